This design comes from an exercise in tuning for small area and a short achievable clock period on the open sky130 flow, not from production work. RTL that was checked went through simulation tests only; none was proved equivalent to the original. Order is by start time. A run may have started before the one above it ended, and the first run may already hold edits. Some runs may be left out. An edit can pass the tests and still lose a function that they never use. No functional check of the RTL was part of run 1. Power and IR drop assume default switching activity.

**flow/run.sh**
```bash
#!/bin/bash
# synth_recipe.tcl (not shown) runs the flow's synth.tcl, then flattens the netlist and writes it again
# the make line also repeats each setting of config.mk as NAME=value (left out here)
make -C /OpenROAD-flow-scripts/flow DESIGN_CONFIG=/design/flow/config.mk WORK_HOME=/design/flow/orfs CLKGATE_MAP_FILE= SYNTH_SCRIPT=/design/flow/synth_recipe.tcl finish
```
**flow/config.mk**
```make
export PLATFORM = sky130hd
export DESIGN_NAME = t5_rv32i
export DESIGN_NICKNAME = t5_rv32i
export VERILOG_FILES = /design/flow/design.v
export SDC_FILE = /design/flow/constraint.sdc
export NUM_CORES = 4
export LEC_CHECK = 0
export CAP_MARGIN = 20
export CELL_PAD_IN_SITES_DETAIL_PLACEMENT = 1
export CORE_MARGIN = 2
export CORE_UTILIZATION = 30
export GPL_ROUTABILITY_DRIVEN = 1
export PLACE_DENSITY = 0.38
export SLEW_MARGIN = 20
```
**flow/constraint.sdc**
```tcl
create_clock -name core_clock -period 10.0 [get_ports {sys_clk}]
set_input_delay 2.0000 -clock core_clock [delete_from_list [all_inputs] [get_ports {sys_clk}]]
set_output_delay 2.0000 -clock core_clock [all_outputs]
set_load 0.01 [all_outputs]
```
**flow/design.v**
```verilog
module t5_rv32i ( 
   mpc, iwb_wre, iwb_stb, iwb_sel, iwb_adr, dwb_wre, dwb_stb, dwb_sel,
   dwb_dto, dwb_adr,
   sys_rst, sys_ena, sys_clk, sexe, iwb_dat, dwb_dti, dwb_ack
   );
   parameter XLEN = 32;   
   output [31:2]	dwb_adr;		 
   output [31:0]	dwb_dto;		 
   output [3:0]		dwb_sel;		 
   output		dwb_stb;		 
   output		dwb_wre;		 
   output [31:2]	iwb_adr;		 
   output [3:0]		iwb_sel;		 
   output		iwb_stb;		 
   output		iwb_wre;		 
   output [31:2]	mpc;			 
   input		dwb_ack;		 
   input [31:0]		dwb_dti;		 
   input [31:0]		iwb_dat;		 
   input		sexe;			 
   input		sys_clk;		 
   input		sys_ena;		 
   input		sys_rst;		 
   wire			dbra;			 
   wire [31:0]		dcp1;			 
   wire [31:0]		dcp2;			 
   wire			dcsr;			 
   wire			dexc;			 
   wire [14:12]		dfn3;			 
   wire [31:25]		dfn7;			 
   wire [1:0]		dhart;			 
   wire			djmp;			 
   wire [31:0]		dop1;			 
   wire [31:0]		dop2;			 
   wire [6:2]		dopc;			 
   wire			dsub;			 
   wire [1:0]		fhart;			 
   wire [31:0]		fpc;			 
   wire [31:0]		malu;			 
   wire [31:0]		mepc;			 
   wire [1:0]		mhart;			 
   wire [31:0]		mtvec;			 
   wire			mwre;			 
   wire [4:0]		rd0a;			 
   wire [31:0]		rd0d;			 
   wire [4:0]		rs1a;			 
   wire [XLEN-1:0]	rs1d;			 
   wire [4:0]		rs2a;			 
   wire [XLEN-1:0]	rs2d;			 
   wire			sclk;			 
   wire			sena;			 
   wire			srst;			 
   wire [31:2]		xbpc;			 
   wire [1:0]		xbra;			 
   wire [31:0]		xdat;			 
   wire [31:2]		xepc;			 
   wire [14:12]		xfn3;			 
   wire [6:2]		xopc;			 
   wire [31:2]		xpc;			 
   wire [3:0]		xsel;			 
   wire [1:0]		xstb;			 
   wire			xwre;			 
   t5_sysc #( 
	     .XLEN			(XLEN))
   csys ( 
	 .sclk				(sclk),
	 .srst				(srst),
	 .sena				(sena),
	 .sys_clk			(sys_clk),
	 .sys_rst			(sys_rst),
	 .sys_ena			(sys_ena),
	 .xstb				(xstb[1:0]),
	 .dwb_ack			(dwb_ack));
   t5_regs #( 
	     .XLEN			(XLEN))
   regs ( 
	 .rs1d				(rs1d[XLEN-1:0]),
	 .rs2d				(rs2d[XLEN-1:0]),
	 .fhart				(fhart[1:0]),
	 .mhart				(mhart[1:0]),
	 .mwre				(mwre),
	 .rd0a				(rd0a[4:0]),
	 .rd0d				(rd0d[XLEN-1:0]),
	 .rs1a				(rs1a[4:0]),
	 .rs2a				(rs2a[4:0]),
	 .sclk				(sclk));
   t5_back #( 
	     .XLEN			(XLEN))
   back ( 
	 .rd0d				(rd0d[31:0]),
	 .rd0a				(rd0a[4:0]),
	 .mwre				(mwre),
	 .iwb_dat			(iwb_dat[11:7]),
	 .xopc				(xopc[6:2]),
	 .xfn3				(xfn3[14:12]),
	 .xstb				(xstb[1:0]),
	 .dwb_dti			(dwb_dti[31:0]),
	 .xsel				(xsel[3:0]),
	 .malu				(malu[31:0]),
	 .srst				(srst),
	 .sclk				(sclk),
	 .sena				(sena));
   t5_inst #( 
	     .XLEN			(XLEN))
   inst ( 
	 .fpc				(fpc[31:0]),
	 .iwb_adr			(iwb_adr[31:2]),
	 .iwb_wre			(iwb_wre),
	 .iwb_stb			(iwb_stb),
	 .iwb_sel			(iwb_sel[3:0]),
	 .fhart				(fhart[1:0]),
	 .mhart				(mhart[1:0]),
	 .dhart				(dhart[1:0]),
	 .xbpc				(xbpc[31:2]),
	 .xpc				(xpc[31:2]),
	 .xbra				(xbra[1:0]),
	 .xsel				(xsel[3:0]),
	 .xstb				(xstb[1:0]),
	 .sclk				(sclk),
	 .sena				(sena),
	 .srst				(srst),
	 .sys_rst			(sys_rst),
	 .mtvec				(mtvec[31:0]),
	 .mepc				(mepc[31:0]));
   t5_data #( 
	     .XLEN			(XLEN))
   data ( 
	 .dwb_adr			(dwb_adr[31:2]),
	 .dwb_dto			(dwb_dto[31:0]),
	 .dwb_sel			(dwb_sel[3:0]),
	 .dwb_wre			(dwb_wre),
	 .dwb_stb			(dwb_stb),
	 .xsel				(xsel[3:0]),
	 .xstb				(xstb[1:0]),
	 .xwre				(xwre),
	 .xbpc				(xbpc[31:2]),
	 .xdat				(xdat[31:0]),
	 .dopc				(dopc[6:2]),
	 .dfn3				(dfn3[14:12]),
	 .dcp1				(dcp1[1:0]),
	 .dcp2				(dcp2[1:0]),
	 .sclk				(sclk),
	 .srst				(srst),
	 .sena				(sena));
   t5_aslu #( 
	     .XLEN			(XLEN))
   aslu ( 
	 .xfn3				(xfn3[14:12]),
	 .malu				(malu[31:0]),
	 .xbpc				(xbpc[31:2]),
	 .xbra				(xbra[1:0]),
	 .xstb				(xstb[1:0]),
	 .xdat				(xdat[31:0]),
	 .xopc				(xopc[6:2]),
	 .mtvec				(mtvec[31:0]),
	 .mepc				(mepc[31:0]),
	 .xepc				(xepc[31:2]),
	 .dop1				(dop1[31:0]),
	 .dop2				(dop2[31:0]),
	 .dcp1				(dcp1[31:0]),
	 .dcp2				(dcp2[31:0]),
	 .dopc				(dopc[6:2]),
	 .dfn7				(dfn7[31:25]),
	 .dfn3				(dfn3[14:12]),
	 .xpc				(xpc[31:2]),
	 .dhart				(dhart[1:0]),
	 .xwre				(xwre),
	 .dexc				(dexc),
	 .dcsr				(dcsr),
	 .dsub				(dsub),
	 .dbra				(dbra),
	 .djmp				(djmp),
	 .sclk				(sclk),
	 .srst				(srst),
	 .sena				(sena));
   t5_ctrl #( 
	     .XLEN			(XLEN))
   ctrl ( 
	 .dfn3				(dfn3[14:12]),
	 .dfn7				(dfn7[31:25]),
	 .dop1				(dop1[31:0]),
	 .dop2				(dop2[31:0]),
	 .dcp1				(dcp1[31:0]),
	 .dcp2				(dcp2[31:0]),
	 .mpc				(mpc[31:2]),
	 .xpc				(xpc[31:2]),
	 .dopc				(dopc[6:2]),
	 .xepc				(xepc[31:2]),
	 .dexc				(dexc),
	 .dcsr				(dcsr),
	 .dsub				(dsub),
	 .dbra				(dbra),
	 .djmp				(djmp),
	 .rs1a				(rs1a[4:0]),
	 .rs2a				(rs2a[4:0]),
	 .fpc				(fpc[31:2]),
	 .iwb_dat			(iwb_dat[31:0]),
	 .rs2d				(rs2d[31:0]),
	 .rs1d				(rs1d[31:0]),
	 .fhart				(fhart[1:0]),
	 .sclk				(sclk),
	 .srst				(srst),
	 .sena				(sena),
	 .sexe				(sexe));
endmodule  
module t5_sysc( 
   sclk, srst, sena,
   sys_clk, sys_rst, sys_ena, xstb, dwb_ack
   );
   parameter XLEN = 32;
   output sclk;
   output srst;
   output sena;
   input  sys_clk;
   input  sys_rst;
   input  sys_ena;
   input [1:0] xstb;
   input  dwb_ack;   
   assign sclk = sys_clk;
   reg [3:0] rst;
   assign srst = rst[3];
   reg 	     ena;
   assign sena = sys_ena & ena & !(xstb[1] ^ dwb_ack);   
   always @(posedge sys_clk)
     if (sys_rst) begin
	rst <= 4'hF;	
     end else begin
	rst <= {rst[2:0],sys_rst};	
     end
   always @(posedge sys_clk)
     if (srst) begin
	ena <= 1'h0;
     end else begin
	ena <= 1'b1;	
     end
endmodule  
module t5_regs ( 
   rs2d, rs1d,
   sclk, rs2a, rs1a, rd0d, rd0a, mwre, mhart, fhart
   );
   parameter XLEN = 32;
   output [XLEN-1:0]	rs1d;			 
   output [XLEN-1:0]	rs2d;			 
   input [1:0]		fhart;			 
   input [1:0]		mhart;			 
   input		mwre;			 
   input [4:0]		rd0a;			 
   input [XLEN-1:0]	rd0d;			 
   input [4:0]		rs1a;			 
   input [4:0]		rs2a;			 
   input		sclk;			 
   t5_gprf
     #( 
       .XLEN				(XLEN))
   gprf
     ( 
      .rs1d				(rs1d[XLEN-1:0]),
      .rs2d				(rs2d[XLEN-1:0]),
      .fhart				(fhart[1:0]),
      .mhart				(mhart[1:0]),
      .mwre				(mwre),
      .rd0a				(rd0a[4:0]),
      .rd0d				(rd0d[XLEN-1:0]),
      .rs1a				(rs1a[4:0]),
      .rs2a				(rs2a[4:0]),
      .sclk				(sclk));
endmodule  
module t5_gprf( 
   rs2d, rs1d,
   sclk, rs2a, rs1a, rd0d, rd0a, mwre, mhart, fhart
   );
   parameter XLEN = 32;
   localparam AW = 7;   
   output [XLEN-1:0]	rs1d;			 
   output [XLEN-1:0]	rs2d;			 
   input [1:0]		fhart;			 
   input [1:0]		mhart;			 
   input		mwre;			 
   input [4:0]		rd0a;			 
   input [XLEN-1:0]	rd0d;			 
   input [4:0]		rs1a;			 
   input [4:0]		rs2a;			 
   input		sclk;			 
   wire [XLEN-1:0]	rs1x, rs2x;
   assign rs1d = (rs1a == 5'd0) ? {XLEN{1'b0}} : rs1x;
   assign rs2d = (rs2a == 5'd0) ? {XLEN{1'b0}} : rs2x;
   dpram #( 
	   .AW				(AW),			  
	   .DW				(XLEN))			  
   rs1 ( 
	.dat_o				(),			  
	.xdat_o				(rs1x[XLEN-1:0]),	  
	.adr_i				({mhart[1:0],rd0a[4:0]}),  
	.dat_i				(rd0d[XLEN-1:0]),	  
	.wre_i				(mwre),			  
	.xadr_i				({fhart[1:0],rs1a[4:0]}),  
	.clk_i				(sclk),			  
	.ena_i				(1'b1));			  
   dpram #( 
	   .AW				(AW),			  
	   .DW				(XLEN))			  
   rs2 ( 
	.dat_o				(),			  
	.xdat_o				(rs2x[XLEN-1:0]),	  
	.adr_i				({mhart[1:0],rd0a[4:0]}),  
	.dat_i				(rd0d[XLEN-1:0]),	  
	.wre_i				(mwre),			  
	.xadr_i				({fhart[1:0],rs2a[4:0]}),  
	.clk_i				(sclk),			  
	.ena_i				(1'b1));			  
endmodule  
module dpram ( 
   dat_o, xdat_o,
   adr_i, dat_i, wre_i, xadr_i, clk_i, ena_i
   ) ;
   parameter AW = 5;  
   parameter DW = 2;  
   output [DW-1:0] dat_o;  
   input [AW-1:0]  adr_i;
   input [DW-1:0]  dat_i;
   input 	   wre_i;
   output [DW-1:0] xdat_o;  
   input [AW-1:0]  xadr_i;
   input 	   clk_i, 
		   ena_i;
   reg [DW-1:0]    rRAM [(1<<AW)-1:0];
   always @(posedge clk_i)
     if (wre_i & ena_i) rRAM[adr_i] <= dat_i;	
   assign 	   dat_o = rRAM[adr_i];
   assign 	   xdat_o = rRAM[xadr_i];   
endmodule  
module t5_back( 
   rd0d, rd0a, mwre,
   iwb_dat, xopc, xfn3, xstb, dwb_dti, xsel, malu, srst, sclk, sena
   );
   parameter XLEN = 32;
   output [31:0] rd0d;
   output [4:0]      rd0a;
   output 	     mwre;
   input [11:7]      iwb_dat;   
   input [6:2] 	     xopc;
   input [14:12]     xfn3;   
   input [1:0] 	     xstb;
   input [31:0]      dwb_dti;
   input [3:0] 	     xsel;   
   input [31:0]      malu;   
   input 	     srst, sclk, sena;   
   wire 	     btype = xopc[6] & !xopc[4] & !xopc[2]; 
   wire 	     stype = !xopc[6] & xopc[5] & !xopc[4];  
   assign rd0a = mrd;
   reg [6:2] 	     mopc;
   always @(posedge sclk)
     if (srst) begin
	mopc <= 5'h0D;	
     end else if (sena) begin
	mopc <= xopc;	
     end
   reg [XLEN-1:0]    dext;
   always @(posedge sclk)
     if (srst) begin
	dext <= {XLEN{1'b0}};
     end else if (sena) begin
	case (xsel)
	  4'h1: begin
	     dext[7:0] <= dwb_dti[7:0];
	     dext[XLEN-1:8] <= (xfn3[14]) ? 24'd0 : {24{dwb_dti[7]}};	   
	  end
	  4'h2: begin
	     dext[7:0] <= dwb_dti[15:8];
	     dext[XLEN-1:8] <= (xfn3[14]) ? 24'd0 : {24{dwb_dti[15]}};	   
	  end
	  4'h4: begin
	     dext[7:0] <= dwb_dti[23:16];
	     dext[XLEN-1:8] <= (xfn3[14]) ? 24'd0 : {24{dwb_dti[23]}};	   
	  end
	  4'h8: begin
	     dext[7:0] <= dwb_dti[31:24];
	     dext[XLEN-1:8] <= (xfn3[14]) ? 24'd0 : {24{dwb_dti[31]}};	   
	  end
	  4'h3: begin
	     dext[15:0] <= dwb_dti[15:0];
	     dext[XLEN-1:16] <= (xfn3[14]) ? 16'd0 : {16{dwb_dti[15]}}; 
	  end
	  4'hC: begin
	     dext[15:0] <= dwb_dti[31:16];
	     dext[XLEN-1:16] <= (xfn3[14]) ? 16'd0 : {16{dwb_dti[31]}}; 
	  end
	  4'hF: begin
	     dext <= dwb_dti;	   
	  end
	  default: dext <= 32'h0;	
	endcase  
     end
   reg [XLEN-1:0] dmux;
   assign rd0d = dmux;   
   always @( dext or malu or mopc) begin
      dmux = (mopc == 5'd0) ? dext : malu;      
   end   
   reg [4:0] 	     drd, xrd, mrd;   
   always @(posedge sclk)
     if (srst) begin
	drd <= 5'h0;
	mrd <= 5'h0;
	xrd <= 5'h0;
     end else if (sena) begin
	mrd <= xrd;
	xrd <= drd;
	drd <= iwb_dat[11:7];	
     end
   reg mwre;   
   always @(posedge sclk)
     if (srst) begin
	mwre <= 1'b1;	
     end else if (sena) begin
	mwre <= ~&xstb & |xrd & !stype & !btype;	
     end
endmodule  
module t5_inst( 
   fpc, iwb_adr, iwb_wre, iwb_stb, iwb_sel, fhart, mhart, dhart,
   xbpc, xpc, xbra, xsel, xstb, sclk, sena, srst, sys_rst, mtvec,
   mepc
   );
   parameter XLEN = 32;
   output [31:0] fpc;   
   output [31:2] iwb_adr;
   output 	 iwb_wre;
   output 	 iwb_stb;   
   output [3:0]  iwb_sel;
   output [1:0]  fhart, mhart, dhart;
   input [31:2]  xbpc, xpc;   
   input [1:0] 	 xbra;
   input [3:0] 	 xsel;
   input [1:0]	 xstb;
   input 	 sclk, sena, srst, sys_rst;
   input [31:0]  mtvec,mepc;   
   assign iwb_sel = 4'hF;
   assign iwb_wre = 1'b0;
   reg [1:0] 	     hart, dhart;
   wire [1:0] 	     whart = {hart[0],!hart[1]};   
   assign mhart = hart;   
   always @(posedge sclk)     
     if (sys_rst) begin
	dhart <= 2'h3;	
	hart <= 2'h0;
     end else if (sena|srst) begin
	hart <= whart;  
	dhart <= ~whart;	
     end
   reg [31:0]    fpc;
   assign fhart = fpc[1:0];
   always @(posedge sclk)
     if (srst) begin
	fpc <= 32'h0;
     end else if (sena) begin 
	fpc <= {iwb_adr, hart};
     end
   reg [31:2]    iwb_adr;
   assign iwb_stb = sena;   
   always @(posedge sclk)
     if (srst) begin
       iwb_adr <= 30'h0;
     end else if (sena) begin
	case ({xbra,&xstb})
	  3'b110,3'b001: iwb_adr <= mtvec[31:2];  
	  3'b010: iwb_adr <= mepc[31:2]; 	  
	  3'b100: iwb_adr <= xbpc[31:2];  
	  default: iwb_adr <= xpc[31:2];  
	endcase  
     end
endmodule  
module t5_data ( 
   dwb_adr, dwb_dto, dwb_sel, dwb_wre, dwb_stb, xsel, xstb, xwre,
   xbpc, xdat, dopc, dfn3, dcp1, dcp2, sclk, srst, sena
   );
   parameter XLEN = 32;
   output [31:2] dwb_adr;
   output [31:0] dwb_dto;
   output [3:0]  dwb_sel;
   output 	 dwb_wre,
		 dwb_stb;
   output [3:0]  xsel;
   output [1:0]  xstb;   
   output 	 xwre;   
   input [31:2]  xbpc;
   input [31:0]  xdat;
   input [6:2] 	 dopc;
   input [14:12] dfn3;
   input [1:0] 	 dcp1, dcp2;		    
   input 	 sclk,
		 srst,
		 sena;   
   reg [3:0] 	 xsel;
   wire [1:0] 	 xoff = dcp1 + dcp2;   
   assign dwb_sel = xsel;
   always @(posedge sclk)
     if (srst) begin
	xsel <= 4'h0;
     end else if (sena) begin
	case ({dfn3[13:12],xoff[1:0]})
	  4'h0: xsel <= 4'h1; 
	  4'h1: xsel <= 4'h2; 
	  4'h2: xsel <= 4'h4; 
	  4'h3: xsel <= 4'h8; 
	  4'h4: xsel <= 4'h3; 
	  4'h6: xsel <= 4'hC; 
	  4'h8: xsel <= 4'hF; 
	  default: xsel <= 4'h0;  
	endcase  
     end
   reg [1:0]		    xstb;
   reg 			    xwre;
   assign dwb_stb = xstb[1];
   assign dwb_wre = xwre;
   always @(posedge sclk)
     if (srst) begin
	xstb <= 2'h0;
	xwre <= 1'h0;
     end else if (sena) begin
	xstb[1] <= !dopc[6] & !dopc[4] & !dopc[2];
	case ({dfn3[13:12],xoff[1:0]})
	  4'h0, 4'h1, 4'h2, 4'h3, 4'h4, 4'h6, 4'h8: begin
	     xstb[0] <= 1'b0;
	  end
	  default: begin  
	     xstb[0] <= 1'b1;
	  end
	endcase  
	xwre <= dopc[5];
     end
   assign dwb_adr = xbpc[31:2];
   assign dwb_dto = xdat[31:0];   
endmodule  
module t5_aslu ( 
   xfn3, malu, xbpc, xbra, xstb, xdat, xopc, mtvec, mepc,
   xepc, dop1, dop2, dcp1, dcp2, dopc, dfn7, dfn3, xpc, dhart, xwre,
   dexc, dcsr, dsub, dbra, djmp, sclk, srst, sena
   );
   parameter XLEN = 32;
   output [14:12] xfn3; 	     
   output [31:0]  malu;
   output [31:2]  xbpc;
   output [1:0]	  xbra;
   input [1:0]	  xstb;
   output [31:0]  xdat;
   output [6:2]   xopc;
   output [31:0]  mtvec,mepc;   
   input [31:2]   xepc;   
   input [31:0]   dop1, dop2;
   input [31:0]   dcp1, dcp2;
   input [6:2] 	  dopc;
   input [31:25]  dfn7;
   input [14:12]  dfn3;
   input [31:2]   xpc;
   input [1:0] 	  dhart;
   input 	  xwre;
   input 	  dexc, dcsr, dsub, dbra, djmp;
   input 	  sclk, srst, sena;
   reg [6:2] 	  xopc;
   reg [14:12] 	  xfn3;
   always @(posedge sclk)
     if (srst) begin
	xopc <= 5'h0D;	
	xfn3 <= 3'h0;
     end else if (sena) begin
	xopc <= dopc;
	xfn3 <= dfn3;	
     end
   reg [31:0] xadr;
   always @( dcp1 or dcp2)
     xadr = dcp1 + dcp2;   
   reg [32:0]    xadd;
   wire [32:0] 	 wop1, wop2;
   assign wop1[32] = (&dfn3[14:13] | &dfn3[13:12]) ? 1'b0 : dop1[31];
   assign wop2[32] = (&dfn3[14:13] | &dfn3[13:12]) ? 1'b0 : dop2[31];
   assign wop1[31:0] = dop1;
   assign wop2[31:0] = dop2;
   always @( dsub or wop1 or wop2)     
       xadd = (dsub) ? wop1 - wop2 :  
	      wop1 + wop2;  
   reg [31:0]    xlog;
   always @( dfn3 or dop1 or dop2)
     case (dfn3[13:12])
       2'b00: xlog = dop1 ^ dop2;  
       2'b10: xlog = dop1 | dop2;  
       2'b11: xlog = dop1 & dop2;  
       default: xlog = 32'h0;       
     endcase  
   reg [31:0]    xshf;
   always @( dfn3 or dfn7 or dop1 or dop2) begin
      case ({dfn3[14],dfn7[30]})
	2'b00: xshf = dop1 << dop2[4:0];  
	2'b10: xshf = dop1 >> dop2[4:0];  
	2'b11: case (dop2[4:0])  
		 5'd00: xshf = dop1;		 
		 5'd01: xshf = {{(1){dop1[31]}}, dop1[31:1]};
		 5'd02: xshf = {{(2){dop1[31]}}, dop1[31:2]};
		 5'd03: xshf = {{(3){dop1[31]}}, dop1[31:3]};
		 5'd04: xshf = {{(4){dop1[31]}}, dop1[31:4]};
		 5'd05: xshf = {{(5){dop1[31]}}, dop1[31:5]};
		 5'd06: xshf = {{(6){dop1[31]}}, dop1[31:6]};
		 5'd07: xshf = {{(7){dop1[31]}}, dop1[31:7]};
		 5'd08: xshf = {{(8){dop1[31]}}, dop1[31:8]};
		 5'd09: xshf = {{(9){dop1[31]}}, dop1[31:9]};
		 5'd10: xshf = {{(10){dop1[31]}}, dop1[31:10]};
		 5'd11: xshf = {{(11){dop1[31]}}, dop1[31:11]};
		 5'd12: xshf = {{(12){dop1[31]}}, dop1[31:12]};
		 5'd13: xshf = {{(13){dop1[31]}}, dop1[31:13]};
		 5'd14: xshf = {{(14){dop1[31]}}, dop1[31:14]};
		 5'd15: xshf = {{(15){dop1[31]}}, dop1[31:15]};
		 5'd16: xshf = {{(16){dop1[31]}}, dop1[31:16]};
		 5'd17: xshf = {{(17){dop1[31]}}, dop1[31:17]};
		 5'd18: xshf = {{(18){dop1[31]}}, dop1[31:18]};
		 5'd19: xshf = {{(19){dop1[31]}}, dop1[31:19]};
		 5'd20: xshf = {{(20){dop1[31]}}, dop1[31:20]};
		 5'd21: xshf = {{(21){dop1[31]}}, dop1[31:21]};
		 5'd22: xshf = {{(22){dop1[31]}}, dop1[31:22]};
		 5'd23: xshf = {{(23){dop1[31]}}, dop1[31:23]};
		 5'd24: xshf = {{(24){dop1[31]}}, dop1[31:24]};
		 5'd25: xshf = {{(25){dop1[31]}}, dop1[31:25]};
		 5'd26: xshf = {{(26){dop1[31]}}, dop1[31:26]};
		 5'd27: xshf = {{(27){dop1[31]}}, dop1[31:27]};
		 5'd28: xshf = {{(28){dop1[31]}}, dop1[31:28]};
		 5'd29: xshf = {{(29){dop1[31]}}, dop1[31:29]};
		 5'd30: xshf = {{(30){dop1[31]}}, dop1[31:30]};
		 5'd31: xshf = {{(31){dop1[31]}}, dop1[31]};
	       endcase  
	default: xshf = 32'h0;	
      endcase  
   end
   wire xneq = |xadd[31:0];   
   reg xcmp;
   always @( dfn3 or xadd or xneq)
     case (dfn3)
       3'o0: xcmp = !xneq;  
       3'o1: xcmp = xneq;  
       3'o2: xcmp = xadd[32];  
       3'o3: xcmp = xadd[32];  
       3'o4: xcmp = xadd[32];  
       3'o5: xcmp = !xadd[32];  
       3'o6: xcmp = xadd[32];  
       3'o7: xcmp = !xadd[32];  
     endcase  
   reg [31:0] xset;
   always @( xadd) begin
     xset = {31'd0, xadd[32]};
   end
   reg [XLEN-1:0] xcsr;
   reg [31:0] 	  rcsr, wcsr;   
   wire [31:0] 	  mask = (dfn3[14]) ? {27'd0,dcp2[19:15]} : dop1;   
   wire 	  wecsr = dcsr;
   always @( dfn3 or mask or rcsr)
     case(dfn3[13:12])
       default: wcsr = 32'h0;       
       2'd1: wcsr = mask;  
       2'd2: wcsr = rcsr | mask;  
       2'd3: wcsr = rcsr & ~mask;  
     endcase  
   localparam [11:0]
     CSR_ECALL = 12'h000,
     CSR_MSTATUS = 12'h300,
     CSR_MISA = 12'h301,
     CSR_MEDELEG = 12'h302,
     CSR_MIDELEG = 12'h303,
     CSR_MIE = 12'h304,
     CSR_MIP = 12'h344,
     CSR_MTVEC = 12'h305,
     CSR_MTVAL = 12'h343,
     CSR_MCAUSE = 12'h342,
     CSR_MSCRATCH = 12'h340,
     CSR_MEPC = 12'h341,
     CSR_MHARTID = 12'hF14;
   reg [31:0] mepc;
   reg [3:0]  mcause;   
   reg [31:0] medeleg, mtvec, mtval;
   reg [31:0] mscratch;   
   reg 	      mie, mpie;
   reg [31:0] mip;   
   always @(posedge sclk)
     if (srst)  begin
	medeleg <= 32'h0;
	mscratch <= 32'h0;
	mtvec <= 32'h0;
     end else if (sena & wecsr) begin
	if (dcp2[31:20] == CSR_MEDELEG) medeleg <= wcsr;
	if (dcp2[31:20] == CSR_MSCRATCH) mscratch <= wcsr;
	if (dcp2[31:20] == CSR_MTVEC) mtvec <= wcsr;
     end
   always @( dcp2 or dhart or mcause or medeleg or mepc
	    or mie or mpie or mscratch or mtval or mtvec)
     case (dcp2[31:20])
       CSR_MHARTID: rcsr = {30'd0,dhart};
       CSR_MISA: rcsr = 32'h40000100;
       CSR_MSCRATCH: rcsr = mscratch;       
       CSR_MEDELEG: rcsr = medeleg;
       CSR_MEPC: rcsr = {mepc[31:2], 2'd0};
       CSR_MTVAL: rcsr = mtval;
       CSR_MTVEC: rcsr = mtvec;
       CSR_MIE,
       CSR_MIP : rcsr = 32'h00000080;  
       CSR_MCAUSE: rcsr = {28'd0,mcause};
       CSR_MSTATUS: rcsr = {21'd3,3'o0,mpie,3'o0,mie,3'o0};       
       default: rcsr = {(XLEN){1'b0}};	  
     endcase  
   always @(posedge sclk)
     if (srst) begin
	xcsr <= {XLEN{1'b0}};
     end else if (sena) begin
	xcsr <= rcsr;	
     end
   wire 	  wbra = (dopc[6] & dopc[5] & !dopc[4] & (dopc[2] | xcmp));  
   wire 	  balign = (|xadr[1:0] & dbra & xcmp) | (djmp & xadr[1]);  
   always @(posedge sclk)
     if (srst) begin
	xbra <= 2'h0;
     end else if (sena) begin
	xbra <= {wbra|(dexc & !dcp2[21]),balign|dexc};	
     end
   reg [31:2] xbpc;
   reg [31:0] xdat;   
   reg [31:0] xmov;
   always @(posedge sclk)
     if (srst) begin
	xbpc <= 30'h0;
	xdat <= 32'h0;
	xmov <= 32'h0;
     end else if (sena) begin
	case ({dexc,dcp2[21]})
	  2'b11: xbpc <= mepc[31:2];  
	  default: xbpc <= {xadr[31:2]};
	endcase  
	xmov <= xadd[31:0];
	case (dfn3[13:12]) 
	  2'o0: xdat <= {4{xadd[7:0]}};
	  2'o1: xdat <= {2{xadd[15:0]}};
	  2'o2: xdat <= xadd[31:0];
	  default: xdat <= 32'h0;       
	endcase  
     end
   reg [XLEN-1:0] xalu, malu;   
   always @(posedge sclk)
     if (srst) begin
	malu <= 32'h0;
	xalu <= {XLEN{1'b0}};
     end else if (sena) begin
	case ({xopc[6],xopc[5],xopc[4],xopc[2]})
	  4'b0111: malu <= xmov;  
	  4'b1101: malu <= {xpc[31:2],2'd0};  
	  4'b0011: malu <= {xbpc[31:2],2'd0};  
	  4'b0010,4'b0110: malu <= xalu;  
	  4'b1110: malu <= xcsr;       
	  default: malu <= 32'h0;       
	endcase  
	case (dfn3)
	  3'o0: xalu <= xadd[31:0];
	  3'o1: xalu <= xshf;
	  3'o2: xalu <= xset;
	  3'o3: xalu <= xset;
	  3'o4: xalu <= xlog;
	  3'o5: xalu <= xshf;
	  3'o6: xalu <= xlog;
	  3'o7: xalu <= xlog;       
	endcase  
     end
   reg [1:0]	  xbra;
   reg [1:0] 	  xoff;
   reg 		  xexc;
   wire 	  wtval = (dcp2[31:20] == CSR_MTVAL) & wecsr;   
   wire 	  wepc = (dcp2[31:20] == CSR_MEPC) & wecsr;
   wire 	  wcause =  (dcp2[31:20] == CSR_MCAUSE) & wecsr;
   wire 	  wstatus = (dcp2[31:20] == CSR_MSTATUS) & wecsr;
   wire 	  xbrk = xbpc[20];
   always @(posedge sclk)
     if (srst) begin
	mcause <= 4'h0;
	mepc <= 32'h0;
	mie <= 1'h0;
	mpie <= 1'h0;
	mtval <= 32'h0;
	xexc <= 1'h0;
	xoff <= 2'h0;
     end else if (sena) begin
	case({xbra,wstatus})
	  3'b110: {mpie,mie} <= {mie,1'b0};
	  3'b010: {mpie,mie} <= {1'b1,mpie};	  
	  default: if (wstatus) {mpie, mie} <= {wcsr[7],wcsr[3]};	  
	endcase  
	case({&xbra|wepc,&xstb|wepc})
	  2'b11: mepc <= wcsr;	  
	  2'b10,2'b01: mepc <= {xepc, 2'd0};
	  default: mepc <= mepc;	  
	endcase  
	case({xexc,&xbra|wcause,&xstb|wcause})
	  3'b011: mcause <= wcsr[3:0];  
	  3'b010: mcause <= 4'h0;  
	  3'b110: mcause <= {!xbrk,3'o3};  
	  3'b001: mcause <= {2'o1, xwre, 1'b0};	 
	  default: mcause <= mcause;	  
	endcase  
	case({&xbra|wtval,&xstb|wtval})
	  2'b11: mtval <= wcsr;	  
	  2'b10, 2'b01: mtval <= {xbpc, xoff};
	  default: mtval <= mtval;	  
	endcase  
	xoff <= (djmp) ? {xadr[1],1'b0} : xadr[1:0];
	xexc <= dexc;
     end
endmodule  
module t5_ctrl ( 
   dfn3, dfn7, dop1, dop2, dcp1, dcp2, mpc, xpc, dopc, xepc, dexc,
   dcsr, dsub, dbra, djmp, rs1a, rs2a,
   fpc, iwb_dat, rs2d, rs1d, fhart, sclk, srst, sena, sexe
   );
   parameter XLEN = 32;
   output [14:12] dfn3;
   output [31:25] dfn7;   
   output [31:0]  dop1, dop2;
   output [31:0]  dcp1, dcp2;
   output [31:2]  mpc, xpc;
   output [6:2]   dopc;
   output [31:2]  xepc;   
   output 	  dexc, dcsr, dsub, dbra, djmp;		  
   output [4:0]   rs1a, rs2a;   
   input [31:2]   fpc;
   input [31:0]   iwb_dat;
   input [31:0]   rs2d, rs1d;
   input [1:0] 	  fhart;
   input 	  sclk, srst, sena, sexe;
   wire [31:0] 	  ireg = iwb_dat;
   wire [6:2] 	  opc = ireg[6:2];
   wire 	  rv32 = ireg[1] & ireg[0];
   wire 	  btype = opc[6] & !opc[4] & !opc[2]; 
   wire 	  stype = !opc[6] & opc[5] & !opc[4];  
   wire 	  utype = !opc[6] & !opc[3] & opc[2];  
   wire 	  jtype = opc[6] & opc[3] & opc[2];  
   wire 	  rtype = !opc[6] & opc[5] & opc[4] & !opc[2];
   wire 	  itype = (!opc[5] & !opc[2]) | (opc == 5'b11001);
   wire 	  ctype = opc[6] & opc[4] & |ireg[13:12];
   wire 	  etype = opc[6] & opc[4] & ~|ireg[13:12];
   reg 		  dexc, dcsr, dsub, dbra, djmp;   
   always @(posedge sclk)
     if (srst) begin
	dbra <= 1'h0;
	dcsr <= 1'h0;
	dexc <= 1'h0;
	djmp <= 1'h0;
	dsub <= 1'h0;
     end else if (sena) begin
	dexc <= etype;
	dcsr <= ctype;
	dsub <= btype | (rtype & (ireg[13] | ireg[30])) | (itype & ireg[13]);
	dbra <= btype;
	djmp <= jtype | (itype & opc[6]);	
     end
   assign rs1a = ireg[19:15];
   assign rs2a = ireg[24:20];   
   reg [31:0]    imm;
   always @( btype or ireg or itype or jtype or stype
	    or utype) begin
      case ({itype,stype})
	2'b10: imm[0] = ireg[20];
	2'b01: imm[0] = ireg[7];
	2'b00: imm[0] = 1'b0;
	default: imm[0] = 1'b0;
      endcase  
      case ({(itype|jtype),(stype|btype)})
	2'b10: imm[4:1] = ireg[24:21];
	2'b01: imm[4:1] = ireg[11:8];
	2'b00: imm[4:1] = 4'h0;	
	default: imm[4:1] = 4'h0;	
      endcase  
      case (utype)
	1'b1: imm[10:5] = 6'd0;
	default: imm[10:5] = ireg[30:25];	
      endcase  
      case ({(utype|jtype),(utype|btype)})
	2'b10: imm[11] = ireg[20];  
	2'b01: imm[11] = ireg[7];  
	2'b11: imm[11] = 1'b0;	 
	default: imm[11] = ireg[31]; 
      endcase  
      case (utype|jtype)
	1'b1: imm[19:12] = ireg[19:12];
	default: imm[19:12] = {8{ireg[31]}};	
      endcase  
      case(utype)
	1'b1: imm[30:20] = ireg[30:20];
	default: imm[30:20] = {11{ireg[31]}};	
      endcase  
      imm[31] = ireg[31];            
   end
   reg [31:0]    dop1, dop2;
   reg [31:0] 	 dcp1, dcp2;
   always @(posedge sclk)
     if (srst) begin
	dcp1 <= 32'h0;
	dcp2 <= 32'h0;
	dop1 <= 32'h0;
	dop2 <= 32'h0;
     end else if (sena & rv32) begin
	dcp1 <= (stype | itype | etype) ? rs1d : {fpc,2'd0};
	dcp2 <= (ctype | etype) ? {ireg[31:15],15'h0} : imm;  
	dop1 <= (rtype | itype | btype | ctype) ? rs1d : 32'd0;	
	dop2 <= (rtype | stype | btype) ? rs2d : imm;		
     end
   reg [14:12] dfn3;
   reg [31:25] dfn7;
   reg [6:2]   dopc;
   always @(posedge sclk)
     if (srst) begin
	dopc <= 5'h0D;	
	dfn3 <= 3'h0;
	dfn7 <= 7'h0;
     end else if (sena & rv32) begin
	dopc <= ireg[6:2];
	dfn3 <= ireg[14:12];
	dfn7 <= ireg[31:25];
     end
   reg [31:2]    dpc, xpc, mpc;
   reg [31:2]    xepc, depc;   
   wire [31:2]   npc = fpc[31:2] + 1;  
   always @(posedge sclk)
     if (srst) begin
	depc <= 30'h0;
	dpc <= 30'h0;
	mpc <= 30'h0;
	xepc <= 30'h0;
	xpc <= 30'h0;
     end else if (sena & rv32) begin
	mpc <= xpc;
	xpc <= dpc;
	dpc <= npc;	
	xepc <= depc;	
	depc <= fpc[31:2];	
     end	 
endmodule  
```
==> results.toml, run 1 <==
[routing]
drtIter0Drc = 17100
wirelength_mm = 1030
postRouteAntennaNets = 0
drtPass1Iterations = 9
wl_per_cell_um = 41.3
vias_per_cell = 5.99
drc = 0
vias = 149000

[setup_path]
crit_required_ns = 10.98
crit_buf_inv = 3
crit_path_cell_trace = "clkinv_1 > ha_1 > clkinv_1 > nor4b_2 > buf_4 > nand3_1 > nor2_2 > a31oi_1 > xnor2_1 > ha_1 > a21o_1 > a2111oi_1 > a21oi_1 > nor2b_1 > nor4b_1 > nand3_1 > nor4_2 > nand4b_1 > nor4_4 > mux2i_1 > a41oi_2"
crit_fanout = 31
critPathCaptureType = "flip-flop"
crit_family = "simple AND/OR/NAND/NOR gates"
cp.arrival_ns = 8.53
crit_path_start_kind = "flip-flop"
crit_type = "flip-flop to flip-flop"
max_stage_delay_ns = 0.79
cp_slowest_cell = "ha_1"

[final_layout]
areaGrowthSynthToFinish_pct = 15.0
fin_nets = 14300
drive_gt1_share_pct = 29.8
nFillCells = 77700
postLayoutCellArea_um2 = 270000

[yosys]
synth-main-ff-cell = "edfxtp_1"
synth_top_area_share_pct = 52.5
ys_types = 94
synth-edff-count = 4096
yosys_warnings = 14
synth-seq-cells = 4884
ys_seq_area_share_pct = 59.2
postSynthAreaPerCell_um2 = 16.7
ys_async_sr_fraction_pct = 0
yosys-top-cells-area = "edfxtp_1, mux4_2, dfxtp_1"
yosysMostFrequentCell = "edfxtp_1"
synth_area_leader_cell = "edfxtp_1"
ys_top_cells_by_count = "edfxtp_1, mux4_2, nand2_1"
syn-cell-area_um2 = 234000
syn_inst = 14000

[placement]
place_area_um2 = 251000
portBuffers = 196
dpl.hpwl_mm = 658
post-place-ws_ns = 2.56
gp_congestion = 0.911

[grt]
grt_use_met1_pct = 34.8
grt_use_total_pct = 25.5
grt_max_degree = 204
antenna_found_initial = 137
gr-total-overflow = 0
grt_pass1_vias = 155000
use_met3_pct = 3.70
busiest_layer = "met2"
gr-usage-met2_pct = 41.0
grt_pass1_wl_mm = 1390

[timing]
fin_crit_ns = 7.55
min_period_over_period_pct = 75.5
slew_violations = 0
final_hold_viol_count = 0
max_slew.worst_pin.slew_ns = 1.21
fin_ws_ns = 2.45
setup_tns_ns = 0
rsz0062_at_grt = "no"
finClkSkew_ns = 0.0671
max-slew-margin-rel_pct = 19.1
setup_viol = 0
timing.fmax_ghz = 0.133

[floorplan]
io_pins = 203
die_h_um = 888
initial_core_util_pct = 30.1
rows = 324
core_um2 = 778000
die_x_um = 888
die_area_um2 = 788000

[clock_tree]
cts.sinks = 4884
clk_pin_slew_worst_paths_ns = 0.07
root_buffer = "clkbuf_16"
clk_latency_ns = 1.15
cts_max_level = 6
cts-buffers-inserted = 585
cts_setup_buffers = 0
cts_tree = "done"
clock_path_buffers = 4
cts_hold_buffers = 0
cts_repair_resize_count = 0

[power_and_ir_drop]
leakage_nw = 88.2
ir_worst_vdd_uv = 144
p_per_area_nw_per_um2 = 168

[outcome]
status = "no timing/DRC/antenna violations"

[job]
drv_cap = 0

[hold_path]
min_path_type = "flip-flop to flip-flop"
layer usage:
metal,vias up,wire (um)
met5,-,146
met4,24,49400
met3,1463,64400
met2,6160,482000
met1,82900,432000
li1,58600,-
path summary, 6_finish.rpt:
check | slack (ns) | cells past startpoint | endpoint | startpoint
setup / recovery | 2.45 | 21 | aslu.xbra[0] | ctrl.dop2[1]
hold / removal | 0.38 | 1 | csys.rst[3] | csys.rst[2]
setup reg to reg | 2.45 | 21 | aslu.xbra[0] | ctrl.dop2[1]
hold reg to reg | 0.38 | 1 | csys.rst[3] | csys.rst[2]
registers in the layout, indices dropped and copies added (netlist names), 32 cells and up:
register,count
aslu.xdat,32
ctrl.dcp1,32
regs.gprf.rs1.rRAM,32
regs.gprf.rs2.rRAM,4064
ctrl.dcp2,32
aslu.malu,32
aslu.xmov,32
aslu.mtval,32
back.dext,32
inst.fpc,32
aslu.medeleg,32
aslu.xalu,32
aslu.xcsr,32
ctrl.dop2,32
aslu.mtvec,32
ctrl.dop1,32
aslu.mscratch,32
layout make-up:
cell class	count	area [um^2]	share of cell area, %
Tap cell	10300	12800	4.77
Antenna cell	84	210	0.0780
Multi-Input combinational cell	7783	91900	34.1
Timing Repair Buffer	755	7240	2.69
Clock inverter	261	2150	0.798
Sequential cell	4884	139000	51.5
Clock buffer	769	16000	5.95
Inverter	105	403	0.149
metrics by stage:
| stage | hold slack [ns] | power, mW | utilization, % | cells |
|---|---|---|---|---|
| floorplan | 0.389 | 23.7 | - | 14000 |
| global placement | 0.397 | 24.9 | 32.2 | 23800 |
| detailed placement | 0.400 | 24.9 | 32.2 | 23800 |
| CTS | 0.382 | 45.8 | 34.6 | 24800 |
| global route | 0.406 | 46.5 | 34.6 | 24800 |
| finish | 0.381 | 45.3 | 34.6 | 24900 |
where the power goes:
group / internal, mW / switching (mW)
Combinational: 1.02 / 1.60
Sequential: 21.8 / 0.0194
Clock: 12.0 / 8.92
worst register-to-register path: stages (launching register included):
cell and delay (ns):
dfxtp_4 0.48, clkinv_1 0.36, ha_1 0.80, clkinv_1 0.72, nor4b_2 0.44, buf_4 0.21, nand3_1 0.18, nor2_2 0.31
a31oi_1 0.15, xnor2_1 0.21, ha_1 0.35, a21o_1 0.22, a2111oi_1 0.62, a21oi_1 0.28, nor2b_1 0.20, nor4b_1 0.30
nand3_1 0.17, nor4_2 0.33, nand4b_1 0.28, nor4_4 0.44, mux2i_1 0.26, a41oi_2 0.13
placed cells by master, fill, tap and decap left out, drive strengths merged, types with 84 or more instances in the layout:
master	count
a21oi	660
a211oi	273
clkdlybuf4s50	186
a22oi	220
o22ai	115
nand2	957
nand3	107
o21ai	346
ha	141
dfxtp	788
mux4	2660
edfxtp	4096
buf	569
mux2i	250
nor3	95
a31oi	102
a22o	107
inv	121
clkinv	207
clkbuf	769
diode	84
nor2	903
cell families after synthesis:
group | Yosys count | share of synthesized area, %
buf+inv | 1335 | 2.24
mux | 2975 | 26.9
other cells | 2 | 0.00320
simple gates | 2313 | 4.13
fa+ha+maj | 143 | 0.770
flops | 4884 | 59.2
xor+xnor | 106 | 0.396
compound gates | 2241 | 6.30
==> run 2, diff against run 1 <==
--- a/flow/design.v
+++ b/flow/design.v
@@ -265,50 +265,53 @@
       .rs2a				(rs2a[4:0]),
       .sclk				(sclk));
 endmodule  
-module t5_gprf( 
+module t5_gprf(
    rs2d, rs1d,
    sclk, rs2a, rs1a, rd0d, rd0a, mwre, mhart, fhart
    );
    parameter XLEN = 32;
-   localparam AW = 7;   
-   output [XLEN-1:0]	rs1d;			 
-   output [XLEN-1:0]	rs2d;			 
-   input [1:0]		fhart;			 
-   input [1:0]		mhart;			 
-   input		mwre;			 
-   input [4:0]		rd0a;			 
-   input [XLEN-1:0]	rd0d;			 
-   input [4:0]		rs1a;			 
-   input [4:0]		rs2a;			 
-   input		sclk;			 
-   wire [XLEN-1:0]	rs1x, rs2x;
-   assign rs1d = (rs1a == 5'd0) ? {XLEN{1'b0}} : rs1x;
-   assign rs2d = (rs2a == 5'd0) ? {XLEN{1'b0}} : rs2x;
-   dpram #( 
-	   .AW				(AW),			  
-	   .DW				(XLEN))			  
-   rs1 ( 
-	.dat_o				(),			  
-	.xdat_o				(rs1x[XLEN-1:0]),	  
-	.adr_i				({mhart[1:0],rd0a[4:0]}),  
-	.dat_i				(rd0d[XLEN-1:0]),	  
-	.wre_i				(mwre),			  
-	.xadr_i				({fhart[1:0],rs1a[4:0]}),  
-	.clk_i				(sclk),			  
-	.ena_i				(1'b1));			  
-   dpram #( 
-	   .AW				(AW),			  
-	   .DW				(XLEN))			  
-   rs2 ( 
-	.dat_o				(),			  
-	.xdat_o				(rs2x[XLEN-1:0]),	  
-	.adr_i				({mhart[1:0],rd0a[4:0]}),  
-	.dat_i				(rd0d[XLEN-1:0]),	  
-	.wre_i				(mwre),			  
-	.xadr_i				({fhart[1:0],rs2a[4:0]}),  
-	.clk_i				(sclk),			  
-	.ena_i				(1'b1));			  
-endmodule  
+   output [XLEN-1:0] rs1d;
+   output [XLEN-1:0] rs2d;
+   input [1:0]       fhart;
+   input [1:0]       mhart;
+   input             mwre;
+   input [4:0]       rd0a;
+   input [XLEN-1:0]  rd0d;
+   input [4:0]       rs1a;
+   input [4:0]       rs2a;
+   input             sclk;
+   wire [3:0] fsel = {fhart == 2'd3, fhart == 2'd2, fhart == 2'd1, fhart == 2'd0};
+   wire [3:0] wsel = {mhart == 2'd3, mhart == 2'd2, mhart == 2'd1, mhart == 2'd0};
+   wire [XLEN-1:0] cur [0:31];
+   assign cur[0] = {XLEN{1'b0}};
+   genvar r;
+   generate
+      for (r = 1; r < 32; r = r + 1) begin : g
+         reg [XLEN-1:0] h0, h1, h2, h3;
+         wire wr = mwre & (rd0a == r);
+         always @(posedge sclk) begin
+            if (wr & wsel[0]) h0 <= rd0d;
+            if (wr & wsel[1]) h1 <= rd0d;
+            if (wr & wsel[2]) h2 <= rd0d;
+            if (wr & wsel[3]) h3 <= rd0d;
+         end
+         assign cur[r] = ({XLEN{fsel[0]}} & h0) | ({XLEN{fsel[1]}} & h1) |
+                         ({XLEN{fsel[2]}} & h2) | ({XLEN{fsel[3]}} & h3);
+      end
+   endgenerate
+   reg [XLEN-1:0] rs1x, rs2x;
+   integer i;
+   always @* begin
+      rs1x = {XLEN{1'b0}};
+      rs2x = {XLEN{1'b0}};
+      for (i = 1; i < 32; i = i + 1) begin
+         rs1x = rs1x | ({XLEN{rs1a == i}} & cur[i]);
+         rs2x = rs2x | ({XLEN{rs2a == i}} & cur[i]);
+      end
+   end
+   assign rs1d = rs1x;
+   assign rs2d = rs2x;
+endmodule
 module dpram ( 
    dat_o, xdat_o,
    adr_i, dat_i, wre_i, xadr_i, clk_i, ena_i
--- a/flow/config.mk
+++ b/flow/config.mk
@@ -11,4 +11,5 @@
 export CORE_UTILIZATION = 30
 export GPL_ROUTABILITY_DRIVEN = 1
 export PLACE_DENSITY = 0.38
+export SETUP_SLACK_MARGIN = 5
 export SLEW_MARGIN = 20
==> results.toml, run 2 <==
[final_layout]
postLayoutCellArea_um2 = 237000
fin_nets = 13800
final_cell_mix = "edfxtp_1, a22oi_1, nand2_1, mux4_2, dfxtp_1"
areaGrowthSynthToFinish_pct = 18.1
drive_gt1_share_pct = 21.8
layout_commonest_cell = "edfxtp_1"
nFillCells = 67400

[timing]
setup_tns_ns = 0
finClkSkew_ns = 0.127
max-slew-margin-rel_pct = 12.6
final_hold_viol_count = 0
timing.fmax_ghz = 0.188
min_period_over_period_pct = 53.2
fin_crit_ns = 5.32
slew_violations = 0
rsz0062_at_grt = "yes"
setup_viol = 0
max_slew.worst_pin.slew_ns = 1.30

[power_and_ir_drop]
ir_worst_vdd_uv = 189
seqPwrFrac_pct = 50.5
p_clk_share_pct = 47.6
sw_frac_of_total_pct = 22.3
p_per_area_nw_per_um2 = 177
leakage_nw = 76.7
total_switching_power_mw = 9.34
combPwrFrac_pct = 1.9
p_int_mw = 32.6

[grt]
busiest_layer = "met2"
gr-usage-met2_pct = 49.2
gr-total-overflow = 0
grt_max_degree = 184
grt_use_met1_pct = 39.0
grt_pass1_wl_mm = 1410
antenna_found_initial = 135
grt_pass1_vias = 141000
grt_use_total_pct = 31.4
use_met3_pct = 8.93

[placement]
dpl.hpwl_mm = 703
place_area_um2 = 217000
portBuffers = 196
gp_congestion = 0.923

[yosys]
ys_seq_area_share_pct = 67.2
synth_area_leader_cell = "edfxtp_1"
yosys-top-cells-area = "edfxtp_1, mux4_2, dfxtp_1"
yosys_warnings = 14
synth-main-ff-cell = "edfxtp_1"
synth-seq-cells = 4756
yosysMostFrequentCell = "edfxtp_1"
synth_top_area_share_pct = 59.4
syn_inst = 13200
syn-cell-area_um2 = 201000
postSynthAreaPerCell_um2 = 15.2
ys_async_sr_fraction_pct = 0
synth-edff-count = 3968
ys_types = 90
ys_top_cells_by_count = "edfxtp_1, a22oi_1, nand2_1"

[clock_tree]
cts-buffers-inserted = 561
cts_tree = "done"
root_buffer = "clkbuf_16"
cts_max_level = 6
cts.sinks = 4756
clk_pin_slew_worst_paths_ns = 0.06
cts_hold_buffers = 0
clock_path_buffers = 4
clk_latency_ns = 1.16

[floorplan]
die_h_um = 822
core_um2 = 667000
io_pins = 203
initial_core_util_pct = 30.1
rows = 300
die_x_um = 822
die_area_um2 = 676000

[setup_path]
crit_type = "primary input to flip-flop"
crit_buf_inv = 3
critPathCaptureType = "flip-flop"
crit_required_ns = 11.05
cp_slowest_cell = "buf_4"
crit_path_cell_trace = "dlygate4sd2_1 > or3_1 > nor2_4 > buf_4 > buf_4 > a22oi_1 > nand4_1 > or4_1 > nor2_1 > nor3_1 > a21oi_1 > nor2_1"
crit_family = "simple AND/OR/NAND/NOR gates"
cp.arrival_ns = 6.38
crit_fanout = 20
max_stage_delay_ns = 0.79
crit_path_start_kind = "primary input"

[outcome]
status = "no timing/DRC/antenna violations"

[job]
drv_cap = 0

[hold_path]
min_path_type = "flip-flop to flip-flop"

[routing]
vias_per_cell = 6.28
wl_per_cell_um = 47.7
drtIter0Drc = 23000
vias = 145000
drc = 0
postRouteAntennaNets = 0
wirelength_mm = 1100
drtPass1Iterations = 12
-- run 2: layout make-up --
cell class | instances | area, um^2 | area share, %
inverter | 106 | 427 | 0.180
sequential | 4756 | 135000 | 56.9
clock buffer | 708 | 15000 | 6.31
tap | 8909 | 11100 | 4.70
antenna | 74 | 185 | 0.0781
timing repair buffer | 881 | 8260 | 3.48
timing repair inverter | 3 | 26.3 | 0.0111
clock inverter | 275 | 2530 | 1.07
multi-input combinational | 7324 | 64500 | 27.2
-- run 2: cell families after synthesis --
kind of cell	share of synthesized area, %
DFF	67.2
muxes	12.6
adders and majority gates	0.899
other	0.00374
buffers and inverters	2.18
AOI/OAI and AO/OA	10.5
and+or+nand+nor	6.21
xor gates and xnor gates	0.415
-- run 2: worst paths after layout --
path | end | slack (ns) | start | cells past startpoint
worst max-delay path | ctrl.dcp1[29] | 4.68 | iwb_dat[15] | 12
worst min-delay path | csys.rst[3] | 0.41 | csys.rst[2] | 1
worst max register to register | aslu.xbra[1] | 4.95 | ctrl.dop2[1] | 21
worst min register to register | csys.rst[3] | 0.41 | csys.rst[2] | 1
-- run 2: power by group through the flow --
| stage | logic (mW) | registers, mW | clock network, mW |
|---|---|---|---|
| after global placement | 0.731 | 21.6 | 0 |
| after detailed placement | 0.733 | 21.6 | 0 |
| after floorplan | 0.220 | 21.6 | 0 |
| after global routing | 0.792 | 21.2 | 21.0 |
| final | 0.812 | 21.2 | 20.0 |
| after CTS | 0.753 | 21.2 | 20.3 |
-- run 2: stage by stage --
step                power, mW  util [%]  setup slack, ns  hold WS, ns  instances
floorplan                21.8         -             4.96        0.389      13200
global placement         22.3      32.5             3.12        0.393      21900
detailed placement       22.3      32.5             3.19        0.398      21900
CTS                      42.2      35.3             4.95        0.413      22900
global route             42.9      35.5             4.80        0.427      23000
finish                   42.0      35.5             4.68        0.409      23000
-- run 2: per-layer routing --
layer | up-vias | share of wire, %
li1 | 54300 | -
met1 | 78000 | 38
met2 | 9556 | 45
met3 | 2657 | 9.6
met4 | 50 | 7.1
met5 | - | 0.056
-- run 2: timing repair --
item                       CTS  global route
resized for setup          148           132
setup buffers               62            30
setup endpoints to repair  153            84
gates cloned                 6             3
pin swaps                   46            39
-- run 2: worst register-to-register path: cells and delay by family, from the launching register on --
family / cells / cell delay (ns)
AND/OR/NAND/NOR: 6 / 1.42
AO/OA/AOI/OAI: 6 / 1.34
buffers and inverters: 4 / 0.63
adder cells (fa/ha/maj): 2 / 0.45
XOR/XNOR: 2 / 0.44
flip-flops: 1 / 0.38
multiplexers: 1 / 0.36
==> run 3, diff against run 2 <==
--- a/flow/design.v
+++ b/flow/design.v
@@ -35,8 +35,9 @@
    wire [6:2]		dopc;			 
    wire			dsub;			 
    wire [1:0]		fhart;			 
+   wire [3:0]		fsel;			 
    wire [31:0]		fpc;			 
-   wire [31:0]		malu;			 
+   wire [31:0]		mald;			 
    wire [31:0]		mepc;			 
    wire [1:0]		mhart;			 
    wire [31:0]		mtvec;			 
@@ -76,7 +77,7 @@
    regs ( 
 	 .rs1d				(rs1d[XLEN-1:0]),
 	 .rs2d				(rs2d[XLEN-1:0]),
-	 .fhart				(fhart[1:0]),
+	 .fsel				(fsel[3:0]),
 	 .mhart				(mhart[1:0]),
 	 .mwre				(mwre),
 	 .rd0a				(rd0a[4:0]),
@@ -96,7 +97,7 @@
 	 .xstb				(xstb[1:0]),
 	 .dwb_dti			(dwb_dti[31:0]),
 	 .xsel				(xsel[3:0]),
-	 .malu				(malu[31:0]),
+	 .mald				(mald[31:0]),
 	 .srst				(srst),
 	 .sclk				(sclk),
 	 .sena				(sena));
@@ -109,6 +110,7 @@
 	 .iwb_stb			(iwb_stb),
 	 .iwb_sel			(iwb_sel[3:0]),
 	 .fhart				(fhart[1:0]),
+	 .fsel				(fsel[3:0]),
 	 .mhart				(mhart[1:0]),
 	 .dhart				(dhart[1:0]),
 	 .xbpc				(xbpc[31:2]),
@@ -146,7 +148,7 @@
 	     .XLEN			(XLEN))
    aslu ( 
 	 .xfn3				(xfn3[14:12]),
-	 .malu				(malu[31:0]),
+	 .mald				(mald[31:0]),
 	 .xbpc				(xbpc[31:2]),
 	 .xbra				(xbra[1:0]),
 	 .xstb				(xstb[1:0]),
@@ -236,12 +238,12 @@
 endmodule  
 module t5_regs ( 
    rs2d, rs1d,
-   sclk, rs2a, rs1a, rd0d, rd0a, mwre, mhart, fhart
+   sclk, rs2a, rs1a, rd0d, rd0a, mwre, mhart, fsel
    );
    parameter XLEN = 32;
    output [XLEN-1:0]	rs1d;			 
    output [XLEN-1:0]	rs2d;			 
-   input [1:0]		fhart;			 
+   input [3:0]		fsel;			 
    input [1:0]		mhart;			 
    input		mwre;			 
    input [4:0]		rd0a;			 
@@ -256,7 +258,7 @@
      ( 
       .rs1d				(rs1d[XLEN-1:0]),
       .rs2d				(rs2d[XLEN-1:0]),
-      .fhart				(fhart[1:0]),
+      .fsel				(fsel[3:0]),
       .mhart				(mhart[1:0]),
       .mwre				(mwre),
       .rd0a				(rd0a[4:0]),
@@ -267,12 +269,12 @@
 endmodule  
 module t5_gprf(
    rs2d, rs1d,
-   sclk, rs2a, rs1a, rd0d, rd0a, mwre, mhart, fhart
+   sclk, rs2a, rs1a, rd0d, rd0a, mwre, mhart, fsel
    );
    parameter XLEN = 32;
    output [XLEN-1:0] rs1d;
    output [XLEN-1:0] rs2d;
-   input [1:0]       fhart;
+   input [3:0]       fsel;	 
    input [1:0]       mhart;
    input             mwre;
    input [4:0]       rd0a;
@@ -280,7 +282,6 @@
    input [4:0]       rs1a;
    input [4:0]       rs2a;
    input             sclk;
-   wire [3:0] fsel = {fhart == 2'd3, fhart == 2'd2, fhart == 2'd1, fhart == 2'd0};
    wire [3:0] wsel = {mhart == 2'd3, mhart == 2'd2, mhart == 2'd1, mhart == 2'd0};
    wire [XLEN-1:0] cur [0:31];
    assign cur[0] = {XLEN{1'b0}};
@@ -332,9 +333,9 @@
    assign 	   dat_o = rRAM[adr_i];
    assign 	   xdat_o = rRAM[xadr_i];   
 endmodule  
-module t5_back( 
+module t5_back(
    rd0d, rd0a, mwre,
-   iwb_dat, xopc, xfn3, xstb, dwb_dti, xsel, malu, srst, sclk, sena
+   iwb_dat, xopc, xfn3, xstb, dwb_dti, xsel, mald, srst, sclk, sena
    );
    parameter XLEN = 32;
    output [31:0] rd0d;
@@ -346,59 +347,52 @@
    input [1:0] 	     xstb;
    input [31:0]      dwb_dti;
    input [3:0] 	     xsel;   
-   input [31:0]      malu;   
+   input [31:0]      mald;   
    input 	     srst, sclk, sena;   
    wire 	     btype = xopc[6] & !xopc[4] & !xopc[2]; 
    wire 	     stype = !xopc[6] & xopc[5] & !xopc[4];  
    assign rd0a = mrd;
-   reg [6:2] 	     mopc;
-   always @(posedge sclk)
-     if (srst) begin
-	mopc <= 5'h0D;	
-     end else if (sena) begin
-	mopc <= xopc;	
-     end
    reg [XLEN-1:0]    dext;
-   always @(posedge sclk)
-     if (srst) begin
-	dext <= {XLEN{1'b0}};
-     end else if (sena) begin
+   always @* begin
 	case (xsel)
 	  4'h1: begin
-	     dext[7:0] <= dwb_dti[7:0];
-	     dext[XLEN-1:8] <= (xfn3[14]) ? 24'd0 : {24{dwb_dti[7]}};	   
+	     dext[7:0] = dwb_dti[7:0];
+	     dext[XLEN-1:8] = (xfn3[14]) ? 24'd0 : {24{dwb_dti[7]}};	   
 	  end
 	  4'h2: begin
-	     dext[7:0] <= dwb_dti[15:8];
-	     dext[XLEN-1:8] <= (xfn3[14]) ? 24'd0 : {24{dwb_dti[15]}};	   
+	     dext[7:0] = dwb_dti[15:8];
+	     dext[XLEN-1:8] = (xfn3[14]) ? 24'd0 : {24{dwb_dti[15]}};	   
 	  end
 	  4'h4: begin
-	     dext[7:0] <= dwb_dti[23:16];
-	     dext[XLEN-1:8] <= (xfn3[14]) ? 24'd0 : {24{dwb_dti[23]}};	   
+	     dext[7:0] = dwb_dti[23:16];
+	     dext[XLEN-1:8] = (xfn3[14]) ? 24'd0 : {24{dwb_dti[23]}};	   
 	  end
 	  4'h8: begin
-	     dext[7:0] <= dwb_dti[31:24];
-	     dext[XLEN-1:8] <= (xfn3[14]) ? 24'd0 : {24{dwb_dti[31]}};	   
+	     dext[7:0] = dwb_dti[31:24];
+	     dext[XLEN-1:8] = (xfn3[14]) ? 24'd0 : {24{dwb_dti[31]}};	   
 	  end
 	  4'h3: begin
-	     dext[15:0] <= dwb_dti[15:0];
-	     dext[XLEN-1:16] <= (xfn3[14]) ? 16'd0 : {16{dwb_dti[15]}}; 
+	     dext[15:0] = dwb_dti[15:0];
+	     dext[XLEN-1:16] = (xfn3[14]) ? 16'd0 : {16{dwb_dti[15]}}; 
 	  end
 	  4'hC: begin
-	     dext[15:0] <= dwb_dti[31:16];
-	     dext[XLEN-1:16] <= (xfn3[14]) ? 16'd0 : {16{dwb_dti[31]}}; 
+	     dext[15:0] = dwb_dti[31:16];
+	     dext[XLEN-1:16] = (xfn3[14]) ? 16'd0 : {16{dwb_dti[31]}}; 
 	  end
 	  4'hF: begin
-	     dext <= dwb_dti;	   
+	     dext = dwb_dti;	   
 	  end
-	  default: dext <= 32'h0;	
-	endcase  
+	  default: dext = 32'h0;	
+	endcase
+   end
+   reg [XLEN-1:0] mres;
+   assign rd0d = mres;   
+   always @(posedge sclk)
+     if (srst) begin
+	mres <= {XLEN{1'b0}};
+     end else if (sena) begin
+	mres <= (xopc == 5'd0) ? dext : mald;
      end
-   reg [XLEN-1:0] dmux;
-   assign rd0d = dmux;   
-   always @( dext or malu or mopc) begin
-      dmux = (mopc == 5'd0) ? dext : malu;      
-   end   
    reg [4:0] 	     drd, xrd, mrd;   
    always @(posedge sclk)
      if (srst) begin
@@ -419,7 +413,7 @@
      end
 endmodule  
 module t5_inst( 
-   fpc, iwb_adr, iwb_wre, iwb_stb, iwb_sel, fhart, mhart, dhart,
+   fpc, iwb_adr, iwb_wre, iwb_stb, iwb_sel, fhart, fsel, mhart, dhart,
    xbpc, xpc, xbra, xsel, xstb, sclk, sena, srst, sys_rst, mtvec,
    mepc
    );
@@ -430,6 +424,7 @@
    output 	 iwb_stb;   
    output [3:0]  iwb_sel;
    output [1:0]  fhart, mhart, dhart;
+   output [3:0]  fsel;	 
    input [31:2]  xbpc, xpc;   
    input [1:0] 	 xbra;
    input [3:0] 	 xsel;
@@ -438,24 +433,26 @@
    input [31:0]  mtvec,mepc;   
    assign iwb_sel = 4'hF;
    assign iwb_wre = 1'b0;
-   reg [1:0] 	     hart, dhart;
+   reg [1:0] 	     hart;
+   wire [1:0] 	     dhart = ~hart;
    wire [1:0] 	     whart = {hart[0],!hart[1]};   
    assign mhart = hart;   
    always @(posedge sclk)     
      if (sys_rst) begin
-	dhart <= 2'h3;	
 	hart <= 2'h0;
      end else if (sena|srst) begin
 	hart <= whart;  
-	dhart <= ~whart;	
      end
    reg [31:0]    fpc;
+   reg [3:0] 	 fsel;
    assign fhart = fpc[1:0];
    always @(posedge sclk)
      if (srst) begin
 	fpc <= 32'h0;
+	fsel <= 4'h1;
      end else if (sena) begin 
 	fpc <= {iwb_adr, hart};
+	fsel <= {hart == 2'd3, hart == 2'd2, hart == 2'd1, hart == 2'd0};
      end
    reg [31:2]    iwb_adr;
    assign iwb_stb = sena;   
@@ -533,14 +530,14 @@
    assign dwb_adr = xbpc[31:2];
    assign dwb_dto = xdat[31:0];   
 endmodule  
-module t5_aslu ( 
-   xfn3, malu, xbpc, xbra, xstb, xdat, xopc, mtvec, mepc,
+module t5_aslu (
+   xfn3, mald, xbpc, xbra, xstb, xdat, xopc, mtvec, mepc,
    xepc, dop1, dop2, dcp1, dcp2, dopc, dfn7, dfn3, xpc, dhart, xwre,
    dexc, dcsr, dsub, dbra, djmp, sclk, srst, sena
    );
    parameter XLEN = 32;
-   output [14:12] xfn3; 	     
-   output [31:0]  malu;
+   output [14:12] xfn3;
+   output [31:0]  mald;	 
    output [31:2]  xbpc;
    output [1:0]	  xbra;
    input [1:0]	  xstb;
@@ -568,96 +565,52 @@
 	xopc <= dopc;
 	xfn3 <= dfn3;	
      end
-   reg [31:0] xadr;
-   always @( dcp1 or dcp2)
-     xadr = dcp1 + dcp2;   
-   reg [32:0]    xadd;
-   wire [32:0] 	 wop1, wop2;
-   assign wop1[32] = (&dfn3[14:13] | &dfn3[13:12]) ? 1'b0 : dop1[31];
-   assign wop2[32] = (&dfn3[14:13] | &dfn3[13:12]) ? 1'b0 : dop2[31];
-   assign wop1[31:0] = dop1;
-   assign wop2[31:0] = dop2;
-   always @( dsub or wop1 or wop2)     
-       xadd = (dsub) ? wop1 - wop2 :  
-	      wop1 + wop2;  
+   wire [31:0] xadr = dcp1 + dcp2;
+   wire [31:0] xadd = dsub ? dop1 - dop2 : dop1 + dop2;
+   wire        xuns = &dfn3[14:13] | &dfn3[13:12];
+   wire        xlt = {dop1[31] ^ !xuns, dop1[30:0]} < {dop2[31] ^ !xuns, dop2[30:0]};
+   wire        xeq = dop1 == dop2;
    reg [31:0]    xlog;
-   always @( dfn3 or dop1 or dop2)
+   always @*
      case (dfn3[13:12])
        2'b00: xlog = dop1 ^ dop2;  
        2'b10: xlog = dop1 | dop2;  
        2'b11: xlog = dop1 & dop2;  
        default: xlog = 32'h0;       
-     endcase  
-   reg [31:0]    xshf;
-   always @( dfn3 or dfn7 or dop1 or dop2) begin
-      case ({dfn3[14],dfn7[30]})
-	2'b00: xshf = dop1 << dop2[4:0];  
-	2'b10: xshf = dop1 >> dop2[4:0];  
-	2'b11: case (dop2[4:0])  
-		 5'd00: xshf = dop1;		 
-		 5'd01: xshf = {{(1){dop1[31]}}, dop1[31:1]};
-		 5'd02: xshf = {{(2){dop1[31]}}, dop1[31:2]};
-		 5'd03: xshf = {{(3){dop1[31]}}, dop1[31:3]};
-		 5'd04: xshf = {{(4){dop1[31]}}, dop1[31:4]};
-		 5'd05: xshf = {{(5){dop1[31]}}, dop1[31:5]};
-		 5'd06: xshf = {{(6){dop1[31]}}, dop1[31:6]};
-		 5'd07: xshf = {{(7){dop1[31]}}, dop1[31:7]};
-		 5'd08: xshf = {{(8){dop1[31]}}, dop1[31:8]};
-		 5'd09: xshf = {{(9){dop1[31]}}, dop1[31:9]};
-		 5'd10: xshf = {{(10){dop1[31]}}, dop1[31:10]};
-		 5'd11: xshf = {{(11){dop1[31]}}, dop1[31:11]};
-		 5'd12: xshf = {{(12){dop1[31]}}, dop1[31:12]};
-		 5'd13: xshf = {{(13){dop1[31]}}, dop1[31:13]};
-		 5'd14: xshf = {{(14){dop1[31]}}, dop1[31:14]};
-		 5'd15: xshf = {{(15){dop1[31]}}, dop1[31:15]};
-		 5'd16: xshf = {{(16){dop1[31]}}, dop1[31:16]};
-		 5'd17: xshf = {{(17){dop1[31]}}, dop1[31:17]};
-		 5'd18: xshf = {{(18){dop1[31]}}, dop1[31:18]};
-		 5'd19: xshf = {{(19){dop1[31]}}, dop1[31:19]};
-		 5'd20: xshf = {{(20){dop1[31]}}, dop1[31:20]};
-		 5'd21: xshf = {{(21){dop1[31]}}, dop1[31:21]};
-		 5'd22: xshf = {{(22){dop1[31]}}, dop1[31:22]};
-		 5'd23: xshf = {{(23){dop1[31]}}, dop1[31:23]};
-		 5'd24: xshf = {{(24){dop1[31]}}, dop1[31:24]};
-		 5'd25: xshf = {{(25){dop1[31]}}, dop1[31:25]};
-		 5'd26: xshf = {{(26){dop1[31]}}, dop1[31:26]};
-		 5'd27: xshf = {{(27){dop1[31]}}, dop1[31:27]};
-		 5'd28: xshf = {{(28){dop1[31]}}, dop1[31:28]};
-		 5'd29: xshf = {{(29){dop1[31]}}, dop1[31:29]};
-		 5'd30: xshf = {{(30){dop1[31]}}, dop1[31:30]};
-		 5'd31: xshf = {{(31){dop1[31]}}, dop1[31]};
-	       endcase  
-	default: xshf = 32'h0;	
-      endcase  
+     endcase
+   wire        sleft = !dfn3[14];
+   wire        sarith = dfn3[14] & dfn7[30];
+   reg [31:0]  sin, sout, xshf;
+   integer     k;
+   always @* begin
+      for (k = 0; k < 32; k = k + 1) sin[k] = sleft ? dop1[31-k] : dop1[k];
+      sout = sin;
+      if (dop2[0]) sout = {{1{sarith & sin[31]}}, sout[31:1]};
+      if (dop2[1]) sout = {{2{sarith & sin[31]}}, sout[31:2]};
+      if (dop2[2]) sout = {{4{sarith & sin[31]}}, sout[31:4]};
+      if (dop2[3]) sout = {{8{sarith & sin[31]}}, sout[31:8]};
+      if (dop2[4]) sout = {{16{sarith & sin[31]}}, sout[31:16]};
+      for (k = 0; k < 32; k = k + 1) xshf[k] = sleft ? sout[31-k] : sout[k];
    end
-   wire xneq = |xadd[31:0];   
    reg xcmp;
-   always @( dfn3 or xadd or xneq)
+   always @*
      case (dfn3)
-       3'o0: xcmp = !xneq;  
-       3'o1: xcmp = xneq;  
-       3'o2: xcmp = xadd[32];  
-       3'o3: xcmp = xadd[32];  
-       3'o4: xcmp = xadd[32];  
-       3'o5: xcmp = !xadd[32];  
-       3'o6: xcmp = xadd[32];  
-       3'o7: xcmp = !xadd[32];  
-     endcase  
-   reg [31:0] xset;
-   always @( xadd) begin
-     xset = {31'd0, xadd[32]};
-   end
-   reg [XLEN-1:0] xcsr;
-   reg [31:0] 	  rcsr, wcsr;   
+       3'o0: xcmp = xeq;  
+       3'o1: xcmp = !xeq;  
+       3'o5: xcmp = !xlt;  
+       3'o7: xcmp = !xlt;  
+       default: xcmp = xlt;
+     endcase
+   reg [31:0] rcsr, wcsr;   
    wire [31:0] 	  mask = (dfn3[14]) ? {27'd0,dcp2[19:15]} : dop1;   
    wire 	  wecsr = dcsr;
-   always @( dfn3 or mask or rcsr)
+   always @*
      case(dfn3[13:12])
        default: wcsr = 32'h0;       
        2'd1: wcsr = mask;  
        2'd2: wcsr = rcsr | mask;  
        2'd3: wcsr = rcsr & ~mask;  
-     endcase  
+     endcase
    localparam [11:0]
      CSR_ECALL = 12'h000,
      CSR_MSTATUS = 12'h300,
@@ -672,12 +625,13 @@
      CSR_MSCRATCH = 12'h340,
      CSR_MEPC = 12'h341,
      CSR_MHARTID = 12'hF14;
-   reg [31:0] mepc;
+   reg [31:2] mepc_r;
    reg [3:0]  mcause;   
-   reg [31:0] medeleg, mtvec, mtval;
-   reg [31:0] mscratch;   
+   reg [31:0] medeleg, mtval;
+   reg [31:0] mtvec;
+   reg [31:0] mscratch;
    reg 	      mie, mpie;
-   reg [31:0] mip;   
+   assign mepc = {mepc_r, 2'b00};
    always @(posedge sclk)
      if (srst)  begin
 	medeleg <= 32'h0;
@@ -688,14 +642,13 @@
 	if (dcp2[31:20] == CSR_MSCRATCH) mscratch <= wcsr;
 	if (dcp2[31:20] == CSR_MTVEC) mtvec <= wcsr;
      end
-   always @( dcp2 or dhart or mcause or medeleg or mepc
-	    or mie or mpie or mscratch or mtval or mtvec)
+   always @*
      case (dcp2[31:20])
        CSR_MHARTID: rcsr = {30'd0,dhart};
        CSR_MISA: rcsr = 32'h40000100;
        CSR_MSCRATCH: rcsr = mscratch;       
        CSR_MEDELEG: rcsr = medeleg;
-       CSR_MEPC: rcsr = {mepc[31:2], 2'd0};
+       CSR_MEPC: rcsr = mepc;
        CSR_MTVAL: rcsr = mtval;
        CSR_MTVEC: rcsr = mtvec;
        CSR_MIE,
@@ -703,15 +656,10 @@
        CSR_MCAUSE: rcsr = {28'd0,mcause};
        CSR_MSTATUS: rcsr = {21'd3,3'o0,mpie,3'o0,mie,3'o0};       
        default: rcsr = {(XLEN){1'b0}};	  
-     endcase  
-   always @(posedge sclk)
-     if (srst) begin
-	xcsr <= {XLEN{1'b0}};
-     end else if (sena) begin
-	xcsr <= rcsr;	
-     end
+     endcase
    wire 	  wbra = (dopc[6] & dopc[5] & !dopc[4] & (dopc[2] | xcmp));  
    wire 	  balign = (|xadr[1:0] & dbra & xcmp) | (djmp & xadr[1]);  
+   reg [1:0]	  xbra;
    always @(posedge sclk)
      if (srst) begin
 	xbra <= 2'h0;
@@ -720,51 +668,44 @@
      end
    reg [31:2] xbpc;
    reg [31:0] xdat;   
-   reg [31:0] xmov;
+   reg [31:0] xres;
+   wire       dlui = !dopc[6] & dopc[5] & dopc[4] & dopc[2];
+   wire       dsys = dopc[6] & dopc[5] & dopc[4] & !dopc[2];
    always @(posedge sclk)
      if (srst) begin
 	xbpc <= 30'h0;
 	xdat <= 32'h0;
-	xmov <= 32'h0;
+	xres <= 32'h0;
      end else if (sena) begin
 	case ({dexc,dcp2[21]})
 	  2'b11: xbpc <= mepc[31:2];  
 	  default: xbpc <= {xadr[31:2]};
-	endcase  
-	xmov <= xadd[31:0];
+	endcase
 	case (dfn3[13:12]) 
-	  2'o0: xdat <= {4{xadd[7:0]}};
-	  2'o1: xdat <= {2{xadd[15:0]}};
-	  2'o2: xdat <= xadd[31:0];
+	  2'o0: xdat <= {4{dop2[7:0]}};
+	  2'o1: xdat <= {2{dop2[15:0]}};
+	  2'o2: xdat <= dop2[31:0];
 	  default: xdat <= 32'h0;       
-	endcase  
-     end
-   reg [XLEN-1:0] xalu, malu;   
-   always @(posedge sclk)
-     if (srst) begin
-	malu <= 32'h0;
-	xalu <= {XLEN{1'b0}};
-     end else if (sena) begin
-	case ({xopc[6],xopc[5],xopc[4],xopc[2]})
-	  4'b0111: malu <= xmov;  
-	  4'b1101: malu <= {xpc[31:2],2'd0};  
-	  4'b0011: malu <= {xbpc[31:2],2'd0};  
-	  4'b0010,4'b0110: malu <= xalu;  
-	  4'b1110: malu <= xcsr;       
-	  default: malu <= 32'h0;       
-	endcase  
-	case (dfn3)
-	  3'o0: xalu <= xadd[31:0];
-	  3'o1: xalu <= xshf;
-	  3'o2: xalu <= xset;
-	  3'o3: xalu <= xset;
-	  3'o4: xalu <= xlog;
-	  3'o5: xalu <= xshf;
-	  3'o6: xalu <= xlog;
-	  3'o7: xalu <= xlog;       
-	endcase  
-     end
-   reg [1:0]	  xbra;
+	endcase
+	if (dlui) xres <= xadd;
+	else if (dsys) xres <= rcsr;
+	else case (dfn3)
+	  3'o0: xres <= xadd[31:0];
+	  3'o1: xres <= xshf;
+	  3'o2: xres <= {31'd0, xlt};
+	  3'o3: xres <= {31'd0, xlt};
+	  3'o5: xres <= xshf;
+	  default: xres <= xlog;
+	endcase
+     end
+   reg [31:0] mald;
+   always @*
+     case ({xopc[6],xopc[5],xopc[4],xopc[2]})
+       4'b0111, 4'b0010, 4'b0110, 4'b1110: mald = xres;
+       4'b1101: mald = {xpc[31:2],2'd0};  
+       4'b0011: mald = {xbpc[31:2],2'd0};  
+       default: mald = 32'h0;       
+     endcase
    reg [1:0] 	  xoff;
    reg 		  xexc;
    wire 	  wtval = (dcp2[31:20] == CSR_MTVAL) & wecsr;   
@@ -775,7 +716,7 @@
    always @(posedge sclk)
      if (srst) begin
 	mcause <= 4'h0;
-	mepc <= 32'h0;
+	mepc_r <= 30'h0;
 	mie <= 1'h0;
 	mpie <= 1'h0;
 	mtval <= 32'h0;
@@ -786,24 +727,24 @@
 	  3'b110: {mpie,mie} <= {mie,1'b0};
 	  3'b010: {mpie,mie} <= {1'b1,mpie};	  
 	  default: if (wstatus) {mpie, mie} <= {wcsr[7],wcsr[3]};	  
-	endcase  
+	endcase
 	case({&xbra|wepc,&xstb|wepc})
-	  2'b11: mepc <= wcsr;	  
-	  2'b10,2'b01: mepc <= {xepc, 2'd0};
-	  default: mepc <= mepc;	  
-	endcase  
+	  2'b11: mepc_r <= wcsr[31:2];	  
+	  2'b10,2'b01: mepc_r <= xepc;
+	  default: mepc_r <= mepc_r;	  
+	endcase
 	case({xexc,&xbra|wcause,&xstb|wcause})
 	  3'b011: mcause <= wcsr[3:0];  
 	  3'b010: mcause <= 4'h0;  
 	  3'b110: mcause <= {!xbrk,3'o3};  
 	  3'b001: mcause <= {2'o1, xwre, 1'b0};	 
 	  default: mcause <= mcause;	  
-	endcase  
+	endcase
 	case({&xbra|wtval,&xstb|wtval})
 	  2'b11: mtval <= wcsr;	  
 	  2'b10, 2'b01: mtval <= {xbpc, xoff};
 	  default: mtval <= mtval;	  
-	endcase  
+	endcase
 	xoff <= (djmp) ? {xadr[1],1'b0} : xadr[1:0];
 	xexc <= dexc;
      end
@@ -899,7 +840,7 @@
 	dcp2 <= 32'h0;
 	dop1 <= 32'h0;
 	dop2 <= 32'h0;
-     end else if (sena & rv32) begin
+     end else if (sena) begin
 	dcp1 <= (stype | itype | etype) ? rs1d : {fpc,2'd0};
 	dcp2 <= (ctype | etype) ? {ireg[31:15],15'h0} : imm;  
 	dop1 <= (rtype | itype | btype | ctype) ? rs1d : 32'd0;	
@@ -913,26 +854,27 @@
 	dopc <= 5'h0D;	
 	dfn3 <= 3'h0;
 	dfn7 <= 7'h0;
-     end else if (sena & rv32) begin
+     end else if (sena) begin
 	dopc <= ireg[6:2];
 	dfn3 <= ireg[14:12];
 	dfn7 <= ireg[31:25];
      end
-   reg [31:2]    dpc, xpc, mpc;
-   reg [31:2]    xepc, depc;   
-   wire [31:2]   npc = fpc[31:2] + 1;  
+   reg [31:2]    mpc;
+   reg [31:2]    xepc, depc;
+   reg 		 dz, xz;
+   assign xpc = xz ? 30'h0 : xepc + 30'd1;
    always @(posedge sclk)
      if (srst) begin
 	depc <= 30'h0;
-	dpc <= 30'h0;
 	mpc <= 30'h0;
 	xepc <= 30'h0;
-	xpc <= 30'h0;
-     end else if (sena & rv32) begin
+	dz <= 1'b1;
+	xz <= 1'b1;
+     end else if (sena) begin
 	mpc <= xpc;
-	xpc <= dpc;
-	dpc <= npc;	
-	xepc <= depc;	
-	depc <= fpc[31:2];	
-     end	 
+	xepc <= depc;
+	depc <= fpc[31:2];
+	dz <= 1'b0;
+	xz <= dz;
+     end
 endmodule  
--- a/flow/config.mk
+++ b/flow/config.mk
@@ -9,6 +9,7 @@
 export CELL_PAD_IN_SITES_DETAIL_PLACEMENT = 1
 export CORE_MARGIN = 2
 export CORE_UTILIZATION = 30
+export CTS_BUF_LIST = sky130_fd_sc_hd__clkbuf_8
 export GPL_ROUTABILITY_DRIVEN = 1
 export PLACE_DENSITY = 0.38
 export SETUP_SLACK_MARGIN = 5
==> results.toml, run 3 <==
[timing]
max-slew-margin-rel_pct = 7.75
finClkSkew_ns = 0.195
min_period_over_period_pct = 53.1
timing.fmax_ghz = 0.188
fin_crit_ns = 5.31
fin_ws_ns = 4.69
setup_viol = 0
slew_violations = 0
setup_tns_ns = 0
rsz0062_at_grt = "no"
final_hold_viol_count = 0
max_slew.worst_pin.slew_ns = 1.38

[power_and_ir_drop]
p_clk_share_pct = 43.6
p_per_area_nw_per_um2 = 170
power.total_mw = 37.6
seqPwrFrac_pct = 54.6
leakage_nw = 75.1
p_int_mw = 28.7
combPwrFrac_pct = 1.8
sw_frac_of_total_pct = 23.7
ir_worst_vdd_uv = 141
total_switching_power_mw = 8.92

[setup_path]
crit_type = "primary input to flip-flop"
crit_family = "simple AND/OR/NAND/NOR gates"
path_depth = 10
crit_path_cell_trace = "clkdlybuf4s50_1 > buf_4 > nor2_1 > nand2_2 > buf_12 > o22ai_1 > nor4_1 > nand4_1 > o211ai_1 > a21oi_1"
crit_path_start_kind = "primary input"
crit_buf_inv = 3
max_stage_delay_ns = 0.76
reg2reg_setup_slack_ns = 4.88
cp_slowest_cell = "nor4_1"
crit_fanout = 19
cp.arrival_ns = 6.50
critPathCaptureType = "flip-flop"
reg2regPathDepth = 10
crit_required_ns = 11.19

[placement]
gp_congestion = 0.987
dpl.cell_count = 21800
post-place-ws_ns = 3.05
dpl.hpwl_mm = 762
portBuffers = 194
place_area_um2 = 206000

[job]
drv_cap = 0

[yosys]
synth-edff-count = 3968
ys_async_sr_fraction_pct = 0
ys_types = 99
postSynthAreaPerCell_um2 = 13.9
ys_top_cells_by_count = "edfxtp_1, nand2_1, a221oi_1"
yosys-top-cells-area = "edfxtp_1, dfxtp_1, a221oi_1"
synth_area_leader_cell = "edfxtp_1"
yosysMostFrequentCell = "edfxtp_1"
synth-seq-cells = 4597
syn-cell-area_um2 = 187000
yosys_warnings = 7
ys_seq_area_share_pct = 70.4
synth-main-ff-cell = "edfxtp_1"
synth_top_area_share_pct = 63.7
syn_inst = 13400

[floorplan]
die_x_um = 794
core_um2 = 623000
rows = 290
die_area_um2 = 630000
io_pins = 203
initial_core_util_pct = 30.1
die_h_um = 794

[final_layout]
seqCellArea_um2 = 132000
multi_input_area_um2 = 53500
nFillCells = 64500
layout_commonest_cell = "edfxtp_1"
drive_gt1_share_pct = 17.2
stdcell_count = 23400
areaGrowthSynthToFinish_pct = 18.2
final_cell_mix = "edfxtp_1, nand2_1, a22o_1, o22ai_1, buf_4"
postLayoutCellArea_um2 = 221000
fin_nets = 14600

[grt]
antenna_found_initial = 149
grt_pass1_wl_mm = 1430
grt_pass1_vias = 140000
grt_max_degree = 140
gr-total-overflow = 0
grt_use_total_pct = 34.0

[clock_tree]
cts_tree = "done"
cts-buffers-inserted = 805
root_buffer = "clkbuf_8"
clock_path_buffers = 4
clk_latency_ns = 1.44
cts_max_level = 6
cts.sinks = 4597
clk_pin_slew_worst_paths_ns = 0.06

[hold_path]
min_path_type = "flip-flop to flip-flop"
hold_depth = 1

[routing]
drtPass1Iterations = 9
vias = 145000
drc = 0
wirelength_mm = 1110
postRouteAntennaNets = 0
drtIter0Drc = 21300
vias_per_cell = 6.19
wl_per_cell_um = 47.6

[outcome]
status = "no timing/DRC/antenna violations"
[run 3: cell count changes after synthesis, moves of 104 or more]
cell,before,now
a22oi_1,1148,189
a222oi_1,110,6
nor2_1,935,726
o21ai_0,371,491
a22o_1,80,973
mux4_2,1051,66
a221oi_1,71,984
nand4_1,296,47
dfxtp_1,788,629
o22ai_1,26,911
nor4_1,48,256
[run 3: routing by layer]
layer	GRT usage [%]	wire length, um	up-vias
li1	-	-	56800
met1	46.7	475000	77400
met2	49.6	469000	8375
met3	9.65	106000	2121
met4	15.5	61600	28
met5	0	490	-
[run 3: worst paths after layout]
path,from,end
min,csys.rst[2],csys.rst[3]
max,iwb_dat[21],ctrl.dop2[2]
max reg2reg,inst.fsel[3],ctrl.dop2[2]
min reg2reg,csys.rst[2],csys.rst[3]
[run 3: final cells by class]
type | instances | area share, %
inverters | 141 | 0.249
clock buffers | 839 | 5.22
flip-flops and latches | 4597 | 59.6
repair inverters | 3 | 0.0119
well taps | 8322 | 4.71
repair buffers | 1177 | 4.48
clock inverters | 603 | 1.44
diodes | 53 | 0.0600
multi-input cells | 7635 | 24.2
[run 3: cells by family after synthesis]
family | Yosys count | synth area share [%]
simple gates | 2506 | 6.02
flops | 4597 | 70.4
compound gates | 4730 | 18.3
xor+xnor | 81 | 0.379
other cells | 2 | 0.00401
fa+ha+maj | 138 | 0.933
mux | 174 | 1.43
buf+inv | 1213 | 2.55
[run 3: repair_timing]
item | CTS | global route
gates resized for setup | 43 | 32
hold buffers | 0 | 0
cloned | 4 | 0
endpoints found under the setup margin | 53 | 41
buffers inserted | 7 | 8
pin swaps | 5 | 4
[run 3: power groups by stage]
| stage | registers [mW] | clock network (mW) | logic, mW |
|---|---|---|---|
| 2_1_floorplan | 20.9 | 0 | 0.195 |
| 3_5_place_dp | 20.9 | 0 | 0.635 |
| 4_1_cts | 20.5 | 16.8 | 0.643 |
| 5_1_grt | 20.5 | 17.5 | 0.659 |
| 3_3_place_gp | 20.9 | 0 | 0.636 |
| 6_report | 20.5 | 16.4 | 0.679 |
[run 3: metrics by stage]
step	utilization, %	hold slack (ns)
after floorplan	-	0.389
after global placement	32.9	0.394
after detailed placement	33.0	0.397
after CTS	35.4	0.405
after global routing	35.5	0.419
final	35.5	0.396
==> run 4, diff against run 3 <==
--- a/flow/design.v
+++ b/flow/design.v
@@ -222,7 +222,8 @@
    reg [3:0] rst;
    assign srst = rst[3];
    reg 	     ena;
-   assign sena = sys_ena & ena & !(xstb[1] ^ dwb_ack);   
+   wire      idle = ena & !xstb[1];
+   assign sena = (sys_ena & idle) | (sys_ena & ena & dwb_ack);
    always @(posedge sys_clk)
      if (sys_rst) begin
 	rst <= 4'hF;	
==> flow/flow/run.sh (new file) <==
#!/bin/bash
# The standard layout (standard.sh: the standard flow's synthesis, floorplan, placement,
# CTS and routing), with two changes:
#  - the port buffers that global placement inserts are buf_4 cells, which
#    repair can resize, instead of the delay cell buffer_ports picks itself;
#  - timing repair aims for a setup slack of SETUP_MARGIN ns at the 10 ns clock.
set -euo pipefail
SETUP_MARGIN=5.3
export BUFFER_PORTS_ARGS="-buffer_cell sky130_fd_sc_hd__buf_4"
bash standard.sh SETUP_SLACK_MARGIN=$SETUP_MARGIN finish > standard.log 2>&1
==> flow/standard.sh (new file) <==
#!/bin/bash
# synth_recipe.tcl (not shown) runs the flow's synth.tcl, then flattens the netlist and writes it again
# the make line also repeats each setting of config.mk as NAME=value (left out here)
make -C /OpenROAD-flow-scripts/flow DESIGN_CONFIG=/design/flow/config.mk WORK_HOME=/design/flow/orfs CLKGATE_MAP_FILE= SYNTH_SCRIPT=/design/flow/synth_recipe.tcl "${@:-finish}"
--- a/flow/config.mk
+++ b/flow/config.mk
@@ -12,5 +12,4 @@
 export CTS_BUF_LIST = sky130_fd_sc_hd__clkbuf_8
 export GPL_ROUTABILITY_DRIVEN = 1
 export PLACE_DENSITY = 0.38
-export SETUP_SLACK_MARGIN = 5
 export SLEW_MARGIN = 20
removed: flow/run.sh
==> results.toml, run 4 <==
[outcome]
status = "no timing/DRC/antenna violations"

[floorplan]
core_um2 = 624000
die_x_um = 795
initial_core_util_pct = 30.1
die_area_um2 = 633000
die_h_um = 795
rows = 290
io_pins = 203

[grt]
grt_use_total_pct = 35.6
antenna_found_initial = 128
grt_max_degree = 164
grt_pass1_vias = 140000
grt_pass1_wl_mm = 1490
gr-total-overflow = 0

[power_and_ir_drop]
leakage_nw = 76.3
ir_worst_vdd_uv = 158
p_per_area_nw_per_um2 = 169

[setup_path]
crit_path_start_kind = "primary input"
reg2reg_setup_slack_ns = 5.06
crit_required_ns = 11.20
critPathCaptureType = "flip-flop"
rr_startpoint = "inst.fsel[2]"
crit_fanout = 19
reg2regPathDepth = 10
endpoint = "ctrl.dop2[6]"
crit_type = "primary input to flip-flop"
startpoint = "iwb_dat[20]"
cp.arrival_ns = 6.20
timing.rr.end = "ctrl.dcp1[28]"

[yosys]
synth-simple-area-share_pct = 6.35
synth_top_area_share_pct = 63.4
muxShareOfSynthArea_pct = 1.53
syn-cell-area_um2 = 188000
ys_async_sr_fraction_pct = 0
synth_area_leader_cell = "edfxtp_1"
yosys_warnings = 7
yosys-top-cells-area = "edfxtp_1, dfxtp_1, a221oi_1"
synth_xor_area_share_pct = 0.359
postSynthAreaPerCell_um2 = 13.8
ys_top_cells_by_count = "edfxtp_1, nand2_1, a221oi_1"
synth-main-ff-cell = "edfxtp_1"
synth-edff-count = 3968
syn_inst = 13600
synth_compound_area_share_pct = 18.3
ys_types = 101
synth_top_family_by_area = "compound AO/OA/AOI/OAI gates"
synth-seq-cells = 4597
ys_seq_area_share_pct = 70.1
synthAdderAreaFrac_pct = 0.929
yosysMostFrequentCell = "edfxtp_1"

[hold_path]
hold_depth = 2
min_path_type = "flip-flop to flip-flop"

[timing]
max-slew-margin-rel_pct = 4.66
rsz0062_at_grt = "yes"
fin_crit_ns = 5.00
max_slew.worst_pin.slew_ns = 1.43
timing.fmax_ghz = 0.200
min_period_over_period_pct = 50.0
setup_tns_ns = 0
finClkSkew_ns = 0.102
setup_viol = 0
slew_violations = 0
whs_ns = 0.409
final_hold_viol_count = 0

[final_layout]
drive_gt1_share_pct = 19.5
final_cell_mix = "edfxtp_1, nand2_1, buf_4, a22o_1, clkbuf_8"
utilization_pct = 35.9
areaGrowthSynthToFinish_pct = 19.0
fin_nets = 14800
layout_commonest_cell = "edfxtp_1"

[routing]
drtIter0Drc = 20500
drc = 0
wirelength_mm = 1170
postRouteAntennaNets = 0
drtPass1Iterations = 6
vias_per_cell = 6.16
vias = 145000
wl_per_cell_um = 49.5

[clock_tree]
cts_max_level = 6
clk_pin_slew_worst_paths_ns = 0.06
cts_hold_buffers = 0
root_buffer = "clkbuf_8"
clock_path_buffers = 4
cts_tree = "done"
clk_latency_ns = 1.38
cts.sinks = 4597
cts-buffers-inserted = 800

[job]
drv_cap = 0

[placement]
gp_congestion = 1.02
portBuffers = 194
dpl.hpwl_mm = 826
-- run 4: cell count changes after synthesis, moves of 23 or more --
| cell | delta |
|---|---|
| a221oi_1 | -59 |
| nand2b_1 | -27 |
| o21ai_0 | -57 |
| nand2_1 | +178 |
| nor4_1 | -44 |
| buf_1 | +112 |
| o22ai_1 | -83 |
| nand3_1 | +23 |
| a22o_1 | -58 |
| buf_2 | +28 |
| clkbuf_1 | -136 |
| a22oi_1 | +159 |
-- run 4: where the power goes --
| group | internal (mW) | switching (mW) | total, mW |
|---|---|---|---|
| Combinational | 0.130 | 0.647 | 0.777 |
| Clock | 8.18 | 8.39 | 16.6 |
| Sequential | 20.5 | 0.0103 | 20.5 |
-- run 4: logic make-up (layout without fill, tap and decap cells) --
family | after synthesis | count (layout)
multiplexers | 167 | 167
AO/OA/AOI/OAI | 4722 | 4722
flip-flops | 4597 | 4597
XOR/XNOR | 77 | 77
AND/OR/NAND/NOR | 2688 | 2688
adder cells (fa/ha/maj) | 138 | 138
buffers and inverters | 1186 | 2842
other | 2 | 55
-- run 4: how the worst min path moves through the flow --
stage	start	endpoint	slack, ns
3_3_place_gp	csys.rst[0]	csys.rst[1]	0.40
2_1_floorplan	csys.rst[0]	csys.rst[1]	0.39
4_1_cts	ctrl.depc[4]	ctrl.xepc[4]	0.39
3_5_place_dp	csys.rst[2]	csys.rst[3]	0.41
6_report	ctrl.depc[4]	ctrl.xepc[4]	0.41
5_1_grt	ctrl.depc[4]	ctrl.xepc[4]	0.42
-- run 4: per-stage QoR --
stage	power, mW	setup slack (ns)	instance area, um^2	std cells
after global routing	38.9	5.17	224000	23600
after CTS	38.2	5.02	223000	23500
after global placement	21.7	3.44	206000	22000
after floorplan	21.2	4.95	188000	13600
final	37.9	5.00	224000	23600
after detailed placement	21.7	3.45	207000	22100
-- run 4: area by class of cell --
cell class / instances / area (um^2)
multi-input combinational: 7797 / 55400
sequential: 4597 / 132000
clock buffer: 834 / 11500
timing repair buffer: 1260 / 10400
tap: 8322 / 10400
fill: 64500 / 400000
inverter: 128 / 512
antenna: 50 / 125
clock inverter: 617 / 3360
timing repair inverter: 3 / 31.3
-- run 4: critical path, stage by stage --
cell	delay [ns]
buf_4	0.40
nor2_1	0.23
nand2_1	0.78
buf_4	0.54
buf_4	0.36
o22ai_1	0.10
nor4_1	0.45
and4_1	0.98
o32ai_1	0.16
-- run 4: what timing repair did --
item	CTS	global route
cloned	4	3
gates resized for setup	91	52
pin swaps	11	11
buffers inserted	7	12
setup endpoints to repair	68	37
-- run 4: routing by layer --
layer	vias to the layer above	global-route usage, %	wire, um
met1	78800	49.6	503000
met5	-	0	168
met4	26	16.3	64500
met3	1724	7.92	99800
met2	7584	52.8	501000
li1	57400	-	-
==> run 5, diff against run 4 <==
--- a/flow/design.v
+++ b/flow/design.v
@@ -36,6 +36,8 @@
    wire			dsub;			 
    wire [1:0]		fhart;			 
    wire [3:0]		fsel;			 
+   wire [3:0]		rsel;			 
+   wire [1:0]		ph;			 
    wire [31:0]		fpc;			 
    wire [31:0]		mald;			 
    wire [31:0]		mepc;			 
@@ -50,6 +52,7 @@
    wire [XLEN-1:0]	rs2d;			 
    wire			sclk;			 
    wire			sena;			 
+   wire			istb;			 
    wire			srst;			 
    wire [31:2]		xbpc;			 
    wire [1:0]		xbra;			 
@@ -67,6 +70,7 @@
 	 .sclk				(sclk),
 	 .srst				(srst),
 	 .sena				(sena),
+	 .istb				(istb),
 	 .sys_clk			(sys_clk),
 	 .sys_rst			(sys_rst),
 	 .sys_ena			(sys_ena),
@@ -78,6 +82,9 @@
 	 .rs1d				(rs1d[XLEN-1:0]),
 	 .rs2d				(rs2d[XLEN-1:0]),
 	 .fsel				(fsel[3:0]),
+	 .rsel				(rsel[3:0]),
+	 .ph				(ph[1:0]),
+	 .srst				(srst),
 	 .mhart				(mhart[1:0]),
 	 .mwre				(mwre),
 	 .rd0a				(rd0a[4:0]),
@@ -111,6 +118,8 @@
 	 .iwb_sel			(iwb_sel[3:0]),
 	 .fhart				(fhart[1:0]),
 	 .fsel				(fsel[3:0]),
+	 .rsel				(rsel[3:0]),
+	 .ph				(ph[1:0]),
 	 .mhart				(mhart[1:0]),
 	 .dhart				(dhart[1:0]),
 	 .xbpc				(xbpc[31:2]),
@@ -120,6 +129,7 @@
 	 .xstb				(xstb[1:0]),
 	 .sclk				(sclk),
 	 .sena				(sena),
+	 .istb				(istb),
 	 .srst				(srst),
 	 .sys_rst			(sys_rst),
 	 .mtvec				(mtvec[31:0]),
@@ -206,13 +216,14 @@
 	 .sexe				(sexe));
 endmodule  
 module t5_sysc( 
-   sclk, srst, sena,
+   sclk, srst, sena, istb,
    sys_clk, sys_rst, sys_ena, xstb, dwb_ack
    );
    parameter XLEN = 32;
    output sclk;
    output srst;
    output sena;
+   output istb;
    input  sys_clk;
    input  sys_rst;
    input  sys_ena;
@@ -222,8 +233,9 @@
    reg [3:0] rst;
    assign srst = rst[3];
    reg 	     ena;
+   assign sena = sys_ena & ena & !(xstb[1] ^ dwb_ack);
    wire      idle = ena & !xstb[1];
-   assign sena = (sys_ena & idle) | (sys_ena & ena & dwb_ack);
+   assign istb = (sys_ena & idle) | (sys_ena & ena & dwb_ack);
    always @(posedge sys_clk)
      if (sys_rst) begin
 	rst <= 4'hF;	
@@ -239,12 +251,15 @@
 endmodule  
 module t5_regs ( 
    rs2d, rs1d,
-   sclk, rs2a, rs1a, rd0d, rd0a, mwre, mhart, fsel
+   sclk, srst, rs2a, rs1a, rd0d, rd0a, mwre, mhart, fsel, rsel, ph
    );
    parameter XLEN = 32;
    output [XLEN-1:0]	rs1d;			 
    output [XLEN-1:0]	rs2d;			 
    input [3:0]		fsel;			 
+   input [3:0]		rsel;			 
+   input [1:0]		ph;			 
+   input		srst;			 
    input [1:0]		mhart;			 
    input		mwre;			 
    input [4:0]		rd0a;			 
@@ -260,6 +275,9 @@
       .rs1d				(rs1d[XLEN-1:0]),
       .rs2d				(rs2d[XLEN-1:0]),
       .fsel				(fsel[3:0]),
+      .rsel				(rsel[3:0]),
+      .ph				(ph[1:0]),
+      .srst				(srst),
       .mhart				(mhart[1:0]),
       .mwre				(mwre),
       .rd0a				(rd0a[4:0]),
@@ -270,37 +288,71 @@
 endmodule  
 module t5_gprf(
    rs2d, rs1d,
-   sclk, rs2a, rs1a, rd0d, rd0a, mwre, mhart, fsel
+   sclk, srst, rs2a, rs1a, rd0d, rd0a, mwre, mhart, fsel, rsel, ph
    );
    parameter XLEN = 32;
    output [XLEN-1:0] rs1d;
    output [XLEN-1:0] rs2d;
    input [3:0]       fsel;	 
+   input [3:0]       rsel;	 
+   input [1:0]       ph;	 
    input [1:0]       mhart;
    input             mwre;
    input [4:0]       rd0a;
    input [XLEN-1:0]  rd0d;
    input [4:0]       rs1a;
    input [4:0]       rs2a;
-   input             sclk;
-   wire [3:0] wsel = {mhart == 2'd3, mhart == 2'd2, mhart == 2'd1, mhart == 2'd0};
+   input             sclk, srst;
+   reg [3:0]         pv;
+   reg [4:0]         prd [0:3];
+   reg [XLEN-1:0]    pdat [0:3];
+   wire              wen = mwre & |rd0a & !srst;
+   wire [3:0]        wsel = {mhart == 2'd3, mhart == 2'd2, mhart == 2'd1, mhart == 2'd0};
+   wire [1:0]        ha = 2'd3 - ph;
+   wire              cmv = pv[ha];
+   wire [4:0]        crd = prd[ha];
+   wire [XLEN-1:0]   cdat = pdat[ha];
+   integer h;
+   always @(posedge sclk) begin
+      for (h = 0; h < 4; h = h + 1) begin
+         if (wen & wsel[h]) begin
+            pv[h] <= 1'b1;
+            prd[h] <= rd0a;
+            pdat[h] <= rd0d;
+         end else if (ha == h) begin
+            pv[h] <= 1'b0;
+         end
+      end
+   end
    wire [XLEN-1:0] cur [0:31];
    assign cur[0] = {XLEN{1'b0}};
    genvar r;
    generate
       for (r = 1; r < 32; r = r + 1) begin : g
-         reg [XLEN-1:0] h0, h1, h2, h3;
-         wire wr = mwre & (rd0a == r);
+         reg [XLEN-1:0] s0, s1, s2, s3;
          always @(posedge sclk) begin
-            if (wr & wsel[0]) h0 <= rd0d;
-            if (wr & wsel[1]) h1 <= rd0d;
-            if (wr & wsel[2]) h2 <= rd0d;
-            if (wr & wsel[3]) h3 <= rd0d;
+            s0 <= (cmv & (crd == r)) ? cdat : s3;
+            s1 <= s0;
+            s2 <= s1;
+            s3 <= s2;
          end
-         assign cur[r] = ({XLEN{fsel[0]}} & h0) | ({XLEN{fsel[1]}} & h1) |
-                         ({XLEN{fsel[2]}} & h2) | ({XLEN{fsel[3]}} & h3);
+         assign cur[r] = ({XLEN{rsel[0]}} & s0) | ({XLEN{rsel[1]}} & s1) |
+                         ({XLEN{rsel[2]}} & s2) | ({XLEN{rsel[3]}} & s3);
       end
    endgenerate
+   reg              bv;
+   reg [4:0]        brd;
+   reg [XLEN-1:0]   bdat;
+   always @* begin
+      bv = 1'b0;
+      brd = 5'd0;
+      bdat = {XLEN{1'b0}};
+      for (h = 0; h < 4; h = h + 1) begin
+         bv = bv | (fsel[h] & pv[h]);
+         brd = brd | ({5{fsel[h]}} & prd[h]);
+         bdat = bdat | ({XLEN{fsel[h]}} & pdat[h]);
+      end
+   end
    reg [XLEN-1:0] rs1x, rs2x;
    integer i;
    always @* begin
@@ -311,8 +363,8 @@
          rs2x = rs2x | ({XLEN{rs2a == i}} & cur[i]);
       end
    end
-   assign rs1d = rs1x;
-   assign rs2d = rs2x;
+   assign rs1d = (bv & (brd == rs1a)) ? bdat : rs1x;
+   assign rs2d = (bv & (brd == rs2a)) ? bdat : rs2x;
 endmodule
 module dpram ( 
    dat_o, xdat_o,
@@ -389,9 +441,7 @@
    reg [XLEN-1:0] mres;
    assign rd0d = mres;   
    always @(posedge sclk)
-     if (srst) begin
-	mres <= {XLEN{1'b0}};
-     end else if (sena) begin
+     if (sena) begin
 	mres <= (xopc == 5'd0) ? dext : mald;
      end
    reg [4:0] 	     drd, xrd, mrd;   
@@ -414,8 +464,8 @@
      end
 endmodule  
 module t5_inst( 
-   fpc, iwb_adr, iwb_wre, iwb_stb, iwb_sel, fhart, fsel, mhart, dhart,
-   xbpc, xpc, xbra, xsel, xstb, sclk, sena, srst, sys_rst, mtvec,
+   fpc, iwb_adr, iwb_wre, iwb_stb, iwb_sel, fhart, fsel, rsel, ph, mhart, dhart,
+   xbpc, xpc, xbra, xsel, xstb, sclk, sena, istb, srst, sys_rst, mtvec,
    mepc
    );
    parameter XLEN = 32;
@@ -426,11 +476,13 @@
    output [3:0]  iwb_sel;
    output [1:0]  fhart, mhart, dhart;
    output [3:0]  fsel;	 
+   output [3:0]  rsel;	 
+   output [1:0]  ph;	 
    input [31:2]  xbpc, xpc;   
    input [1:0] 	 xbra;
    input [3:0] 	 xsel;
    input [1:0]	 xstb;
-   input 	 sclk, sena, srst, sys_rst;
+   input 	 sclk, sena, istb, srst, sys_rst;
    input [31:0]  mtvec,mepc;   
    assign iwb_sel = 4'hF;
    assign iwb_wre = 1'b0;
@@ -455,8 +507,16 @@
 	fpc <= {iwb_adr, hart};
 	fsel <= {hart == 2'd3, hart == 2'd2, hart == 2'd1, hart == 2'd0};
      end
+   reg [1:0] 	 ph;
+   reg [3:0] 	 rsel;
+   wire [1:0] 	 fh_n = srst ? 2'd0 : sena ? hart : fpc[1:0];
+   wire [1:0] 	 rs_n = fh_n + ph + 2'd1;
+   always @(posedge sclk) begin
+      ph <= ph + 2'd1;
+      rsel <= {rs_n == 2'd3, rs_n == 2'd2, rs_n == 2'd1, rs_n == 2'd0};
+   end
    reg [31:2]    iwb_adr;
-   assign iwb_stb = sena;   
+   assign iwb_stb = istb;	 
    always @(posedge sclk)
      if (srst) begin
        iwb_adr <= 30'h0;
@@ -494,9 +554,7 @@
    wire [1:0] 	 xoff = dcp1 + dcp2;   
    assign dwb_sel = xsel;
    always @(posedge sclk)
-     if (srst) begin
-	xsel <= 4'h0;
-     end else if (sena) begin
+     if (sena) begin
 	case ({dfn3[13:12],xoff[1:0]})
 	  4'h0: xsel <= 4'h1; 
 	  4'h1: xsel <= 4'h2; 
@@ -514,10 +572,12 @@
    assign dwb_wre = xwre;
    always @(posedge sclk)
      if (srst) begin
-	xstb <= 2'h0;
-	xwre <= 1'h0;
+	xstb[1] <= 1'h0;
      end else if (sena) begin
 	xstb[1] <= !dopc[6] & !dopc[4] & !dopc[2];
+     end
+   always @(posedge sclk)
+     if (sena) begin
 	case ({dfn3[13:12],xoff[1:0]})
 	  4'h0, 4'h1, 4'h2, 4'h3, 4'h4, 4'h6, 4'h8: begin
 	     xstb[0] <= 1'b0;
@@ -561,9 +621,11 @@
    always @(posedge sclk)
      if (srst) begin
 	xopc <= 5'h0D;	
-	xfn3 <= 3'h0;
      end else if (sena) begin
 	xopc <= dopc;
+     end
+   always @(posedge sclk)
+     if (sena) begin
 	xfn3 <= dfn3;	
      end
    wire [31:0] xadr = dcp1 + dcp2;
@@ -673,11 +735,7 @@
    wire       dlui = !dopc[6] & dopc[5] & dopc[4] & dopc[2];
    wire       dsys = dopc[6] & dopc[5] & dopc[4] & !dopc[2];
    always @(posedge sclk)
-     if (srst) begin
-	xbpc <= 30'h0;
-	xdat <= 32'h0;
-	xres <= 32'h0;
-     end else if (sena) begin
+     if (sena) begin
 	case ({dexc,dcp2[21]})
 	  2'b11: xbpc <= mepc[31:2];  
 	  default: xbpc <= {xadr[31:2]};
@@ -722,7 +780,6 @@
 	mpie <= 1'h0;
 	mtval <= 32'h0;
 	xexc <= 1'h0;
-	xoff <= 2'h0;
      end else if (sena) begin
 	case({xbra,wstatus})
 	  3'b110: {mpie,mie} <= {mie,1'b0};
@@ -746,9 +803,12 @@
 	  2'b10, 2'b01: mtval <= {xbpc, xoff};
 	  default: mtval <= mtval;	  
 	endcase
-	xoff <= (djmp) ? {xadr[1],1'b0} : xadr[1:0];
 	xexc <= dexc;
      end
+   always @(posedge sclk)
+     if (sena) begin
+	xoff <= (djmp) ? {xadr[1],1'b0} : xadr[1:0];
+     end
 endmodule  
 module t5_ctrl ( 
    dfn3, dfn7, dop1, dop2, dcp1, dcp2, mpc, xpc, dopc, xepc, dexc,
@@ -788,11 +848,9 @@
 	dcsr <= 1'h0;
 	dexc <= 1'h0;
 	djmp <= 1'h0;
-	dsub <= 1'h0;
      end else if (sena) begin
 	dexc <= etype;
 	dcsr <= ctype;
-	dsub <= btype | (rtype & (ireg[13] | ireg[30])) | (itype & ireg[13]);
 	dbra <= btype;
 	djmp <= jtype | (itype & opc[6]);	
      end
@@ -836,12 +894,8 @@
    reg [31:0]    dop1, dop2;
    reg [31:0] 	 dcp1, dcp2;
    always @(posedge sclk)
-     if (srst) begin
-	dcp1 <= 32'h0;
-	dcp2 <= 32'h0;
-	dop1 <= 32'h0;
-	dop2 <= 32'h0;
-     end else if (sena) begin
+     if (sena) begin
+	dsub <= btype | (rtype & (ireg[13] | ireg[30])) | (itype & ireg[13]);
 	dcp1 <= (stype | itype | etype) ? rs1d : {fpc,2'd0};
 	dcp2 <= (ctype | etype) ? {ireg[31:15],15'h0} : imm;  
 	dop1 <= (rtype | itype | btype | ctype) ? rs1d : 32'd0;	
@@ -853,10 +907,11 @@
    always @(posedge sclk)
      if (srst) begin
 	dopc <= 5'h0D;	
-	dfn3 <= 3'h0;
-	dfn7 <= 7'h0;
      end else if (sena) begin
 	dopc <= ireg[6:2];
+     end
+   always @(posedge sclk)
+     if (sena) begin
 	dfn3 <= ireg[14:12];
 	dfn7 <= ireg[31:25];
      end
@@ -866,16 +921,17 @@
    assign xpc = xz ? 30'h0 : xepc + 30'd1;
    always @(posedge sclk)
      if (srst) begin
-	depc <= 30'h0;
 	mpc <= 30'h0;
-	xepc <= 30'h0;
 	dz <= 1'b1;
 	xz <= 1'b1;
      end else if (sena) begin
 	mpc <= xpc;
-	xepc <= depc;
-	depc <= fpc[31:2];
 	dz <= 1'b0;
 	xz <= dz;
      end
+   always @(posedge sclk)
+     if (sena) begin
+	xepc <= depc;
+	depc <= fpc[31:2];
+     end
 endmodule  
==> results.toml, run 5 <==
[grt]
grt_max_degree = 171
gr-total-overflow = 0
grt_use_total_pct = 30.4
grt_pass1_vias = 137000
antenna_found_initial = 115
grt_pass1_wl_mm = 1190

[yosys]
ys_types = 91
postSynthAreaPerCell_um2 = 10.3
muxShareOfSynthArea_pct = 1.62
yosys_warnings = 9
synth_compound_area_share_pct = 23.1
synth-edff-count = 476
ys_top_cells_by_count = "dfxtp_1, nand2_1, a22oi_1"
ys_seq_area_share_pct = 60.6
yosys-top-cells-area = "dfxtp_1, edfxtp_1, a22oi_1"
synth-seq-cells = 4757
synthAdderAreaFrac_pct = 1.10
yosysMostFrequentCell = "dfxtp_1"
synth_top_area_share_pct = 51.9
syn-cell-area_um2 = 165000
synth_xor_area_share_pct = 0.488
syn_inst = 16000
synth_top_family_by_area = "compound AO/OA/AOI/OAI gates"
ys_async_sr_fraction_pct = 0
synth-main-ff-cell = "dfxtp_1"
synth-simple-area-share_pct = 9.86
synth_area_leader_cell = "dfxtp_1"

[timing]
rsz0062_at_grt = "yes"
max-slew-margin-rel_pct = 13.2
setup_viol = 0
fin_ws_ns = 5.14
finClkSkew_ns = 0.132
setup_tns_ns = 0
min_period_over_period_pct = 48.6
fin_crit_ns = 4.86
slew_violations = 0
max_slew.worst_pin.slew_ns = 1.30
final_hold_viol_count = 0
whs_ns = 0.279
timing.fmax_ghz = 0.206

[floorplan]
die_x_um = 746
io_pins = 203
rows = 272
core_um2 = 549000
die_area_um2 = 556000
die_h_um = 746
initial_core_util_pct = 30.1

[clock_tree]
clock_path_buffers = 4
cts-buffers-inserted = 809
clk_pin_slew_worst_paths_ns = 0.07
clk_latency_ns = 1.42
root_buffer = "clkbuf_8"
cts.sinks = 4757
cts_max_level = 6
cts_tree = "done"
cts_hold_buffers = 0

[routing]
postRouteAntennaNets = 0
drtPass1Iterations = 10
vias = 142000
vias_per_cell = 5.84
wirelength_mm = 885
drtIter0Drc = 16800
drc = 0
wl_per_cell_um = 36.5

[hold_path]
hp-start = "regs.gprf.g[15].s2[12]"
hold_depth = 0
min_path_type = "flip-flop to flip-flop"
whs_endpoint = "regs.gprf.g[15].s3[12]"

[placement]
dpl.cell_count = 22700
portBuffers = 194
gp_congestion = 0.962
post-place-ws_ns = 3.26
dpl.hpwl_mm = 595
place_area_um2 = 176000

[final_layout]
utilization_pct = 35.3
nFillCells = 60800
postLayoutCellArea_um2 = 193000
layout_commonest_cell = "dfxtp_1"
final_cell_mix = "dfxtp_1, nand2_1, a22oi_1, o21ai_0, clkbuf_8"
areaGrowthSynthToFinish_pct = 17.2
fin_nets = 16400
drive_gt1_share_pct = 13.3
stdcell_count = 24200

[setup_path]
timing.rr.end = "ctrl.dop2[1]"
crit_fanout = 93
crit_required_ns = 11.09
cp.arrival_ns = 5.94
startpoint = "inst.rsel[1]"
rr_startpoint = "inst.rsel[1]"
reg2reg_setup_slack_ns = 5.14
reg2regPathDepth = 9
critPathCaptureType = "flip-flop"
crit_type = "flip-flop to flip-flop"
crit_path_start_kind = "flip-flop"

[job]
drv_cap = 0

[power_and_ir_drop]
p_per_area_nw_per_um2 = 195
ir_worst_vdd_uv = 152
leakage_nw = 70.3
power.total_mw = 37.7

[outcome]
status = "no timing/DRC/antenna violations"
[run 5: cell type report]
type / instances / area, um^2 / area share [%]
Inverter: 130 / 500 / 0.259
Antenna cell: 86 / 215 / 0.111
Multi-Input combinational cell: 9859 / 61700 / 31.9
Clock buffer: 997 / 13700 / 7.09
Tap cell: 7261 / 9080 / 4.70
Clock inverter: 465 / 2690 / 1.39
Timing Repair Buffer: 678 / 5490 / 2.84
Sequential cell: 4757 / 100000 / 51.7
[run 5: layer usage]
metal	GRT usage (%)	vias up	share of wire, %
met4	17.3	26	6.5
li1	-	59900	-
met2	45.7	7390	43
met5	0	-	0.020
met3	6.46	2214	8.0
met1	40.4	72100	42
[run 5: what timing repair did]
| item | in CTS | in global routing |
|---|---|---|
| buffers inserted | 4 | 7 |
| endpoints found under the setup margin | 264 | 217 |
| gates resized for setup | 68 | 73 |
| pin swaps | 4 | 13 |
[run 5: cell families after synthesis]
family                   count (synthesis)
multiplexers                           174
flip-flops                            4757
AO/OA/AOI/OAI                         5559
AND/OR/NAND/NOR                       3885
adder cells (fa/ha/maj)                144
other                                    2
buffers and inverters                 1414
XOR/XNOR                                92
[run 5: worst max-delay path by stage]
stage / endpoint / slack (ns)
3_5_place_dp: ctrl.dcp1[9] / 3.26
5_1_grt: ctrl.dcp1[3] / 5.29
6_report: ctrl.dop2[1] / 5.14
3_3_place_gp: ctrl.dcp1[25] / 3.29
4_1_cts: regs.gprf.g[7].s0[21] / 5.18
2_1_floorplan: aslu.xbpc[10] / 5.39
[run 5: where the power goes]
part,internal [mW],switching [mW],leakage (nW)
Clock,9.33,8.60,9.64
Sequential,19.2,0.0181,38.8
Combinational,0.108,0.444,21.9
Total,28.7,9.06,70.3
[run 5: critical path, stage by stage, from the launching register on]
cell and delay, ns:
dfxtp_4 0.50, buf_12 0.30, buf_4 0.44, a22o_1 0.27, a221oi_1 0.98, o22ai_1 0.17
nor3_1 0.18, nand4_1 0.53, o311ai_1 0.82, o31ai_1 0.15
==> run 6, diff against run 5 <==
--- a/flow/design.v
+++ b/flow/design.v
@@ -36,7 +36,7 @@
    wire			dsub;			 
    wire [1:0]		fhart;			 
    wire [3:0]		fsel;			 
-   wire [3:0]		rsel;			 
+   wire [15:0]		rsel;			 
    wire [1:0]		ph;			 
    wire [31:0]		fpc;			 
    wire [31:0]		mald;			 
@@ -82,7 +82,7 @@
 	 .rs1d				(rs1d[XLEN-1:0]),
 	 .rs2d				(rs2d[XLEN-1:0]),
 	 .fsel				(fsel[3:0]),
-	 .rsel				(rsel[3:0]),
+	 .rsel				(rsel[15:0]),
 	 .ph				(ph[1:0]),
 	 .srst				(srst),
 	 .mhart				(mhart[1:0]),
@@ -118,7 +118,7 @@
 	 .iwb_sel			(iwb_sel[3:0]),
 	 .fhart				(fhart[1:0]),
 	 .fsel				(fsel[3:0]),
-	 .rsel				(rsel[3:0]),
+	 .rsel				(rsel[15:0]),
 	 .ph				(ph[1:0]),
 	 .mhart				(mhart[1:0]),
 	 .dhart				(dhart[1:0]),
@@ -257,7 +257,7 @@
    output [XLEN-1:0]	rs1d;			 
    output [XLEN-1:0]	rs2d;			 
    input [3:0]		fsel;			 
-   input [3:0]		rsel;			 
+   input [15:0]		rsel;			 
    input [1:0]		ph;			 
    input		srst;			 
    input [1:0]		mhart;			 
@@ -275,7 +275,7 @@
       .rs1d				(rs1d[XLEN-1:0]),
       .rs2d				(rs2d[XLEN-1:0]),
       .fsel				(fsel[3:0]),
-      .rsel				(rsel[3:0]),
+      .rsel				(rsel[15:0]),
       .ph				(ph[1:0]),
       .srst				(srst),
       .mhart				(mhart[1:0]),
@@ -294,7 +294,7 @@
    output [XLEN-1:0] rs1d;
    output [XLEN-1:0] rs2d;
    input [3:0]       fsel;	 
-   input [3:0]       rsel;	 
+   input [15:0]      rsel;	 
    input [1:0]       ph;	 
    input [1:0]       mhart;
    input             mwre;
@@ -329,15 +329,32 @@
    genvar r;
    generate
       for (r = 1; r < 32; r = r + 1) begin : g
+         wire           hit = cmv & (crd == r);
          reg [XLEN-1:0] s0, s1, s2, s3;
          always @(posedge sclk) begin
-            s0 <= (cmv & (crd == r)) ? cdat : s3;
-            s1 <= s0;
-            s2 <= s1;
-            s3 <= s2;
+            s0[7:0] <= hit ? cdat[7:0] : s3[7:0];
+            s1[7:0] <= s0[7:0];
+            s2[7:0] <= s1[7:0];
+            s3[7:0] <= s2[7:0];
+            s0[15:8] <= s3[15:8];
+            s1[15:8] <= hit ? cdat[15:8] : s0[15:8];
+            s2[15:8] <= s1[15:8];
+            s3[15:8] <= s2[15:8];
+            s0[23:16] <= s3[23:16];
+            s1[23:16] <= s0[23:16];
+            s2[23:16] <= hit ? cdat[23:16] : s1[23:16];
+            s3[23:16] <= s2[23:16];
+            s0[31:24] <= s3[31:24];
+            s1[31:24] <= s0[31:24];
+            s2[31:24] <= s1[31:24];
+            s3[31:24] <= hit ? cdat[31:24] : s2[31:24];
+         end
+         genvar q;
+         for (q = 0; q < 4; q = q + 1) begin : b
+            assign cur[r][8*q+7:8*q] =
+               ({8{rsel[4*q]}} & s0[8*q+7:8*q]) | ({8{rsel[4*q+1]}} & s1[8*q+7:8*q]) |
+               ({8{rsel[4*q+2]}} & s2[8*q+7:8*q]) | ({8{rsel[4*q+3]}} & s3[8*q+7:8*q]);
          end
-         assign cur[r] = ({XLEN{rsel[0]}} & s0) | ({XLEN{rsel[1]}} & s1) |
-                         ({XLEN{rsel[2]}} & s2) | ({XLEN{rsel[3]}} & s3);
       end
    endgenerate
    reg              bv;
@@ -476,7 +493,7 @@
    output [3:0]  iwb_sel;
    output [1:0]  fhart, mhart, dhart;
    output [3:0]  fsel;	 
-   output [3:0]  rsel;	 
+   output [15:0] rsel;	 
    output [1:0]  ph;	 
    input [31:2]  xbpc, xpc;   
    input [1:0] 	 xbra;
@@ -508,12 +525,15 @@
 	fsel <= {hart == 2'd3, hart == 2'd2, hart == 2'd1, hart == 2'd0};
      end
    reg [1:0] 	 ph;
-   reg [3:0] 	 rsel;
+   reg [15:0] 	 rsel;
    wire [1:0] 	 fh_n = srst ? 2'd0 : sena ? hart : fpc[1:0];
    wire [1:0] 	 rs_n = fh_n + ph + 2'd1;
    always @(posedge sclk) begin
       ph <= ph + 2'd1;
-      rsel <= {rs_n == 2'd3, rs_n == 2'd2, rs_n == 2'd1, rs_n == 2'd0};
+      rsel[3:0] <= {rs_n == 2'd3, rs_n == 2'd2, rs_n == 2'd1, rs_n == 2'd0};
+      rsel[7:4] <= {rs_n == 2'd2, rs_n == 2'd1, rs_n == 2'd0, rs_n == 2'd3};
+      rsel[11:8] <= {rs_n == 2'd1, rs_n == 2'd0, rs_n == 2'd3, rs_n == 2'd2};
+      rsel[15:12] <= {rs_n == 2'd0, rs_n == 2'd3, rs_n == 2'd2, rs_n == 2'd1};
    end
    reg [31:2]    iwb_adr;
    assign iwb_stb = istb;	 
--- a/flow/flow/run.sh
+++ b/flow/flow/run.sh
@@ -5,6 +5,6 @@
 #    repair can resize, instead of the delay cell buffer_ports picks itself;
 #  - timing repair aims for a setup slack of SETUP_MARGIN ns at the 10 ns clock.
 set -euo pipefail
-SETUP_MARGIN=5.3
+SETUP_MARGIN=5.5
 export BUFFER_PORTS_ARGS="-buffer_cell sky130_fd_sc_hd__buf_4"
 bash standard.sh SETUP_SLACK_MARGIN=$SETUP_MARGIN finish > standard.log 2>&1
==> results.toml, run 6 <==
[floorplan]
die_x_um = 742
initial_core_util_pct = 30.1
die_area_um2 = 551000
die_h_um = 742
io_pins = 203
core_um2 = 544000
rows = 271

[timing]
fin_crit_ns = 4.81
timing.fmax_ghz = 0.208
finClkSkew_ns = 0.108
slew_violations = 0
setup_tns_ns = 0
rsz0062_at_grt = "yes"
setup_viol = 0
min_period_over_period_pct = 48.1
final_hold_viol_count = 0
max-slew-margin-rel_pct = 10.8
max_slew.worst_pin.slew_ns = 1.33

[final_layout]
fin_nets = 15800
utilization_pct = 35.5
multi_input_area_um2 = 60900
layout_commonest_cell = "dfxtp_1"
seqCellArea_um2 = 100000
areaGrowthSynthToFinish_pct = 18.1
nFillCells = 59800
final_cell_mix = "dfxtp_1, nand2_1, o21ai_0, clkbuf_8, a22o_1"
postLayoutCellArea_um2 = 193000
drive_gt1_share_pct = 14.4
stdcell_count = 23600

[setup_path]
crit_path_cell_trace = "buf_4 > nor2_1 > and2_1 > nand2_4 > buf_8 > o22ai_1 > nor4_1 > nand4_1 > o211ai_1 > o31ai_1"
critPathCaptureType = "flip-flop"
cp.arrival_ns = 5.87
crit_required_ns = 11.06
cp_slowest_cell = "nand4_1"
crit_fanout = 18
crit_type = "primary input to flip-flop"
crit_path_start_kind = "primary input"
max_stage_delay_ns = 0.79

[routing]
drtIter0Drc = 14400
vias_per_cell = 5.82
drtPass1Iterations = 9
postRouteAntennaNets = 0
wl_per_cell_um = 36.1
wirelength_mm = 851
drc = 0
vias = 137000

[power_and_ir_drop]
leakage_nw = 68.6
p_per_area_nw_per_um2 = 197
ir_worst_vdd_uv = 144

[clock_tree]
cts_max_level = 6
cts_hold_buffers = 0
clk_latency_ns = 1.41
cts_tree = "done"
root_buffer = "clkbuf_8"
clk_pin_slew_worst_paths_ns = 0.06
clock_path_buffers = 4
cts-buffers-inserted = 810
cts.sinks = 4757

[yosys]
synth_area_leader_cell = "dfxtp_1"
synth-edff-count = 476
ys_seq_area_share_pct = 61.1
ys_async_sr_fraction_pct = 0
yosysMostFrequentCell = "dfxtp_1"
yosys_warnings = 9
syn_inst = 15500
ys_top_cells_by_count = "dfxtp_1, nand2_1, o21ai_0"
ys_types = 105
synth-seq-cells = 4757
synth-main-ff-cell = "dfxtp_1"
synth_top_area_share_pct = 52.4
syn-cell-area_um2 = 164000
yosys-top-cells-area = "dfxtp_1, edfxtp_1, a221oi_1"
postSynthAreaPerCell_um2 = 10.6

[grt]
grt_max_degree = 141
use_met3_pct = 5.84
gr-total-overflow = 0
busiest_layer = "met2"
grt_pass1_vias = 135000
gr-usage-met2_pct = 46.7
grt_pass1_wl_mm = 1150
antenna_found_initial = 94
grt_use_total_pct = 29.5
grt_use_met1_pct = 37.4

[placement]
gp_congestion = 0.911
dpl.hpwl_mm = 556
dpl.cell_count = 22000
place_area_um2 = 174000
portBuffers = 194

[outcome]
status = "no timing/DRC/antenna violations"

[hold_path]
min_path_type = "flip-flop to flip-flop"

[job]
drv_cap = 0
-- run 6: cell count changes after synthesis, moves of 71 or more --
cell	delta
o22ai_1	+494
a21oi_1	-71
nor2_1	-117
a22o_1	+366
o21ai_1	+93
clkbuf_1	+73
nor4_1	+145
buf_1	-75
nand2_1	-561
o211ai_1	-71
a22oi_1	-1080
a221oi_1	+387
-- run 6: final cells by class --
class | count | share of cell area, %
tap | 7234 | 4.69
multi-input combinational | 9246 | 31.5
antenna | 45 | 0.0583
timing repair buffer | 665 | 2.98
inverter | 152 | 0.308
clock inverter | 484 | 1.67
sequential | 4757 | 51.8
clock buffer | 983 | 7.00
-- run 6: path summary, 6_finish.rpt --
| kind | start | end | slack, ns | depth (start not counted) |
|---|---|---|---|---|
| setup / recovery | iwb_dat[20] | ctrl.dop2[3] | 5.19 | 10 |
| hold / removal | regs.gprf.g[17].s2[1] | regs.gprf.g[17].s3[1] | 0.27 | 0 |
| setup reg to reg | inst.rsel[10] | ctrl.dop2[3] | 5.27 | 9 |
| hold reg to reg | regs.gprf.g[17].s2[1] | regs.gprf.g[17].s3[1] | 0.27 | 0 |
-- run 6: metrics by stage --
step	hold WS, ns	power (mW)	setup slack [ns]
4_1_cts	0.264	38.3	5.34
3_3_place_gp	0.332	20.2	3.31
6_report	0.270	38.0	5.19
3_5_place_dp	0.337	20.2	3.27
2_1_floorplan	0.331	19.9	5.56
5_1_grt	0.277	39.2	5.37
-- run 6: where the power goes --
group	total, mW	internal (mW)	switching [mW]
sequential	19.3	19.2	0.0174
clock	18.2	9.43	8.75
combinational	0.555	0.115	0.440
total	38.0	28.8	9.21
-- run 6: kinds of logic (layout without fill, tap and decap cells) --
family | count (synthesis) | after routing | synth area share (%)
other cells | 2 | 50 | 0.00459
buf+inv | 1464 | 2284 | 3.44
flops | 4757 | 4757 | 61.1
xor+xnor | 99 | 99 | 0.530
fa+ha+maj | 144 | 144 | 1.11
compound gates | 5626 | 5626 | 23.9
mux | 146 | 146 | 1.49
simple gates | 3222 | 3226 | 8.44
-- run 6: metal layers --
metal	routed length (um)	vias up
li1	-	58700
met1	348000	69900
met2	380000	6282
met3	61300	2174
met4	61500	38
met5	286	-
-- run 6: worst max-delay path: cells and delay by family --
family | cells | cell delay [ns]
simple gates | 5 | 2.13
compound gates | 3 | 0.94
buf+inv | 2 | 0.70
-- run 6: timing repair --
action	CTS	global route
gates cloned	1	4
resized for setup	158	227
pin swaps	25	37
buffers inserted	16	23
setup endpoints to repair	201	434
==> run 7, diff against run 6 <==
--- a/flow/config.mk
+++ b/flow/config.mk
@@ -10,6 +10,8 @@
 export CORE_MARGIN = 2
 export CORE_UTILIZATION = 30
 export CTS_BUF_LIST = sky130_fd_sc_hd__clkbuf_8
+export CTS_CLUSTER_DIAMETER = 100
+export CTS_CLUSTER_SIZE = 12
 export GPL_ROUTABILITY_DRIVEN = 1
 export PLACE_DENSITY = 0.38
 export SLEW_MARGIN = 20
==> results.toml, run 7 <==
[outcome]
status = "no timing/DRC/antenna violations"

[setup_path]
critPathCaptureType = "flip-flop"
crit_path_start_kind = "primary input"
max_stage_delay_ns = 0.69
crit_buf_inv = 2
crit_required_ns = 11.00
crit_type = "primary input to flip-flop"
cp_slowest_cell = "nand2_4"
crit_fanout = 23
cp.arrival_ns = 5.87
crit_family = "simple AND/OR/NAND/NOR gates"
crit_path_cell_trace = "buf_4 > nor3_1 > nand2_4 > buf_4 > o22ai_1 > nor4_1 > nand4_1 > o21ai_0 > o21ai_0"

[final_layout]
final_cell_mix = "dfxtp_1, nand2_1, o21ai_0, a22o_1, o22ai_1"
fin_nets = 15500
stdcell_count = 22600
layout_commonest_cell = "dfxtp_1"
areaGrowthSynthToFinish_pct = 11.9
drive_gt1_share_pct = 11.0

[clock_tree]
cts.sinks = 4757
cts_hold_buffers = 0
clk_latency_ns = 1.32
cts_max_level = 5
clk_pin_slew_worst_paths_ns = 0.10
clock_path_buffers = 4
root_buffer = "clkbuf_8"
cts_tree = "done"
cts-buffers-inserted = 440

[timing]
fin_crit_ns = 4.87
min_period_over_period_pct = 48.7
setup_viol = 0
final_hold_viol_count = 0
max_slew.worst_pin.slew_ns = 1.31
whs_ns = 0.279
rsz0062_at_grt = "yes"
finClkSkew_ns = 0.147
max-slew-margin-rel_pct = 11.8
slew_violations = 0
timing.fmax_ghz = 0.205
setup_tns_ns = 0
fin_ws_ns = 5.13

[routing]
wirelength_mm = 842
drc = 0
wl_per_cell_um = 37.2
drtIter0Drc = 14400
postRouteAntennaNets = 0
vias_per_cell = 5.91
drtPass1Iterations = 9
vias = 134000

[yosys]
ys_async_sr_fraction_pct = 0
synth_area_leader_cell = "dfxtp_1"
synth-seq-cells = 4757
yosys_warnings = 9
ys_top_cells_by_count = "dfxtp_1, nand2_1, o21ai_0"
syn-cell-area_um2 = 164000
postSynthAreaPerCell_um2 = 10.6
synth-edff-count = 476
syn_inst = 15500
synth_top_area_share_pct = 52.4
ys_types = 105
synth-main-ff-cell = "dfxtp_1"
yosys-top-cells-area = "dfxtp_1, edfxtp_1, a221oi_1"
ys_seq_area_share_pct = 61.1
yosysMostFrequentCell = "dfxtp_1"

[grt]
grt_use_total_pct = 29.3
grt_pass1_wl_mm = 1140
gr-total-overflow = 0
antenna_found_initial = 90
grt_pass1_vias = 131000
grt_max_degree = 141

[floorplan]
rows = 271
initial_core_util_pct = 30.1
core_um2 = 544000
die_x_um = 742
io_pins = 203
die_area_um2 = 551000
die_h_um = 742

[hold_path]
min_path_type = "flip-flop to flip-flop"

[power_and_ir_drop]
leakage_nw = 62.5
ir_worst_vdd_uv = 115
power.total_mw = 30.8
p_per_area_nw_per_um2 = 168

[job]
drv_cap = 0

[placement]
dpl.hpwl_mm = 556
portBuffers = 194
gp_congestion = 0.911
dpl.cell_count = 22000
post-place-ws_ns = 3.27
## run 7: path summary, 6_finish.rpt
kind         slack (ns)                endpoint                    from  cells after the start
max reg2reg        5.24            ctrl.dop2[3]           inst.rsel[10]                      9
min                0.28  regs.gprf.g[12].s3[10]  regs.gprf.g[12].s2[10]                      0
min reg2reg        0.28  regs.gprf.g[12].s3[10]  regs.gprf.g[12].s2[10]                      0
max                5.13           ctrl.dcp1[17]             iwb_dat[15]                      9
## run 7: repair_timing
item                                    4_1_cts  5_1_grt
endpoints found under the setup margin      202      374
cloned                                        2        1
gates resized for setup                     175      226
setup buffers                                12       20
pin swaps                                    29       39
## run 7: cell type report
type	instances	area, um^2
fill	59900	361000
sequential	4757	100000
multi-input combinational	9245	61000
tap	7234	9050
clock buffer	442	6080
timing repair buffer	657	5580
clock inverter	105	673
inverter	152	592
antenna	37	92.6
## run 7: power by group
group	leakage, nW	internal, mW	switching, mW	total (mW)
sequential	38.8	19.2	0.0178	19.2
clock	3.75	4.07	6.93	11.0
combinational	20.0	0.115	0.439	0.554
total	62.5	23.4	7.39	30.8
## run 7: stage by stage
stage | utilization [%] | cell area, um^2
finish | 33.7 | 183000
global route | 33.7 | 183000
CTS | 33.4 | 182000
detailed placement | 32.0 | 174000
global placement | 31.9 | 174000
floorplan | - | 164000
## run 7: kinds of logic after synthesis
| group | Yosys count | synth area share [%] |
|---|---|---|
| adders and majority gates | 144 | 1.11 |
| other | 2 | 0.00459 |
| and+or+nand+nor | 3222 | 8.44 |
| muxes | 146 | 1.49 |
| DFF | 4757 | 61.1 |
| xor gates and xnor gates | 99 | 0.530 |
| buffers and inverters | 1464 | 3.44 |
| AOI/OAI and AO/OA | 5626 | 23.9 |
## run 7: per-layer routing
layer	wire [um]	share of wire, %	track usage, %	vias to the layer above
met5	484	0.057	0.201	-
met4	60400	7.2	16.5	54
met3	58200	6.9	5.50	2064
met2	376000	45	46.7	5886
met1	347000	41	37.3	68400
li1	-	-	-	57400
==> run 8, diff against run 7 <==
--- a/flow/config.mk
+++ b/flow/config.mk
@@ -14,4 +14,4 @@
 export CTS_CLUSTER_SIZE = 12
 export GPL_ROUTABILITY_DRIVEN = 1
 export PLACE_DENSITY = 0.38
-export SLEW_MARGIN = 20
+export SLEW_MARGIN = 40
==> results.toml, run 8 <==
[floorplan]
core_um2 = 544000
die_h_um = 742
io_pins = 203
die_x_um = 742
die_area_um2 = 551000
rows = 271
initial_core_util_pct = 30.1

[yosys]
synth-edff-count = 476
yosys-top-cells-area = "dfxtp_1, edfxtp_1, a221oi_1"
muxShareOfSynthArea_pct = 1.49
syn-cell-area_um2 = 164000
postSynthAreaPerCell_um2 = 10.6
synth_area_leader_cell = "dfxtp_1"
ys_seq_area_share_pct = 61.1
synth-seq-cells = 4757
yosysMostFrequentCell = "dfxtp_1"
synth_top_area_share_pct = 52.4
ys_types = 105
yosys_warnings = 9
synth_compound_area_share_pct = 23.9
ys_async_sr_fraction_pct = 0
synthAdderAreaFrac_pct = 1.11
synth_top_family_by_area = "compound AO/OA/AOI/OAI gates"
ys_top_cells_by_count = "dfxtp_1, nand2_1, o21ai_0"
synth-simple-area-share_pct = 8.44
synth-main-ff-cell = "dfxtp_1"
syn_inst = 15500
synth_xor_area_share_pct = 0.530

[timing]
finClkSkew_ns = 0.138
setup_viol = 0
min_period_over_period_pct = 50.0
rsz0062_at_grt = "yes"
final_hold_viol_count = 0
max_slew.worst_pin.slew_ns = 1.06
max-slew-margin-rel_pct = 29.3
slew_violations = 0
fin_crit_ns = 5.00
timing.fmax_ghz = 0.200
setup_tns_ns = 0

[power_and_ir_drop]
leakage_nw = 62.7
p_per_area_nw_per_um2 = 167
ir_worst_vdd_uv = 104

[grt]
gr-total-overflow = 0
grt_pass1_wl_mm = 1140
grt_use_total_pct = 29.3
grt_max_degree = 141
grt_pass1_vias = 131000
antenna_found_initial = 77

[clock_tree]
cts_max_level = 5
cts-buffers-inserted = 439
clock_path_buffers = 4
root_buffer = "clkbuf_8"
clk_pin_slew_worst_paths_ns = 0.09
cts_tree = "done"
cts.sinks = 4757
clk_latency_ns = 1.34

[setup_path]
crit_path_cell_trace = "buf_4 > nor2_1 > and2_1 > nand2_4 > buf_4 > a21oi_1 > nor4_1 > nand4_1 > o21ai_0 > o21ai_0"
crit_fanout = 20
crit_buf_inv = 2
critPathCaptureType = "flip-flop"
crit_family = "simple AND/OR/NAND/NOR gates"
cp.arrival_ns = 5.97
crit_path_start_kind = "primary input"
crit_required_ns = 10.97
cp_slowest_cell = "nand2_4"
crit_type = "primary input to flip-flop"
max_stage_delay_ns = 0.73

[routing]
vias_per_cell = 5.91
postRouteAntennaNets = 0
wirelength_mm = 843
drc = 0
wl_per_cell_um = 37.1
drtPass1Iterations = 8
vias = 134000
drtIter0Drc = 14100

[placement]
gp_congestion = 0.911
dpl.hpwl_mm = 557
place_area_um2 = 175000
portBuffers = 194

[final_layout]
multi_input_area_um2 = 60800
drive_gt1_share_pct = 11.4
layout_commonest_cell = "dfxtp_1"
fin_nets = 15500
utilization_pct = 33.7
nFillCells = 60000
final_cell_mix = "dfxtp_1, nand2_1, o21ai_0, a22o_1, o22ai_1"
areaGrowthSynthToFinish_pct = 12.2
seqCellArea_um2 = 100000
postLayoutCellArea_um2 = 184000

[outcome]
status = "no timing/DRC/antenna violations"

[hold_path]
min_path_type = "flip-flop to flip-flop"

[job]
drv_cap = 0
[run 8: cell counts after synthesis]
No cell type changed its count.
[run 8: cell families after synthesis]
family | after synthesis
other | 2
buffers and inverters | 1464
DFF | 4757
xor gates and xnor gates | 99
adders and majority gates | 144
muxes | 146
and+or+nand+nor | 3222
AOI/OAI and AO/OA | 5626
[run 8: power breakdown]
group	switching, mW	internal (mW)	total [mW]	leakage, nW
Clock	6.91	4.04	11.0	3.74
Sequential	0.0175	19.2	19.2	38.8
Combinational	0.441	0.115	0.557	20.2
[run 8: through the flow]
stage               instances  hold WS, ns  power, mW  setup WS [ns]
global placement        22000        0.332       20.2           3.31
floorplan               15500        0.331       19.9           5.56
CTS                     22600        0.285       31.0           5.40
detailed placement      22100        0.337       20.2           3.49
finish                  22700        0.302       30.7           5.00
global route            22700        0.304       31.8           5.29
[run 8: area by class of cell]
type	instances	area share, %
multi-input cells	9243	33.1
clock inverters	102	0.348
well taps	7234	4.93
inverters	152	0.322
clock buffers	443	3.32
flip-flops and latches	4757	54.5
repair buffers	741	3.39
diodes	41	0.0559
[run 8: final timing paths]
kind | cells past startpoint | to | slack [ns] | startpoint
hold / removal | 0 | regs.gprf.g[1].s3[8] | 0.30 | regs.gprf.g[1].s2[8]
setup / recovery | 10 | ctrl.dcp1[17] | 5.00 | iwb_dat[15]
setup reg to reg | 10 | ctrl.dop2[3] | 5.41 | inst.rsel[10]
hold reg to reg | 0 | regs.gprf.g[1].s3[8] | 0.30 | regs.gprf.g[1].s2[8]
[run 8: routing by layer]
layer,track usage (%),up-vias,part of all wire (%)
li1,-,57500,-
met1,37.2,68800,41
met2,46.7,5878,45
met3,5.49,1920,6.6
met4,17.0,28,7.1
met5,0.192,-,0.044
[run 8: repair_timing]
| item | in CTS | in global routing |
|---|---|---|
| pin swaps | 30 | 28 |
| resized for setup | 136 | 140 |
| gates cloned | 1 | 0 |
| setup buffers | 15 | 9 |
| endpoints found under the setup margin | 115 | 297 |
| hold buffers | 0 | 0 |
==> run 9, diff against run 8 <==
--- a/flow/config.mk
+++ b/flow/config.mk
@@ -13,5 +13,5 @@
 export CTS_CLUSTER_DIAMETER = 100
 export CTS_CLUSTER_SIZE = 12
 export GPL_ROUTABILITY_DRIVEN = 1
-export PLACE_DENSITY = 0.38
-export SLEW_MARGIN = 40
+export PLACE_DENSITY = 0.46
+export SLEW_MARGIN = 20
==> results.toml, run 9 <==
[outcome]
status = "no timing/DRC/antenna violations"

[setup_path]
cp.arrival_ns = 5.83
crit_path_cell_trace = "buf_4 > nor3_2 > nand2_4 > buf_4 > o22ai_1 > a221oi_1 > nand4_1 > o31ai_1 > nor2_1"
crit_type = "primary input to flip-flop"
crit_required_ns = 11.02
crit_top_cell = "buf_4"
cp_slowest_cell = "o31ai_1"
crit_buf_inv = 2
critPathCaptureType = "flip-flop"
crit_path_start_kind = "primary input"
crit_fanout = 15
crit_family = "simple AND/OR/NAND/NOR gates"
startpoint = "iwb_dat[17]"
max_stage_delay_ns = 0.73
rr_startpoint = "inst.rsel[14]"

[power_and_ir_drop]
seqPwrFrac_pct = 62.9
combPwrFrac_pct = 1.8
p_per_area_nw_per_um2 = 167
leakage_nw = 62.3
sw_frac_of_total_pct = 23.6
power.total_mw = 30.6
p_int_mw = 23.4
total_switching_power_mw = 7.20
ir_worst_vdd_uv = 116
p_clk_share_pct = 35.3

[final_layout]
layout_commonest_cell = "dfxtp_1"
utilization_pct = 33.6
drive_gt1_share_pct = 10.5
postLayoutCellArea_um2 = 183000
final_cell_mix = "dfxtp_1, nand2_1, o21ai_0, a22o_1, o22ai_1"
stdcell_count = 22600
fin_nets = 15400
nFillCells = 60300
areaGrowthSynthToFinish_pct = 11.8

[timing]
rsz0062_at_grt = "yes"
fin_crit_ns = 4.81
timing.fmax_ghz = 0.208
finClkSkew_ns = 0.147
setup_tns_ns = 0
min_period_over_period_pct = 48.1
max-slew-margin-rel_pct = 15.3
final_hold_viol_count = 0
max_slew.worst_pin.slew_ns = 1.27
slew_violations = 0
fin_ws_ns = 5.19
whs_ns = 0.282
setup_viol = 0

[clock_tree]
cts_hold_buffers = 0
clk_latency_ns = 1.30
clock_path_buffers = 4
clk_pin_slew_worst_paths_ns = 0.09
cts_tree = "done"
cts_max_level = 5
cts-buffers-inserted = 438
cts.sinks = 4757
root_buffer = "clkbuf_8"

[floorplan]
die_h_um = 742
io_pins = 203
initial_core_util_pct = 30.1
rows = 271
core_um2 = 544000
die_area_um2 = 551000
die_x_um = 742

[yosys]
synth-main-ff-cell = "dfxtp_1"
synth_compound_area_share_pct = 23.9
synth_area_leader_cell = "dfxtp_1"
yosys_warnings = 9
yosys-top-cells-area = "dfxtp_1, edfxtp_1, a221oi_1"
syn-cell-area_um2 = 164000
ys_seq_area_share_pct = 61.1
ys_async_sr_fraction_pct = 0
synthAdderAreaFrac_pct = 1.11
ys_types = 105
postSynthAreaPerCell_um2 = 10.6
synth-edff-count = 476
yosysMostFrequentCell = "dfxtp_1"
ys_top_cells_by_count = "dfxtp_1, nand2_1, o21ai_0"
syn_inst = 15500
synth-simple-area-share_pct = 8.44
synth_top_family_by_area = "compound AO/OA/AOI/OAI gates"
synth_top_area_share_pct = 52.4
synth-seq-cells = 4757
muxShareOfSynthArea_pct = 1.49
synth_xor_area_share_pct = 0.530

[grt]
antenna_found_initial = 98
gr-total-overflow = 0
grt_use_total_pct = 26.8
grt_max_degree = 161
grt_pass1_vias = 130000
grt_pass1_wl_mm = 1060

[routing]
vias_per_cell = 6.01
wl_per_cell_um = 34.5
drtIter0Drc = 17600
wl_met1_mm = 318
vias = 136000
top_layer = "met5"
wl_met2_mm = 333
wl_met3_mm = 72.9
drc = 0
postRouteAntennaNets = 0
wirelength_mm = 780
drtPass1Iterations = 13

[placement]
dpl.cell_count = 21900
place_area_um2 = 173000
gp_congestion = 0.950
portBuffers = 194
dpl.hpwl_mm = 502
post-place-ws_ns = 3.34

[hold_path]
hp-start = "regs.gprf.g[19].s1[6]"
min_path_type = "flip-flop to flip-flop"

[job]
drv_cap = 0
[run 9: repair_timing]
| item | CTS | global route |
|---|---|---|
| pin swaps | 25 | 40 |
| resized for setup | 159 | 226 |
| setup endpoints to repair | 179 | 361 |
| buffers inserted | 20 | 56 |
| cloned | 1 | 7 |
[run 9: path summary, 6_finish.rpt]
check | cells past startpoint | end | slack, ns
setup / recovery | 9 | ctrl.dop1[11] | 5.19
hold / removal | 0 | regs.gprf.g[19].s2[6] | 0.28
setup reg to reg | 9 | ctrl.dcp1[16] | 5.42
hold reg to reg | 0 | regs.gprf.g[19].s2[6] | 0.28
[run 9: cell families (layout without fill, tap and decap cells)]
family                     after synthesis  in the layout
DFF                                   4757           4757
other                                    2             54
xor gates and xnor gates                99             99
and+or+nand+nor                       3222           3230
adders and majority gates              144            144
muxes                                  146            146
AOI/OAI and AO/OA                     5626           5626
buffers and inverters                 1464           1328
[run 9: metal layers]
| layer | global-route usage, % | vias up |
|---|---|---|
| met2 | 40.5 | 7449 |
| li1 | - | 57300 |
| met5 | 0.0262 | - |
| met4 | 15.4 | 73 |
| met3 | 6.56 | 2206 |
| met1 | 34.9 | 68900 |
[run 9: power by group through the flow]
stage	registers, mW	logic (mW)	clock network, mW
final	19.2	0.554	10.8
after global routing	19.2	0.545	11.7
after CTS	19.2	0.496	11.0
after detailed placement	19.7	0.482	0
after global placement	19.7	0.479	0
after floorplan	19.7	0.202	0
[run 9: cell type report]
type	count	area (um^2)	area share [%]
multi-input cells	9250	60800	33.2
diodes	49	123	0.0671
repair buffers	630	5560	3.04
well taps	7234	9050	4.95
inverters	152	584	0.320
clock buffers	442	6080	3.33
flip-flops and latches	4757	100000	54.7
clock inverters	104	631	0.345
==> run 10, diff against run 9 <==
--- a/flow/config.mk
+++ b/flow/config.mk
@@ -14,4 +14,4 @@
 export CTS_CLUSTER_SIZE = 12
 export GPL_ROUTABILITY_DRIVEN = 1
 export PLACE_DENSITY = 0.46
-export SLEW_MARGIN = 20
+export SLEW_MARGIN = 40
==> results.toml, run 10 <==
[final_layout]
areaGrowthSynthToFinish_pct = 11.8
fin_nets = 15500
layout_commonest_cell = "dfxtp_1"
seqCellArea_um2 = 100000
postLayoutCellArea_um2 = 183000
nFillCells = 60400
drive_gt1_share_pct = 10.8
utilization_pct = 33.6
final_cell_mix = "dfxtp_1, nand2_1, o21ai_0, a22o_1, a221oi_1"
multi_input_area_um2 = 60500

[yosys]
synth_top_family_by_area = "compound AO/OA/AOI/OAI gates"
synth-seq-cells = 4757
syn-cell-area_um2 = 164000
synth-simple-area-share_pct = 8.44
synth-edff-count = 476
yosys_warnings = 9
synth_area_leader_cell = "dfxtp_1"
ys_async_sr_fraction_pct = 0
ys_types = 105
muxShareOfSynthArea_pct = 1.49
syn_inst = 15500
synth_compound_area_share_pct = 23.9
postSynthAreaPerCell_um2 = 10.6
synthAdderAreaFrac_pct = 1.11
ys_top_cells_by_count = "dfxtp_1, nand2_1, o21ai_0"
yosys-top-cells-area = "dfxtp_1, edfxtp_1, a221oi_1"
synth-main-ff-cell = "dfxtp_1"
ys_seq_area_share_pct = 61.1
synth_top_area_share_pct = 52.4
synth_xor_area_share_pct = 0.530
yosysMostFrequentCell = "dfxtp_1"

[timing]
setup_viol = 0
whs_ns = 0.291
min_period_over_period_pct = 48.0
setup_tns_ns = 0
timing.fmax_ghz = 0.208
fin_ws_ns = 5.20
rsz0062_at_grt = "yes"
slew_violations = 0
fin_crit_ns = 4.80
max_slew.worst_pin.slew_ns = 1.17
finClkSkew_ns = 0.130
max-slew-margin-rel_pct = 21.9
final_hold_viol_count = 0

[routing]
wl_per_cell_um = 34.3
vias = 136000
drtPass1Iterations = 10
postRouteAntennaNets = 0
drtIter0Drc = 17100
wirelength_mm = 779
vias_per_cell = 6.01
drc = 0

[floorplan]
core_um2 = 544000
die_x_um = 742
die_area_um2 = 551000
io_pins = 203
die_h_um = 742
initial_core_util_pct = 30.1
rows = 271

[setup_path]
crit_path_start_kind = "primary input"
cp.arrival_ns = 5.79
crit_fanout = 18
crit_required_ns = 10.99
critPathCaptureType = "flip-flop"
crit_type = "primary input to flip-flop"

[power_and_ir_drop]
p_per_area_nw_per_um2 = 167
ir_worst_vdd_uv = 112
p_int_mw = 23.4
seqPwrFrac_pct = 62.7
sw_frac_of_total_pct = 23.6
p_clk_share_pct = 35.5
total_switching_power_mw = 7.23
leakage_nw = 62.3
combPwrFrac_pct = 1.8

[placement]
place_area_um2 = 174000
dpl.hpwl_mm = 503
post-place-ws_ns = 3.58
gp_congestion = 0.950
portBuffers = 194

[clock_tree]
root_buffer = "clkbuf_8"
clk_pin_slew_worst_paths_ns = 0.08
cts_hold_buffers = 0
cts_max_level = 5
clk_latency_ns = 1.29
cts-buffers-inserted = 439
cts_tree = "done"
cts.sinks = 4757
clock_path_buffers = 4

[grt]
gr-total-overflow = 0
grt_pass1_vias = 130000
grt_use_total_pct = 26.8
grt_max_degree = 161
grt_pass1_wl_mm = 1060
antenna_found_initial = 98

[outcome]
status = "no timing/DRC/antenna violations"

[hold_path]
min_path_type = "flip-flop to flip-flop"

[job]
drv_cap = 0
run 10: metal layers:
| metal | track usage [%] | up-vias | part of all wire (%) |
|---|---|---|---|
| met1 | 35.0 | 68900 | 41 |
| met3 | 6.22 | 2225 | 9.2 |
| li1 | - | 57400 | - |
| met4 | 15.8 | 68 | 7.2 |
| met2 | 40.4 | 7654 | 43 |
| met5 | 0.0611 | - | 0.069 |
run 10: final timing paths:
| kind | start | endpoint | slack, ns | depth (start not counted) |
|---|---|---|---|---|
| worst max register to register | inst.rsel[13] | ctrl.dcp1[28] | 5.38 | 10 |
| worst min register to register | regs.gprf.g[16].s3[26] | regs.gprf.g[16].s0[26] | 0.29 | 0 |
| worst min-delay path | regs.gprf.g[16].s3[26] | regs.gprf.g[16].s0[26] | 0.29 | 0 |
| worst max-delay path | iwb_dat[20] | ctrl.dop2[6] | 5.20 | 9 |
run 10: power groups by stage:
stage / registers, mW / logic [mW] / clock network (mW)
2_1_floorplan: 19.7 / 0.202 / 0
3_3_place_gp: 19.7 / 0.479 / 0
3_5_place_dp: 19.7 / 0.485 / 0
4_1_cts: 19.2 / 0.498 / 11.1
5_1_grt: 19.2 / 0.542 / 11.8
6_report: 19.2 / 0.551 / 10.9
run 10: final cells by class:
cell class / instances / share of cell area, %
antenna: 45 / 0.0616
clock buffer: 442 / 3.33
clock inverter: 104 / 0.385
inverter: 152 / 0.319
multi-input combinational: 9248 / 33.1
sequential: 4757 / 54.7
tap: 7234 / 4.95
timing repair buffer: 700 / 3.20
run 10: critical path, stage by stage:
cell and delay, ns:
buf_4 0.38, nor3b_2 0.27, nand2_4 0.40, buf_4 0.56
o22ai_1 0.14, nor4_1 0.41, nand4_1 0.82, o211ai_1 0.51
o21ai_0 0.18
run 10: cell families (layout without fill, tap and decap cells):
| family | count (synthesis) | count (layout) |
|---|---|---|
| adders and majority gates | 144 | 144 |
| and+or+nand+nor | 3222 | 3228 |
| DFF | 4757 | 4757 |
| other | 2 | 50 |
| AOI/OAI and AO/OA | 5626 | 5626 |
| xor gates and xnor gates | 99 | 99 |
| buffers and inverters | 1464 | 1398 |
| muxes | 146 | 146 |
run 10: stage by stage:
step,total power [mW],std cells
after floorplan,19.9,15500
after global placement,20.2,21900
after detailed placement,20.2,22000
after CTS,30.8,22600
after global routing,31.6,22600
final,30.6,22700
run 10: repair_timing:
action	in CTS	in global routing
pin swaps	24	39
resized for setup	119	128
gates cloned	0	6
endpoints found under the setup margin	107	110
buffers inserted	14	37
==> run 11, diff against run 10 <==
--- a/flow/config.mk
+++ b/flow/config.mk
@@ -13,5 +13,5 @@
 export CTS_CLUSTER_DIAMETER = 100
 export CTS_CLUSTER_SIZE = 12
 export GPL_ROUTABILITY_DRIVEN = 1
-export PLACE_DENSITY = 0.46
-export SLEW_MARGIN = 40
+export PLACE_DENSITY = 0.55
+export SLEW_MARGIN = 20
==> results.toml, run 11 <==
[setup_path]
crit_path_cell_trace = "buf_6 > nor3b_2 > nand2_4 > buf_6 > o22ai_1 > nor4_1 > nand4_1 > o21ai_4 > buf_4 > o21ai_1"
crit_top_cell = "buf_6"
rr_startpoint = "inst.rsel[12]"
crit_type = "primary input to flip-flop"
cp_slowest_cell = "nand4_1"
crit_family = "simple AND/OR/NAND/NOR gates"
startpoint = "iwb_dat[17]"
cp.arrival_ns = 5.74
crit_path_start_kind = "primary input"
crit_required_ns = 10.92
crit_fanout = 15
max_stage_delay_ns = 0.87
critPathCaptureType = "flip-flop"
crit_buf_inv = 3

[floorplan]
die_area_um2 = 551000
io_pins = 203
rows = 271
core_um2 = 544000
die_h_um = 742
die_x_um = 742
initial_core_util_pct = 30.1

[outcome]
status = "no timing/DRC/antenna violations"

[grt]
grt_use_total_pct = 25.3
grt_pass1_vias = 131000
grt_max_degree = 125
gr-total-overflow = 0
antenna_found_initial = 104
grt_pass1_wl_mm = 1020

[yosys]
yosys_warnings = 9
synth-seq-cells = 4757
syn_inst = 15500
ys_top_cells_by_count = "dfxtp_1, nand2_1, o21ai_0"
synth-edff-count = 476
synth_top_area_share_pct = 52.4
yosysMostFrequentCell = "dfxtp_1"
yosys-top-cells-area = "dfxtp_1, edfxtp_1, a221oi_1"
syn-cell-area_um2 = 164000
ys_async_sr_fraction_pct = 0
ys_seq_area_share_pct = 61.1
ys_types = 105
synth-main-ff-cell = "dfxtp_1"
synth_area_leader_cell = "dfxtp_1"
postSynthAreaPerCell_um2 = 10.6

[routing]
drtPass1Iterations = 10
drtIter0Drc = 19000
postRouteAntennaNets = 0
wl_met2_mm = 306
wl_per_cell_um = 32.6
vias = 138000
drc = 0
wirelength_mm = 736
wl_met1_mm = 288
vias_per_cell = 6.13
top_layer = "met5"
wl_met3_mm = 86.6

[power_and_ir_drop]
seqPwrFrac_pct = 63.2
combPwrFrac_pct = 1.8
p_clk_share_pct = 35.0
sw_frac_of_total_pct = 23.2
power.total_mw = 30.4
p_per_area_nw_per_um2 = 168
total_switching_power_mw = 7.05
p_int_mw = 23.4
leakage_nw = 62.0
ir_worst_vdd_uv = 121

[final_layout]
areaGrowthSynthToFinish_pct = 10.9
layout_commonest_cell = "dfxtp_1"
postLayoutCellArea_um2 = 181000
drive_gt1_share_pct = 9.67
final_cell_mix = "dfxtp_1, nand2_1, o21ai_0, a22o_1, a221oi_1"
fin_nets = 15400
utilization_pct = 33.4
stdcell_count = 22600

[clock_tree]
clock_path_buffers = 4
cts_hold_buffers = 0
cts_max_level = 5
cts.sinks = 4757
clk_latency_ns = 1.32
root_buffer = "clkbuf_8"
cts_tree = "done"
clk_pin_slew_worst_paths_ns = 0.09
cts-buffers-inserted = 435

[timing]
max_slew.worst_pin.slew_ns = 1.34
min_period_over_period_pct = 48.2
final_hold_viol_count = 0
max-slew-margin-rel_pct = 10.3
slew_violations = 0
setup_viol = 0
fin_ws_ns = 5.18
fin_crit_ns = 4.82
finClkSkew_ns = 0.168
timing.fmax_ghz = 0.207
rsz0062_at_grt = "yes"
setup_tns_ns = 0
whs_ns = 0.228

[placement]
place_area_um2 = 173000
post-place-ws_ns = 3.16
dpl.cell_count = 21900
portBuffers = 194
gp_congestion = 0.977
dpl.hpwl_mm = 467

[hold_path]
hp-start = "regs.gprf.g[18].s2[12]"
min_path_type = "flip-flop to flip-flop"

[job]
drv_cap = 0
[run 11: repair_timing]
action / in CTS / in global routing
pin swaps: 23 / 42
endpoints found under the hold margin: 0 / 0
resized for setup: 155 / 179
cloned: 2 / 2
setup endpoints to repair: 366 / 204
setup buffers: 11 / 28
[run 11: cells by family (layout without fill, tap and decap cells)]
group                    count (synthesis)  count (layout)  share of synthesized area [%]
multiplexers                           146             146                           1.49
adder cells (fa/ha/maj)                144             144                           1.11
XOR/XNOR                                99              99                          0.530
AND/OR/NAND/NOR                       3222            3226                           8.44
AO/OA/AOI/OAI                         5626            5626                           23.9
flip-flops                            4757            4757                           61.1
buffers and inverters                 1464            1260                           3.44
other                                    2              74                        0.00459
[run 11: cell type report]
type | instances | area, um^2
flip-flops and latches | 4757 | 100000
repair buffers | 574 | 5030
diodes | 69 | 173
well taps | 7234 | 9050
multi-input cells | 9246 | 60000
inverters | 152 | 598
clock inverters | 95 | 614
clock buffers | 439 | 6040
fillers | 60500 | 362000
[run 11: power by group through the flow]
stage	clock (mW)	sequential, mW	combinational (mW)
6_report	10.6	19.2	0.537
4_1_cts	10.8	19.2	0.480
3_5_place_dp	0	19.7	0.468
5_1_grt	11.5	19.2	0.525
2_1_floorplan	0	19.7	0.202
3_3_place_gp	0	19.7	0.464
[run 11: worst paths after layout]
kind / endpoint / slack (ns) / cells after the start
worst min register to register: regs.gprf.g[18].s3[12] / 0.23 / 0
worst min-delay path: regs.gprf.g[18].s3[12] / 0.23 / 0
worst max-delay path: ctrl.dcp1[6] / 5.18 / 10
worst max register to register: ctrl.dcp1[6] / 5.21 / 10
[run 11: per-layer routing]
metal	up-vias	GRT usage, %
li1	57200	-
met1	69100	32.5
met2	9320	36.9
met3	2593	7.92
met4	70	16.0
met5	-	0.192

[static timing again, ports no longer ideal]
The results above use ideal ports. As a check the final layouts listed here were re-extracted and re-timed, cells and wires unchanged. Step 1 sets driving cells, clkbuf_16 on the clock port and buf_2 on the other inputs (assumed; they add their load-dependent delay and slew). Step 2, shift: input delay + t, output delay - t, t = (earliest + latest rising clock arrival at the registers) / 2. This alone moves slack from input paths to output paths. a / b / c = ideal ports / drivers / drivers and shift; a / b = the first two.
| run | t, ns | setup WS [ns] | worst setup path after step 2 | latest minus earliest clock arrival (ns) |
|---|---|---|---|---|
| run 1 | 1.255 | 2.454 / 2.454 / 2.394 | input to register | 0.069 / 0.070 |
| run 2 | 1.226 | 4.679 / 4.674 / 3.449 | input to register | 0.134 / 0.133 |
| run 3 | 1.470 | 4.685 / 4.657 / 3.187 | input to register | 0.202 / 0.202 |
| run 4 | 1.470 | 5.001 / 5.059 / 3.644 | input to register | 0.116 / 0.116 |
| run 5 | 1.483 | 5.142 / 5.100 / 3.617 | input to register | 0.135 / 0.135 |
| run 6 | 1.471 | 5.189 / 5.095 / 3.624 | input to register | 0.123 / 0.124 |
| run 7 | 1.388 | 5.131 / 5.177 / 3.789 | input to register | 0.192 / 0.192 |
| run 8 | 1.397 | 4.997 / 5.096 / 3.699 | input to register | 0.155 / 0.155 |
| run 9 | 1.361 | 5.186 / 5.133 / 3.773 | input to register | 0.149 / 0.149 |
| run 10 | 1.361 | 5.201 / 5.147 / 3.786 | input to register | 0.134 / 0.134 |
| run 11 | 1.348 | 5.176 / 5.107 / 3.759 | input to register | 0.181 / 0.180 |
After both steps every run listed still meets setup and hold. For run 6, which loses most, drivers alone change the setup slack by -0.094 ns; drivers and shift together by -1.565 ns.
